What follows belongs to an exercise in optimizing a design on an open flow for small area; a production flow would make more cautious choices. RTL that was checked went through simulation tests only; none was proved equivalent to the original. The runs stand in the order in which they began. Some may have run side by side, so a run need not build on the results above it, and the first need not be the original design. Not every run is shown, and edits may drop behaviour that the tests do not exercise. For runs 5, 11, 15, 16 and 20, only the layout was checked, not whether the RTL still works. No activity file was given, so power comes from the tool's default toggle rates.

## flow/config.mk

```make
export PLATFORM = sky130hd
export DESIGN_NAME = air_defense_top
export DESIGN_NICKNAME = air_defense_top
export VERILOG_FILES = /design/flow/design.v
export SDC_FILE = /design/flow/constraint.sdc
export NUM_CORES = 4
export LEC_CHECK = 0
export CAP_MARGIN = 20
export CORE_MARGIN = 2
export CORE_UTILIZATION = 40
export SLEW_MARGIN = 20
```

## flow/design.v

```verilog
`timescale 1ns / 1ps
module coord_parser (
    input  wire         clk,             
    input  wire         reset_n,         
    input  wire [47:0]  data_in,         
    input  wire         data_in_valid,   
    output wire [15:0]  x_coord,         
    output wire [15:0]  y_coord,         
    output wire [15:0]  z_coord,         
    output wire         data_valid,      
    input  wire         data_ready       
);
    reg [15:0] x_buffer_bin;
    reg [15:0] y_buffer_bin;
    reg [15:0] z_buffer_bin;
    reg        buffer_valid;
    wire [15:0] x_gray, y_gray, z_gray;
    assign x_gray = x_buffer_bin ^ (x_buffer_bin >> 1);
    assign y_gray = y_buffer_bin ^ (y_buffer_bin >> 1);
    assign z_gray = z_buffer_bin ^ (z_buffer_bin >> 1);
    always @(posedge clk or negedge reset_n) begin
        if (!reset_n) begin
            x_buffer_bin <= 16'd0;
            y_buffer_bin <= 16'd0;
            z_buffer_bin <= 16'd0;
            buffer_valid <= 1'b0;
        end else begin
            if (data_in_valid && !buffer_valid) begin
                x_buffer_bin <= data_in[47:32];
                y_buffer_bin <= data_in[31:16];
                z_buffer_bin <= data_in[15:0];
                buffer_valid <= 1'b1;
            end else if (buffer_valid && data_ready) begin
                buffer_valid <= 1'b0;
            end
        end
    end
    assign x_coord    = x_gray;
    assign y_coord    = y_gray;
    assign z_coord    = z_gray;
    assign data_valid = buffer_valid;
endmodule
`timescale 1ns / 1ps
module coord_cleaner (
    input  wire         clk,             
    input  wire         reset_n,         
    input  wire [15:0]  x_in,            
    input  wire [15:0]  y_in,            
    input  wire [15:0]  z_in,            
    input  wire         data_in_valid,   
    output wire         data_in_ready,   
    output wire [15:0]  x_out,           
    output wire [15:0]  y_out,           
    output wire [15:0]  z_out,           
    output wire         data_out_valid,  
    input  wire         data_out_ready   
);   
    parameter [15:0] THRESHOLD_X = 16'd4;
    parameter [15:0] THRESHOLD_Y = 16'd4;
    parameter [15:0] THRESHOLD_Z = 16'd4;
    reg [15:0] prev_x;
    reg [15:0] prev_y;
    reg [15:0] prev_z;
    reg [15:0] x_buffer;
    reg [15:0] y_buffer;
    reg [15:0] z_buffer;
    reg        buffer_valid;   
    wire [15:0] delta_x = (x_in > prev_x) ? (x_in - prev_x) : (prev_x - x_in);
    wire [15:0] delta_y = (y_in > prev_y) ? (y_in - prev_y) : (prev_y - y_in);
    wire [15:0] delta_z = (z_in > prev_z) ? (z_in - prev_z) : (prev_z - z_in);
    assign data_in_ready = ~buffer_valid;
    always @(posedge clk or negedge reset_n) begin
        if (!reset_n) begin
            prev_x       <= 16'd0;
            prev_y       <= 16'd0;
	    prev_z       <= 16'd0;
            x_buffer     <= 16'd0;
            y_buffer     <= 16'd0;
            z_buffer     <= 16'd0;
            buffer_valid <= 1'b0;
        end else begin
            if (data_in_valid && ~buffer_valid) begin
                if ((delta_x <= THRESHOLD_X) && (delta_y <= THRESHOLD_Y) && (delta_z <= THRESHOLD_Z)) begin
                    x_buffer     <= x_in;
                    y_buffer     <= y_in;
                    z_buffer     <= z_in;
                    buffer_valid <= 1'b1;
                    prev_x       <= x_in;
                    prev_y       <= y_in;
		            prev_z       <= z_in;
                end
            end
            else if (buffer_valid && data_out_ready) begin
                buffer_valid <= 1'b0;
            end
        end
    end
    assign x_out          = x_buffer;
    assign y_out          = y_buffer;
    assign z_out          = z_buffer;
    assign data_out_valid = buffer_valid;
endmodule
`timescale 1ns / 1ps
module target_acq (
    input  wire         clk,               
    input  wire         reset_n,           
    input  wire [15:0]  x_in,              
    input  wire [15:0]  y_in,              
    input  wire [15:0]  z_in,              
    input  wire         data_in_valid,     
    output wire         data_in_ready,     
    output wire [15:0]  x_out,             
    output wire [15:0]  y_out,             
    output wire [15:0]  z_out,             
    output wire         target_found,      
    output wire         data_out_valid,    
    input  wire         data_out_ready     
);
    parameter [15:0] TRACK_THRESHOLD = 16'd3;    
    parameter        LOCK_COUNT      = 4;        
    reg [15:0] prev_x;
    reg [15:0] prev_y;
    reg [15:0] prev_z;
    reg [15:0] x_buffer;
    reg [15:0] y_buffer;
    reg [15:0] z_buffer;
    reg [2:0]  lock_counter;          
    reg        buffer_valid;
    reg        target_acquired;
    wire [15:0] delta_x = (x_in > prev_x) ? (x_in - prev_x) : (prev_x - x_in);
    wire [15:0] delta_y = (y_in > prev_y) ? (y_in - prev_y) : (prev_y - y_in);
    wire [15:0] delta_z = (z_in > prev_z) ? (z_in - prev_z) : (prev_z - z_in);
    assign data_in_ready  = ~buffer_valid;       
    assign data_out_valid = buffer_valid;
    assign target_found   = target_acquired;
    assign x_out = x_buffer;
    assign y_out = y_buffer;
    assign z_out = z_buffer;
    always @(posedge clk or negedge reset_n) begin
        if (!reset_n) begin
            prev_x           <= 16'd0;
            prev_y           <= 16'd0;
            prev_z           <= 16'd0;
            x_buffer         <= 16'd0;
            y_buffer         <= 16'd0;
            z_buffer         <= 16'd0;
            lock_counter     <= 3'd0;
            buffer_valid     <= 1'b0;
            target_acquired  <= 1'b0;
        end else begin
            if (data_in_valid && ~buffer_valid) begin
                if ((delta_x <= TRACK_THRESHOLD) && (delta_y <= TRACK_THRESHOLD) && (delta_z <= TRACK_THRESHOLD))begin
                    if (lock_counter < LOCK_COUNT)
                        lock_counter <= lock_counter + 1'b1;
                    if (lock_counter + 1 >= LOCK_COUNT)
                        target_acquired <= 1'b1;
                end else begin
                    lock_counter    <= 3'd0;
                    target_acquired <= 1'b0;
                end
                prev_x <= x_in;
                prev_y <= y_in;
                prev_z <= z_in;
                x_buffer     <= x_in;
                y_buffer     <= y_in;
                z_buffer     <= z_in;
                buffer_valid <= 1'b1;
            end
            else if (buffer_valid && data_out_ready) begin
                buffer_valid <= 1'b0;
            end
        end
    end
endmodule
`timescale 1ns / 1ps
module lock_fsm (
    input  wire clk,                
    input  wire reset_n,            
    input  wire target_found,       
    input  wire data_valid,         
    output reg  lock_active         
);
    localparam [2:0] STATE_IDLE    = 3'd0,
                     STATE_ACQUIRE = 3'd1,
                     STATE_VERIFY  = 3'd2,
                     STATE_LOCKED  = 3'd3,
                     STATE_LOST    = 3'd4;
    reg [2:0] state, next_state;
    parameter TIMEOUT_MAX = 16'd50000;   
    reg [15:0] timeout_counter;
    always @(posedge clk or negedge reset_n) begin
        if (!reset_n)
            state <= STATE_IDLE;
        else
            state <= next_state;
    end
    always @(*) begin
        next_state = state;
        case (state)
            STATE_IDLE: begin
                if (target_found)
                    next_state = STATE_ACQUIRE;
            end
            STATE_ACQUIRE: begin
                if (target_found)
                    next_state = STATE_VERIFY;
                else
                    next_state = STATE_IDLE;
            end
            STATE_VERIFY: begin
                if (target_found)
                    next_state = STATE_LOCKED;
                else
                    next_state = STATE_IDLE;
            end
            STATE_LOCKED: begin
                if (timeout_counter >= TIMEOUT_MAX)
                    next_state = STATE_LOST;
            end
            STATE_LOST: begin
                next_state = STATE_IDLE;
            end
            default: next_state = STATE_IDLE;
        endcase
    end
    always @(posedge clk or negedge reset_n) begin
        if (!reset_n)
            timeout_counter <= 16'd0;
        else if (state == STATE_LOCKED) begin
            if (data_valid)
                timeout_counter <= 16'd0;  
            else
                timeout_counter <= timeout_counter + 1'b1;
        end else
            timeout_counter <= 16'd0;
    end
    always @(posedge clk or negedge reset_n) begin
        if (!reset_n)
            lock_active <= 1'b0;
        else begin
            if (state == STATE_LOCKED)
                lock_active <= 1'b1;
            else
                lock_active <= 1'b0;
        end
    end
endmodule
`timescale 1ns / 1ps
module tracker_core (
    input  wire         clk,
    input  wire         reset_n,
    input  wire         lock_active,       
    input  wire [15:0]  x_in,              
    input  wire [15:0]  y_in,              
    input  wire [15:0]  z_in,              
    input  wire         data_in_valid,     
    output wire         data_in_ready,     
    output wire [15:0]  x_curr,            
    output wire [15:0]  y_curr,            
    output wire [15:0]  z_curr,            
    output wire [15:0]  x_pred,            
    output wire [15:0]  y_pred,            
    output wire [15:0]  z_pred,            
    output wire         data_out_valid,    
    input  wire         data_out_ready,    
    output wire         target_moving      
);
    parameter [15:0] VELOCITY_THRESHOLD = 16'd2;
    reg [15:0] prev_x;
    reg [15:0] prev_y;
    reg [15:0] prev_z;
    reg [15:0] dx;
    reg [15:0] dy;
    reg [15:0] dz;
    reg [15:0] x_reg;
    reg [15:0] y_reg;
    reg [15:0] z_reg;
    reg [15:0] x_predict;
    reg [15:0] y_predict;
    reg [15:0] z_predict;
    reg        buffer_valid;
    wire [15:0] delta_x = (x_in > prev_x) ? (x_in - prev_x) : (prev_x - x_in);
    wire [15:0] delta_y = (y_in > prev_y) ? (y_in - prev_y) : (prev_y - y_in);
    wire [15:0] delta_z = (z_in > prev_z) ? (z_in - prev_z) : (prev_z - z_in);
    assign target_moving = (delta_x >= VELOCITY_THRESHOLD) || (delta_y >= VELOCITY_THRESHOLD) || (delta_z >= VELOCITY_THRESHOLD);
    assign data_in_ready  = ~buffer_valid && lock_active;
    assign data_out_valid = buffer_valid;
    assign x_curr = x_reg;
    assign y_curr = y_reg;
    assign z_curr = z_reg;
    assign x_pred = x_predict;
    assign y_pred = y_predict;
    assign z_pred = z_predict;
    always @(posedge clk or negedge reset_n) begin
        if (!reset_n) begin
            prev_x        <= 16'd0;
            prev_y        <= 16'd0;
            prev_z        <= 16'd0;
            dx            <= 16'd0;
            dy            <= 16'd0;
            dz            <= 16'd0;
            x_reg         <= 16'd0;
            y_reg         <= 16'd0;
            z_reg         <= 16'd0;
            x_predict     <= 16'd0;
            y_predict     <= 16'd0;
            z_predict     <= 16'd0;
            buffer_valid  <= 1'b0;
        end else begin
            if (data_in_valid && data_in_ready) begin
                dx <= x_in - prev_x;
                dy <= y_in - prev_y;
                dz <= z_in - prev_z;
                x_reg <= x_in;
                y_reg <= y_in;
                z_reg <= z_in;
                x_predict <= x_in + dx;
                y_predict <= y_in + dy;
                z_predict <= z_in + dz;
                prev_x <= x_in;
                prev_y <= y_in;
                prev_z <= z_in;
                buffer_valid <= 1'b1;
            end else if (buffer_valid && data_out_ready) begin
                buffer_valid <= 1'b0;  
            end
        end
    end
endmodule
`timescale 1ns / 1ps
module fire_ctrl (
    input  wire         clk,
    input  wire         reset_n,
    input  wire         lock_active,       
    input  wire         target_moving,     
    input  wire [15:0]  x_curr,            
    input  wire [15:0]  y_curr,            
    input  wire [15:0]  z_curr,            
    input  wire [15:0]  x_pred,            
    input  wire [15:0]  y_pred,            
    input  wire [15:0]  z_pred,            
    output reg          fire_pulse         
);
    parameter [15:0] STRIKE_TOLERANCE = 16'd3;
    wire [15:0] dx = (x_curr > x_pred) ? (x_curr - x_pred) : (x_pred - x_curr);
    wire [15:0] dy = (y_curr > y_pred) ? (y_curr - y_pred) : (y_pred - y_curr);
    wire [15:0] dz = (z_curr > z_pred) ? (z_curr - z_pred) : (z_pred - z_curr);
    wire within_strike_window = (dx <= STRIKE_TOLERANCE) && (dy <= STRIKE_TOLERANCE) && (dz <= STRIKE_TOLERANCE);
    reg fire_armed;
    always @(posedge clk or negedge reset_n) begin
        if (!reset_n) begin
            fire_pulse <= 1'b0;
            fire_armed <= 1'b0;
        end else begin
            if (lock_active && within_strike_window && target_moving && ~fire_armed) begin
                fire_pulse <= 1'b1;     
                fire_armed <= 1'b1;     
            end else begin
                fire_pulse <= 1'b0;     
                if (!within_strike_window)
                    fire_armed <= 1'b0;
            end
        end
    end
endmodule
`timescale 1ns / 1ps
module air_defense_top (
    input  wire         clk,
    input  wire         reset_n,         
    input  wire [47:0]  data_in,         
    input  wire         data_in_valid,
    output wire         in_ready,        
    output wire [15:0]  x_curr,
    output wire [15:0]  y_curr,
    output wire [15:0]  z_curr,
    output wire [15:0]  x_pred,
    output wire [15:0]  y_pred,
    output wire [15:0]  z_pred,
    output wire         track_valid,
    input  wire         track_ready,
    output wire         target_moving,
    output wire         lock_active,
    output wire         fire_pulse
);
    wire [15:0] p_x, p_y, p_z;
    wire        p_valid, p_ready;
    wire [15:0] c_x, c_y, c_z;
    wire        c_valid, c_ready;
    wire [15:0] a_x, a_y, a_z;
    wire        a_valid, a_ready;
    wire        target_found;
    wire        t_ready;
    coord_parser u_parser (
        .clk           (clk),
        .reset_n       (reset_n),
        .data_in       (data_in),
        .data_in_valid (data_in_valid),
        .x_coord       (p_x),
        .y_coord       (p_y),
        .z_coord       (p_z),
        .data_valid    (p_valid),
        .data_ready    (p_ready)
    );
    assign in_ready = ~p_valid;
    coord_cleaner u_cleaner (
        .clk            (clk),
        .reset_n        (reset_n),
        .x_in           (p_x),
        .y_in           (p_y),
        .z_in           (p_z),
        .data_in_valid  (p_valid),
        .data_in_ready  (p_ready),
        .x_out          (c_x),
        .y_out          (c_y),
        .z_out          (c_z),
        .data_out_valid (c_valid),
        .data_out_ready (c_ready)
    );
    target_acq u_acq (
        .clk            (clk),
        .reset_n        (reset_n),
        .x_in           (c_x),
        .y_in           (c_y),
        .z_in           (c_z),
        .data_in_valid  (c_valid),
        .data_in_ready  (c_ready),
        .x_out          (a_x),
        .y_out          (a_y),
        .z_out          (a_z),
        .target_found   (target_found),
        .data_out_valid (a_valid),
        .data_out_ready (a_ready)
    );
    lock_fsm u_lock (
        .clk          (clk),
        .reset_n      (reset_n),
        .target_found (target_found),
        .data_valid   (a_valid),
        .lock_active  (lock_active)
    );
    assign a_ready = t_ready | ~lock_active;
    tracker_core u_tracker (
        .clk            (clk),
        .reset_n        (reset_n),
        .lock_active    (lock_active),
        .x_in           (a_x),
        .y_in           (a_y),
        .z_in           (a_z),
        .data_in_valid  (a_valid),
        .data_in_ready  (t_ready),
        .x_curr         (x_curr),
        .y_curr         (y_curr),
        .z_curr         (z_curr),
        .x_pred         (x_pred),
        .y_pred         (y_pred),
        .z_pred         (z_pred),
        .data_out_valid (track_valid),
        .data_out_ready (track_ready),
        .target_moving  (target_moving)
    );
    fire_ctrl u_fire (
        .clk           (clk),
        .reset_n       (reset_n),
        .lock_active   (lock_active),
        .target_moving (target_moving),
        .x_curr        (x_curr),
        .y_curr        (y_curr),
        .z_curr        (z_curr),
        .x_pred        (x_pred),
        .y_pred        (y_pred),
        .z_pred        (z_pred),
        .fire_pulse    (fire_pulse)
    );
endmodule
```

## flow/constraint.sdc

```tcl
create_clock -name core_clock -period 6.5 [get_ports {clk}]
set_input_delay 1.3000 -clock core_clock [delete_from_list [all_inputs] [get_ports {clk}]]
set_output_delay 1.3000 -clock core_clock [all_outputs]
set_load 0.01 [all_outputs]
```

## flow/run.sh

```bash
#!/bin/bash
# synth_recipe.tcl (not shown) runs the flow's synth.tcl, then flattens the netlist and writes it again
# the make line also repeats each setting of config.mk as NAME=value (left out here)
make -C /OpenROAD-flow-scripts/flow DESIGN_CONFIG=/design/flow/config.mk WORK_HOME=/design/flow/orfs CLKGATE_MAP_FILE= SYNTH_SCRIPT=/design/flow/synth_recipe.tcl finish
```

==> impl_metrics.csv, run 1 <==
group,metric,value,unit
cts,clk_latency,580,ps
cts,tritoncts,"yes",
logic_synthesis,avgSynthCellArea,8.16,um2
cts,clock-sinks,318,
cells_and_area,fin_util,0.449,
global_routing,grt_overflow,0,
timing,clock_skew,24.0,ps
logic_synthesis,syn-num-nets,4452,
cts,post-cts-setup-buffer-count,0,
setup_path,cp_common_cell,"inv_1",
setup_path,cp-start-kind,"flip-flop",
die,core_area,0.0803,mm2
power_and_ir_drop,vdd_drop_max,0.148,mV
logic_synthesis,netlist.area_leader.share,0.246,
logic_synthesis,yosysSeqAreaShare,0.246,
logic_synthesis,yosys-top-cells-area,"dfrtp_1 25%, ha_1 16%, o21ai_0 5.1%",
cells_and_area,final_nets,4482,
logic_synthesis,synth_cell_types,92,
logic_synthesis,synthCells,3959,
place,dp_hpwl,77800,um
timing,slew_headroom,0.152,
timing,holdWs,459,ps
timing,setup-violations-final,0,
cts,cts_max_level,2,
cells_and_area,n_antenna_cell,0,
logic_synthesis,syn_area,0.0323,mm2
setup_path,slowest_stage,"clkdlybuf4s50_1",
cells_and_area,area_growth,11.5,%
status,status,"complete, no violations",
timing,fin_crit_sh,0.960,
routing,wl_per_cell,19.1,um
die,die-area,0.0831,mm2
routing,postRouteAntennaNets,0,
setup_path,path_class,"reg -> out",
setup_path,crit_fanout,6,
routing,route.detailed.drc,0,
cells_and_area,final_cells,5079,
logic_synthesis,synthFlopType,"dfrtp_1",
power_and_ir_drop,power_leakage,17.0,nW
global_routing,grtUsageTotal,0.228,
setup_path,end_kind,"primary output",
die,die_h,288,um
setup_path,cp_data_required_time,5200,ps
setup_path,cpLargestDelayFamily,"simple AND/OR/NAND/NOR gates",
power_and_ir_drop,power_density,160,mW/mm2
timing,finalMaxSlewViolations,0,
logic_synthesis,async_flop_share,1.00,
global_routing,grt_pass1_vias,26146,
setup_path,crit_arrival,4940,ps
power_and_ir_drop,total_power,5.77,mW
logic_synthesis,synth.most_common_cell,"ha_1",
place,dpl.cell_count,5006,
hold_path,hp-class,"reg -> reg",
routing,drtIter0Drc,1907,
routing,routed_wl,96900,um
timing,report.final.hold_viol_count,0,
logic_synthesis,synthTopCellsByCount,"420 x ha_1, 383 x inv_1, 374 x nand2_1",
place,place_ws,461,ps
setup_path,cp-startpoint,"u_tracker.prev_x[0]$_DFFE_PN0P_",
die,chipWidth,288,um
hold_path,hold_path_startpoint,"u_fire.fire_armed$_DFFE_PN0P_",
global_routing,grt_max_degree,151,
cells_and_area,drive_above_1_share,0.0523,
logic_synthesis,ys_ff_latch,318,
timing,tightest_slew,1240,ps
place,io_buffer_count,152,
timing,max_clock_freq,0.160,GHz
setup_path,r2r_start,"u_parser.y_buffer_bin[6]$_DFFE_PN0P_",
cts,cts.path.max_buffers,3,
place,gp_congestion,0.954,
routing,vias_per_cell,5.59,
cts,cts_inserted_buffers,41,
routing,dr.pass1.iters,5,
timing,setup_ws,263,ps
die,start_util,0.402,
routing,vias,28371,
logic_synthesis,synth-edff-count,0,
logic_synthesis,synth_warnings,6,
setup_path,crit_chain,"inv_1 > ha_1 > inv_1 > fa_1 > a21o_1 > a21oi_2 > o32ai_1 > nor3_1 > nand2_1 > a2111oi_0 > a21oi_1 > nor4_2 > buf_4 > o22ai_1 > or2_2 > clkdlybuf4s50_1",
cts,clkTransAtPathRegs,50,ps
die,num_rows,104,
cts,cts_root_buf,"clkbuf_16",
logic_synthesis,yosysTopAreaCell,"dfrtp_1",
setup_path,max_stage_delay,490,ps
place,placed_cell_area,0.0347,mm2
die,io_pins,153,
timing,finalSetupTns,0,ps
global_routing,antenna_found_initial,0,
job,maxCapViolCount,0,
timing,finalCriticalPeriod,6240,ps
global_routing,grt_first_pass_wirelength,150000,um
setup_path,crit_buf_inv,4,
cells_and_area,final_cell_area,0.0360,mm2
[flip-flops by register name (all words and copies together), names as in the netlist, 3 cells and up]
register                cells
u_tracker.z_predict        16
u_lock.state                3
u_parser.y_buffer_bin      16
u_lock.timeout_counter     16
u_cleaner.x_buffer         16
u_tracker.prev_z           16
u_tracker.prev_x           16
u_tracker.prev_y           16
u_tracker.dz               16
u_acq.z_buffer             16
u_cleaner.z_buffer         16
u_tracker.dy               16
u_acq.lock_counter          3
u_tracker.dx               16
u_tracker.x_predict        16
u_acq.prev_y               16
u_parser.x_buffer_bin      16
u_parser.z_buffer_bin      16
u_cleaner.prev_y           16
u_tracker.y_predict        16
u_acq.prev_x               16
[worst register-to-register path: stages, from the launching register on]
cell	delay, ps
dfrtp_1	410
xor2_1	310
ha_1	430
o211a_1	270
a211oi_1	350
or2_2	200
o21a_1	220
nor2_2	120
mux2_1	340
or3_1	340
a2111oi_0	960
and4b_1	340
nand4_1	100
nand4b_4	470
buf_4	430
mux2i_1	210
[layer usage]
layer | up-vias | global-route usage | share of wire
met2 | 767 | 0.332 | 0.41
li1 | 14146 | - | -
met1 | 13327 | 0.347 | 0.50
met3 | 131 | 0.0276 | 0.055
met4 | 0 | 0.0736 | 0.032
met5 | - | 0 | 0
[path summary, 6_finish.rpt]
path / end / slack (ps) / cells after the start
max: target_moving / 260 / 16
min: u_fire.fire_pulse$_DFF_PN0_ / 460 / 1
max reg2reg: u_cleaner.x_buffer[6]$_DFFE_PN0P_ / 880 / 15
min reg2reg: u_fire.fire_pulse$_DFF_PN0_ / 460 / 1
max in group asynchronous: u_acq.z_buffer[1]$_DFFE_PN0P_ / 4610 / 2
min in group asynchronous: u_parser.x_buffer_bin[0]$_DFFE_PN0P_ / 690 / 1
[cells by family after synthesis]
group / share of synthesized area
AOI/OAI and AO/OA: 0.231
adders and majority gates: 0.176
buffers and inverters: 0.0671
xor gates and xnor gates: 0.0670
muxes: 0.0597
DFF: 0.246
and+or+nand+nor: 0.153
[repair_timing]
action,4_1_cts,5_1_grt
endpoints found under the setup margin,1,1
pin swaps,0,0
hold buffers,0,0
gates resized for setup,1,6
[cell type report]
type / instances / area [um2]
clock inverter: 9 / 105
timing repair buffer: 168 / 1700
multi-input combinational: 3077 / 22300
inverter: 383 / 1440
tap: 1060 / 1330
fill: 8025 / 44300
clock buffer: 64 / 1230
sequential: 318 / 7960
[report_power, final]
| group | leakage (nW) | internal, mW | switching, mW |
|---|---|---|---|
| clock network | 0.655 | 1.38 | 0.899 |
| registers | 4.33 | 2.03 | 0.0496 |
| logic | 12.0 | 0.569 | 0.845 |
| total | 17.0 | 3.98 | 1.79 |
[cell usage in the layout (no fill, tap or decap), types with 45 or more instances in the layout]
cell type	n
ha_1	420
inv_1	383
nand2_1	374
o21ai_0	328
dfrtp_1	316
a21oi_1	286
nor2_1	204
clkdlybuf4s50_1	151
xor2_1	133
xnor2_1	114
a21o_1	112
mux2i_1	105
nor3_1	89
nand3_1	72
mux2_2	71
nand4_1	63
o21a_1	59
a31oi_1	46
a211oi_1	45
==> run 2: changes to the inputs <==
==> flow/design.v (replaced) <==
`timescale 1ns / 1ps
module air_defense_top (
    input  wire         clk,
    input  wire         reset_n,
    input  wire [47:0]  data_in,
    input  wire         data_in_valid,
    output wire         in_ready,
    output wire [15:0]  x_curr,
    output wire [15:0]  y_curr,
    output wire [15:0]  z_curr,
    output wire [15:0]  x_pred,
    output wire [15:0]  y_pred,
    output wire [15:0]  z_pred,
    output wire         track_valid,
    input  wire         track_ready,
    output wire         target_moving,
    output wire         lock_active,
    output wire         fire_pulse
);
    reg         p_valid, p_pass;
    reg  [3:0]  pd_x, pd_y, pd_z;       
    reg         c_valid;
    reg  [3:0]  cd_x, cd_y, cd_z;       
    reg         a_valid;
    reg  [15:0] a_x, a_y, a_z;          
    reg  [2:0]  lock_cnt;               
    reg  [2:0]  st;                     
    reg  [15:0] tmo;
    reg         t_valid;
    reg  [15:0] t_x, t_y, t_z;          
    reg  [15:0] v_x, v_y, v_z;          
    reg  [15:0] q_x, q_y, q_z;          
    reg         win;                    
    reg         armed, fire;
    wire la = st[2];
    wire [15:0] cm_x = c_valid ? {{12{cd_x[3]}}, cd_x} : 16'd0;
    wire [15:0] cm_y = c_valid ? {{12{cd_y[3]}}, cd_y} : 16'd0;
    wire [15:0] cm_z = c_valid ? {{12{cd_z[3]}}, cd_z} : 16'd0;
    wire [15:0] cr_x = a_x + cm_x;
    wire [15:0] cr_y = a_y + cm_y;
    wire [15:0] cr_z = a_z + cm_z;
    wire [15:0] b_x = data_in[47:32];
    wire [15:0] b_y = data_in[31:16];
    wire [15:0] b_z = data_in[15:0];
    wire [15:0] g_x = b_x ^ (b_x >> 1);
    wire [15:0] g_y = b_y ^ (b_y >> 1);
    wire [15:0] g_z = b_z ^ (b_z >> 1);
    wire [16:0] e_x = {1'b0, g_x} - {1'b0, cr_x};
    wire [16:0] e_y = {1'b0, g_y} - {1'b0, cr_y};
    wire [16:0] e_z = {1'b0, g_z} - {1'b0, cr_z};
    function in4(input [16:0] e);
        in4 = (e[16:3] == 14'd0 && e[2:0] <= 3'd4) ||
              (e[16:3] == 14'h3fff && e[2:0] >= 3'd4);
    endfunction
    wire pass_now = in4(e_x) & in4(e_y) & in4(e_z);
    wire p_take = data_in_valid & ~p_valid;
    wire c_take = p_valid & ~c_valid;
    wire a_take = c_valid & ~a_valid;
    wire t_take = a_valid & ~t_valid & la;
    wire a_drop = a_valid & (~t_valid | ~la);
    assign in_ready = ~p_valid;
    wire near3 = (cd_x[2:0] != 3'b100) & (cd_y[2:0] != 3'b100) & (cd_z[2:0] != 3'b100);
    wire [16:0] d_x = {1'b0, a_x} - {1'b0, t_x};
    wire [16:0] d_y = {1'b0, a_y} - {1'b0, t_y};
    wire [16:0] d_z = {1'b0, a_z} - {1'b0, t_z};
    function in1(input [16:0] d);
        in1 = (d[16:1] == 16'd0) || (d == 17'h1ffff);
    endfunction
    assign target_moving = ~(in1(d_x) & in1(d_y) & in1(d_z));
    wire [16:0] s_x = {1'b0, a_x} + {1'b0, v_x};
    wire [16:0] s_y = {1'b0, a_y} + {1'b0, v_y};
    wire [16:0] s_z = {1'b0, a_z} + {1'b0, v_z};
    function winf(input [15:0] v, input c);
        winf = (~c & (v[15:2] == 14'd0)) | (c & (v[15:2] == 14'h3fff) & (v[1:0] != 2'd0));
    endfunction
    wire win_next = winf(v_x, s_x[16]) & winf(v_y, s_y[16]) & winf(v_z, s_z[16]);
    wire found   = lock_cnt[2];
    wire locked  = (st == 3'b011) | (st == 3'b100);
    wire timeout = (tmo[15] & tmo[14] & tmo[9] & tmo[8] & tmo[6] & tmo[4]);  
    reg [2:0] st_n;
    always @(*) begin
        case (st)
            3'b000:  st_n = found ? 3'b001 : 3'b000;
            3'b001:  st_n = found ? 3'b010 : 3'b000;
            3'b010:  st_n = found ? 3'b011 : 3'b000;
            3'b011:  st_n = 3'b100;
            3'b100:  st_n = timeout ? 3'b101 : 3'b100;
            default: st_n = 3'b000;
        endcase
    end
    wire fire_now = la & win & target_moving & ~armed;
    always @(posedge clk or negedge reset_n) begin
        if (!reset_n) begin
            p_valid  <= 1'b0;
            p_pass   <= 1'b0;
            pd_x     <= 4'd0;
            pd_y     <= 4'd0;
            pd_z     <= 4'd0;
            c_valid  <= 1'b0;
            cd_x     <= 4'd0;
            cd_y     <= 4'd0;
            cd_z     <= 4'd0;
            a_valid  <= 1'b0;
            a_x      <= 16'd0;
            a_y      <= 16'd0;
            a_z      <= 16'd0;
            lock_cnt <= 3'd0;
            st       <= 3'd0;
            tmo      <= 16'd0;
            t_valid  <= 1'b0;
            t_x      <= 16'd0;
            t_y      <= 16'd0;
            t_z      <= 16'd0;
            v_x      <= 16'd0;
            v_y      <= 16'd0;
            v_z      <= 16'd0;
            q_x      <= 16'd0;
            q_y      <= 16'd0;
            q_z      <= 16'd0;
            win      <= 1'b1;
            armed    <= 1'b0;
            fire     <= 1'b0;
        end else begin
            if (p_take) begin
                p_valid <= 1'b1;
                p_pass  <= pass_now;
                pd_x    <= e_x[3:0];
                pd_y    <= e_y[3:0];
                pd_z    <= e_z[3:0];
            end else if (c_take) begin
                p_valid <= 1'b0;
            end
            if (c_take) begin
                if (p_pass) begin
                    c_valid <= 1'b1;
                    cd_x    <= pd_x;
                    cd_y    <= pd_y;
                    cd_z    <= pd_z;
                end
            end else if (a_take) begin
                c_valid <= 1'b0;
            end
            if (a_take) begin
                a_valid <= 1'b1;
                a_x     <= cr_x;
                a_y     <= cr_y;
                a_z     <= cr_z;
                if (near3) begin
                    if (!lock_cnt[2]) lock_cnt <= lock_cnt + 3'd1;
                end else begin
                    lock_cnt <= 3'd0;
                end
            end else if (a_drop) begin
                a_valid <= 1'b0;
            end
            st  <= st_n;
            tmo <= (locked & ~a_valid) ? tmo + 16'd1 : 16'd0;
            if (t_take) begin
                t_valid <= 1'b1;
                t_x     <= a_x;
                t_y     <= a_y;
                t_z     <= a_z;
                v_x     <= d_x[15:0];
                v_y     <= d_y[15:0];
                v_z     <= d_z[15:0];
                q_x     <= s_x[15:0];
                q_y     <= s_y[15:0];
                q_z     <= s_z[15:0];
                win     <= win_next;
            end else if (t_valid && track_ready) begin
                t_valid <= 1'b0;
            end
            fire  <= fire_now;
            armed <= fire_now | (armed & win);
        end
    end
    assign lock_active = la;
    assign track_valid = t_valid;
    assign fire_pulse  = fire;
    assign x_curr = t_x;
    assign y_curr = t_y;
    assign z_curr = t_z;
    assign x_pred = q_x;
    assign y_pred = q_y;
    assign z_pred = q_z;
endmodule
==> run 2 against run 1 <==
Effect of this change:
- non-clock buffer count is 2 higher
- critical path type unchanged
- clock power is 25% lower
- routed wire length is 48% lower
- combinational power is 71% lower
- largest power group unchanged
- sequential share of layout area is 6.0 points higher
==> impl_metrics.csv, run 2 <==
group,metric,value,unit
status,status,"complete, no violations",
logic_synthesis,synthCells,2127,
logic_synthesis,yosysSeqAreaShare,0.328,
die,chipWidth,221,um
cells_and_area,final_nets,2474,
routing,vias_per_cell,5.51,
die,core_area,0.0465,mm2
die,start_util,0.404,
global_routing,grtUsageTotal,0.205,
cts,clkTransAtPathRegs,60,ps
logic_synthesis,synth_cell_types,81,
setup_path,max_stage_delay,530,ps
logic_synthesis,avgSynthCellArea,8.82,um2
timing,finalMaxSlewViolations,0,
power_and_ir_drop,switchingPower,0.921,mW
cts,cts.path.max_buffers,3,
global_routing,grt_overflow,0,
global_routing,grt_max_degree,139,
routing,route.detailed.drc,0,
logic_synthesis,ys_ff_latch,246,
routing,dr.pass1.iters,5,
setup_path,end_kind,"primary output",
timing,tightest_slew,902,ps
timing,rsz0062_at_grt,"no",
cts,clock-sinks,246,
timing,fin_crit_sh,0.941,
timing,report.final.hold_viol_count,0,
cells_and_area,area_growth,16.9,%
setup_path,crit_fanout,3,
cts,tritoncts,"yes",
logic_synthesis,syn_area,0.0188,mm2
routing,vias,15875,
setup_path,crit_chain,"inv_1 > ha_1 > inv_1 > fa_1 > a21o_1 > a21oi_1 > xnor2_2 > nand4_1 > or4_1 > or4_1 > or4_1 > or4_1 > a22oi_2 > nand2_1 > dlymetal6s2s_1",
logic_synthesis,yosysTopAreaCell,"dfrtp_1",
setup_path,cp-start-kind,"flip-flop",
logic_synthesis,netlist.area_leader.share,0.327,
global_routing,grt_pass1_vias,14840,
die,num_rows,79,
cells_and_area,final_cell_mix,"245 x dfrtp_1, 230 x nand2_1, 192 x o21ai_0",
setup_path,path_class,"reg -> out",
cts,clk_latency,560,ps
timing,clock_skew,9.14,ps
power_and_ir_drop,power_leakage,9.63,nW
die,io_pins,153,
timing,setup-violations-final,0,
setup_path,cp_data_required_time,5200,ps
routing,routed_wl,50600,um
die,die-area,0.0487,mm2
job,maxCapViolCount,0,
hold_path,whs_path_depth,2,
logic_synthesis,synth_warnings,1,
cells_and_area,final_common_cell,"dfrtp_1",
setup_path,r2r_cells,25,
power_and_ir_drop,power_switching_share,0.251,
global_routing,antenna_found_initial,0,
setup_path,cp_common_cell,"or4_1",
timing,max_clock_freq,0.164,GHz
timing,slew_headroom,0.399,
die,die_h,221,um
cells_and_area,fin_util,0.472,
timing,finalCriticalPeriod,6110,ps
hold_path,hp-class,"reg -> reg",
cells_and_area,n_antenna_cell,0,
place,io_buffer_count,152,
routing,drtIter0Drc,944,
routing,wl_per_cell,17.6,um
logic_synthesis,yosys-top-cells-area,"dfrtp_1 33%, ha_1 11%, xor2_1 5.3%",
setup_path,crit_arrival,4810,ps
power_and_ir_drop,p_int,2.75,mW
place,gp_congestion,0.881,
logic_synthesis,synthTopCellsByCount,"245 x dfrtp_1, 230 x nand2_1, 192 x o21ai_0",
setup_path,slowest_stage,"or4_1",
global_routing,grt_first_pass_wirelength,79600,um
routing,postRouteAntennaNets,0,
cells_and_area,drive_above_1_share,0.0704,
place,dp_hpwl,39300,um
logic_synthesis,syn-num-nets,2349,
cts,cts_max_level,1,
cts,cts_inserted_buffers,29,
logic_synthesis,synth-edff-count,0,
power_and_ir_drop,vdd_drop_max,0.217,mV
power_and_ir_drop,power_density,168,mW/mm2
cts,hold_buffers,0,
logic_synthesis,async_flop_share,1.00,
logic_synthesis,synth.most_common_cell,"dfrtp_1",
logic_synthesis,synthFlopType,"dfrtp_1",
power_and_ir_drop,pwr-share-comb,0.112,
timing,finalSetupTns,0,ps
power_and_ir_drop,p_seq_frac,0.423,
power_and_ir_drop,clkPwrFrac,0.465,
cts,cts_root_buf,"clkbuf_16",
==> run 2: cell count changes after synthesis, moves of 32 or more <==
cell / delta
a21o_1: -71
a21oi_1: -187
clkbuf_1: -70
dfrtp_1: -73
ha_1: -262
inv_1: -287
mux2i_1: -96
nand2_1: -144
nand4_1: -32
nor2_1: -91
nor3_1: -41
o21a_1: -35
o21ai_0: -136
==> run 2: through the flow <==
stage          cell area [um2]  instances  worst slack [ps]  total power [mW]  hold WS [ps]
3_5_place_dp             20900       2828               639              1.99           471
3_3_place_gp             20900       2828               699              1.98           462
6_report                 21900       2881               386              3.67           475
5_1_grt                  21900       2881               174              3.84           494
2_1_floorplan            18800       2127              1400              1.85           446
4_1_cts                  21900       2881              29.5              3.72           485
==> run 2: cell families after synthesis <==
group | after synthesis | synth area share
buf+inv | 173 | 0.0347
compound gates | 541 | 0.182
mux | 74 | 0.0438
flops | 246 | 0.328
simple gates | 702 | 0.189
fa+ha+maj | 170 | 0.118
xor+xnor | 221 | 0.104
==> run 2: final timing paths <==
kind | from | end | slack (ps)
worst min-delay path | q_y[2]$_DFFE_PN0P_ | q_y[2]$_DFFE_PN0P_ | 470
worst max-delay path | a_y[0]$_DFFE_PN0P_ | target_moving | 390
worst max register to register | c_valid$_DFFE_PN0P_ | p_pass$_DFFE_PN0P_ | 790
worst min register to register | q_y[2]$_DFFE_PN0P_ | q_y[2]$_DFFE_PN0P_ | 470
max in group asynchronous | reset_n | q_z[9]$_DFFE_PN0P_ | 4430
min in group asynchronous | reset_n | a_y[8]$_DFFE_PN0P_ | 820
==> run 2: worst max-delay path, delay by kind of cell (launching register included) <==
kind            cells  cell delay, ps
buf+inv             3             390
flops               1             400
simple gates        6            2080
compound gates      3             630
xor+xnor            1             160
fa+ha+maj           2             590
==> run 2: area by class of cell <==
class,instances,area [um2]
clock inverters,18,241
inverters,97,364
multi-input cells,1708,12000
repair buffers,170,1680
fillers,4478,24500
well taps,607,759
clock buffers,35,758
flip-flops and latches,246,6160
==> run 2: routing by layer <==
| layer | global-route usage | part of all wire | vias to the layer above |
|---|---|---|---|
| li1 | - | - | 7999 |
| met1 | 0.307 | 0.50 | 7510 |
| met2 | 0.320 | 0.44 | 321 |
| met3 | 0.0208 | 0.044 | 45 |
| met4 | 0.0416 | 0.015 | 0 |
| met5 | 0 | 0 | - |
==> run 2: timing repair <==
| item | 4_1_cts | 5_1_grt |
|---|---|---|
| setup endpoints to repair | 0 | 1 |
| buffers inserted | 0 | 0 |
| gates resized for setup | 0 | 1 |
| hold endpoints to repair | 0 | 0 |
==> run 2: power groups by stage <==
stage                     registers (mW)  logic (mW)  clock network, mW
after floorplan                     1.58       0.272                  0
after global placement              1.58       0.402                  0
after detailed placement            1.58       0.411                  0
after CTS                           1.55       0.413               1.75
after global routing                1.56       0.462               1.82
final                               1.55       0.410               1.71
==> run 3: changes to the inputs <==
--- a/flow/config.mk
+++ b/flow/config.mk
@@ -5,6 +5,7 @@
 export SDC_FILE = /design/flow/constraint.sdc
 export NUM_CORES = 4
 export LEC_CHECK = 0
+export ABC_AREA = 1
 export CAP_MARGIN = 20
 export CORE_MARGIN = 2
 export CORE_UTILIZATION = 40
==> run 3 against run 2 <==
Effect of this change:
- synthesized area rose by 12%
- critical path type unchanged
- die area rose by 11%
- core utilization barely moved
- critical endpoint unchanged
- first-iteration DRC count rose by 36%
- final area rose by 11%
- routed wire length rose by 25%
- critical path depth rose by 2
- global-route usage rose by 2.9 points
- setup slack improved by 1000 ps
- sequential cell count did not move
- clock power rose by 12%
- clock skew rose by 8.1 ps
- largest cell class unchanged
==> impl_metrics.csv, run 3 <==
group,metric,value,unit
hold_path,hp-class,"reg -> reg",
die,start_util,0.407,
job,maxCapViolCount,0,
timing,finalCriticalPeriod,5110,ps
timing,finalSetupTns,0,ps
timing,slew_headroom,0.347,
setup_path,max_stage_delay,500,ps
die,chipWidth,233,um
logic_synthesis,synthCells,3160,
cells_and_area,final_nets,3520,
logic_synthesis,netlist.area_leader.share,0.293,
global_routing,grtUsageTotal,0.234,
routing,wl_per_cell,15.8,um
routing,vias,20627,
cts,clk_latency,600,ps
routing,dr.pass1.iters,5,
power_and_ir_drop,vdd_drop_max,0.204,mV
global_routing,antenna_found_initial,0,
logic_synthesis,syn-num-nets,3382,
timing,tightest_slew,979,ps
timing,finalMaxSlewViolations,0,
global_routing,grt_max_degree,174,
die,die_h,233,um
global_routing,grt_pass1_vias,20078,
logic_synthesis,yosysTopAreaCell,"dfrtp_1",
cts,cts_inserted_buffers,31,
setup_path,r2r_cells,24,
die,io_pins,153,
place,io_buffer_count,152,
routing,drtIter0Drc,1282,
routing,postRouteAntennaNets,0,
global_routing,grt_overflow,0,
timing,max_clock_freq,0.196,GHz
setup_path,cp-start-kind,"flip-flop",
cells_and_area,area_growth,16.0,%
cells_and_area,n_antenna_cell,0,
cells_and_area,final_cell_area,0.0243,mm2
logic_synthesis,synth_cell_types,50,
setup_path,crit_arrival,3810,ps
routing,routed_wl,63200,um
timing,setup-violations-final,0,
logic_synthesis,synth.most_common_cell,"nand2_1",
setup_path,slowest_stage,"clkdlybuf4s50_1",
logic_synthesis,yosysSeqAreaShare,0.294,
status,status,"complete, no violations",
place,place_ws,1440,ps
setup_path,crit_fanout,4,
setup_path,r2r_end,"p_pass$_DFFE_PN0P_",
setup_path,path_class,"reg -> out",
routing,route.detailed.drc,0,
logic_synthesis,yosys-top-cells-area,"dfrtp_1 29%, nand2_1 18%, ha_1 9.4%",
setup_path,r2r_start,"c_valid$_DFFE_PN0P_",
power_and_ir_drop,power_leakage,12.3,nW
setup_path,end_kind,"primary output",
cts,post-cts-setup-buffer-count,0,
cells_and_area,drive_above_1_share,0.0343,
place,gp_congestion,0.897,
logic_synthesis,async_flop_share,1.00,
die,core_area,0.0515,mm2
logic_synthesis,synth-edff-count,0,
logic_synthesis,synthFlopType,"dfrtp_1",
logic_synthesis,avgSynthCellArea,6.63,um2
routing,vias_per_cell,5.15,
hold_path,hold_path_startpoint,"tmo[15]$_DFF_PN0_",
cts,clock-sinks,246,
cts,hold_buffers,0,
timing,clock_skew,17.2,ps
die,die-area,0.0542,mm2
cts,cts_max_level,1,
timing,holdWs,465,ps
cts,cts.path.max_buffers,3,
global_routing,grt_first_pass_wirelength,102000,um
logic_synthesis,synthTopCellsByCount,"1032 x nand2_1, 414 x inv_1, 245 x dfrtp_1",
timing,report.final.hold_viol_count,0,
timing,setup_ws,1390,ps
setup_path,crit_chain,"inv_1 > ha_1 > inv_1 > fa_1 > nand3_1 > nand2_1 > nand2_1 > nand2_1 > nand2_1 > nand2_1 > nand2_1 > nand2_1 > nor3_1 > nand3b_1 > nand2_1 > nand3_1 > clkdlybuf4s50_1",
place,dp_hpwl,49900,um
power_and_ir_drop,power_density,162,mW/mm2
hold_path,whs_path_depth,1,
die,num_rows,83,
hold_path,min_to,"tmo[15]$_DFF_PN0_",
cts,cts-resized-gates,0,
setup_path,cp_common_cell,"nand2_1",
setup_path,cp_data_required_time,5200,ps
cts,clkTransAtPathRegs,60,ps
logic_synthesis,syn_area,0.0209,mm2
cells_and_area,fillers,5364,
cts,tritoncts,"yes",
timing,fin_crit_sh,0.786,
cells_and_area,final_common_cell,"nand2_1",
cells_and_area,fin_util,0.472,
cts,cts_root_buf,"clkbuf_16",
cells_and_area,final_cell_mix,"1032 x nand2_1, 414 x inv_1, 245 x dfrtp_1",
place,placed_cell_area,0.0232,mm2
timing,rsz0062_at_grt,"no",
logic_synthesis,ys_ff_latch,246,
setup_path,r2r_slack,1500,ps
logic_synthesis,synth_warnings,1,
## run 3: how the worst max path moves through the flow
stage | slack, ps | startpoint | depth (start not counted) | endpoint
6_report | 1390 | a_z[0]$_DFFE_PN0P_ | 17 | target_moving
5_1_grt | 950 | c_valid$_DFFE_PN0P_ | 24 | p_pass$_DFFE_PN0P_
4_1_cts | 1360 | a_z[0]$_DFFE_PN0P_ | 17 | target_moving
3_5_place_dp | 1440 | c_valid$_DFFE_PN0P_ | 24 | p_pass$_DFFE_PN0P_
3_3_place_gp | 1440 | c_valid$_DFFE_PN0P_ | 24 | p_pass$_DFFE_PN0P_
2_1_floorplan | 2800 | c_valid$_DFFE_PN0P_ | 27 | p_pass$_DFFE_PN0P_
## run 3: stage by stage
| step | cells | total power [mW] |
|---|---|---|
| floorplan | 3160 | 1.89 |
| CTS | 4002 | 3.99 |
| global route | 4002 | 4.13 |
| detailed placement | 3945 | 2.06 |
| global placement | 3945 | 2.06 |
| finish | 4002 | 3.94 |
## run 3: cell type report
cell class,count,area [um2],area share
clock buffers,41,873,0.0359
clock inverters,16,259,0.0107
inverters,423,1590,0.0655
multi-input cells,2438,13000,0.534
flip-flops and latches,246,6160,0.253
well taps,680,851,0.0350
repair buffers,158,1590,0.0654
## run 3: metal layers
metal / track usage / part of all wire / wire, um
met5: 0 / 0 / 0
met4: 0.0762 / 0.031 / 1970
met3: 0.0240 / 0.042 / 2640
met2: 0.408 / 0.48 / 30200
met1: 0.303 / 0.45 / 28400
## run 3: cell families (layout without fill, tap and decap cells)
| family | count (synthesis) | in the layout | share of synthesized area |
|---|---|---|---|
| AND/OR/NAND/NOR | 1657 | 1657 | 0.331 |
| XOR/XNOR | 138 | 138 | 0.0588 |
| flip-flops | 246 | 246 | 0.294 |
| adder cells (fa/ha/maj) | 170 | 170 | 0.106 |
| multiplexers | 6 | 6 | 0.00323 |
| buffers and inverters | 476 | 638 | 0.0871 |
| AO/OA/AOI/OAI | 467 | 467 | 0.121 |
## run 3: power breakdown
group | switching [mW] | internal, mW | leakage, nW
Combinational | 0.307 | 0.172 | 8.35
Sequential | 0.00612 | 1.55 | 3.41
Clock | 0.725 | 1.18 | 0.545
## run 3: critical path, delay by kind of cell, from the launching register on
kind / cells / cell delay, ps
adder cells (fa/ha/maj): 2 / 580
AND/OR/NAND/NOR: 12 / 1520
flip-flops: 1 / 420
buffers and inverters: 3 / 700
==> run 4: changes to the inputs <==
--- a/flow/config.mk
+++ b/flow/config.mk
@@ -8,5 +8,7 @@
 export ABC_AREA = 1
 export CAP_MARGIN = 20
 export CORE_MARGIN = 2
-export CORE_UTILIZATION = 40
+export CORE_UTILIZATION = 70
+export CTS_BUF_LIST = sky130_fd_sc_hd__clkbuf_4 sky130_fd_sc_hd__clkbuf_8
+export PLACE_DENSITY = 0.8
 export SLEW_MARGIN = 20
==> run 4 against run 3 <==
Effect of this change:
- final area fell by 2.2%
- critical path depth rose by 7
- die area down 42%
- via count is 8.1% higher
- first-iteration DRC count grew 88%
- largest cell class unchanged
- routed wire length about the same
- fmax is 2.0% lower
- sequential cell count unchanged
- sequential power barely moved
- register-to-register slack worse by 220 ps
- synthesized area unchanged
==> impl_metrics.csv, run 4 <==
group,metric,value,unit
power_and_ir_drop,p_int,2.59,mW
cts,cts_max_level,2,
power_and_ir_drop,power_density,152,mW/mm2
die,chipWidth,177,um
cts,cts-resized-gates,0,
cts,post-cts-setup-buffer-count,0,
timing,holdWs,478,ps
power_and_ir_drop,pwr-share-comb,0.134,
place,dpl.cell_count,3654,
global_routing,grtUsageTotal,0.405,
power_and_ir_drop,p_seq_frac,0.429,
die,die-area,0.0313,mm2
routing,vias_per_cell,5.97,
timing,slew_headroom,0.315,
setup_path,crit_arrival,5690,ps
timing,finalCriticalPeriod,5220,ps
global_routing,grt_first_pass_wirelength,102000,um
routing,route.detailed.drc,0,
timing,finalMaxSlewViolations,0,
global_routing,grt_overflow,0,
logic_synthesis,synthTopCellsByCount,"1032 x nand2_1, 414 x inv_1, 245 x dfrtp_1",
logic_synthesis,yosysTopAreaCell,"dfrtp_1",
logic_synthesis,syn-num-nets,3382,
logic_synthesis,yosys-top-cells-area,"dfrtp_1 29%, nand2_1 18%, ha_1 9.4%",
setup_path,crit_fanout,16,
logic_synthesis,synth.most_common_cell,"nand2_1",
routing,postRouteAntennaNets,0,
place,dp_hpwl,47200,um
routing,vias,22293,
global_routing,grt_pass1_vias,21234,
timing,finalSetupTns,0,ps
status,status,"complete, no violations",
global_routing,grt_max_degree,127,
routing,dr.pass1.iters,8,
cts,cts_root_buf,"clkbuf_8",
routing,wl_per_cell,16.9,um
routing,routed_wl,63300,um
die,core_area,0.0296,mm2
timing,report.final.hold_viol_count,0,
cells_and_area,final_nets,3533,
cts,tritoncts,"yes",
setup_path,cp_data_required_time,6980,ps
cells_and_area,final_cell_mix,"1032 x nand2_1, 414 x inv_1, 245 x dfrtp_1",
logic_synthesis,avgSynthCellArea,6.63,um2
logic_synthesis,synth_cell_types,50,
power_and_ir_drop,power_switching_share,0.283,
logic_synthesis,synth_warnings,1,
cells_and_area,final_common_cell,"nand2_1",
die,die_h,177,um
timing,max_clock_freq,0.192,GHz
logic_synthesis,syn_area,0.0209,mm2
logic_synthesis,yosysSeqAreaShare,0.294,
die,start_util,0.709,
job,maxCapViolCount,0,
logic_synthesis,netlist.area_leader.share,0.293,
routing,drtIter0Drc,2409,
timing,fin_crit_sh,0.802,
logic_synthesis,synthFlopType,"dfrtp_1",
die,io_pins,153,
cts,clkTransAtPathRegs,70,ps
logic_synthesis,synth-edff-count,0,
place,io_buffer_count,152,
cells_and_area,n_antenna_cell,0,
timing,rsz0062_at_grt,"no",
cts,hold_buffers,0,
place,gp_congestion,1.00,
cts,cts_inserted_buffers,44,
global_routing,antenna_found_initial,0,
logic_synthesis,synthCells,3160,
power_and_ir_drop,switchingPower,1.02,mW
power_and_ir_drop,vdd_drop_max,0.167,mV
setup_path,path_class,"reg -> reg",
cts,clk_latency,580,ps
power_and_ir_drop,power_leakage,12.3,nW
power_and_ir_drop,clkPwrFrac,0.437,
timing,setup-violations-final,0,
cells_and_area,area_growth,13.4,%
setup_path,end_kind,"flip-flop",
cts,clock-sinks,246,
cells_and_area,drive_above_1_share,0.0419,
logic_synthesis,async_flop_share,1.00,
cells_and_area,final_cells,3734,
cts,cts.path.max_buffers,3,
die,num_rows,63,
setup_path,cp-start-kind,"flip-flop",
timing,clock_skew,46.0,ps
timing,tightest_slew,1030,ps
hold_path,hp-class,"reg -> reg",
logic_synthesis,ys_ff_latch,246,
-- run 4: kinds of logic (layout without fill, tap and decap cells) --
family	after synthesis	in the layout	share of synthesized area
AO/OA/AOI/OAI	467	467	0.121
XOR/XNOR	138	138	0.0588
multiplexers	6	6	0.00323
adder cells (fa/ha/maj)	170	170	0.106
flip-flops	246	246	0.294
buffers and inverters	476	660	0.0871
AND/OR/NAND/NOR	1657	1657	0.331
-- run 4: area by class of cell --
type | instances | area (um2)
multi-input cells | 2438 | 13000
flip-flops and latches | 246 | 6160
fillers | 2157 | 5810
repair buffers | 158 | 1600
inverters | 423 | 1590
clock buffers | 57 | 741
well taps | 390 | 488
clock inverters | 22 | 196
-- run 4: power by group through the flow --
| stage | combinational [mW] | clock [mW] | sequential (mW) |
|---|---|---|---|
| after floorplan | 0.313 | 0 | 1.58 |
| after global placement | 0.460 | 0 | 1.58 |
| after detailed placement | 0.474 | 0 | 1.58 |
| after CTS | 0.477 | 1.57 | 1.55 |
| after global routing | 0.550 | 1.65 | 1.55 |
| final | 0.483 | 1.58 | 1.55 |
-- run 4: per-layer routing --
metal / share of wire / up-vias / GRT usage
met1: 0.40 / 10224 / 0.524
met4: 0.054 / 0 / 0.213
met5: 0 / - / 0
met2: 0.45 / 1205 / 0.648
li1: - / 10588 / -
met3: 0.097 / 276 / 0.0724
-- run 4: stage by stage --
stage	utilization	cell area, um2	setup WS [ps]	power (mW)
after floorplan	-	20900	2800	1.89
after global placement	0.771	22800	1760	2.04
after detailed placement	0.771	22800	1500	2.05
after CTS	0.803	23700	1440	3.60
after global routing	0.804	23800	953	3.76
final	0.804	23800	1280	3.62
-- run 4: worst paths after layout --
check                                    startpoint                   to  slack, ps  depth (start not counted)
worst max-delay path            c_valid$_DFFE_PN0P_   p_pass$_DFFE_PN0P_       1280                         24
worst min-delay path              tmo[15]$_DFF_PN0_    tmo[15]$_DFF_PN0_        480                          1
worst max register to register  c_valid$_DFFE_PN0P_   p_pass$_DFFE_PN0P_       1280                         24
worst min register to register    tmo[15]$_DFF_PN0_    tmo[15]$_DFF_PN0_        480                          1
max in group asynchronous                   reset_n  cd_y[0]$_DFFE_PN0P_       4490                          2
min in group asynchronous                   reset_n  t_x[11]$_DFFE_PN0P_        770                          1
-- run 4: critical path: stages, from the launching register on --
cell and delay [ps]:
dfrtp_1 800, nand2_2 450, inv_2 300, nand2_1 130
nand2_1 170, o21bai_1 140, a21boi_2 260, nor2_1 70
a21oi_1 180, xor2_1 200, inv_1 80, ha_1 390
nand2_1 150, inv_1 50, a21oi_1 290, nor2_1 90
nor2_1 170, nand3_1 100, nand2_1 70, nand2_1 50
nor2_1 80, nand2_1 70, a21oi_1 540, nand3_1 150
nand2_1 90
==> run 5: changes to the inputs <==
--- a/flow/design.v
+++ b/flow/design.v
@@ -33,21 +33,36 @@
     reg         win;                    
     reg         armed, fire;
     wire la = st[2];
+    function [16:0] radd(input [15:0] a, input [15:0] b, input ci);
+        integer i;
+        reg c;
+        begin
+            c = ci;
+            for (i = 0; i < 16; i = i + 1) begin
+                radd[i] = a[i] ^ b[i] ^ c;
+                c = (a[i] & b[i]) | (c & (a[i] ^ b[i]));
+            end
+            radd[16] = c;
+        end
+    endfunction
     wire [15:0] cm_x = c_valid ? {{12{cd_x[3]}}, cd_x} : 16'd0;
     wire [15:0] cm_y = c_valid ? {{12{cd_y[3]}}, cd_y} : 16'd0;
     wire [15:0] cm_z = c_valid ? {{12{cd_z[3]}}, cd_z} : 16'd0;
-    wire [15:0] cr_x = a_x + cm_x;
-    wire [15:0] cr_y = a_y + cm_y;
-    wire [15:0] cr_z = a_z + cm_z;
+    wire [15:0] cr_x = radd(a_x, cm_x, 1'b0);
+    wire [15:0] cr_y = radd(a_y, cm_y, 1'b0);
+    wire [15:0] cr_z = radd(a_z, cm_z, 1'b0);
     wire [15:0] b_x = data_in[47:32];
     wire [15:0] b_y = data_in[31:16];
     wire [15:0] b_z = data_in[15:0];
     wire [15:0] g_x = b_x ^ (b_x >> 1);
     wire [15:0] g_y = b_y ^ (b_y >> 1);
     wire [15:0] g_z = b_z ^ (b_z >> 1);
-    wire [16:0] e_x = {1'b0, g_x} - {1'b0, cr_x};
-    wire [16:0] e_y = {1'b0, g_y} - {1'b0, cr_y};
-    wire [16:0] e_z = {1'b0, g_z} - {1'b0, cr_z};
+    wire [16:0] e_x_c = radd(g_x, ~cr_x, 1'b1);
+    wire [16:0] e_x = {~e_x_c[16], e_x_c[15:0]};
+    wire [16:0] e_y_c = radd(g_y, ~cr_y, 1'b1);
+    wire [16:0] e_y = {~e_y_c[16], e_y_c[15:0]};
+    wire [16:0] e_z_c = radd(g_z, ~cr_z, 1'b1);
+    wire [16:0] e_z = {~e_z_c[16], e_z_c[15:0]};
     function in4(input [16:0] e);
         in4 = (e[16:3] == 14'd0 && e[2:0] <= 3'd4) ||
               (e[16:3] == 14'h3fff && e[2:0] >= 3'd4);
@@ -60,23 +75,27 @@
     wire a_drop = a_valid & (~t_valid | ~la);
     assign in_ready = ~p_valid;
     wire near3 = (cd_x[2:0] != 3'b100) & (cd_y[2:0] != 3'b100) & (cd_z[2:0] != 3'b100);
-    wire [16:0] d_x = {1'b0, a_x} - {1'b0, t_x};
-    wire [16:0] d_y = {1'b0, a_y} - {1'b0, t_y};
-    wire [16:0] d_z = {1'b0, a_z} - {1'b0, t_z};
+    wire [16:0] d_x_c = radd(a_x, ~t_x, 1'b1);
+    wire [16:0] d_x = {~d_x_c[16], d_x_c[15:0]};
+    wire [16:0] d_y_c = radd(a_y, ~t_y, 1'b1);
+    wire [16:0] d_y = {~d_y_c[16], d_y_c[15:0]};
+    wire [16:0] d_z_c = radd(a_z, ~t_z, 1'b1);
+    wire [16:0] d_z = {~d_z_c[16], d_z_c[15:0]};
     function in1(input [16:0] d);
         in1 = (d[16:1] == 16'd0) || (d == 17'h1ffff);
     endfunction
     assign target_moving = ~(in1(d_x) & in1(d_y) & in1(d_z));
-    wire [16:0] s_x = {1'b0, a_x} + {1'b0, v_x};
-    wire [16:0] s_y = {1'b0, a_y} + {1'b0, v_y};
-    wire [16:0] s_z = {1'b0, a_z} + {1'b0, v_z};
+    wire [16:0] s_x = radd(a_x, v_x, 1'b0);
+    wire [16:0] s_y = radd(a_y, v_y, 1'b0);
+    wire [16:0] s_z = radd(a_z, v_z, 1'b0);
     function winf(input [15:0] v, input c);
         winf = (~c & (v[15:2] == 14'd0)) | (c & (v[15:2] == 14'h3fff) & (v[1:0] != 2'd0));
     endfunction
     wire win_next = winf(v_x, s_x[16]) & winf(v_y, s_y[16]) & winf(v_z, s_z[16]);
     wire found   = lock_cnt[2];
     wire locked  = (st == 3'b011) | (st == 3'b100);
-    wire timeout = (tmo[15] & tmo[14] & tmo[9] & tmo[8] & tmo[6] & tmo[4]);  
+    wire timeout = (tmo == 16'h290f);
+    wire [15:0] tmo_step = {tmo[14:0], ~(tmo[15] ^ tmo[14] ^ tmo[12] ^ tmo[3])};
     reg [2:0] st_n;
     always @(*) begin
         case (st)
@@ -154,7 +173,7 @@
                 a_valid <= 1'b0;
             end
             st  <= st_n;
-            tmo <= (locked & ~a_valid) ? tmo + 16'd1 : 16'd0;
+            tmo <= (locked & ~a_valid) ? tmo_step : 16'd0;
             if (t_take) begin
                 t_valid <= 1'b1;
                 t_x     <= a_x;
==> flow/config.mk (replaced) <==
export PLATFORM = sky130hd
export DESIGN_NAME = air_defense_top
export DESIGN_NICKNAME = air_defense_top
export VERILOG_FILES = /design/flow/design.v
export SDC_FILE = /design/flow/constraint.sdc
export NUM_CORES = 4
export LEC_CHECK = 0
export CAP_MARGIN = 20
export CORE_MARGIN = 2
export CORE_UTILIZATION = 40
export SLEW_MARGIN = 20
==> run 5 against run 4 <==
Effect of this change:
- now fails the layout checks on setup timing
- register-to-register slack worse by 3100 ps
- core utilization is 27 points lower
- sequential cell count stayed put
- first-iteration DRC count is 82% lower
- critical endpoint is now target_moving
- fmax is 42% lower
- synthesized cell count is 62% lower
- largest cell class unchanged
- highest routed layer unchanged
==> impl_metrics.csv, run 5 <==
group,metric,value,unit
logic_synthesis,yosysSeqAreaShare,0.435,
cells_and_area,fillers,3025,
cts,clkTransAtPathRegs,60,ps
setup_path,cpLargestDelayFamily,"adder cells",
place,io_buffer_count,152,
cts,clock-sinks,246,
timing,report.final.hold_viol_count,0,
logic_synthesis,synth_simple_gate_area_share,0.109,
timing,rsz0062_at_grt,"yes",
logic_synthesis,synth-edff-count,0,
timing,setup_ws,-2460,ps
logic_synthesis,synthFlopType,"dfrtp_1",
setup_path,r2r_cells,27,
timing,finalCriticalPeriod,8960,ps
timing,fin_crit_sh,1.38,
logic_synthesis,synth_fa_ha_area_frac,0.263,
setup_path,crit_fanout,3,
hold_path,hp-class,"reg -> reg",
hold_path,min_to,"a_x[1]$_DFFE_PN0P_",
place,dp_hpwl,27400,um
logic_synthesis,yosys-top-cells-area,"dfrtp_1 43%, fa_1 25%, mux2_2 5.5%",
timing,finalMaxSlewViolations,0,
die,chipWidth,192,um
setup_path,r2r_start,"a_x[0]$_DFFE_PN0P_",
logic_synthesis,synth_warnings,1,
routing,vias,9588,
global_routing,grt_first_pass_wirelength,57600,um
setup_path,r2r_slack,-1780,ps
power_and_ir_drop,vdd_drop_max,0.201,mV
logic_synthesis,synthCells,1188,
cts,cts_max_level,1,
setup_path,end_kind,"primary output",
setup_path,r2r_end,"p_pass$_DFFE_PN0P_",
power_and_ir_drop,power_leakage,8.18,nW
die,core_area,0.0347,mm2
logic_synthesis,synth_top_family_by_area,"adder cells",
timing,holdWs,475,ps
setup_path,crit_buf_inv,4,
logic_synthesis,syn_area,0.0141,mm2
setup_path,path_class,"reg -> out",
routing,drtIter0Drc,441,
cells_and_area,final_common_cell,"dfrtp_1",
setup_path,crit_arrival,7660,ps
job,maxCapViolCount,0,
global_routing,antenna_found_initial,0,
routing,routed_wl,35400,um
routing,vias_per_cell,4.91,
hold_path,hold_path_startpoint,"a_x[1]$_DFFE_PN0P_",
status,status,"complete, but fails checks",
timing,tightest_slew,924,ps
die,start_util,0.407,
setup_path,crit_chain,"ha_4 > fa_2 > fa_2 > fa_2 > fa_2 > fa_2 > fa_2 > fa_2 > fa_2 > fa_2 > fa_2 > fa_2 > fa_2 > fa_2 > inv_2 > fa_1 > inv_1 > fa_1 > nor4_1 > nand4_1 > o41ai_4 > buf_4 > nand3_2 > buf_2",
timing,max_clock_freq,0.112,GHz
setup_path,cp-start-kind,"flip-flop",
setup_path,cp_common_cell,"fa_2",
logic_synthesis,synth_compound_area_frac,0.0615,
status,so.violations,"setup timing",
logic_synthesis,synthTopCellsByCount,"245 x dfrtp_1, 178 x nand2_1, 177 x fa_1",
cells_and_area,area_growth,32.0,%
die,die-area,0.0369,mm2
timing,slew_headroom,0.384,
die,io_pins,153,
power_and_ir_drop,power_density,175,mW/mm2
cts,cts_root_buf,"clkbuf_16",
cells_and_area,fin_util,0.538,
global_routing,grt_pass1_vias,10588,
routing,dr.pass1.iters,4,
cts,tritoncts,"yes",
logic_synthesis,avgSynthCellArea,11.9,um2
global_routing,grt_overflow,0,
cells_and_area,final_nets,1721,
routing,route.detailed.drc,0,
setup_path,slowest_stage,"fa_1",
hold_path,whs_path_depth,2,
cells_and_area,drive_above_1_share,0.309,
logic_synthesis,synth_cell_types,44,
logic_synthesis,synth_mux_area_frac,0.0557,
cells_and_area,n_antenna_cell,0,
timing,setup-violations-final,7,
cts,cts.path.max_buffers,3,
timing,finalSetupTns,-7670,ps
setup_path,max_stage_delay,470,ps
logic_synthesis,yosysTopAreaCell,"dfrtp_1",
timing,clock_skew,7.70,ps
global_routing,grtUsageTotal,0.203,
cts,clk_latency,540,ps
logic_synthesis,synthXorXnorAreaFrac,0.0334,
cells_and_area,final_cell_mix,"245 x dfrtp_1, 178 x nand2_1, 147 x clkdlybuf4s50_1, 147 x buf_4, 146 x fa_2",
logic_synthesis,syn-num-nets,1431,
routing,wl_per_cell,18.1,um
setup_path,cp_data_required_time,5200,ps
logic_synthesis,synth.most_common_cell,"dfrtp_1",
die,num_rows,68,
power_and_ir_drop,total_power,3.26,mW
place,gp_congestion,0.878,
global_routing,grt_max_degree,96,
routing,postRouteAntennaNets,0,
die,die_h,192,um
cts,cts_inserted_buffers,29,
logic_synthesis,netlist.area_leader.share,0.434,
logic_synthesis,async_flop_share,1.00,
logic_synthesis,ys_ff_latch,246,
-- run 5: cell types whose count changed after synthesis, sizes merged, moves of 26 or more --
cell	change
mux2	+64
xor2	-99
nand4	-27
fa	+165
nand3b	-26
nand3	-219
a21oi	-141
o21ai	-113
ha	-144
inv	-312
nand2	-859
nor2	-219
nor3	-35
-- run 5: worst max path at each step --
stage	from	end	slack (ps)	cells past startpoint
finish	t_x[0]$_DFFE_PN0P_	target_moving	-2460	24
detailed placement	data_in[33]	p_pass$_DFFE_PN0P_	-2640	26
CTS	t_x[0]$_DFFE_PN0P_	target_moving	-2560	24
global placement	data_in[33]	p_pass$_DFFE_PN0P_	-2460	26
global route	a_x[0]$_DFFE_PN0P_	target_moving	-2660	25
floorplan	data_in[32]	p_pass$_DFFE_PN0P_	-1680	25
-- run 5: logic make-up (layout without fill, tap and decap cells) --
group | count (synthesis) | count (layout)
AOI/OAI and AO/OA | 163 | 163
muxes | 70 | 70
buffers and inverters | 153 | 462
DFF | 246 | 246
and+or+nand+nor | 311 | 311
xor gates and xnor gates | 54 | 54
adders and majority gates | 191 | 191
-- run 5: layer usage --
layer  GRT usage  wire length [um]
met1       0.276             15900
met2       0.344             17400
met3      0.0301              1280
met4      0.0508               855
met5           0                 0
-- run 5: layout make-up --
cell class	instances	area [um2]	share of cell area
Clock inverter	5	27.5	0.00147
Multi-Input combinational cell	789	7990	0.428
Sequential cell	246	6160	0.330
Timing Repair Buffer	302	2660	0.142
Inverter	110	413	0.0221
Tap cell	455	569	0.0305
Clock buffer	45	856	0.0459
-- run 5: worst register-to-register path: stages (launching register included) --
cell      delay (ps)
dfrtp_1          360
buf_4            110
buf_6             90
ha_4             120
inv_2             30
fa_2             380
fa_2             360
fa_1             570
inv_2             50
fa_2             400
fa_2             380
fa_2             380
fa_2             370
fa_2             370
fa_2             370
fa_2             370
fa_2             380
fa_2             380
fa_2             400
fa_2             370
fa_2             360
inv_2             60
fa_1             410
nand4b_1         210
a211oi_2         180
nand4_1          180
a222oi_1         370
mux2_4           200
-- run 5: timing repair --
item | in CTS | in global routing
hold endpoints to repair | 0 | 0
gates resized for setup | 69 | 68
setup endpoints to repair | 12 | 12
pin swaps | 42 | 82
hold buffers | 0 | 0
buffers inserted | 8 | 4
-- run 5: metrics by stage --
stage               setup slack (ps)  area [um2]  std cells
finish                         -2460       18700       1952
detailed placement             -2640       17400       1892
CTS                            -2560       18500       1950
global route                   -2660       18700       1952
global placement               -2460       17400       1892
floorplan                      -1680       14400       1188
-- run 5: report_power, final --
group | internal, mW | leakage (nW) | switching [mW]
registers | 1.55 | 3.41 | 0.00636
logic | 0.0888 | 4.34 | 0.103
clock network | 0.893 | 0.434 | 0.623
total | 2.53 | 8.18 | 0.732
==> run 6: changes to the inputs <==
--- a/flow/design.v
+++ b/flow/design.v
@@ -31,43 +31,106 @@
     reg  [15:0] v_x, v_y, v_z;          
     reg  [15:0] q_x, q_y, q_z;          
     reg         win;                    
+    reg         mv;                     
     reg         armed, fire;
     wire la = st[2];
-    function [16:0] radd(input [15:0] a, input [15:0] b, input ci);
+    function [4:0] add4(input [3:0] a, input [3:0] b, input ci);
+        integer i;
+        reg c;
+        begin
+            c = ci;
+            for (i = 0; i < 4; i = i + 1) begin
+                add4[i] = a[i] ^ b[i] ^ c;
+                c = (a[i] & b[i]) | (c & (a[i] ^ b[i]));
+            end
+            add4[4] = c;
+        end
+    endfunction
+    function [5:0] add5(input [4:0] a, input [4:0] b, input ci);
+        integer i;
+        reg c;
+        begin
+            c = ci;
+            for (i = 0; i < 5; i = i + 1) begin
+                add5[i] = a[i] ^ b[i] ^ c;
+                c = (a[i] & b[i]) | (c & (a[i] ^ b[i]));
+            end
+            add5[5] = c;
+        end
+    endfunction
+    function [8:0] add8(input [7:0] a, input [7:0] b, input ci);
+        integer i;
+        reg c;
+        begin
+            c = ci;
+            for (i = 0; i < 8; i = i + 1) begin
+                add8[i] = a[i] ^ b[i] ^ c;
+                c = (a[i] & b[i]) | (c & (a[i] ^ b[i]));
+            end
+            add8[8] = c;
+        end
+    endfunction
+    function [12:0] add12(input [11:0] a, input [11:0] b, input ci);
+        integer i;
+        reg c;
+        begin
+            c = ci;
+            for (i = 0; i < 12; i = i + 1) begin
+                add12[i] = a[i] ^ b[i] ^ c;
+                c = (a[i] & b[i]) | (c & (a[i] ^ b[i]));
+            end
+            add12[12] = c;
+        end
+    endfunction
+    function [16:0] add16(input [15:0] a, input [15:0] b, input ci);
         integer i;
         reg c;
         begin
             c = ci;
             for (i = 0; i < 16; i = i + 1) begin
-                radd[i] = a[i] ^ b[i] ^ c;
-                c = (a[i] & b[i]) | (c & (a[i] ^ b[i]));
-            end
-            radd[16] = c;
-        end
-    endfunction
-    wire [15:0] cm_x = c_valid ? {{12{cd_x[3]}}, cd_x} : 16'd0;
-    wire [15:0] cm_y = c_valid ? {{12{cd_y[3]}}, cd_y} : 16'd0;
-    wire [15:0] cm_z = c_valid ? {{12{cd_z[3]}}, cd_z} : 16'd0;
-    wire [15:0] cr_x = radd(a_x, cm_x, 1'b0);
-    wire [15:0] cr_y = radd(a_y, cm_y, 1'b0);
-    wire [15:0] cr_z = radd(a_z, cm_z, 1'b0);
+                add16[i] = a[i] ^ b[i] ^ c;
+                c = (a[i] & b[i]) | (c & (a[i] ^ b[i]));
+            end
+            add16[16] = c;
+        end
+    endfunction
+    function [4:0] pcheck(input [15:0] g, input [15:0] a, input [4:0] cm);
+        reg [8:0] lo, hi;
+        reg       hz, ho, fz, fo;
+        reg [5:0] r;
+        begin
+            lo = add8(g[7:0],  ~a[7:0],  1'b1);    
+            hi = add8(g[15:8], ~a[15:8], 1'b1);    
+            hz = lo[8] ? (hi[8] & (hi[7:0] == 8'h00))
+                       : (hi[8] & (hi[7:0] == 8'h01));
+            ho = lo[8] ? (~hi[8] & (hi[7:0] == 8'hff))
+                       : (hi[8] & (hi[7:0] == 8'h00));
+            fz = hz & (lo[7:4] == 4'h0);
+            fo = ho & (lo[7:4] == 4'hf);
+            r  = add5(lo[4:0], ~cm, 1'b1);         
+            r[5] = lo[4] ^ ~cm[4] ^ r[5];
+            pcheck[4]   = (fz | fo) &
+                          (((r[5:3] == 3'b000) & (r[2:0] <= 3'd4)) |
+                           ((r[5:3] == 3'b111) & (r[2:0] >= 3'd4)));
+            pcheck[3:0] = r[3:0];
+        end
+    endfunction
     wire [15:0] b_x = data_in[47:32];
     wire [15:0] b_y = data_in[31:16];
     wire [15:0] b_z = data_in[15:0];
     wire [15:0] g_x = b_x ^ (b_x >> 1);
     wire [15:0] g_y = b_y ^ (b_y >> 1);
     wire [15:0] g_z = b_z ^ (b_z >> 1);
-    wire [16:0] e_x_c = radd(g_x, ~cr_x, 1'b1);
-    wire [16:0] e_x = {~e_x_c[16], e_x_c[15:0]};
-    wire [16:0] e_y_c = radd(g_y, ~cr_y, 1'b1);
-    wire [16:0] e_y = {~e_y_c[16], e_y_c[15:0]};
-    wire [16:0] e_z_c = radd(g_z, ~cr_z, 1'b1);
-    wire [16:0] e_z = {~e_z_c[16], e_z_c[15:0]};
-    function in4(input [16:0] e);
-        in4 = (e[16:3] == 14'd0 && e[2:0] <= 3'd4) ||
-              (e[16:3] == 14'h3fff && e[2:0] >= 3'd4);
-    endfunction
-    wire pass_now = in4(e_x) & in4(e_y) & in4(e_z);
+    wire [4:0] cm_x = c_valid ? {cd_x[3], cd_x} : 5'd0;
+    wire [4:0] cm_y = c_valid ? {cd_y[3], cd_y} : 5'd0;
+    wire [4:0] cm_z = c_valid ? {cd_z[3], cd_z} : 5'd0;
+    wire [4:0] pc_x = pcheck(g_x, a_x, cm_x);
+    wire [4:0] pc_y = pcheck(g_y, a_y, cm_y);
+    wire [4:0] pc_z = pcheck(g_z, a_z, cm_z);
+    wire pass_now = pc_x[4] & pc_y[4] & pc_z[4];
+    wire [15:0] cr_x = add16(a_x, {{11{cm_x[4]}}, cm_x}, 1'b0);
+    wire [15:0] cr_y = add16(a_y, {{11{cm_y[4]}}, cm_y}, 1'b0);
+    wire [15:0] cr_z = add16(a_z, {{11{cm_z[4]}}, cm_z}, 1'b0);
     wire p_take = data_in_valid & ~p_valid;
     wire c_take = p_valid & ~c_valid;
     wire a_take = c_valid & ~a_valid;
@@ -75,23 +138,41 @@
     wire a_drop = a_valid & (~t_valid | ~la);
     assign in_ready = ~p_valid;
     wire near3 = (cd_x[2:0] != 3'b100) & (cd_y[2:0] != 3'b100) & (cd_z[2:0] != 3'b100);
-    wire [16:0] d_x_c = radd(a_x, ~t_x, 1'b1);
-    wire [16:0] d_x = {~d_x_c[16], d_x_c[15:0]};
-    wire [16:0] d_y_c = radd(a_y, ~t_y, 1'b1);
-    wire [16:0] d_y = {~d_y_c[16], d_y_c[15:0]};
-    wire [16:0] d_z_c = radd(a_z, ~t_z, 1'b1);
-    wire [16:0] d_z = {~d_z_c[16], d_z_c[15:0]};
-    function in1(input [16:0] d);
-        in1 = (d[16:1] == 16'd0) || (d == 17'h1ffff);
-    endfunction
-    assign target_moving = ~(in1(d_x) & in1(d_y) & in1(d_z));
-    wire [16:0] s_x = radd(a_x, v_x, 1'b0);
-    wire [16:0] s_y = radd(a_y, v_y, 1'b0);
-    wire [16:0] s_z = radd(a_z, v_z, 1'b0);
-    function winf(input [15:0] v, input c);
-        winf = (~c & (v[15:2] == 14'd0)) | (c & (v[15:2] == 14'h3fff) & (v[1:0] != 2'd0));
-    endfunction
-    wire win_next = winf(v_x, s_x[16]) & winf(v_y, s_y[16]) & winf(v_z, s_z[16]);
+    function [16:0] dcalc(input [15:0] a, input [15:0] t, input [3:0] cd);
+        reg [12:0] lo;
+        reg [4:0]  hv, hi, r;
+        reg        hz, ho, sm;
+        begin
+            lo = add12(a[11:0],  ~t[11:0],  1'b1);
+            hv = add4(a[15:12], ~t[15:12], lo[12]);
+            hi = add4(a[15:12], ~t[15:12], 1'b1);      
+            hz = lo[12] ? (hi[4] & (hi[3:0] == 4'h0))
+                        : (hi[4] & (hi[3:0] == 4'h1));
+            ho = lo[12] ? (~hi[4] & (hi[3:0] == 4'hf))
+                        : (hi[4] & (hi[3:0] == 4'h0));
+            sm = (hz & (lo[11:3] == 9'h000)) | (ho & (lo[11:3] == 9'h1ff));
+            r  = add4(lo[3:0], cd, 1'b0);
+            r[4] = lo[3] ^ cd[3] ^ r[4];                
+            dcalc[16]   = ~(sm & ((r == 5'd0) | (r == 5'd1) | (r == 5'h1f)));
+            dcalc[15:0] = {hv[3:0], lo[11:0]};
+        end
+    endfunction
+    wire [16:0] dc_x = dcalc(a_x, t_x, cd_x);
+    wire [16:0] dc_y = dcalc(a_y, t_y, cd_y);
+    wire [16:0] dc_z = dcalc(a_z, t_z, cd_z);
+    wire mv_next = dc_x[16] | dc_y[16] | dc_z[16];
+    wire [15:0] s_x = add16(a_x, v_x, 1'b0);
+    wire [15:0] s_y = add16(a_y, v_y, 1'b0);
+    wire [15:0] s_z = add16(a_z, v_z, 1'b0);
+    function winf(input [15:0] a, input [15:0] v);
+        reg c2;
+        begin
+            c2 = (a[1] & v[1]) | ((a[1] | v[1]) & a[0] & v[0]);
+            winf = ((v[15:2] == 14'd0) & ~((a[15:2] == 14'h3fff) & c2)) |
+                   ((v[15:2] == 14'h3fff) & (v[1:0] != 2'd0) & ((a[15:2] != 14'd0) | c2));
+        end
+    endfunction
+    wire win_next = winf(a_x, v_x) & winf(a_y, v_y) & winf(a_z, v_z);
     wire found   = lock_cnt[2];
     wire locked  = (st == 3'b011) | (st == 3'b100);
     wire timeout = (tmo == 16'h290f);
@@ -107,7 +188,7 @@
             default: st_n = 3'b000;
         endcase
     end
-    wire fire_now = la & win & target_moving & ~armed;
+    wire fire_now = la & win & mv & ~armed;
     always @(posedge clk or negedge reset_n) begin
         if (!reset_n) begin
             p_valid  <= 1'b0;
@@ -137,15 +218,16 @@
             q_y      <= 16'd0;
             q_z      <= 16'd0;
             win      <= 1'b1;
+            mv       <= 1'b0;
             armed    <= 1'b0;
             fire     <= 1'b0;
         end else begin
             if (p_take) begin
                 p_valid <= 1'b1;
                 p_pass  <= pass_now;
-                pd_x    <= e_x[3:0];
-                pd_y    <= e_y[3:0];
-                pd_z    <= e_z[3:0];
+                pd_x    <= pc_x[3:0];
+                pd_y    <= pc_y[3:0];
+                pd_z    <= pc_z[3:0];
             end else if (c_take) begin
                 p_valid <= 1'b0;
             end
@@ -179,23 +261,28 @@
                 t_x     <= a_x;
                 t_y     <= a_y;
                 t_z     <= a_z;
-                v_x     <= d_x[15:0];
-                v_y     <= d_y[15:0];
-                v_z     <= d_z[15:0];
-                q_x     <= s_x[15:0];
-                q_y     <= s_y[15:0];
-                q_z     <= s_z[15:0];
+                v_x     <= dc_x[15:0];
+                v_y     <= dc_y[15:0];
+                v_z     <= dc_z[15:0];
+                q_x     <= s_x;
+                q_y     <= s_y;
+                q_z     <= s_z;
                 win     <= win_next;
             end else if (t_valid && track_ready) begin
                 t_valid <= 1'b0;
             end
+            if (a_take)
+                mv <= mv_next;
+            else if (t_take)
+                mv <= 1'b0;
             fire  <= fire_now;
             armed <= fire_now | (armed & win);
         end
     end
-    assign lock_active = la;
-    assign track_valid = t_valid;
-    assign fire_pulse  = fire;
+    assign target_moving = mv;
+    assign lock_active   = la;
+    assign track_valid   = t_valid;
+    assign fire_pulse    = fire;
     assign x_curr = t_x;
     assign y_curr = t_y;
     assign z_curr = t_z;
==> run 6 against run 5 <==
Effect of this change:
- now clean on timing, DRC and antenna
- via count is 8.5% higher
- combinational power is 4% lower
- register-to-register slack better by 1900 ps
- highest routed layer unchanged
- critical path depth is 4 lower
- critical endpoint is now a_y[15]$_DFFE_PN0P_
- clock power is 12% higher
- core utilization is 4.3 points lower
- die area is 9.9% higher
- hold slack better by 0.87 ps
- sequential share of layout area is 0.60 points lower
- final area is 2.3% higher
- sequential power hardly changed
==> impl_metrics.csv, run 6 <==
group,metric,value,unit
timing,max_clock_freq,0.157,GHz
logic_synthesis,synthCells,1353,
timing,fin_crit_sh,0.981,
cells_and_area,area_growth,22.6,%
die,die_h,201,um
cells_and_area,final_common_cell,"dfrtp_1",
cells_and_area,drive_above_1_share,0.154,
cells_and_area,final_nets,1821,
die,die-area,0.0405,mm2
global_routing,grt_pass1_vias,11232,
logic_synthesis,synth_cell_types,49,
logic_synthesis,synthTopCellsByCount,"246 x dfrtp_1, 198 x fa_1, 178 x nand2_1",
setup_path,crit_arrival,6800,ps
logic_synthesis,yosysSeqAreaShare,0.397,
cells_and_area,final_cell_mix,"245 x dfrtp_1, 177 x nand2_1, 156 x inv_1",
timing,finalSetupTns,0,ps
status,status,"complete, no violations",
place,dp_hpwl,29000,um
timing,slew_headroom,0.376,
routing,routed_wl,37800,um
setup_path,cp_data_required_time,6920,ps
routing,postRouteAntennaNets,0,
global_routing,antenna_found_initial,0,
die,core_area,0.0386,mm2
cts,clock-sinks,247,
cts,hold_buffers,0,
cells_and_area,n_antenna_cell,0,
logic_synthesis,synth-edff-count,0,
logic_synthesis,ys_ff_latch,247,
global_routing,grtUsageTotal,0.192,
power_and_ir_drop,power_leakage,8.58,nW
setup_path,cp-start-kind,"flip-flop",
place,placed_cell_area,0.0180,mm2
timing,report.final.hold_viol_count,0,
routing,wl_per_cell,18.3,um
cts,cts_max_level,1,
logic_synthesis,async_flop_share,1.00,
cts,clkTransAtPathRegs,60,ps
job,maxCapViolCount,0,
global_routing,grt_max_degree,134,
cells_and_area,final_cells,2071,
logic_synthesis,syn_area,0.0156,mm2
power_and_ir_drop,total_power,3.44,mW
hold_path,hp-class,"reg -> reg",
cts,cts_root_buf,"clkbuf_16",
routing,dr.pass1.iters,4,
routing,vias_per_cell,5.02,
setup_path,path_class,"reg -> reg",
logic_synthesis,netlist.area_leader.share,0.395,
routing,route.detailed.drc,0,
power_and_ir_drop,vdd_drop_max,0.178,mV
timing,finalCriticalPeriod,6380,ps
place,io_buffer_count,152,
timing,clock_skew,13.2,ps
place,gp_congestion,0.855,
timing,setup-violations-final,0,
die,start_util,0.404,
setup_path,end_kind,"flip-flop",
logic_synthesis,yosysTopAreaCell,"dfrtp_1",
timing,tightest_slew,936,ps
die,chipWidth,201,um
logic_synthesis,synth.most_common_cell,"dfrtp_1",
global_routing,grt_overflow,0,
setup_path,crit_fanout,4,
logic_synthesis,yosys-top-cells-area,"dfrtp_1 40%, fa_1 25%, mux2_2 5.2%",
logic_synthesis,avgSynthCellArea,11.5,um2
power_and_ir_drop,power_density,180,mW/mm2
global_routing,grt_first_pass_wirelength,61800,um
die,io_pins,153,
logic_synthesis,synthFlopType,"dfrtp_1",
routing,drtIter0Drc,472,
logic_synthesis,synth_warnings,1,
cts,cts_inserted_buffers,29,
timing,finalMaxSlewViolations,0,
cts,clk_latency,540,ps
logic_synthesis,syn-num-nets,1641,
routing,vias,10403,
die,num_rows,72,
cells_and_area,fin_util,0.495,
place,dpl.cell_count,2016,
cells_and_area,final_cell_area,0.0191,mm2
cts,cts.path.max_buffers,3,
cts,tritoncts,"yes",
-- run 6: cell types whose count changed after synthesis, moves of 9 or more --
cell    delta
xor2_1    +14
buf_2      -9
or4_1     +10
ha_1      +24
fa_1      +21
inv_1     +46
-- run 6: cells by family after synthesis --
group                      count (synthesis)  synth area share
AOI/OAI and AO/OA                        185            0.0661
xor gates and xnor gates                  67            0.0377
adders and majority gates                236             0.285
buffers and inverters                    198            0.0477
DFF                                      247             0.397
muxes                                     74            0.0534
and+or+nand+nor                          346             0.113
-- run 6: report_power, final --
part	leakage (nW)	internal (mW)	switching, mW
Sequential	3.42	1.55	0.00743
Clock	0.483	1.05	0.654
Combinational	4.67	0.0831	0.101
-- run 6: critical path: stages (launching register included) --
cell	delay [ps]
dfrtp_2	420
buf_4	150
and2_4	140
ha_2	180
fa_2	380
fa_2	350
fa_2	360
fa_2	380
fa_2	360
fa_2	380
fa_2	350
fa_2	340
fa_2	350
fa_2	360
fa_2	340
fa_2	340
fa_2	350
fa_2	350
xnor2_1	160
nor2_1	60
xnor2_1	150
-- run 6: layout make-up --
class | count | area, um2
fillers | 3531 | 19500
multi-input cells | 908 | 8850
flip-flops and latches | 247 | 6180
repair buffers | 191 | 1830
clock buffers | 37 | 786
well taps | 518 | 648
inverters | 156 | 586
clock inverters | 14 | 204
-- run 6: metrics by stage --
step           worst slack, ps  hold slack (ps)
6_report                   123              476
5_1_grt                  -14.8              488
4_1_cts                  -39.6              476
3_5_place_dp              -315              464
3_3_place_gp              -275              458
2_1_floorplan             14.9              443
-- run 6: final timing paths --
check,cells after the start,endpoint,from,slack (ps)
worst max-delay path,20,a_y[15]$_DFFE_PN0P_,c_valid$_DFFE_PN0P_,120
worst min-delay path,1,armed$_DFF_PN0_,armed$_DFF_PN0_,480
worst max register to register,20,a_y[15]$_DFFE_PN0P_,c_valid$_DFFE_PN0P_,120
worst min register to register,1,armed$_DFF_PN0_,armed$_DFF_PN0_,480
max in group asynchronous,2,c_valid$_DFFE_PN0P_,reset_n,4390
min in group asynchronous,1,q_y[4]$_DFFE_PN0P_,reset_n,800
-- run 6: routing by layer --
layer  vias up  share of wire  global-route usage
li1       4819              -                   -
met1      5347           0.46               0.272
met2       191           0.49               0.320
met3        46          0.038              0.0245
met4         0          0.018              0.0425
met5         -              0                   0
-- run 6: timing repair --
action,in CTS,in global routing
pin swaps,10,35
setup buffers,2,2
resized for setup,22,18
endpoints found under the setup margin,12,12
==> run 7: changes to the inputs <==
==> flow/flow/run.sh (new file) <==
#!/bin/bash
# Standard layout (standard.sh) with smaller port buffers, a clock
# tree without dummy loads, and power recovery (downsizing) after routing.
set -euo pipefail
export BUFFER_PORTS_ARGS="-buffer_cell sky130_fd_sc_hd__buf_1"
export CTS_ARGS="-sink_clustering_enable -repair_clock_nets -dont_use_dummy_load -sink_clustering_size 24 -sink_clustering_max_diameter 60 -buf_list {sky130_fd_sc_hd__clkbuf_4 sky130_fd_sc_hd__clkbuf_8}"
export RECOVER_POWER=0
bash standard.sh > standard.log 2>&1
==> flow/standard.sh (new file) <==
#!/bin/bash
# synth_recipe.tcl (not shown) runs the flow's synth.tcl, then flattens the netlist and writes it again
# the make line also repeats each setting of config.mk as NAME=value (left out here)
make -C /OpenROAD-flow-scripts/flow DESIGN_CONFIG=/design/flow/config.mk WORK_HOME=/design/flow/orfs CLKGATE_MAP_FILE= SYNTH_SCRIPT=/design/flow/synth_recipe.tcl "${@:-finish}"
--- a/flow/config.mk
+++ b/flow/config.mk
@@ -7,5 +7,5 @@
 export LEC_CHECK = 0
 export CAP_MARGIN = 20
 export CORE_MARGIN = 2
-export CORE_UTILIZATION = 40
+export CORE_UTILIZATION = 55
 export SLEW_MARGIN = 20
removed: flow/run.sh
==> run 7 against run 6 <==
Effect of this change:
- largest cell class unchanged
- die area decreased by 27%
- fmax increased by 0.31%
- total power decreased by 23%
- synthesized area unchanged
- routed wire length decreased by 4.6%
- final area decreased by 9.0%
==> impl_metrics.csv, run 7 <==
group,metric,value,unit
global_routing,grtUsageMet2,0.413,
setup_path,r2r_cells,16,
logic_synthesis,ys_ff_latch,247,
routing,routed_wl,36100,um
cts,hold_buffers,0,
global_routing,antenna_found_initial,0,
global_routing,grtUsageTotal,0.255,
cells_and_area,final_cell_mix,"245 x dfrtp_1, 177 x nand2_1, 156 x inv_1",
cts,cts_root_buf,"clkbuf_8",
cells_and_area,final_common_cell,"dfrtp_1",
cells_and_area,fillers,2366,
setup_path,crit_chain,"ha_1 > fa_1 > fa_1 > fa_1 > fa_2 > fa_1 > fa_1 > fa_1 > fa_1 > fa_1 > fa_1 > fa_2 > fa_1 > fa_1 > fa_1 > mux2_2",
job,maxCapViolCount,0,
die,die-area,0.0297,mm2
die,die_h,172,um
cells_and_area,seq_area,0.00618,mm2
logic_synthesis,netlist.area_leader.share,0.395,
timing,slew_headroom,0.297,
routing,route.detailed.drc,0,
setup_path,slowest_stage,"fa_1",
timing,tightest_slew,1050,ps
hold_path,hp-class,"reg -> reg",
global_routing,grt_use_met1,0.378,
global_routing,grt_max_degree,108,
setup_path,cp_common_cell,"fa_1",
routing,vias_per_cell,5.38,
die,num_rows,61,
setup_path,r2r_slack,140,ps
logic_synthesis,async_flop_share,1.00,
place,dpl.cell_count,1877,
routing,drtIter0Drc,555,
routing,dr.pass1.iters,4,
timing,fin_crit_sh,0.978,
global_routing,gr-usage-met3,0.0304,
setup_path,end_kind,"flip-flop",
cells_and_area,final_nets,1820,
routing,postRouteAntennaNets,0,
setup_path,path_class,"reg -> reg",
routing,wl_per_cell,18.9,um
cells_and_area,drive_above_1_share,0.142,
global_routing,grt_pass1_vias,10578,
routing,vias,10263,
logic_synthesis,synth-edff-count,0,
logic_synthesis,synth.most_common_cell,"dfrtp_1",
timing,report.final.hold_viol_count,0,
setup_path,crit_fanout,3,
cts,tritoncts,"yes",
timing,finalCriticalPeriod,6360,ps
setup_path,max_stage_delay,430,ps
setup_path,r2r_start,"a_z[0]$_DFFE_PN0P_",
setup_path,crit_end,"q_z[14]$_DFFE_PN0P_",
power_and_ir_drop,power_leakage,7.95,nW
setup_path,cp_data_required_time,6980,ps
cts,cts_max_level,1,
cts,cts_inserted_buffers,29,
cells_and_area,area_growth,11.5,%
place,dp_hpwl,27800,um
die,io_pins,153,
cts,clock-sinks,247,
die,chipWidth,172,um
logic_synthesis,yosysSeqAreaShare,0.397,
setup_path,crit_arrival,6840,ps
place,gp_congestion,0.836,
cts,clk_latency,600,ps
timing,setup_ws,143,ps
place,io_buffer_count,152,
logic_synthesis,synthCells,1353,
die,core_area,0.0279,mm2
global_routing,grt_first_pass_wirelength,57900,um
cells_and_area,final_cells,1908,
logic_synthesis,syn_area,0.0156,mm2
die,start_util,0.559,
logic_synthesis,synthFlopType,"dfrtp_1",
timing,max_clock_freq,0.157,GHz
power_and_ir_drop,vdd_drop_max,0.146,mV
setup_path,r2r_end,"q_z[14]$_DFFE_PN0P_",
place,place_ws,-299,ps
timing,finalMaxSlewViolations,0,
logic_synthesis,synthTopCellsByCount,"246 x dfrtp_1, 198 x fa_1, 178 x nand2_1",
timing,setup-violations-final,0,
logic_synthesis,syn-num-nets,1641,
power_and_ir_drop,power_density,153,mW/mm2
logic_synthesis,yosysTopAreaCell,"dfrtp_1",
logic_synthesis,synth_cell_types,49,
global_routing,top_usage_layer,"met2",
cts,clkTransAtPathRegs,90,ps
cells_and_area,multi_input_comb_area,0.00885,mm2
cells_and_area,n_antenna_cell,0,
status,status,"complete, no violations",
timing,clock_skew,59.7,ps
setup_path,cp-startpoint,"a_z[0]$_DFFE_PN0P_",
logic_synthesis,synth_warnings,1,
cts,cts.path.max_buffers,3,
global_routing,grt_overflow,0,
logic_synthesis,yosys-top-cells-area,"dfrtp_1 40%, fa_1 25%, mux2_2 5.2%",
setup_path,cp-start-kind,"flip-flop",
logic_synthesis,avgSynthCellArea,11.5,um2
run 7: cell counts after synthesis:
Identical to the previous run, type by type.
run 7: layer usage:
metal,routed length (um),part of all wire
met1,16800,0.46
met3,1420,0.039
met2,17300,0.48
met4,611,0.017
met5,0,0
run 7: through the flow:
step	power (mW)	TNS [ps]	area (um2)	utilization	hold slack (ps)
5_1_grt	2.77	-21.6	17400	0.623	496
2_1_floorplan	1.67	0	15700	-	443
6_report	2.65	0	17400	0.623	475
4_1_cts	2.69	0	17300	0.621	470
3_3_place_gp	1.75	-1180	16800	0.605	461
3_5_place_dp	1.75	-1820	16800	0.605	468
run 7: timing repair:
action,CTS,global route
endpoints found under the setup margin,10,11
pin swaps,13,50
gates resized for setup,21,17
buffers inserted,1,1
run 7: kinds of logic after synthesis:
group,after synthesis,share of synthesized area
AOI/OAI and AO/OA,185,0.0661
xor gates and xnor gates,67,0.0377
adders and majority gates,236,0.285
buffers and inverters,198,0.0477
DFF,247,0.397
muxes,74,0.0534
and+or+nand+nor,346,0.113
run 7: layout make-up:
cell class / count / share of cell area
multi-input combinational: 908 / 0.510
clock buffer: 29 / 0.0230
tap: 378 / 0.0272
sequential: 247 / 0.356
timing repair buffer: 190 / 0.0504
inverter: 156 / 0.0337
run 7: critical path: cells and delay by family (launching register included):
| family | cells | cell delay, ps |
|---|---|---|
| adders and majority gates | 15 | 5600 |
| DFF | 1 | 410 |
| muxes | 1 | 260 |
run 7: worst min path at each step:
| stage | cells past startpoint | startpoint | endpoint | slack [ps] |
|---|---|---|---|---|
| floorplan | 1 | tmo[10]$_DFF_PN0_ | tmo[11]$_DFF_PN0_ | 440 |
| global placement | 1 | armed$_DFF_PN0_ | armed$_DFF_PN0_ | 460 |
| detailed placement | 1 | armed$_DFF_PN0_ | armed$_DFF_PN0_ | 470 |
| CTS | 1 | pd_z[2]$_DFFE_PN0P_ | cd_z[2]$_DFFE_PN0P_ | 470 |
| global route | 1 | pd_y[2]$_DFFE_PN0P_ | cd_y[2]$_DFFE_PN0P_ | 500 |
| finish | 1 | pd_z[2]$_DFFE_PN0P_ | cd_z[2]$_DFFE_PN0P_ | 480 |
run 7: power breakdown:
group / internal (mW) / switching, mW / total [mW]
Clock: 0.393 / 0.542 / 0.936
Sequential: 1.55 / 0.00658 / 1.56
Combinational: 0.0630 / 0.0989 / 0.162
==> run 8: changes to the inputs <==
==> flow/flow/run.sh (replaced) <==
#!/bin/bash
# Standard layout (standard.sh) with smaller port buffers, a clock
# tree without dummy loads, and power recovery (downsizing) after routing.
set -euo pipefail
export BUFFER_PORTS_ARGS="-buffer_cell sky130_fd_sc_hd__buf_1"
export CTS_ARGS="-sink_clustering_enable -repair_clock_nets -dont_use_dummy_load -sink_clustering_size 16 -sink_clustering_max_diameter 50 -buf_list {sky130_fd_sc_hd__clkbuf_4 sky130_fd_sc_hd__clkbuf_8}"
export RECOVER_POWER=100
bash standard.sh > standard.log 2>&1
==> run 8 against run 7 <==
Effect of this change:
- now fails the layout checks on capacitance limit, slew limit
- combinational power is essentially flat
- sequential cell count did not move
- sequential share of layout area down 0.10 points
- hold slack worse by 1.3 ps
- cell count rose by 0.31%
- via count up 0.42%
- critical path type unchanged
- highest routed layer unchanged
==> impl_metrics.csv, run 8 <==
group,metric,value,unit
cts,cts_max_level,2,
job,maxCapViolCount,4,
global_routing,grt_pass1_vias,10655,
routing,routed_wl,36200,um
setup_path,r2r_cells,16,
cts,clock-sinks,247,
routing,dr.pass1.iters,4,
logic_synthesis,synthCells,1353,
logic_synthesis,syn-num-nets,1641,
routing,route.detailed.drc,0,
global_routing,grt_overflow,0,
power_and_ir_drop,power_leakage,7.95,nW
global_routing,grt_max_degree,108,
logic_synthesis,yosysSeqAreaShare,0.397,
setup_path,crit_arrival,6810,ps
place,place_ws,-299,ps
setup_path,end_kind,"flip-flop",
status,so.violations,"capacitance limit, slew limit",
die,die_h,172,um
routing,drtIter0Drc,550,
die,die-area,0.0297,mm2
die,chipWidth,172,um
cells_and_area,n_antenna_cell,0,
setup_path,path_class,"reg -> reg",
setup_path,cp-start-kind,"flip-flop",
routing,postRouteAntennaNets,0,
setup_path,r2r_end,"q_z[14]$_DFFE_PN0P_",
timing,holdWs,474,ps
cts,cts_inserted_buffers,35,
routing,vias_per_cell,5.38,
timing,tightest_slew,4170,ps
global_routing,grtUsageTotal,0.257,
setup_path,r2r_slack,120,ps
timing,setup_ws,123,ps
logic_synthesis,ys_ff_latch,247,
setup_path,r2r_start,"a_z[0]$_DFFE_PN0P_",
global_routing,antenna_found_initial,0,
hold_path,hold_path_startpoint,"armed$_DFF_PN0_",
timing,fin_crit_sh,0.981,
timing,finalCriticalPeriod,6380,ps
place,gp_congestion,0.836,
timing,report.final.hold_viol_count,0,
setup_path,cp_data_required_time,6930,ps
logic_synthesis,yosys-top-cells-area,"dfrtp_1 40%, fa_1 25%, mux2_2 5.2%",
timing,max_clock_freq,0.157,GHz
cts,tritoncts,"yes",
die,core_area,0.0279,mm2
setup_path,max_stage_delay,430,ps
power_and_ir_drop,power_density,158,mW/mm2
logic_synthesis,synth_cell_types,49,
setup_path,crit_fanout,3,
setup_path,crit_buf_inv,0,
cts,clk_latency,540,ps
logic_synthesis,synth-edff-count,0,
cells_and_area,final_cell_mix,"245 x dfrtp_1, 177 x nand2_1, 156 x inv_1",
hold_path,hp-class,"reg -> reg",
timing,slew_headroom,-1.78,
status,status,"complete, but fails checks",
cts,clkTransAtPathRegs,80,ps
logic_synthesis,synthTopCellsByCount,"246 x dfrtp_1, 198 x fa_1, 178 x nand2_1",
setup_path,cp_common_cell,"fa_1",
die,io_pins,153,
logic_synthesis,synth_warnings,1,
hold_path,min_to,"armed$_DFF_PN0_",
place,io_buffer_count,152,
global_routing,grt_first_pass_wirelength,58000,um
setup_path,crit_chain,"ha_1 > fa_1 > fa_1 > fa_1 > fa_2 > fa_1 > fa_1 > fa_1 > fa_1 > fa_1 > fa_1 > fa_1 > fa_1 > fa_1 > fa_1 > mux2_2",
logic_synthesis,avgSynthCellArea,11.5,um2
cts,cts.path.max_buffers,3,
cells_and_area,seq_area,0.00618,mm2
power_and_ir_drop,vdd_drop_max,0.162,mV
logic_synthesis,netlist.area_leader.share,0.395,
logic_synthesis,synth.most_common_cell,"dfrtp_1",
cells_and_area,area_growth,11.9,%
logic_synthesis,syn_area,0.0156,mm2
setup_path,slowest_stage,"fa_1",
cts,cts_root_buf,"clkbuf_8",
hold_path,whs_path_depth,1,
place,dp_hpwl,27800,um
cells_and_area,fillers,2350,
cells_and_area,final_common_cell,"dfrtp_1",
logic_synthesis,async_flop_share,1.00,
logic_synthesis,yosysTopAreaCell,"dfrtp_1",
timing,clock_skew,45.9,ps
cells_and_area,multi_input_comb_area,0.00885,mm2
die,start_util,0.559,
cts,hold_buffers,0,
die,num_rows,61,
routing,wl_per_cell,18.9,um
timing,setup-violations-final,0,
setup_path,cpLargestDelayFamily,"adder cells",
routing,vias,10306,
timing,finalMaxSlewViolations,303,
cells_and_area,drive_above_1_share,0.142,
logic_synthesis,synthFlopType,"dfrtp_1",
cells_and_area,final_nets,1826,
run 8: cell counts after synthesis:
Identical to the previous run, type by type.
run 8: cell type report:
type	count	area share
multi-input cells	908	0.508
flip-flops and latches	247	0.355
repair buffers	190	0.0484
inverters	156	0.0336
clock buffers	35	0.0277
well taps	378	0.0272
run 8: cells by family after synthesis:
group                      share of synthesized area
muxes                                         0.0534
adders and majority gates                      0.285
xor gates and xnor gates                      0.0377
and+or+nand+nor                                0.113
buffers and inverters                         0.0477
DFF                                            0.397
AOI/OAI and AO/OA                             0.0661
run 8: worst max-delay path by stage:
stage	depth (start not counted)	end	startpoint	slack [ps]
floorplan	19	a_x[15]$_DFFE_PN0P_	c_valid$_DFFE_PN0P_	10
global placement	19	a_y[15]$_DFFE_PN0P_	c_valid$_DFFE_PN0P_	-240
detailed placement	18	q_y[15]$_DFFE_PN0P_	a_y[0]$_DFFE_PN0P_	-300
CTS	19	a_y[15]$_DFFE_PN0P_	c_valid$_DFFE_PN0P_	3
global route	19	a_y[15]$_DFFE_PN0P_	c_valid$_DFFE_PN0P_	-5
finish	16	q_z[14]$_DFFE_PN0P_	a_z[0]$_DFFE_PN0P_	120
run 8: stage by stage:
step                      instance area [um2]  instances  power, mW  TNS, ps  utilization
after floorplan                         15700       1353       1.67        0            -
after global placement                  16800       1877       1.75    -1180        0.605
after detailed placement                16800       1877       1.75    -1820        0.605
after CTS                               17400       1913       2.79        0        0.624
after global routing                    17400       1914       2.87    -8.83        0.625
final                                   17400       1914       2.75        0        0.625
run 8: power by group:
part / internal [mW] / switching (mW)
clock network: 0.478 / 0.553
logic: 0.0612 / 0.0991
registers: 1.55 / 0.00659
total: 2.09 / 0.659
run 8: layer usage:
metal,track usage,part of all wire
met1,0.376,0.46
met2,0.411,0.48
met3,0.0373,0.038
met4,0.0617,0.021
met5,0,0
run 8: what timing repair did:
| action | in CTS | in global routing |
|---|---|---|
| pin swaps | 9 | 34 |
| buffers inserted | 1 | 1 |
| endpoints found under the setup margin | 10 | 12 |
| resized for setup | 21 | 17 |
==> run 9: changes to the inputs <==
==> flow/flow/run.sh (replaced) <==
#!/bin/bash
# Standard layout (standard.sh) with smaller port buffers and a clock
# tree of small buffers without dummy loads.
set -euo pipefail
export BUFFER_PORTS_ARGS="-buffer_cell sky130_fd_sc_hd__buf_1"
export CTS_ARGS="-sink_clustering_enable -repair_clock_nets -dont_use_dummy_load -sink_clustering_size 12 -sink_clustering_max_diameter 40 -buf_list {sky130_fd_sc_hd__clkbuf_4}"
bash standard.sh > standard.log 2>&1
--- a/flow/config.mk
+++ b/flow/config.mk
@@ -7,5 +7,5 @@
 export LEC_CHECK = 0
 export CAP_MARGIN = 20
 export CORE_MARGIN = 2
-export CORE_UTILIZATION = 55
+export CORE_UTILIZATION = 70
 export SLEW_MARGIN = 20
==> run 9 against run 8 <==
Effect of this change:
- now clean on timing, DRC and antenna
- sequential share of layout area grew 0.62 points
- sequential power is essentially flat
- synthesized area is the same
- critical path depth grew 3
- setup slack gained 23 ps
- via count grew 4.2%
- total power shrank 9.5%
- register-to-register slack gained 20 ps
- clock-buffer cell count grew 1
- critical path type unchanged
- largest power group unchanged
==> impl_metrics.csv, run 9 <==
group,metric,value,unit
logic_synthesis,ys_ff_latch,247,
place,gp_congestion,0.897,
logic_synthesis,synth-edff-count,0,
routing,dr.pass1.iters,5,
setup_path,r2r_cells,19,
cts,cts.path.max_buffers,3,
job,maxCapViolCount,0,
power_and_ir_drop,vdd_drop_max,0.127,mV
cts,cts_inserted_buffers,36,
cts,cts_root_buf,"clkbuf_4",
logic_synthesis,syn_area,0.0156,mm2
logic_synthesis,synth_cell_types,49,
cells_and_area,drive_above_1_share,0.149,
setup_path,cp_data_required_time,7030,ps
logic_synthesis,synthFlopType,"dfrtp_1",
logic_synthesis,yosys-top-cells-area,"dfrtp_1 40%, fa_1 25%, mux2_2 5.2%",
routing,routed_wl,35700,um
timing,setup-violations-final,0,
setup_path,crit_chain,"and2_4 > ha_2 > fa_2 > fa_2 > fa_2 > fa_2 > fa_2 > fa_2 > fa_2 > fa_2 > fa_2 > fa_2 > fa_2 > fa_2 > fa_2 > fa_2 > xnor2_1 > nor2_1 > xnor2_1",
power_and_ir_drop,power_density,145,mW/mm2
setup_path,r2r_end,"a_x[15]$_DFFE_PN0P_",
setup_path,slowest_stage,"dfrtp_2",
die,start_util,0.713,
setup_path,path_depth,19,
global_routing,grt_pass1_vias,11407,
timing,tightest_slew,996,ps
setup_path,end_kind,"flip-flop",
setup_path,r2r_slack,150,ps
place,dp_hpwl,27700,um
place,io_buffer_count,152,
timing,max_clock_freq,0.157,GHz
setup_path,cpLargestDelayFamily,"adder cells",
timing,slew_headroom,0.327,
global_routing,grt_overflow,0,
place,dpl.cell_count,1774,
cells_and_area,area_growth,9.93,%
cts,tritoncts,"yes",
hold_path,min_to,"tmo[2]$_DFF_PN0_",
cells_and_area,final_cells,1817,
logic_synthesis,yosysTopAreaCell,"dfrtp_1",
setup_path,max_stage_delay,490,ps
cells_and_area,multi_input_comb_area,0.00885,mm2
cells_and_area,final_common_cell,"dfrtp_1",
setup_path,crit_arrival,6880,ps
timing,fin_crit_sh,0.978,
timing,clock_skew,90.5,ps
setup_path,r2r_start,"c_valid$_DFFE_PN0P_",
die,chipWidth,153,um
timing,holdWs,468,ps
timing,finalMaxSlewViolations,0,
global_routing,grtUsageTotal,0.323,
die,num_rows,54,
timing,report.final.hold_viol_count,0,
logic_synthesis,avgSynthCellArea,11.5,um2
cts,clkTransAtPathRegs,110,ps
routing,vias_per_cell,5.91,
global_routing,antenna_found_initial,1,
logic_synthesis,netlist.area_leader.share,0.395,
cts,clk_latency,680,ps
cells_and_area,fillers,1472,
logic_synthesis,yosysSeqAreaShare,0.397,
cells_and_area,seq_area,0.00618,mm2
cells_and_area,final_nets,1826,
setup_path,path_class,"reg -> reg",
setup_path,crit_fanout,6,
hold_path,whs_path_depth,1,
cts,clock-sinks,247,
routing,wl_per_cell,19.6,um
setup_path,cp-start-kind,"flip-flop",
power_and_ir_drop,p_int,1.87,mW
die,die-area,0.0235,mm2
logic_synthesis,synth.most_common_cell,"dfrtp_1",
timing,finalCriticalPeriod,6350,ps
setup_path,cp_common_cell,"fa_2",
power_and_ir_drop,p_seq_frac,0.625,
cells_and_area,final_cell_area,0.0171,mm2
status,status,"complete, no violations",
die,core_area,0.0218,mm2
routing,route.detailed.drc,0,
hold_path,hold_path_startpoint,"tmo[1]$_DFF_PN0_",
logic_synthesis,synthTopCellsByCount,"246 x dfrtp_1, 198 x fa_1, 178 x nand2_1",
cts,hold_buffers,0,
routing,drtIter0Drc,614,
cts,cts_max_level,2,
logic_synthesis,syn-num-nets,1641,
routing,vias,10737,
logic_synthesis,async_flop_share,1.00,
power_and_ir_drop,switchingPower,0.622,mW
power_and_ir_drop,clkPwrFrac,0.310,
global_routing,grt_first_pass_wirelength,59000,um
timing,setup_ws,146,ps
setup_path,crit_buf_inv,0,
cells_and_area,final_cell_mix,"245 x dfrtp_1, 177 x nand2_1, 156 x inv_1",
routing,postRouteAntennaNets,0,
logic_synthesis,synthCells,1353,
cells_and_area,fin_util,0.784,
hold_path,hp-class,"reg -> reg",
die,io_pins,153,
logic_synthesis,synth_warnings,1,
power_and_ir_drop,power_switching_share,0.250,
die,die_h,153,um
place,place_ws,-381,ps
global_routing,grt_max_degree,126,
place,placed_cell_area,0.0167,mm2
power_and_ir_drop,power_leakage,7.88,nW
power_and_ir_drop,pwr-share-comb,0.065,
run 9: cell counts after synthesis:
Identical to the previous run, type by type.
run 9: worst max-delay path by stage:
stage,from,endpoint
floorplan,c_valid$_DFFE_PN0P_,a_x[15]$_DFFE_PN0P_
global placement,c_valid$_DFFE_PN0P_,a_y[15]$_DFFE_PN0P_
detailed placement,c_valid$_DFFE_PN0P_,a_x[15]$_DFFE_PN0P_
CTS,c_valid$_DFFE_PN0P_,a_y[15]$_DFFE_PN0P_
global route,c_valid$_DFFE_PN0P_,a_z[15]$_DFFE_PN0P_
finish,c_valid$_DFFE_PN0P_,a_x[15]$_DFFE_PN0P_
run 9: repair_timing:
item                                    in CTS  in global routing
setup buffers                                3                  3
resized for setup                           20                 23
gates cloned                                 0                  0
pin swaps                                   15                 42
endpoints found under the setup margin      11                 13
run 9: final cells by class:
cell class,count,area share
Antenna cell,1,0.000146
Clock buffer,36,0.0158
Inverter,156,0.0342
Multi-Input combinational cell,908,0.517
Sequential cell,247,0.361
Tap cell,280,0.0205
Timing Repair Buffer,189,0.0507
run 9: kinds of logic (layout without fill, tap and decap cells):
kind of cell    Yosys count  count (layout)  synth area share
simple gates            346             346             0.113
mux                      74              74            0.0534
other cells               0               1                 0
fa+ha+maj               236             236             0.285
xor+xnor                 67              67            0.0377
flops                   247             247             0.397
buf+inv                 198             381            0.0477
compound gates          185             185            0.0661
run 9: per-layer routing:
| layer | global-route usage | part of all wire | vias up |
|---|---|---|---|
| met5 | 0 | 0 | - |
| met4 | 0.109 | 0.034 | 0 |
| met3 | 0.0493 | 0.059 | 90 |
| met2 | 0.539 | 0.50 | 369 |
| met1 | 0.445 | 0.41 | 5449 |
| li1 | - | - | 4829 |
run 9: power by group through the flow:
stage	combinational, mW	sequential [mW]	clock, mW
final	0.161	1.56	0.772
after global routing	0.184	1.56	0.841
after CTS	0.163	1.56	0.784
after detailed placement	0.163	1.59	0
after global placement	0.158	1.59	0
after floorplan	0.0853	1.58	0
run 9: worst reg2reg max path: cells and delay by family (launching register included):
kind | cells | cell delay [ps]
XOR/XNOR | 2 | 320
adder cells (fa/ha/maj) | 15 | 5150
flip-flops | 1 | 490
AND/OR/NAND/NOR | 2 | 260
run 9: metrics by stage:
stage,setup TNS (ps),power (mW)
2_1_floorplan,0,1.67
3_3_place_gp,-1510,1.74
3_5_place_dp,-2370,1.75
4_1_cts,0,2.50
5_1_grt,-19.5,2.58
6_report,0,2.49
==> run 10: changes to the inputs <==
==> flow/flow/run.sh (replaced) <==
#!/bin/bash
# Standard layout (standard.sh) with smaller port buffers, a clock
# tree without dummy loads, and power recovery (downsizing) after routing.
set -euo pipefail
export BUFFER_PORTS_ARGS="-buffer_cell sky130_fd_sc_hd__buf_1"
export CTS_ARGS="-sink_clustering_enable -repair_clock_nets -dont_use_dummy_load -sink_clustering_size 24 -sink_clustering_max_diameter 60 -buf_list {sky130_fd_sc_hd__clkbuf_4 sky130_fd_sc_hd__clkbuf_8}"

bash standard.sh > standard.log 2>&1
==> run 10 against run 9 <==
Effect of this change:
- highest routed layer unchanged
- cell count shrank 0.94%
- non-clock buffer count down 1
- core utilization up 0.063 points
- global-route usage shrank 0.19 points
- critical path depth did not move
- still clean on timing, DRC and antenna
- sequential cell count did not move
- clock-buffer cell count down 15
==> impl_metrics.csv, run 10 <==
group,metric,value,unit
status,status,"complete, no violations",
logic_synthesis,syn_area,0.0156,mm2
timing,finalMaxSlewViolations,0,
timing,clock_skew,49.1,ps
timing,holdWs,465,ps
global_routing,grtUsageTotal,0.321,
routing,vias_per_cell,5.90,
logic_synthesis,synth_cell_types,49,
cts,cts_root_buf,"clkbuf_8",
power_and_ir_drop,clkPwrFrac,0.313,
global_routing,grt_use_met1,0.444,
die,num_rows,54,
place,place_ws,-381,ps
global_routing,grt_first_pass_wirelength,59000,um
global_routing,gr-usage-met3,0.0405,
global_routing,grtUsageMet2,0.544,
global_routing,grt_max_degree,126,
power_and_ir_drop,p_int,1.90,mW
cells_and_area,n_antenna_cell,0,
setup_path,cpLargestDelayFamily,"adder cells",
place,io_buffer_count,152,
logic_synthesis,netlist.area_leader.share,0.395,
logic_synthesis,ys_ff_latch,247,
setup_path,end_kind,"flip-flop",
cells_and_area,fillers,1446,
cts,cts_max_level,1,
timing,setup-violations-final,0,
timing,rsz0062_at_grt,"yes",
setup_path,cp_data_required_time,6940,ps
hold_path,hp-class,"reg -> reg",
setup_path,path_depth,19,
routing,dr.pass1.iters,5,
place,dp_hpwl,27700,um
setup_path,cp-start-kind,"flip-flop",
setup_path,slowest_stage,"dfrtp_2",
routing,wl_per_cell,19.8,um
logic_synthesis,synthTopCellsByCount,"246 x dfrtp_1, 198 x fa_1, 178 x nand2_1",
routing,postRouteAntennaNets,0,
global_routing,grt_overflow,0,
place,placed_cell_area,0.0167,mm2
cts,clk_latency,560,ps
timing,finalSetupTns,0,ps
logic_synthesis,avgSynthCellArea,11.5,um2
die,core_area,0.0218,mm2
power_and_ir_drop,total_power,2.50,mW
cts,cts_inserted_buffers,21,
logic_synthesis,yosysSeqAreaShare,0.397,
logic_synthesis,synthFlopType,"dfrtp_1",
setup_path,path_class,"reg -> reg",
logic_synthesis,synthCells,1353,
global_routing,top_usage_layer,"met2",
logic_synthesis,synth_warnings,1,
power_and_ir_drop,power_switching_share,0.239,
setup_path,r2r_slack,130,ps
setup_path,crit_arrival,6810,ps
setup_path,crit_fanout,6,
timing,finalCriticalPeriod,6370,ps
power_and_ir_drop,switchingPower,0.599,mW
power_and_ir_drop,pwr-share-comb,0.064,
routing,routed_wl,35700,um
cts,tritoncts,"yes",
routing,drtIter0Drc,710,
timing,fin_crit_sh,0.979,
die,io_pins,153,
cells_and_area,area_growth,10.0,%
setup_path,crit_chain,"and2_4 > ha_1 > fa_2 > fa_2 > fa_2 > fa_2 > fa_2 > fa_2 > fa_2 > fa_2 > fa_2 > fa_2 > fa_2 > fa_2 > fa_2 > fa_2 > xnor2_1 > nor2_1 > xnor2_1",
setup_path,r2r_cells,19,
die,chipWidth,153,um
routing,vias,10619,
timing,slew_headroom,0.355,
die,die-area,0.0235,mm2
power_and_ir_drop,power_density,146,mW/mm2
logic_synthesis,synth-edff-count,0,
setup_path,crit_buf_inv,0,
cells_and_area,final_nets,1810,
timing,tightest_slew,967,ps
timing,max_clock_freq,0.157,GHz
cts,cts.path.max_buffers,3,
routing,route.detailed.drc,0,
global_routing,grt_pass1_vias,11276,
place,gp_congestion,0.897,
global_routing,antenna_found_initial,0,
die,start_util,0.713,
cells_and_area,final_common_cell,"dfrtp_1",
timing,setup_ws,133,ps
die,die_h,153,um
power_and_ir_drop,vdd_drop_max,0.181,mV
cts,clkTransAtPathRegs,100,ps
logic_synthesis,yosysTopAreaCell,"dfrtp_1",
hold_path,whs_path_depth,1,
cells_and_area,final_cell_mix,"244 x dfrtp_1, 177 x nand2_1, 155 x inv_1",
cells_and_area,final_cell_area,0.0171,mm2
setup_path,cp_common_cell,"fa_2",
logic_synthesis,syn-num-nets,1641,
job,maxCapViolCount,0,
logic_synthesis,yosys-top-cells-area,"dfrtp_1 40%, fa_1 25%, mux2_2 5.2%",
power_and_ir_drop,power_leakage,7.87,nW
setup_path,max_stage_delay,500,ps
cts,clock-sinks,247,
logic_synthesis,synth.most_common_cell,"dfrtp_1",
timing,report.final.hold_viol_count,0,
cells_and_area,drive_above_1_share,0.141,
logic_synthesis,async_flop_share,1.00,
power_and_ir_drop,p_seq_frac,0.622,
==> run 10: power groups by stage <==
stage / Clock (mW) / Sequential, mW / Combinational, mW
2_1_floorplan: 0 / 1.58 / 0.0853
3_3_place_gp: 0 / 1.59 / 0.158
3_5_place_dp: 0 / 1.59 / 0.163
4_1_cts: 0.799 / 1.56 / 0.164
5_1_grt: 0.851 / 1.56 / 0.184
6_report: 0.783 / 1.56 / 0.161
==> run 10: cell type report <==
class | count | area, um2 | area share
Inverter | 156 | 586 | 0.0342
Clock buffer | 21 | 289 | 0.0169
Tap cell | 280 | 350 | 0.0205
Multi-Input combinational cell | 908 | 8850 | 0.517
Timing Repair Buffer | 188 | 865 | 0.0505
Sequential cell | 247 | 6180 | 0.361
==> run 10: what timing repair did <==
action,CTS,global route
endpoints found under the setup margin,12,13
resized for setup,25,22
pin swaps,12,45
buffers inserted,4,1
hold buffers,0,0
cloned,0,0
==> run 10: worst paths after layout <==
kind / start / to
max in group asynchronous: reset_n / q_z[5]$_DFFE_PN0P_
setup / recovery: c_valid$_DFFE_PN0P_ / a_x[15]$_DFFE_PN0P_
min in group asynchronous: reset_n / a_y[4]$_DFFE_PN0P_
hold reg to reg: tmo[2]$_DFF_PN0_ / tmo[3]$_DFF_PN0_
setup reg to reg: c_valid$_DFFE_PN0P_ / a_x[15]$_DFFE_PN0P_
hold / removal: tmo[2]$_DFF_PN0_ / tmo[3]$_DFF_PN0_
==> run 10: cells by family after synthesis <==
family          count (synthesis)  synth area share
simple gates                  346             0.113
flops                         247             0.397
fa+ha+maj                     236             0.285
buf+inv                       198            0.0477
compound gates                185            0.0661
mux                            74            0.0534
xor+xnor                       67            0.0377
==> run 10: metal layers <==
| metal | part of all wire | up-vias |
|---|---|---|
| li1 | - | 4780 |
| met1 | 0.41 | 5424 |
| met2 | 0.51 | 337 |
| met3 | 0.052 | 78 |
| met4 | 0.029 | 0 |
| met5 | 0 | - |
==> run 10: per-stage QoR <==
step,utilization,instances
6_report,0.785,1800
3_5_place_dp,0.764,1774
3_3_place_gp,0.764,1774
4_1_cts,0.782,1799
2_1_floorplan,-,1353
5_1_grt,0.785,1800
==> run 11: changes to the inputs <==
--- a/flow/design.v
+++ b/flow/design.v
@@ -34,6 +34,30 @@
     reg         mv;                     
     reg         armed, fire;
     wire la = st[2];
+    function [2:0] add2(input [1:0] a, input [1:0] b, input ci);
+        integer i;
+        reg c;
+        begin
+            c = ci;
+            for (i = 0; i < 2; i = i + 1) begin
+                add2[i] = a[i] ^ b[i] ^ c;
+                c = (a[i] & b[i]) | (c & (a[i] ^ b[i]));
+            end
+            add2[2] = c;
+        end
+    endfunction
+    function [14:0] add14(input [13:0] a, input [13:0] b, input ci);
+        integer i;
+        reg c;
+        begin
+            c = ci;
+            for (i = 0; i < 14; i = i + 1) begin
+                add14[i] = a[i] ^ b[i] ^ c;
+                c = (a[i] & b[i]) | (c & (a[i] ^ b[i]));
+            end
+            add14[14] = c;
+        end
+    endfunction
     function [4:0] add4(input [3:0] a, input [3:0] b, input ci);
         integer i;
         reg c;
@@ -68,18 +92,6 @@
                 c = (a[i] & b[i]) | (c & (a[i] ^ b[i]));
             end
             add8[8] = c;
-        end
-    endfunction
-    function [12:0] add12(input [11:0] a, input [11:0] b, input ci);
-        integer i;
-        reg c;
-        begin
-            c = ci;
-            for (i = 0; i < 12; i = i + 1) begin
-                add12[i] = a[i] ^ b[i] ^ c;
-                c = (a[i] & b[i]) | (c & (a[i] ^ b[i]));
-            end
-            add12[12] = c;
         end
     endfunction
     function [16:0] add16(input [15:0] a, input [15:0] b, input ci);
@@ -128,9 +140,6 @@
     wire [4:0] pc_y = pcheck(g_y, a_y, cm_y);
     wire [4:0] pc_z = pcheck(g_z, a_z, cm_z);
     wire pass_now = pc_x[4] & pc_y[4] & pc_z[4];
-    wire [15:0] cr_x = add16(a_x, {{11{cm_x[4]}}, cm_x}, 1'b0);
-    wire [15:0] cr_y = add16(a_y, {{11{cm_y[4]}}, cm_y}, 1'b0);
-    wire [15:0] cr_z = add16(a_z, {{11{cm_z[4]}}, cm_z}, 1'b0);
     wire p_take = data_in_valid & ~p_valid;
     wire c_take = p_valid & ~c_valid;
     wire a_take = c_valid & ~a_valid;
@@ -139,31 +148,35 @@
     assign in_ready = ~p_valid;
     wire near3 = (cd_x[2:0] != 3'b100) & (cd_y[2:0] != 3'b100) & (cd_z[2:0] != 3'b100);
     function [16:0] dcalc(input [15:0] a, input [15:0] t, input [3:0] cd);
-        reg [12:0] lo;
-        reg [4:0]  hv, hi, r;
+        reg [14:0] lo;
+        reg [2:0]  hv, hi;
+        reg [4:0]  r;
         reg        hz, ho, sm;
         begin
-            lo = add12(a[11:0],  ~t[11:0],  1'b1);
-            hv = add4(a[15:12], ~t[15:12], lo[12]);
-            hi = add4(a[15:12], ~t[15:12], 1'b1);      
-            hz = lo[12] ? (hi[4] & (hi[3:0] == 4'h0))
-                        : (hi[4] & (hi[3:0] == 4'h1));
-            ho = lo[12] ? (~hi[4] & (hi[3:0] == 4'hf))
-                        : (hi[4] & (hi[3:0] == 4'h0));
-            sm = (hz & (lo[11:3] == 9'h000)) | (ho & (lo[11:3] == 9'h1ff));
+            lo = add14(a[13:0],  ~t[13:0],  1'b1);
+            hv = add2(a[15:14], ~t[15:14], lo[14]);
+            hi = add2(a[15:14], ~t[15:14], 1'b1);      
+            hz = lo[14] ? (hi[2] & (hi[1:0] == 2'h0))
+                        : (hi[2] & (hi[1:0] == 2'h1));
+            ho = lo[14] ? (~hi[2] & (hi[1:0] == 2'h3))
+                        : (hi[2] & (hi[1:0] == 2'h0));
+            sm = (hz & (lo[13:3] == 11'h000)) | (ho & (lo[13:3] == 11'h7ff));
             r  = add4(lo[3:0], cd, 1'b0);
             r[4] = lo[3] ^ cd[3] ^ r[4];                
             dcalc[16]   = ~(sm & ((r == 5'd0) | (r == 5'd1) | (r == 5'h1f)));
-            dcalc[15:0] = {hv[3:0], lo[11:0]};
+            dcalc[15:0] = {hv[1:0], lo[13:0]};
         end
     endfunction
     wire [16:0] dc_x = dcalc(a_x, t_x, cd_x);
     wire [16:0] dc_y = dcalc(a_y, t_y, cd_y);
     wire [16:0] dc_z = dcalc(a_z, t_z, cd_z);
     wire mv_next = dc_x[16] | dc_y[16] | dc_z[16];
-    wire [15:0] s_x = add16(a_x, v_x, 1'b0);
-    wire [15:0] s_y = add16(a_y, v_y, 1'b0);
-    wire [15:0] s_z = add16(a_z, v_z, 1'b0);
+    wire [15:0] ad_x = a_valid ? v_x : {{12{cd_x[3]}}, cd_x};
+    wire [15:0] ad_y = a_valid ? v_y : {{12{cd_y[3]}}, cd_y};
+    wire [15:0] ad_z = a_valid ? v_z : {{12{cd_z[3]}}, cd_z};
+    wire [15:0] s_x = add16(a_x, ad_x, 1'b0);
+    wire [15:0] s_y = add16(a_y, ad_y, 1'b0);
+    wire [15:0] s_z = add16(a_z, ad_z, 1'b0);
     function winf(input [15:0] a, input [15:0] v);
         reg c2;
         begin
@@ -243,9 +256,9 @@
             end
             if (a_take) begin
                 a_valid <= 1'b1;
-                a_x     <= cr_x;
-                a_y     <= cr_y;
-                a_z     <= cr_z;
+                a_x     <= s_x;
+                a_y     <= s_y;
+                a_z     <= s_z;
                 if (near3) begin
                     if (!lock_cnt[2]) lock_cnt <= lock_cnt + 3'd1;
                 end else begin
==> run 11 against run 10 <==
Effect of this change:
- the layout now fails its checks (setup timing)
- clock-buffer cell count did not move
- die area down 4.3%
- final area shrank 4.7%
- synthesized area shrank 4.5%
- core utilization decreased by 0.58 points
- setup slack got worse by 140 ps
- sequential cell count unchanged
- clock skew is 28 ps higher
- sequential share of layout area increased by 1.8 points
- routed wire length decreased by 4.6%
- fmax shrank 2.2%
- register-to-register slack worse by 140 ps
- critical path type unchanged
==> impl_metrics.csv, run 11 <==
group,metric,value,unit
place,io_buffer_count,152,
timing,fin_crit_sh,1.00,
setup_path,crit_buf_inv,1,
setup_path,slowest_stage,"dfrtp_2",
cts,cts.path.max_buffers,3,
logic_synthesis,synth_cell_types,56,
cts,clkTransAtPathRegs,120,ps
setup_path,cp-startpoint,"a_valid$_DFFE_PN0P_",
global_routing,antenna_found_initial,0,
status,so.violations,"setup timing",
power_and_ir_drop,power_density,153,mW/mm2
logic_synthesis,yosys-top-cells-area,"dfrtp_1 41%, fa_1 20%, nand2_1 6.4%",
logic_synthesis,synth-edff-count,0,
logic_synthesis,syn_area,0.0149,mm2
power_and_ir_drop,pwr-share-comb,0.064,
cells_and_area,final_nets,1744,
routing,routed_wl,34100,um
hold_path,hold_path_startpoint,"pd_x[2]$_DFFE_PN0P_",
routing,vias,10533,
die,start_util,0.710,
logic_synthesis,async_flop_share,1.00,
timing,max_clock_freq,0.154,GHz
die,num_rows,53,
hold_path,hp-class,"reg -> reg",
die,io_pins,153,
die,die_h,150,um
logic_synthesis,synth.most_common_cell,"nand2_1",
setup_path,cp-start-kind,"flip-flop",
power_and_ir_drop,p_int,1.90,mW
routing,dr.pass1.iters,5,
power_and_ir_drop,switchingPower,0.598,mW
die,core_area,0.0210,mm2
status,status,"complete, but fails checks",
routing,route.detailed.drc,0,
timing,finalSetupTns,-17.1,ps
cts,tritoncts,"yes",
timing,finalMaxSlewViolations,0,
cells_and_area,drive_above_1_share,0.110,
place,gp_congestion,0.879,
power_and_ir_drop,total_power,2.50,mW
logic_synthesis,ys_ff_latch,247,
routing,postRouteAntennaNets,0,
power_and_ir_drop,clkPwrFrac,0.314,
global_routing,grt_pass1_vias,10624,
timing,setup_ws,-10.1,ps
power_and_ir_drop,power_switching_share,0.239,
place,dp_hpwl,25700,um
global_routing,grt_first_pass_wirelength,55600,um
global_routing,grtUsageTotal,0.319,
logic_synthesis,avgSynthCellArea,10.9,um2
global_routing,grt_use_met1,0.477,
global_routing,top_usage_layer,"met2",
power_and_ir_drop,vdd_drop_max,0.174,mV
routing,vias_per_cell,5.90,
timing,tightest_slew,1000,ps
setup_path,crit_fanout,7,
logic_synthesis,syn-num-nets,1599,
logic_synthesis,synthTopCellsByCount,"252 x nand2_1, 246 x dfrtp_1, 150 x fa_1",
cts,cts_inserted_buffers,21,
timing,clock_skew,76.8,ps
setup_path,end_kind,"flip-flop",
setup_path,cp_data_required_time,6900,ps
logic_synthesis,yosysSeqAreaShare,0.416,
cells_and_area,final_common_cell,"nand2_1",
cts,cts_max_level,1,
cells_and_area,final_cell_mix,"252 x nand2_1, 243 x dfrtp_1, 151 x buf_1",
die,die-area,0.0224,mm2
timing,setup-violations-final,2,
cts,post-cts-setup-buffer-count,0,
die,chipWidth,150,um
timing,finalCriticalPeriod,6510,ps
logic_synthesis,synthFlopType,"dfrtp_1",
setup_path,path_class,"reg -> reg",
logic_synthesis,netlist.area_leader.share,0.414,
routing,wl_per_cell,19.1,um
global_routing,grtUsageMet2,0.493,
global_routing,grt_overflow,0,
global_routing,grt_max_degree,146,
setup_path,cpLargestDelayFamily,"adder cells",
logic_synthesis,synth_warnings,1,
cts,hold_buffers,0,
job,maxCapViolCount,0,
setup_path,max_stage_delay,440,ps
timing,holdWs,452,ps
global_routing,gr-usage-met3,0.0503,
power_and_ir_drop,power_leakage,7.50,nW
setup_path,cp_common_cell,"fa_2",
setup_path,crit_arrival,6910,ps
cts,clock-sinks,247,
timing,rsz0062_at_grt,"yes",
timing,report.final.hold_viol_count,0,
setup_path,crit_chain,"buf_8 > mux2_4 > ha_4 > fa_2 > fa_2 > fa_2 > fa_2 > fa_2 > fa_2 > fa_2 > fa_2 > fa_2 > fa_2 > fa_2 > fa_2 > fa_2 > fa_2 > xnor2_2 > xnor2_1 > o21ai_1",
logic_synthesis,yosysTopAreaCell,"dfrtp_1",
cts,cts_root_buf,"clkbuf_8",
cells_and_area,n_antenna_cell,0,
timing,slew_headroom,0.333,
logic_synthesis,synthCells,1368,
setup_path,r2r_start,"a_valid$_DFFE_PN0P_",
routing,drtIter0Drc,912,
cts,clk_latency,570,ps
power_and_ir_drop,p_seq_frac,0.622,
cells_and_area,area_growth,9.74,%
[run 11: metal layers]
metal  wire length, um  vias up
met3              2080       75
met1             15000     5240
met4               892        0
met5                 0        -
met2             16100      395
li1                  -     4823
[run 11: cell families (layout without fill, tap and decap cells)]
logic type               Yosys count  count (layout)  synth area share
adder cells (fa/ha/maj)          179             179             0.226
flip-flops                       247             247             0.416
multiplexers                      86              86            0.0651
AO/OA/AOI/OAI                    181             181            0.0691
XOR/XNOR                          63              63            0.0371
buffers and inverters            180             323            0.0456
AND/OR/NAND/NOR                  432             432             0.141
[run 11: area by class of cell]
type | instances | area [um2]
Multi-Input combinational cell | 941 | 8250
Timing Repair Buffer | 172 | 772
Inverter | 130 | 488
Tap cell | 275 | 344
Sequential cell | 247 | 6190
Fill cell | 1431 | 4630
Clock buffer | 21 | 289
[run 11: stage by stage]
stage	area [um2]	utilization	instances	setup WS, ps
floorplan	15000	-	1368	1.94
global placement	15900	0.759	1764	31.5
finish	16300	0.779	1786	-10.1
global route	16300	0.779	1786	-147
detailed placement	15900	0.759	1764	-143
CTS	16200	0.775	1785	-31.3
[run 11: final timing paths]
check	slack [ps]	cells after the start	to
max in group asynchronous	4380	2	v_y[1]$_DFFE_PN0P_
setup reg to reg	-10	20	q_y[15]$_DFFE_PN0P_
setup / recovery	-10	20	q_y[15]$_DFFE_PN0P_
hold / removal	450	1	cd_x[2]$_DFFE_PN0P_
hold reg to reg	450	1	cd_x[2]$_DFFE_PN0P_
min in group asynchronous	840	1	q_x[4]$_DFFE_PN0P_
[run 11: power by group through the flow]
stage,sequential [mW],clock (mW),combinational (mW)
2_1_floorplan,1.58,0,0.0857
3_3_place_gp,1.59,0,0.156
3_5_place_dp,1.59,0,0.161
4_1_cts,1.56,0.800,0.163
5_1_grt,1.56,0.851,0.183
6_report,1.56,0.784,0.160
[run 11: timing repair]
action                                  CTS  global route
cloned                                    0             0
endpoints found under the setup margin    9            13
resized for setup                        13            17
pin swaps                                 4             8
==> run 12: changes to the inputs <==
--- a/flow/design.v
+++ b/flow/design.v
@@ -94,16 +94,16 @@
             add8[8] = c;
         end
     endfunction
-    function [16:0] add16(input [15:0] a, input [15:0] b, input ci);
+    function [12:0] add12(input [11:0] a, input [11:0] b, input ci);
         integer i;
         reg c;
         begin
             c = ci;
-            for (i = 0; i < 16; i = i + 1) begin
-                add16[i] = a[i] ^ b[i] ^ c;
+            for (i = 0; i < 12; i = i + 1) begin
+                add12[i] = a[i] ^ b[i] ^ c;
                 c = (a[i] & b[i]) | (c & (a[i] ^ b[i]));
             end
-            add16[16] = c;
+            add12[12] = c;
         end
     endfunction
     function [4:0] pcheck(input [15:0] g, input [15:0] a, input [4:0] cm);
@@ -148,23 +148,22 @@
     assign in_ready = ~p_valid;
     wire near3 = (cd_x[2:0] != 3'b100) & (cd_y[2:0] != 3'b100) & (cd_z[2:0] != 3'b100);
     function [16:0] dcalc(input [15:0] a, input [15:0] t, input [3:0] cd);
-        reg [14:0] lo;
-        reg [2:0]  hv, hi;
-        reg [4:0]  r;
+        reg [12:0] lo;
+        reg [4:0]  hv, hi, r;
         reg        hz, ho, sm;
         begin
-            lo = add14(a[13:0],  ~t[13:0],  1'b1);
-            hv = add2(a[15:14], ~t[15:14], lo[14]);
-            hi = add2(a[15:14], ~t[15:14], 1'b1);      
-            hz = lo[14] ? (hi[2] & (hi[1:0] == 2'h0))
-                        : (hi[2] & (hi[1:0] == 2'h1));
-            ho = lo[14] ? (~hi[2] & (hi[1:0] == 2'h3))
-                        : (hi[2] & (hi[1:0] == 2'h0));
-            sm = (hz & (lo[13:3] == 11'h000)) | (ho & (lo[13:3] == 11'h7ff));
+            lo = add12(a[11:0],  ~t[11:0],  1'b1);
+            hv = add4(a[15:12], ~t[15:12], lo[12]);
+            hi = add4(a[15:12], ~t[15:12], 1'b1);      
+            hz = lo[12] ? (hi[4] & (hi[3:0] == 4'h0))
+                        : (hi[4] & (hi[3:0] == 4'h1));
+            ho = lo[12] ? (~hi[4] & (hi[3:0] == 4'hf))
+                        : (hi[4] & (hi[3:0] == 4'h0));
+            sm = (hz & (lo[11:3] == 9'h000)) | (ho & (lo[11:3] == 9'h1ff));
             r  = add4(lo[3:0], cd, 1'b0);
             r[4] = lo[3] ^ cd[3] ^ r[4];                
             dcalc[16]   = ~(sm & ((r == 5'd0) | (r == 5'd1) | (r == 5'h1f)));
-            dcalc[15:0] = {hv[1:0], lo[13:0]};
+            dcalc[15:0] = {hv[3:0], lo[11:0]};
         end
     endfunction
     wire [16:0] dc_x = dcalc(a_x, t_x, cd_x);
@@ -174,9 +173,19 @@
     wire [15:0] ad_x = a_valid ? v_x : {{12{cd_x[3]}}, cd_x};
     wire [15:0] ad_y = a_valid ? v_y : {{12{cd_y[3]}}, cd_y};
     wire [15:0] ad_z = a_valid ? v_z : {{12{cd_z[3]}}, cd_z};
-    wire [15:0] s_x = add16(a_x, ad_x, 1'b0);
-    wire [15:0] s_y = add16(a_y, ad_y, 1'b0);
-    wire [15:0] s_z = add16(a_z, ad_z, 1'b0);
+    function [15:0] sadd(input [15:0] a, input [15:0] b);
+        reg [14:0] lo;
+        reg [2:0]  h0, h1;
+        begin
+            lo = add14(a[13:0], b[13:0], 1'b0);
+            h0 = add2(a[15:14], b[15:14], 1'b0);
+            h1 = add2(a[15:14], b[15:14], 1'b1);
+            sadd = {lo[14] ? h1[1:0] : h0[1:0], lo[13:0]};
+        end
+    endfunction
+    wire [15:0] s_x = sadd(a_x, ad_x);
+    wire [15:0] s_y = sadd(a_y, ad_y);
+    wire [15:0] s_z = sadd(a_z, ad_z);
     function winf(input [15:0] a, input [15:0] v);
         reg c2;
         begin
==> flow/flow/run.sh (replaced) <==
#!/bin/bash
# Standard layout (standard.sh) with smaller port buffers, a clock
# tree without dummy loads.
set -euo pipefail
export BUFFER_PORTS_ARGS="-buffer_cell sky130_fd_sc_hd__buf_1"
export CTS_ARGS="-sink_clustering_enable -repair_clock_nets -dont_use_dummy_load -sink_clustering_size 12 -sink_clustering_max_diameter 40 -buf_list {sky130_fd_sc_hd__clkbuf_4 sky130_fd_sc_hd__clkbuf_8}"

bash standard.sh > standard.log 2>&1
==> run 12 against run 11 <==
Effect of this change:
- the run now finishes clean
- die area up 1.6%
- clock power grew 33%
- fmax is 4.0% higher
- combinational power about the same
- critical endpoint unchanged
- largest power group unchanged
- core utilization grew 0.99 points
- highest routed layer unchanged
==> impl_metrics.csv, run 12 <==
group,metric,value,unit
cts,clkTransAtPathRegs,70,ps
logic_synthesis,avgSynthCellArea,10.7,um2
cells_and_area,final_cell_mix,"251 x nand2_1, 245 x dfrtp_1, 152 x inv_1",
setup_path,crit_chain,"mux2_2 > ha_1 > fa_2 > fa_2 > fa_1 > fa_1 > fa_1 > fa_2 > fa_2 > fa_1 > fa_2 > fa_2 > fa_1 > inv_1 > fa_1 > inv_1 > fa_2 > o21ai_2 > xnor2_2 > o21ai_1",
place,dp_hpwl,25200,um
die,die-area,0.0228,mm2
timing,clock_skew,41.2,ps
routing,wl_per_cell,18.2,um
timing,holdWs,475,ps
cts,cts.path.max_buffers,3,
die,num_rows,53,
timing,finalSetupTns,0,ps
place,gp_congestion,0.881,
logic_synthesis,synth_compound_area_frac,0.0743,
power_and_ir_drop,power_leakage,7.67,nW
cells_and_area,fillers,1458,
timing,fin_crit_sh,0.963,
logic_synthesis,syn_area,0.0151,mm2
cts,cts_root_buf,"clkbuf_8",
logic_synthesis,syn-num-nets,1658,
cells_and_area,drive_above_1_share,0.109,
logic_synthesis,synthCells,1418,
die,start_util,0.717,
global_routing,grt_pass1_vias,11027,
cts,cts_max_level,2,
global_routing,grtUsageTotal,0.315,
global_routing,grt_first_pass_wirelength,55600,um
routing,route.detailed.drc,0,
place,placed_cell_area,0.0160,mm2
timing,setup-violations-final,0,
cells_and_area,final_cell_area,0.0166,mm2
routing,routed_wl,33800,um
place,place_ws,-163,ps
timing,tightest_slew,1060,ps
cells_and_area,area_growth,10.1,%
timing,max_clock_freq,0.160,GHz
setup_path,crit_fanout,6,
routing,vias,10738,
global_routing,grt_max_degree,165,
routing,vias_per_cell,5.79,
logic_synthesis,synth_warnings,1,
global_routing,grt_overflow,0,
cells_and_area,fin_util,0.789,
logic_synthesis,synth_simple_gate_area_share,0.140,
logic_synthesis,synth_fa_ha_area_frac,0.232,
cells_and_area,final_common_cell,"nand2_1",
timing,slew_headroom,0.292,
job,maxCapViolCount,0,
logic_synthesis,yosysTopAreaCell,"dfrtp_1",
logic_synthesis,yosysSeqAreaShare,0.409,
logic_synthesis,synthFlopType,"dfrtp_1",
logic_synthesis,async_flop_share,1.00,
place,io_buffer_count,152,
logic_synthesis,netlist.area_leader.share,0.407,
cells_and_area,multi_input_comb_area,0.00825,mm2
timing,rsz0062_at_grt,"no",
timing,report.final.hold_viol_count,0,
logic_synthesis,synthXorXnorAreaFrac,0.0365,
logic_synthesis,synthTopCellsByCount,"251 x nand2_1, 246 x dfrtp_1, 155 x o21ai_0",
cells_and_area,final_cells,1853,
cells_and_area,final_nets,1820,
die,die_h,151,um
power_and_ir_drop,power_density,166,mW/mm2
logic_synthesis,synth-edff-count,0,
setup_path,path_class,"reg -> reg",
setup_path,cp-start-kind,"flip-flop",
die,io_pins,153,
logic_synthesis,synth_cell_types,54,
global_routing,antenna_found_initial,0,
setup_path,cp_common_cell,"fa_2",
setup_path,max_stage_delay,450,ps
setup_path,end_kind,"flip-flop",
hold_path,hp-class,"reg -> reg",
timing,finalMaxSlewViolations,0,
logic_synthesis,yosys-top-cells-area,"dfrtp_1 41%, fa_1 20%, nand2_1 6.2%",
status,status,"complete, no violations",
timing,setup_ws,241,ps
place,dpl.cell_count,1814,
logic_synthesis,ys_ff_latch,247,
routing,postRouteAntennaNets,0,
cts,cts_inserted_buffers,37,
logic_synthesis,synth_mux_area_frac,0.0565,
cells_and_area,seq_area,0.00618,mm2
logic_synthesis,synth.most_common_cell,"nand2_1",
power_and_ir_drop,vdd_drop_max,0.128,mV
setup_path,crit_buf_inv,2,
routing,drtIter0Drc,709,
timing,finalCriticalPeriod,6260,ps
cts,clock-sinks,247,
logic_synthesis,synth_top_family_by_area,"adder cells",
setup_path,crit_arrival,6610,ps
cts,tritoncts,"yes",
die,chipWidth,151,um
power_and_ir_drop,total_power,2.76,mW
setup_path,cpLargestDelayFamily,"adder cells",
routing,dr.pass1.iters,5,
setup_path,slowest_stage,"dfrtp_2",
die,core_area,0.0211,mm2
cells_and_area,n_antenna_cell,0,
cts,clk_latency,530,ps
setup_path,cp_data_required_time,6850,ps
==> run 12: cell types whose count changed after synthesis, moves of 6 or more <==
cell	before	now
mux2_2	53	75
ha_1	29	35
inv_1	128	152
buf_2	2	15
clkbuf_1	40	31
nor4b_1	12	5
o21ai_1	61	2
a21oi_1	6	17
mux2_1	33	0
o21ai_0	76	155
==> run 12: cell type report <==
type                            count  area share
Clock buffer                       37      0.0306
Inverter                          152      0.0343
Multi-Input combinational cell    967       0.496
Sequential cell                   247       0.372
Tap cell                          275      0.0207
Timing Repair Buffer              175      0.0466
==> run 12: cells by family after synthesis <==
kind of cell,Yosys count
buffers and inverters,204
AOI/OAI and AO/OA,205
and+or+nand+nor,435
xor gates and xnor gates,63
muxes,76
adders and majority gates,188
DFF,247
==> run 12: worst paths after layout <==
path / startpoint / end / slack, ps / depth (start not counted)
hold reg to reg: tmo[14]$_DFF_PN0_ / tmo[15]$_DFF_PN0_ / 480 / 1
max in group asynchronous: reset_n / a_valid$_DFFE_PN0P_ / 4850 / 2
min in group asynchronous: reset_n / t_z[0]$_DFFE_PN0P_ / 970 / 2
setup / recovery: a_valid$_DFFE_PN0P_ / q_y[15]$_DFFE_PN0P_ / 240 / 20
setup reg to reg: a_valid$_DFFE_PN0P_ / q_y[15]$_DFFE_PN0P_ / 240 / 20
hold / removal: tmo[14]$_DFF_PN0_ / tmo[15]$_DFF_PN0_ / 480 / 1
==> run 12: where the power goes <==
part / total, mW / leakage [nW] / switching [mW] / internal (mW)
clock network: 1.04 / 0.266 / 0.540 / 0.504
logic: 0.161 / 3.98 / 0.0984 / 0.0628
registers: 1.56 / 3.42 / 0.00697 / 1.55
==> run 12: worst reg2reg max path, stage by stage, from the launching register on <==
cell	delay, ps
dfrtp_2	450
mux2_2	360
ha_1	210
fa_2	360
fa_2	350
fa_1	380
fa_1	380
fa_1	390
fa_2	350
fa_2	340
fa_1	390
fa_2	350
fa_2	350
fa_1	360
inv_1	70
fa_1	160
inv_1	60
fa_2	380
o21ai_2	180
xnor2_2	130
o21ai_1	80
==> run 12: timing repair <==
item	4_1_cts	5_1_grt
setup endpoints to repair	10	16
hold endpoints to repair	0	0
pin swaps	2	6
setup buffers	2	0
gates resized for setup	12	22
hold buffers	0	0
==> run 12: layer usage <==
metal  vias to the layer above  wire (um)  GRT usage  part of all wire
met2                       324      16700      0.521              0.49
met1                      5372      14200      0.442              0.42
li1                       4980          -          -                 -
met5                         -          0          0                 0
met3                        62       2050     0.0557             0.061
met4                         0        786     0.0818             0.023
==> run 13: changes to the inputs <==
==> flow/flow/run.sh (replaced) <==
#!/bin/bash
# Standard layout (standard.sh) with smaller port buffers, a clock
# tree without dummy loads.
set -euo pipefail
export BUFFER_PORTS_ARGS="-buffer_cell sky130_fd_sc_hd__buf_1"
export CTS_ARGS="-sink_clustering_enable -repair_clock_nets -dont_use_dummy_load -sink_clustering_size 16 -sink_clustering_max_diameter 45 -buf_list {sky130_fd_sc_hd__clkbuf_8}"

bash standard.sh > standard.log 2>&1
==> run 13 against run 12 <==
Effect of this change:
- cell count is 0.22% lower
- synthesized area stayed put
- non-clock buffer count is 1 lower
- via count stayed put
- sequential share of layout area is 0.081 points higher
- clock power is 4% lower
- core utilization is 0.17 points lower
- setup slack worse by 26 ps
- total power is 1.6% lower
- largest power group unchanged
- still clean
- sequential power hardly changed
- sequential cell count stayed put
==> impl_metrics.csv, run 13 <==
group,metric,value,unit
cts,clk_latency,530,ps
logic_synthesis,synth_simple_gate_area_share,0.140,
logic_synthesis,synth_mux_area_frac,0.0565,
cts,post-cts-setup-buffer-count,0,
die,die-area,0.0228,mm2
logic_synthesis,synth.most_common_cell,"nand2_1",
logic_synthesis,avgSynthCellArea,10.7,um2
die,die_h,151,um
place,dp_hpwl,25200,um
die,num_rows,53,
routing,vias,10738,
timing,finalCriticalPeriod,6280,ps
logic_synthesis,synth_warnings,1,
cts,cts_inserted_buffers,34,
setup_path,crit_arrival,6660,ps
setup_path,r2r_end,"q_y[14]$_DFFE_PN0P_",
cells_and_area,final_common_cell,"nand2_1",
logic_synthesis,async_flop_share,1.00,
global_routing,grt_pass1_vias,11055,
timing,tightest_slew,992,ps
cells_and_area,final_cell_mix,"251 x nand2_1, 245 x dfrtp_1, 152 x inv_1",
timing,report.final.hold_viol_count,0,
timing,rsz0062_at_grt,"no",
logic_synthesis,synthCells,1418,
cells_and_area,n_antenna_cell,0,
cells_and_area,area_growth,9.82,%
global_routing,grt_overflow,0,
die,core_area,0.0211,mm2
setup_path,r2r_start,"a_valid$_DFFE_PN0P_",
logic_synthesis,yosysTopAreaCell,"dfrtp_1",
logic_synthesis,synth_fa_ha_area_frac,0.232,
routing,routed_wl,33800,um
die,io_pins,153,
global_routing,antenna_found_initial,0,
global_routing,grt_max_degree,165,
power_and_ir_drop,vdd_drop_max,0.151,mV
hold_path,whs_path_depth,1,
cts,cts.path.max_buffers,3,
logic_synthesis,netlist.area_leader.share,0.407,
cts,hold_buffers,0,
hold_path,min_to,"tmo[8]$_DFF_PN0_",
logic_synthesis,syn_area,0.0151,mm2
setup_path,cp_data_required_time,6880,ps
timing,slew_headroom,0.338,
timing,finalMaxSlewViolations,0,
logic_synthesis,synthTopCellsByCount,"251 x nand2_1, 246 x dfrtp_1, 155 x o21ai_0",
routing,route.detailed.drc,0,
timing,max_clock_freq,0.159,GHz
logic_synthesis,yosys-top-cells-area,"dfrtp_1 41%, fa_1 20%, nand2_1 6.2%",
logic_synthesis,synth_compound_area_frac,0.0743,
power_and_ir_drop,power_density,164,mW/mm2
setup_path,end_kind,"flip-flop",
setup_path,r2r_slack,220,ps
logic_synthesis,ys_ff_latch,247,
die,start_util,0.717,
cts,clock-sinks,247,
power_and_ir_drop,total_power,2.72,mW
job,maxCapViolCount,0,
logic_synthesis,synth_cell_types,54,
setup_path,cp-start-kind,"flip-flop",
cells_and_area,drive_above_1_share,0.105,
setup_path,crit_fanout,6,
status,status,"complete, no violations",
setup_path,r2r_cells,20,
power_and_ir_drop,power_leakage,7.66,nW
cts,cts_root_buf,"clkbuf_8",
timing,finalSetupTns,0,ps
routing,dr.pass1.iters,6,
cells_and_area,final_nets,1816,
setup_path,path_class,"reg -> reg",
cts,cts_max_level,2,
place,io_buffer_count,152,
global_routing,grt_first_pass_wirelength,55600,um
cts,tritoncts,"yes",
global_routing,grtUsageTotal,0.315,
timing,clock_skew,41.8,ps
logic_synthesis,synth-edff-count,0,
hold_path,hp-class,"reg -> reg",
routing,vias_per_cell,5.81,
hold_path,hold_path_startpoint,"tmo[7]$_DFF_PN0_",
die,chipWidth,151,um
place,gp_congestion,0.881,
timing,fin_crit_sh,0.967,
logic_synthesis,synthXorXnorAreaFrac,0.0365,
logic_synthesis,synth_top_family_by_area,"adder cells",
logic_synthesis,syn-num-nets,1658,
logic_synthesis,synthFlopType,"dfrtp_1",
cts,clkTransAtPathRegs,70,ps
logic_synthesis,yosysSeqAreaShare,0.409,
routing,drtIter0Drc,702,
routing,wl_per_cell,18.3,um
routing,postRouteAntennaNets,0,
timing,setup-violations-final,0,
## run 13: cell counts after synthesis
No cell type changed its count.
## run 13: layout make-up
| type | instances | area (um2) |
|---|---|---|
| well taps | 275 | 344 |
| repair buffers | 174 | 779 |
| inverters | 152 | 571 |
| multi-input cells | 967 | 8260 |
| fillers | 1486 | 4490 |
| flip-flops and latches | 247 | 6180 |
| clock buffers | 34 | 468 |
## run 13: stage by stage
| stage | hold slack, ps | utilization | instances | instance area (um2) | setup slack [ps] |
|---|---|---|---|---|---|
| floorplan | 443 | - | 1418 | 15100 | 8.06 |
| global placement | 454 | 0.759 | 1814 | 16000 | -2.47 |
| detailed placement | 468 | 0.759 | 1814 | 16000 | -163 |
| CTS | 483 | 0.783 | 1848 | 16500 | 18.2 |
| global route | 500 | 0.787 | 1849 | 16600 | 12.7 |
| finish | 479 | 0.787 | 1849 | 16600 | 215 |
## run 13: logic make-up (layout without fill, tap and decap cells)
| group | count (synthesis) | after routing |
|---|---|---|
| AOI/OAI and AO/OA | 205 | 205 |
| xor gates and xnor gates | 63 | 63 |
| adders and majority gates | 188 | 188 |
| buffers and inverters | 204 | 360 |
| DFF | 247 | 247 |
| muxes | 76 | 76 |
| and+or+nand+nor | 435 | 435 |
## run 13: routing by layer
| metal | track usage | vias up | share of wire |
|---|---|---|---|
| li1 | - | 4983 | - |
| met1 | 0.443 | 5410 | 0.43 |
| met2 | 0.528 | 303 | 0.50 |
| met3 | 0.0506 | 42 | 0.055 |
| met4 | 0.0701 | 0 | 0.016 |
| met5 | 0 | - | 0 |
## run 13: critical path: stages (launching register included)
cell	delay [ps]
dfrtp_2	460
mux2_2	360
ha_1	200
fa_2	340
fa_2	350
fa_1	380
fa_1	380
fa_1	390
fa_1	390
fa_2	350
fa_1	380
fa_1	390
fa_2	350
fa_1	360
inv_1	70
fa_1	160
inv_1	60
fa_2	360
buf_4	160
xnor2_2	150
o21ai_0	90
## run 13: repair_timing
action / 4_1_cts / 5_1_grt
pin swaps: 2 / 3
endpoints found under the hold margin: 0 / 0
resized for setup: 14 / 16
setup endpoints to repair: 10 / 12
## run 13: power by group
part	switching (mW)	leakage, nW	internal (mW)	total [mW]
combinational	0.0980	4.00	0.0628	0.161
sequential	0.00696	3.42	1.55	1.56
clock	0.535	0.244	0.465	1.00
total	0.640	7.66	2.08	2.72
## run 13: how the worst max path moves through the flow
stage	startpoint	endpoint	slack [ps]
after floorplan	a_valid$_DFFE_PN0P_	q_x[15]$_DFFE_PN0P_	8
after global placement	a_valid$_DFFE_PN0P_	q_y[15]$_DFFE_PN0P_	-2
after detailed placement	a_valid$_DFFE_PN0P_	q_y[15]$_DFFE_PN0P_	-160
after CTS	a_valid$_DFFE_PN0P_	q_x[15]$_DFFE_PN0P_	20
after global routing	a_valid$_DFFE_PN0P_	q_y[15]$_DFFE_PN0P_	10
final	a_valid$_DFFE_PN0P_	q_y[14]$_DFFE_PN0P_	220
==> run 14: changes to the inputs <==
--- a/flow/config.mk
+++ b/flow/config.mk
@@ -7,5 +7,6 @@
 export LEC_CHECK = 0
 export CAP_MARGIN = 20
 export CORE_MARGIN = 2
-export CORE_UTILIZATION = 70
+export CORE_UTILIZATION = 88
+export PLACE_DENSITY = 0.92
 export SLEW_MARGIN = 20
==> run 14 against run 13 <==
Effect of this change:
- the run now fails in global routing (5_1_grt)
- synthesized area did not move
- synthesized cell count did not move
==> impl_metrics.csv, run 14 <==
group,metric,value,unit
die,die_h,135,um
logic_synthesis,synth.most_common_cell,"nand2_1",
global_routing,grt_max_degree,178,
place,io_buffer_count,152,
place,gp_congestion,0.903,
logic_synthesis,synth-edff-count,0,
logic_synthesis,ys_ff_latch,247,
logic_synthesis,synth_simple_gate_area_share,0.140,
logic_synthesis,syn-num-nets,1658,
global_routing,grt_first_pass_wirelength,112000,um
place,dp_hpwl,33700,um
logic_synthesis,synth_compound_area_frac,0.0743,
logic_synthesis,async_flop_share,1.00,
logic_synthesis,synth_warnings,1,
logic_synthesis,synthFlopType,"dfrtp_1",
logic_synthesis,synthCells,1418,
cts,clock-sinks,247,
status,tool.error,"[ERROR GRT-0116] Global routing finished with congestion. Check the congestion regions in the DRC Viewer.",
logic_synthesis,yosysTopAreaCell,"dfrtp_1",
logic_synthesis,yosysSeqAreaShare,0.409,
logic_synthesis,syn_area,0.0151,mm2
logic_synthesis,synth_mux_area_frac,0.0565,
logic_synthesis,synth_cell_types,54,
global_routing,grtUsageTotal,0.843,
place,place_ws,-311,ps
die,chipWidth,135,um
logic_synthesis,netlist.area_leader.share,0.407,
logic_synthesis,yosys-top-cells-area,"dfrtp_1 41%, fa_1 20%, nand2_1 6.2%",
logic_synthesis,synth_top_family_by_area,"adder cells",
cts,cts_inserted_buffers,28,
global_routing,grt_pass1_vias,17746,
global_routing,grt_overflow,190,
cts,cts_max_level,1,
cts,post-cts-setup-buffer-count,0,
die,start_util,0.905,
cts,cts.path.max_buffers,3,
logic_synthesis,synthTopCellsByCount,"251 x nand2_1, 246 x dfrtp_1, 155 x o21ai_0",
status,status,"did not finish",
logic_synthesis,synth_fa_ha_area_frac,0.232,
die,io_pins,153,
place,placed_cell_area,0.0159,mm2
logic_synthesis,synthXorXnorAreaFrac,0.0365,
cts,hold_buffers,0,
status,failing_step,"global routing (5_1_grt)",
die,num_rows,47,
logic_synthesis,avgSynthCellArea,10.7,um2
cts,cts_root_buf,"clkbuf_8",
## run 14: cell counts after synthesis
No cell type changed its count.
## run 14: power by group through the flow
| stage | Clock [mW] | Sequential (mW) | Combinational (mW) |
|---|---|---|---|
| after CTS | 0.908 | 1.56 | 0.185 |
| after global placement | 0 | 1.59 | 0.155 |
| after detailed placement | 0 | 1.59 | 0.174 |
| after floorplan | 0 | 1.58 | 0.0871 |
## run 14: layer usage
layer	track usage	GRT overflow
met1	0.829	1
met3	0.688	4
met2	0.990	91
met4	0.946	94
met5	0.164	0
## run 14: timing repair
action                     CTS
hold endpoints to repair     0
pin swaps                    4
setup endpoints to repair   18
resized for setup           30
## run 14: worst max path at each step
stage | slack, ps | to | depth (start not counted) | from
after floorplan | 8 | q_x[15]$_DFFE_PN0P_ | 23 | a_valid$_DFFE_PN0P_
after global placement | 30 | q_y[15]$_DFFE_PN0P_ | 20 | a_valid$_DFFE_PN0P_
after detailed placement | -310 | q_y[15]$_DFFE_PN0P_ | 20 | a_valid$_DFFE_PN0P_
after CTS | 20 | a_z[15]$_DFFE_PN0P_ | 20 | a_valid$_DFFE_PN0P_
## run 14: logic make-up after synthesis
logic type,after synthesis
simple gates,435
compound gates,205
mux,76
fa+ha+maj,188
xor+xnor,63
flops,247
buf+inv,204
## run 14: through the flow
stage	cells	setup TNS [ps]	util
after floorplan	1418	0	-
after CTS	1783	0	0.982
after global placement	1755	0	0.954
after detailed placement	1755	-1950	0.954
==> run 15: changes to the inputs <==
--- a/flow/design.v
+++ b/flow/design.v
@@ -173,28 +173,24 @@
     wire [15:0] ad_x = a_valid ? v_x : {{12{cd_x[3]}}, cd_x};
     wire [15:0] ad_y = a_valid ? v_y : {{12{cd_y[3]}}, cd_y};
     wire [15:0] ad_z = a_valid ? v_z : {{12{cd_z[3]}}, cd_z};
-    function [15:0] sadd(input [15:0] a, input [15:0] b);
+    function [16:0] sadd(input [15:0] a, input [15:0] b);
         reg [14:0] lo;
         reg [2:0]  h0, h1;
         begin
             lo = add14(a[13:0], b[13:0], 1'b0);
             h0 = add2(a[15:14], b[15:14], 1'b0);
             h1 = add2(a[15:14], b[15:14], 1'b1);
-            sadd = {lo[14] ? h1[1:0] : h0[1:0], lo[13:0]};
+            sadd = {lo[14] ? h1 : h0, lo[13:0]};
         end
     endfunction
-    wire [15:0] s_x = sadd(a_x, ad_x);
-    wire [15:0] s_y = sadd(a_y, ad_y);
-    wire [15:0] s_z = sadd(a_z, ad_z);
-    function winf(input [15:0] a, input [15:0] v);
-        reg c2;
-        begin
-            c2 = (a[1] & v[1]) | ((a[1] | v[1]) & a[0] & v[0]);
-            winf = ((v[15:2] == 14'd0) & ~((a[15:2] == 14'h3fff) & c2)) |
-                   ((v[15:2] == 14'h3fff) & (v[1:0] != 2'd0) & ((a[15:2] != 14'd0) | c2));
-        end
+    wire [16:0] s_x = sadd(a_x, ad_x);
+    wire [16:0] s_y = sadd(a_y, ad_y);
+    wire [16:0] s_z = sadd(a_z, ad_z);
+    function winf(input [15:0] v, input c);
+        winf = ((v[15:2] == 14'd0) & ~c) |
+               ((v[15:2] == 14'h3fff) & (v[1:0] != 2'd0) & c);
     endfunction
-    wire win_next = winf(a_x, v_x) & winf(a_y, v_y) & winf(a_z, v_z);
+    wire win_next = winf(v_x, s_x[16]) & winf(v_y, s_y[16]) & winf(v_z, s_z[16]);
     wire found   = lock_cnt[2];
     wire locked  = (st == 3'b011) | (st == 3'b100);
     wire timeout = (tmo == 16'h290f);
@@ -265,9 +261,9 @@
             end
             if (a_take) begin
                 a_valid <= 1'b1;
-                a_x     <= s_x;
-                a_y     <= s_y;
-                a_z     <= s_z;
+                a_x     <= s_x[15:0];
+                a_y     <= s_y[15:0];
+                a_z     <= s_z[15:0];
                 if (near3) begin
                     if (!lock_cnt[2]) lock_cnt <= lock_cnt + 3'd1;
                 end else begin
@@ -286,9 +282,9 @@
                 v_x     <= dc_x[15:0];
                 v_y     <= dc_y[15:0];
                 v_z     <= dc_z[15:0];
-                q_x     <= s_x;
-                q_y     <= s_y;
-                q_z     <= s_z;
+                q_x     <= s_x[15:0];
+                q_y     <= s_y[15:0];
+                q_z     <= s_z[15:0];
                 win     <= win_next;
             end else if (t_valid && track_ready) begin
                 t_valid <= 1'b0;
--- a/flow/config.mk
+++ b/flow/config.mk
@@ -7,6 +7,6 @@
 export LEC_CHECK = 0
 export CAP_MARGIN = 20
 export CORE_MARGIN = 2
-export CORE_UTILIZATION = 88
-export PLACE_DENSITY = 0.92
+export CORE_UTILIZATION = 80
+export PLACE_DENSITY = 0.85
 export SLEW_MARGIN = 20
==> run 15 against run 14 <==
Effect of this change:
- synthesized cell count shrank 3.5%
- synthesized area is 1.7% lower
- now fails the layout checks on setup timing
==> impl_metrics.csv, run 15 <==
group,metric,value,unit
status,status,"complete, but fails checks",
status,so.violations,"setup timing",
timing,rsz0062_at_grt,"yes",
logic_synthesis,synth-edff-count,0,
global_routing,grt_pass1_vias,11752,
logic_synthesis,synth_top_family_by_area,"adder cells",
place,io_buffer_count,152,
setup_path,crit_buf_inv,2,
routing,wl_per_cell,20.6,um
hold_path,hold_path_startpoint,"tmo[4]$_DFF_PN0_",
timing,setup_ws,-237,ps
timing,holdWs,484,ps
global_routing,grtUsageMet2,0.657,
timing,setup-violations-final,6,
routing,routed_wl,36200,um
logic_synthesis,synth.most_common_cell,"nand2_1",
routing,drtIter0Drc,974,
cells_and_area,area_growth,10.6,%
setup_path,cp_data_required_time,7020,ps
cells_and_area,final_cell_area,0.0164,mm2
logic_synthesis,synth_cell_types,53,
cells_and_area,drive_above_1_share,0.125,
setup_path,crit_fanout,4,
logic_synthesis,synthCells,1369,
logic_synthesis,synth_simple_gate_area_share,0.127,
logic_synthesis,syn-num-nets,1612,
global_routing,gr-usage-met3,0.0677,
logic_synthesis,synthXorXnorAreaFrac,0.0348,
setup_path,r2r_start,"a_valid$_DFFE_PN0P_",
logic_synthesis,avgSynthCellArea,10.9,um2
power_and_ir_drop,total_power,2.68,mW
die,io_pins,153,
global_routing,grt_max_degree,181,
place,placed_cell_area,0.0159,mm2
logic_synthesis,synth_compound_area_frac,0.0693,
setup_path,crit_chain,"buf_12 > mux2_4 > ha_4 > fa_2 > fa_2 > fa_2 > fa_2 > fa_2 > fa_2 > fa_2 > fa_2 > fa_2 > fa_2 > fa_2 > fa_2 > inv_2 > fa_2 > mux2i_2 > fa_2 > nor4_2 > nand4_1 > a21oi_2 > a22o_1",
logic_synthesis,syn_area,0.0149,mm2
logic_synthesis,yosys-top-cells-area,"dfrtp_1 41%, fa_1 21%, nand2_1 6.4%",
routing,postRouteAntennaNets,0,
cts,cts_max_level,1,
logic_synthesis,async_flop_share,1.00,
logic_synthesis,synth_mux_area_frac,0.0611,
global_routing,top_usage_layer,"met2",
logic_synthesis,netlist.area_leader.share,0.414,
die,chipWidth,140,um
place,gp_congestion,0.894,
power_and_ir_drop,power_leakage,7.62,nW
setup_path,slowest_stage,"dfrtp_2",
die,num_rows,49,
logic_synthesis,ys_ff_latch,247,
cts,clock-sinks,247,
cells_and_area,fin_util,0.909,
routing,route.detailed.drc,0,
logic_synthesis,yosysTopAreaCell,"dfrtp_1",
setup_path,max_stage_delay,450,ps
cts,cts_inserted_buffers,31,
cells_and_area,final_nets,1777,
setup_path,crit_arrival,7260,ps
setup_path,end_kind,"flip-flop",
timing,slew_headroom,0.343,
cells_and_area,seq_area,0.00618,mm2
cells_and_area,fillers,753,
timing,max_clock_freq,0.148,GHz
timing,finalCriticalPeriod,6740,ps
power_and_ir_drop,power_density,163,mW/mm2
global_routing,grt_overflow,0,
setup_path,cp-start-kind,"flip-flop",
die,die_h,140,um
global_routing,antenna_found_initial,0,
global_routing,grt_first_pass_wirelength,58700,um
cts,cts.path.max_buffers,3,
routing,dr.pass1.iters,6,
timing,tightest_slew,985,ps
setup_path,cp_common_cell,"fa_2",
setup_path,cp-startpoint,"a_valid$_DFFE_PN0P_",
routing,vias_per_cell,6.23,
cells_and_area,multi_input_comb_area,0.00813,mm2
cells_and_area,n_antenna_cell,0,
setup_path,cpLargestDelayFamily,"adder cells",
cells_and_area,final_common_cell,"nand2_1",
cells_and_area,final_cell_mix,"253 x nand2_1, 245 x dfrtp_1, 151 x buf_1",
timing,finalMaxSlewViolations,0,
logic_synthesis,synthTopCellsByCount,"254 x nand2_1, 246 x dfrtp_1, 156 x fa_1",
power_and_ir_drop,vdd_drop_max,0.190,mV
logic_synthesis,synth_fa_ha_area_frac,0.240,
routing,vias,10970,
timing,fin_crit_sh,1.04,
logic_synthesis,yosysSeqAreaShare,0.416,
timing,clock_skew,47.0,ps
die,core_area,0.0181,mm2
cts,clk_latency,590,ps
logic_synthesis,synth_warnings,1,
timing,report.final.hold_viol_count,0,
hold_path,hp-class,"reg -> reg",
job,maxCapViolCount,0,
die,start_util,0.822,
cts,tritoncts,"yes",
global_routing,grt_use_met1,0.481,
place,dp_hpwl,25900,um
setup_path,path_class,"reg -> reg",
place,place_ws,-372,ps
cts,clkTransAtPathRegs,80,ps
logic_synthesis,synthFlopType,"dfrtp_1",
die,die-area,0.0197,mm2
global_routing,grtUsageTotal,0.381,
cts,cts_root_buf,"clkbuf_8",
==> run 15: cell types whose count changed after synthesis, moves of 5 or more <==
cell and change:
o21ai_0 -43, buf_2 -5, mux2_2 -13, a21oi_1 -6
mux2_1 +16, xnor2_1 -8, nor2_1 -15, nor4_1 -10
nor3_1 +7, o21ai_1 +36, nand4_1 -12
==> run 15: final timing paths <==
| kind | endpoint | slack, ps | cells after the start |
|---|---|---|---|
| worst max-delay path | win$_DFFE_PN1P_ | -240 | 23 |
| worst min-delay path | tmo[5]$_DFF_PN0_ | 480 | 1 |
| worst max register to register | win$_DFFE_PN1P_ | -240 | 23 |
| worst min register to register | tmo[5]$_DFF_PN0_ | 480 | 1 |
| max in group asynchronous | a_y[8]$_DFFE_PN0P_ | 4820 | 2 |
| min in group asynchronous | t_z[7]$_DFFE_PN0P_ | 930 | 2 |
==> run 15: metrics by stage <==
stage,std cells,setup TNS [ps]
after floorplan,1369,-172
after global placement,1725,-411
after detailed placement,1725,-1300
after CTS,1760,-880
after global routing,1761,-1510
final,1761,-930
==> run 15: power breakdown <==
group | total (mW) | switching, mW | internal, mW
sequential | 1.56 | 0.00761 | 1.55
combinational | 0.169 | 0.105 | 0.0639
clock | 0.951 | 0.532 | 0.419
total | 2.68 | 0.645 | 2.03
==> run 15: kinds of logic (layout without fill, tap and decap cells) <==
logic type                 count (synthesis)  after routing
adders and majority gates                191            191
DFF                                      247            247
muxes                                     81             81
xor gates and xnor gates                  59             59
and+or+nand+nor                          399            399
AOI/OAI and AO/OA                        188            188
buffers and inverters                    204            367
==> run 15: area by class of cell <==
class                           instances  area share
Multi-Input combinational cell        918       0.495
Clock buffer                           31      0.0259
Inverter                              152      0.0347
Sequential cell                       247       0.376
Timing Repair Buffer                  184      0.0513
Tap cell                              229      0.0174
==> run 15: repair_timing <==
action	in CTS	in global routing
cloned	0	0
setup buffers	4	2
endpoints found under the hold margin	0	0
endpoints found under the setup margin	7	7
resized for setup	21	8
pin swaps	9	2
hold buffers	0	0
==> run 15: routing by layer <==
layer | up-vias | share of wire
li1 | 4772 | -
met1 | 5477 | 0.36
met2 | 570 | 0.52
met3 | 151 | 0.072
met4 | 0 | 0.049
met5 | - | 0
==> run 16: changes to the inputs <==
==> flow/flow/run.sh (replaced) <==
#!/bin/bash
# Standard layout (standard.sh) with:
#  - an area-recovering ABC script for the synthesis's logic mapping (the
#    flow's scripts are copied and only abc_speed.script is replaced; the
#    flip-flops, mapped before ABC, are untouched),
#  - one-site port buffers (buf_1),
#  - a clock tree of clkbuf_8 without dummy loads.
set -euo pipefail
cp -r "$FLOW_HOME/scripts" ./scripts
cp flow/abc_area_recover.script ./scripts/abc_speed.script
export SCRIPTS_DIR="$PWD/scripts"
export BUFFER_PORTS_ARGS="-buffer_cell sky130_fd_sc_hd__buf_1"
export CTS_ARGS="-sink_clustering_enable -repair_clock_nets -dont_use_dummy_load -sink_clustering_size 16 -sink_clustering_max_diameter 45 -buf_list {sky130_fd_sc_hd__clkbuf_8}"
bash standard.sh > standard.log 2>&1
==> flow/flow/abc_area_recover.script (new file) <==
&get -n
&st
&syn2
&dch
&nf -R 20
&put
==> run 16 against run 15 <==
Effect of this change:
- the layout still fails its checks (setup timing)
- register-to-register slack lost 180 ps
- synthesized cell count is 2.6% lower
- synthesized area is 2.0% lower
- largest cell class unchanged
- clock-buffer cell count is the same
- setup slack lost 180 ps
- final area fell by 0.56%
- critical endpoint unchanged
- sequential power barely moved
- largest power group unchanged
- critical path depth rose by 1
- cell count increased by 0.74%
- die area shrank 1.9%
- hold slack worse by 14 ps
==> impl_metrics.csv, run 16 <==
group,metric,value,unit
status,status,"complete, but fails checks",
status,so.violations,"setup timing",
routing,routed_wl,35600,um
cts,cts_max_level,1,
global_routing,grtUsageTotal,0.384,
cells_and_area,drive_above_1_share,0.0829,
logic_synthesis,avgSynthCellArea,10.9,um2
timing,setup_ws,-416,ps
logic_synthesis,syn-num-nets,1576,
power_and_ir_drop,vdd_drop_max,0.175,mV
routing,drtIter0Drc,1073,
setup_path,path_class,"reg -> reg",
timing,rsz0062_at_grt,"yes",
power_and_ir_drop,power_density,164,mW/mm2
logic_synthesis,yosys-top-cells-area,"dfrtp_1 42%, fa_1 21%, nand2_1 6.7%",
logic_synthesis,yosysSeqAreaShare,0.424,
logic_synthesis,synthTopCellsByCount,"261 x nand2_1, 246 x dfrtp_1, 156 x fa_1",
logic_synthesis,synth_compound_area_frac,0.0730,
logic_synthesis,synth.most_common_cell,"nand2_1",
cts,hold_buffers,0,
setup_path,cp_data_required_time,6970,ps
place,gp_congestion,0.889,
routing,route.detailed.drc,0,
place,dpl.cell_count,1741,
hold_path,min_to,"tmo[7]$_DFF_PN0_",
logic_synthesis,synth_top_family_by_area,"adder cells",
die,die-area,0.0193,mm2
hold_path,hold_path_startpoint,"tmo[6]$_DFF_PN0_",
cts,tritoncts,"yes",
die,num_rows,49,
setup_path,r2r_start,"a_valid$_DFFE_PN0P_",
routing,postRouteAntennaNets,0,
global_routing,antenna_found_initial,1,
routing,vias_per_cell,6.25,
timing,max_clock_freq,0.145,GHz
global_routing,gr-usage-met3,0.0749,
setup_path,cp-start-kind,"flip-flop",
job,maxCapViolCount,0,
cts,cts_root_buf,"clkbuf_8",
routing,vias,11085,
setup_path,r2r_end,"win$_DFFE_PN1P_",
power_and_ir_drop,power_leakage,7.36,nW
timing,report.final.hold_viol_count,0,
die,core_area,0.0179,mm2
setup_path,crit_arrival,7390,ps
hold_path,whs_path_depth,1,
timing,finalMaxSlewViolations,0,
timing,setup-violations-final,6,
cts,clkTransAtPathRegs,80,ps
die,chipWidth,139,um
hold_path,hp-class,"reg -> reg",
cts,clk_latency,610,ps
timing,clock_skew,36.0,ps
routing,wl_per_cell,20.1,um
timing,tightest_slew,1030,ps
timing,fin_crit_sh,1.06,
cells_and_area,area_growth,12.2,%
logic_synthesis,synthCells,1333,
logic_synthesis,synth_cell_types,42,
setup_path,r2r_cells,24,
logic_synthesis,synth_fa_ha_area_frac,0.244,
cells_and_area,final_cells,1774,
logic_synthesis,ys_ff_latch,247,
setup_path,end_kind,"flip-flop",
die,die_h,139,um
global_routing,grt_pass1_vias,11902,
cells_and_area,final_nets,1789,
cts,cts_inserted_buffers,31,
logic_synthesis,synth_mux_area_frac,0.0564,
global_routing,grt_first_pass_wirelength,59000,um
logic_synthesis,yosysTopAreaCell,"dfrtp_1",
logic_synthesis,synth_simple_gate_area_share,0.131,
timing,slew_headroom,0.315,
logic_synthesis,syn_area,0.0146,mm2
place,place_ws,-472,ps
logic_synthesis,synth_warnings,1,
global_routing,grtUsageMet2,0.637,
global_routing,grt_use_met1,0.514,
cts,clock-sinks,247,
die,io_pins,153,
logic_synthesis,synthFlopType,"dfrtp_1",
place,io_buffer_count,152,
die,start_util,0.814,
cells_and_area,final_cell_mix,"260 x nand2_1, 245 x dfrtp_1, 151 x buf_1",
logic_synthesis,async_flop_share,1.00,
cells_and_area,fin_util,0.913,
global_routing,grt_overflow,0,
logic_synthesis,synth-edff-count,0,
logic_synthesis,synthXorXnorAreaFrac,0.0324,
global_routing,top_usage_layer,"met2",
timing,finalCriticalPeriod,6920,ps
place,dp_hpwl,25100,um
global_routing,grt_max_degree,242,
routing,dr.pass1.iters,5,
cells_and_area,final_common_cell,"nand2_1",
setup_path,r2r_slack,-420,ps
logic_synthesis,netlist.area_leader.share,0.422,
cts,cts.path.max_buffers,3,
setup_path,crit_fanout,7,
==> run 16: routing by layer <==
metal  share of wire  wire [um]
met5               0          0
met4           0.038       1340
met3           0.078       2770
met2            0.51      18100
met1            0.38      13400
==> run 16: final cells by class <==
cell class / instances / area [um2]
Clock buffer: 31 / 427
Timing Repair Buffer: 180 / 821
Inverter: 149 / 563
Multi-Input combinational cell: 937 / 8060
Antenna cell: 1 / 2.50
Fill cell: 730 / 1550
Tap cell: 229 / 287
Sequential cell: 247 / 6190
==> run 16: kinds of logic after synthesis <==
family	after synthesis
DFF	247
buffers and inverters	149
AOI/OAI and AO/OA	199
muxes	73
xor gates and xnor gates	54
adders and majority gates	191
and+or+nand+nor	420
==> run 16: timing repair <==
action                                  CTS  global route
gates resized for setup                   4            12
setup buffers                             0             1
endpoints found under the setup margin    6             7
hold endpoints to repair                  0             0
pin swaps                                 6             2
==> run 16: through the flow <==
| stage | cell area [um2] | TNS, ps | hold slack [ps] | power, mW |
|---|---|---|---|---|
| floorplan | 14700 | -663 | 443 | 1.67 |
| CTS | 16300 | -1110 | 478 | 2.68 |
| detailed placement | 15900 | -1250 | 468 | 1.75 |
| global placement | 15900 | -490 | 455 | 1.74 |
| global route | 16300 | -1850 | 501 | 2.76 |
| finish | 16300 | -1060 | 470 | 2.68 |
==> run 16: how the worst max path moves through the flow <==
stage                                   start               to  slack [ps]  cells after the start
after global routing      a_valid$_DFFE_PN0P_  win$_DFFE_PN1P_        -560                     23
final                     a_valid$_DFFE_PN0P_  win$_DFFE_PN1P_        -420                     24
after floorplan           a_valid$_DFFE_PN0P_  win$_DFFE_PN1P_        -400                     23
after detailed placement  a_valid$_DFFE_PN0P_  win$_DFFE_PN1P_        -470                     24
after CTS                 a_valid$_DFFE_PN0P_  win$_DFFE_PN1P_        -420                     24
after global placement    a_valid$_DFFE_PN0P_  win$_DFFE_PN1P_        -270                     24
==> run 16: power by group <==
group,leakage (nW),switching (mW),internal (mW)
clock,0.223,0.532,0.419
combinational,3.71,0.109,0.0618
sequential,3.42,0.00793,1.55
==> run 16: critical path, stage by stage (launching register included) <==
cell and delay, ps:
dfrtp_4 510, buf_6 150, mux2_4 310, ha_4 160
fa_2 340, fa_2 360, fa_2 360, fa_2 350
fa_2 350, fa_2 360, fa_2 350, fa_2 350
fa_2 340, fa_2 350, fa_2 360, fa_2 340
clkinv_2 60, fa_2 210, o21ai_2 60, fa_2 360
nor3_2 130, nand4_1 150, nor2_2 170, a21oi_1 80
o41ai_2 240
==> run 17: changes to the inputs <==
==> flow/design.v: back to that of run 12 <==
==> run 17 against run 16 <==
Effect of this change:
- now clean on timing, DRC and antenna
- sequential share of layout area up 0.078 points
- register-to-register slack improved by 570 ps
- die area grew 1.7%
- cell count increased by 1.6%
- fmax up 9.0%
- largest power group unchanged
- highest routed layer unchanged
==> impl_metrics.csv, run 17 <==
group,metric,value,unit
place,gp_congestion,0.912,
cts,cts_root_buf,"clkbuf_8",
cells_and_area,final_cell_mix,"257 x nand2_1, 245 x dfrtp_1, 154 x clkinv_1",
cts,clock-sinks,247,
global_routing,grtUsageTotal,0.386,
logic_synthesis,avgSynthCellArea,10.7,um2
global_routing,grt_overflow,0,
logic_synthesis,synth_mux_area_frac,0.0524,
logic_synthesis,synth-edff-count,0,
cells_and_area,fillers,793,
power_and_ir_drop,vdd_drop_max,0.177,mV
logic_synthesis,synthXorXnorAreaFrac,0.0372,
power_and_ir_drop,power_density,160,mW/mm2
setup_path,cp_data_required_time,6950,ps
logic_synthesis,ys_ff_latch,247,
timing,holdWs,477,ps
power_and_ir_drop,power_leakage,7.27,nW
routing,top_layer_used,"met4",
cts,hold_buffers,0,
logic_synthesis,synth_fa_ha_area_frac,0.236,
status,status,"complete, no violations",
logic_synthesis,yosysSeqAreaShare,0.417,
power_and_ir_drop,pwr-share-comb,0.065,
cts,tritoncts,"yes",
setup_path,path_class,"reg -> reg",
timing,report.final.hold_viol_count,0,
power_and_ir_drop,clkPwrFrac,0.339,
cts,cts.path.max_buffers,3,
logic_synthesis,yosysTopAreaCell,"dfrtp_1",
die,chipWidth,140,um
cells_and_area,fin_util,0.902,
cells_and_area,area_growth,10.0,%
logic_synthesis,synthFlopType,"dfrtp_1",
power_and_ir_drop,p_int,1.98,mW
cts,cts_inserted_buffers,27,
logic_synthesis,synth_top_family_by_area,"adder cells",
cells_and_area,final_common_cell,"nand2_1",
timing,max_clock_freq,0.158,GHz
cells_and_area,multi_input_comb_area,0.00819,mm2
cts,clkTransAtPathRegs,90,ps
die,core_area,0.0181,mm2
die,num_rows,49,
timing,finalSetupTns,0,ps
routing,wl_met1,13300,um
routing,wl_met3,2880,um
logic_synthesis,synthTopCellsByCount,"257 x nand2_1, 246 x dfrtp_1, 156 x clkinv_1",
logic_synthesis,synth_compound_area_frac,0.0784,
cts,post-cts-setup-buffer-count,0,
global_routing,grt_max_degree,125,
power_and_ir_drop,power_switching_share,0.242,
routing,dr.pass1.iters,22,
global_routing,grt_pass1_vias,12060,
timing,finalCriticalPeriod,6340,ps
logic_synthesis,netlist.area_leader.share,0.415,
timing,finalMaxSlewViolations,0,
timing,fin_crit_sh,0.976,
place,io_buffer_count,152,
power_and_ir_drop,switchingPower,0.633,mW
logic_synthesis,syn_area,0.0148,mm2
cts,clk_latency,610,ps
logic_synthesis,synth_cell_types,42,
job,maxCapViolCount,0,
die,die_h,140,um
logic_synthesis,synthCells,1383,
cts,cts-resized-gates,0,
cells_and_area,seq_area,0.00619,mm2
routing,postRouteAntennaNets,0,
setup_path,end_kind,"flip-flop",
setup_path,cp-start-kind,"flip-flop",
routing,vias_per_cell,6.34,
cells_and_area,final_nets,1815,
cells_and_area,drive_above_1_share,0.0559,
timing,tightest_slew,1070,ps
power_and_ir_drop,p_seq_frac,0.595,
timing,clock_skew,62.5,ps
routing,routed_wl,36000,um
logic_synthesis,async_flop_share,1.00,
routing,met2_length,18100,um
cts,cts_max_level,1,
logic_synthesis,yosys-top-cells-area,"dfrtp_1 42%, fa_1 21%, nand2_1 6.5%",
routing,vias,11424,
timing,rsz0062_at_grt,"no",
power_and_ir_drop,total_power,2.62,mW
logic_synthesis,syn-num-nets,1623,
die,io_pins,153,
logic_synthesis,synth_simple_gate_area_share,0.140,
die,die-area,0.0196,mm2
hold_path,hp-class,"reg -> reg",
cells_and_area,final_cells,1802,
global_routing,grt_first_pass_wirelength,59900,um
setup_path,crit_fanout,6,
logic_synthesis,synth_warnings,1,
place,dp_hpwl,26200,um
global_routing,antenna_found_initial,0,
die,start_util,0.820,
routing,wl_per_cell,20.0,um
setup_path,crit_arrival,6790,ps
cells_and_area,n_antenna_cell,0,
routing,drtIter0Drc,952,
logic_synthesis,synth.most_common_cell,"nand2_1",
routing,route.detailed.drc,0,
timing,slew_headroom,0.286,
timing,setup-violations-final,0,
place,dpl.cell_count,1774,
-- run 17: changes by cell type after synthesis, moves of 5 or more --
cell	previous run	this run
a21oi_1	25	33
clkinv_1	149	156
nand4_1	20	35
nor2_1	32	42
nor3_1	16	9
nor4_1	24	31
or4_1	1	6
xnor2_1	35	45
-- run 17: worst max-delay path, stage by stage (launching register included) --
cell and delay [ps]:
dfrtp_4 540, mux2_4 320, ha_1 210, fa_2 350, fa_2 350, fa_2 350
fa_2 350, fa_2 360, fa_2 350, fa_2 350, fa_2 350, fa_2 350
fa_2 340, fa_1 380, clkinv_1 70, fa_1 180, clkinv_2 60, fa_2 370
a21oi_1 170, xnor2_1 160, xnor2_1 170, o21ai_0 110
-- run 17: per-stage QoR --
stage	area (um2)	setup WS [ps]
after floorplan	14900	62.1
after detailed placement	15900	37.0
final	16300	157
after global placement	15900	195
after CTS	16300	69.0
after global routing	16300	1.23
-- run 17: final timing paths --
| check | from | end | slack, ps | cells past startpoint |
|---|---|---|---|---|
| setup / recovery | a_valid$_DFFE_PN0P_ | q_x[15]$_DFFE_PN0P_ | 160 | 21 |
| hold / removal | pd_x[3]$_DFFE_PN0P_ | pd_x[3]$_DFFE_PN0P_ | 480 | 1 |
| setup reg to reg | a_valid$_DFFE_PN0P_ | q_x[15]$_DFFE_PN0P_ | 160 | 21 |
| hold reg to reg | pd_x[3]$_DFFE_PN0P_ | pd_x[3]$_DFFE_PN0P_ | 480 | 1 |
| max in group asynchronous | reset_n | win$_DFFE_PN1P_ | 4590 | 3 |
| min in group asynchronous | reset_n | t_x[15]$_DFFE_PN0P_ | 740 | 1 |
-- run 17: cells by family (layout without fill, tap and decap cells) --
family                     after synthesis  count (layout)
and+or+nand+nor                        445             445
muxes                                   69              69
buffers and inverters                  156             346
DFF                                    247             247
AOI/OAI and AO/OA                      215             215
adders and majority gates              188             188
xor gates and xnor gates                63              63
-- run 17: cell type report --
cell class | instances | area share
inverters | 156 | 0.0360
flip-flops and latches | 247 | 0.379
repair buffers | 163 | 0.0423
clock buffers | 27 | 0.0228
multi-input cells | 980 | 0.502
well taps | 229 | 0.0176
-- run 17: power by group through the flow --
stage	Combinational (mW)	Sequential (mW)	Clock (mW)
6_report	0.171	1.56	0.887
3_3_place_gp	0.157	1.59	0
3_5_place_dp	0.166	1.59	0
2_1_floorplan	0.0863	1.58	0
4_1_cts	0.168	1.56	0.883
5_1_grt	0.190	1.56	0.941
-- run 17: metal layers --
layer	GRT usage	up-vias
li1	-	4979
met1	0.520	5650
met2	0.646	634
met3	0.0571	161
met4	0.159	0
met5	0	-
==> run 18: changes to the inputs <==
==> flow/flow/run.sh (replaced) <==
#!/bin/bash
# Standard layout (standard.sh) with smaller port buffers, a clock
# tree without dummy loads.
set -euo pipefail
export BUFFER_PORTS_ARGS="-buffer_cell sky130_fd_sc_hd__buf_1"
export CTS_ARGS="-sink_clustering_enable -repair_clock_nets -dont_use_dummy_load -sink_clustering_size 32 -sink_clustering_max_diameter 60 -buf_list {sky130_fd_sc_hd__clkbuf_16}"

bash standard.sh > standard.log 2>&1
removed: flow/flow/abc_area_recover.script
==> run 18 against run 17 <==
Effect of this change:
- routed wire length increased by 0.53%
- hold slack improved by 1.0 ps
- global-route usage decreased by 0.73 points
- non-clock buffer count increased by 3
- die area increased by 1.9%
- combinational power decreased by 2%
- critical path depth decreased by 1
- largest power group unchanged
==> impl_metrics.csv, run 18 <==
group,metric,value,unit
timing,tightest_slew,901,ps
hold_path,hp-class,"reg -> reg",
logic_synthesis,yosysSeqAreaShare,0.409,
logic_synthesis,async_flop_share,1.00,
routing,vias,11218,
logic_synthesis,yosys-top-cells-area,"dfrtp_1 41%, fa_1 20%, nand2_1 6.2%",
cells_and_area,seq_area,0.00618,mm2
die,chipWidth,141,um
die,num_rows,50,
cts,clk_latency,510,ps
cts,cts_max_level,1,
cts,hold_buffers,0,
cts,clock-sinks,247,
logic_synthesis,synthCells,1418,
place,io_buffer_count,152,
logic_synthesis,ys_ff_latch,247,
routing,routed_wl,36200,um
place,dpl.cell_count,1766,
place,dp_hpwl,26300,um
routing,vias_per_cell,6.29,
cells_and_area,drive_above_1_share,0.0936,
routing,route.detailed.drc,0,
power_and_ir_drop,pwr-share-comb,0.062,
logic_synthesis,synth_top_family_by_area,"adder cells",
cells_and_area,area_growth,8.72,%
logic_synthesis,syn_area,0.0151,mm2
logic_synthesis,yosysTopAreaCell,"dfrtp_1",
setup_path,cp-start-kind,"flip-flop",
timing,setup-violations-final,0,
logic_synthesis,synth-edff-count,0,
timing,clock_skew,31.9,ps
timing,report.final.hold_viol_count,0,
cts,cts_root_buf,"clkbuf_16",
setup_path,crit_fanout,6,
job,maxCapViolCount,0,
routing,drtIter0Drc,960,
timing,finalMaxSlewViolations,0,
cells_and_area,final_nets,1791,
logic_synthesis,synthXorXnorAreaFrac,0.0365,
cells_and_area,final_cell_mix,"250 x nand2_1, 245 x dfrtp_1, 152 x inv_1",
power_and_ir_drop,vdd_drop_max,0.189,mV
timing,max_clock_freq,0.158,GHz
power_and_ir_drop,p_seq_frac,0.575,
logic_synthesis,synth_warnings,1,
logic_synthesis,avgSynthCellArea,10.7,um2
die,start_util,0.811,
cells_and_area,multi_input_comb_area,0.00826,mm2
cells_and_area,final_cells,1783,
place,place_ws,-141,ps
global_routing,antenna_found_initial,0,
cts,cts_inserted_buffers,17,
cells_and_area,n_antenna_cell,0,
timing,finalSetupTns,0,ps
cts,cts.path.max_buffers,3,
routing,wl_per_cell,20.3,um
die,die-area,0.0200,mm2
power_and_ir_drop,p_int,2.08,mW
status,status,"complete, no violations",
power_and_ir_drop,power_density,165,mW/mm2
setup_path,end_kind,"flip-flop",
cells_and_area,final_common_cell,"nand2_1",
timing,fin_crit_sh,0.971,
routing,postRouteAntennaNets,0,
power_and_ir_drop,clkPwrFrac,0.364,
place,gp_congestion,0.867,
setup_path,crit_arrival,6690,ps
timing,slew_headroom,0.399,
setup_path,cp_data_required_time,6880,ps
logic_synthesis,synth_mux_area_frac,0.0565,
power_and_ir_drop,switchingPower,0.630,mW
die,io_pins,153,
power_and_ir_drop,power_switching_share,0.232,
timing,setup_ws,189,ps
logic_synthesis,synth_compound_area_frac,0.0743,
logic_synthesis,syn-num-nets,1658,
logic_synthesis,synth_cell_types,54,
logic_synthesis,synth_fa_ha_area_frac,0.232,
global_routing,grt_pass1_vias,11775,
logic_synthesis,synth_simple_gate_area_share,0.140,
timing,finalCriticalPeriod,6310,ps
die,core_area,0.0186,mm2
cts,clkTransAtPathRegs,100,ps
power_and_ir_drop,power_leakage,7.57,nW
logic_synthesis,synthFlopType,"dfrtp_1",
die,die_h,141,um
cells_and_area,fillers,938,
routing,dr.pass1.iters,9,
global_routing,grt_max_degree,213,
logic_synthesis,synth.most_common_cell,"nand2_1",
global_routing,grt_first_pass_wirelength,59100,um
cts,tritoncts,"yes",
global_routing,grtUsageTotal,0.379,
logic_synthesis,synthTopCellsByCount,"251 x nand2_1, 246 x dfrtp_1, 155 x o21ai_0",
logic_synthesis,netlist.area_leader.share,0.407,
setup_path,path_class,"reg -> reg",
global_routing,grt_overflow,0,
run 18: cell types whose count changed in the layout (fill, tap and decap cells not counted), sizes merged, moves of 4 or more:
cell	before	now
clkinv	156	0
inv	0	152
a21oi	33	17
nor2	42	28
clkbuf	28	18
mux2	69	75
nand2	257	251
o21ai	152	157
nand3	12	8
o211ai	7	3
or4	6	2
run 18: cell families (layout without fill, tap and decap cells):
| group | Yosys count | after routing |
|---|---|---|
| xor gates and xnor gates | 63 | 63 |
| and+or+nand+nor | 435 | 435 |
| buffers and inverters | 204 | 335 |
| adders and majority gates | 188 | 188 |
| muxes | 76 | 76 |
| AOI/OAI and AO/OA | 205 | 205 |
| DFF | 247 | 247 |
run 18: what timing repair did:
item	CTS	global route
resized for setup	13	18
setup endpoints to repair	12	15
buffers inserted	1	0
pin swaps	3	6
run 18: layout make-up:
type / count / share of cell area
timing repair buffer: 166 / 0.0429
multi-input combinational: 967 / 0.503
tap: 234 / 0.0178
sequential: 247 / 0.376
inverter: 152 / 0.0347
clock buffer: 17 / 0.0259
run 18: worst paths after layout:
| kind | start | endpoint | slack [ps] | cells after the start |
|---|---|---|---|---|
| max | a_valid$_DFFE_PN0P_ | a_z[15]$_DFFE_PN0P_ | 190 | 20 |
| min | armed$_DFF_PN0_ | armed$_DFF_PN0_ | 480 | 1 |
| max reg2reg | a_valid$_DFFE_PN0P_ | a_z[15]$_DFFE_PN0P_ | 190 | 20 |
| min reg2reg | armed$_DFF_PN0_ | armed$_DFF_PN0_ | 480 | 1 |
| max in group asynchronous | reset_n | a_y[8]$_DFFE_PN0P_ | 4440 | 2 |
| min in group asynchronous | reset_n | st[2]$_DFF_PN0_ | 910 | 1 |
run 18: metal layers:
layer  wire length (um)  track usage  vias to the layer above
met5                  0            0                        -
met4               1360        0.145                        0
met3               2410       0.0547                      119
met2              18500        0.641                      540
met1              13900        0.509                     5630
li1                   -            -                     4929
run 18: power by group through the flow:
stage	clock [mW]	combinational [mW]	sequential, mW
6_report	0.985	0.167	1.56
5_1_grt	1.04	0.189	1.56
4_1_cts	0.987	0.168	1.56
3_5_place_dp	0	0.166	1.59
3_3_place_gp	0	0.157	1.59
2_1_floorplan	0	0.0871	1.58
run 18: stage by stage:
step | hold WS (ps) | total power [mW] | instance area, um2 | util
finish | 478 | 2.71 | 16400 | 0.882
detailed placement | 462 | 1.75 | 15900 | 0.854
CTS | 481 | 2.71 | 16400 | 0.879
global route | 501 | 2.78 | 16400 | 0.882
floorplan | 443 | 1.67 | 15100 | -
global placement | 455 | 1.74 | 15900 | 0.854
run 18: critical path: stages (launching register included):
cell     delay (ps)
dfrtp_2         470
mux2_2          360
ha_1            210
fa_2            350
fa_2            350
fa_2            350
fa_2            350
fa_2            350
fa_2            350
fa_2            340
fa_2            340
fa_1            380
fa_1            390
fa_1            380
inv_1            80
fa_1            170
inv_1            50
fa_1            390
mux2i_1         210
xnor2_1         170
o21ai_0         120
==> run 19: changes to the inputs <==
==> flow/flow/run.sh (replaced) <==
#!/bin/bash
# Standard layout (standard.sh) with smaller port buffers, a clock
# tree without dummy loads.
set -euo pipefail
export BUFFER_PORTS_ARGS="-buffer_cell sky130_fd_sc_hd__buf_1"
export CTS_ARGS="-sink_clustering_enable -repair_clock_nets -dont_use_dummy_load -sink_clustering_size 16 -sink_clustering_max_diameter 45 -buf_list {sky130_fd_sc_hd__clkbuf_8}"

bash standard.sh > standard.log 2>&1
==> run 19 against run 18 <==
Effect of this change:
- hold slack improved by 2.4 ps
- largest power group unchanged
- setup slack is essentially flat
- die area unchanged
- first-iteration DRC count rose by 4.1%
- critical path type unchanged
- non-clock buffer count stayed put
- still clean on timing, DRC and antenna
- fmax about the same
==> impl_metrics.csv, run 19 <==
group,metric,value,unit
place,dp_hpwl,26300,um
power_and_ir_drop,power_leakage,7.57,nW
global_routing,grtUsageTotal,0.369,
routing,drtIter0Drc,999,
routing,postRouteAntennaNets,0,
logic_synthesis,yosysSeqAreaShare,0.409,
die,num_rows,50,
routing,vias_per_cell,6.28,
power_and_ir_drop,power_density,160,mW/mm2
cells_and_area,final_cell_area,0.0164,mm2
cells_and_area,n_antenna_cell,0,
logic_synthesis,synth_cell_types,54,
routing,dr.pass1.iters,5,
setup_path,crit_arrival,6730,ps
setup_path,r2r_cells,20,
logic_synthesis,synthFlopType,"dfrtp_1",
hold_path,hp-class,"reg -> reg",
timing,finalSetupTns,0,ps
timing,finalMaxSlewViolations,0,
setup_path,cp-start-kind,"flip-flop",
timing,holdWs,481,ps
global_routing,grt_pass1_vias,11612,
setup_path,path_class,"reg -> reg",
place,io_buffer_count,152,
logic_synthesis,avgSynthCellArea,10.7,um2
global_routing,grt_first_pass_wirelength,57700,um
setup_path,r2r_slack,190,ps
die,start_util,0.811,
cts,cts_root_buf,"clkbuf_8",
job,maxCapViolCount,0,
setup_path,cp-startpoint,"a_valid$_DFFE_PN0P_",
logic_synthesis,yosys-top-cells-area,"dfrtp_1 41%, fa_1 20%, nand2_1 6.2%",
cells_and_area,area_growth,8.48,%
logic_synthesis,ys_ff_latch,247,
routing,wl_per_cell,19.9,um
die,die-area,0.0200,mm2
routing,route.detailed.drc,0,
cts,clk_latency,590,ps
timing,report.final.hold_viol_count,0,
hold_path,hold_path_startpoint,"armed$_DFF_PN0_",
die,die_h,141,um
logic_synthesis,yosysTopAreaCell,"dfrtp_1",
cts,hold_buffers,0,
cells_and_area,final_cell_mix,"251 x nand2_1, 245 x dfrtp_1, 152 x inv_1",
logic_synthesis,synthCells,1418,
setup_path,cp_data_required_time,6920,ps
cells_and_area,fillers,965,
logic_synthesis,syn-num-nets,1658,
cells_and_area,final_nets,1802,
global_routing,antenna_found_initial,0,
timing,finalCriticalPeriod,6310,ps
cells_and_area,drive_above_1_share,0.0994,
logic_synthesis,syn_area,0.0151,mm2
logic_synthesis,synthTopCellsByCount,"251 x nand2_1, 246 x dfrtp_1, 155 x o21ai_0",
timing,tightest_slew,866,ps
place,placed_cell_area,0.0159,mm2
cts,cts_inserted_buffers,28,
logic_synthesis,synth-edff-count,0,
logic_synthesis,synth.most_common_cell,"nand2_1",
setup_path,crit_fanout,6,
timing,max_clock_freq,0.158,GHz
setup_path,crit_end,"a_y[14]$_DFFE_PN0P_",
power_and_ir_drop,vdd_drop_max,0.152,mV
setup_path,r2r_end,"a_y[14]$_DFFE_PN0P_",
timing,clock_skew,49.6,ps
global_routing,grt_overflow,0,
setup_path,r2r_start,"a_valid$_DFFE_PN0P_",
timing,slew_headroom,0.423,
die,chipWidth,141,um
logic_synthesis,async_flop_share,1.00,
timing,fin_crit_sh,0.971,
timing,setup-violations-final,0,
routing,vias,11271,
die,io_pins,153,
die,core_area,0.0186,mm2
global_routing,grt_max_degree,213,
cts,clock-sinks,247,
cts,cts_max_level,1,
status,status,"complete, no violations",
cts,clkTransAtPathRegs,100,ps
power_and_ir_drop,total_power,2.63,mW
logic_synthesis,netlist.area_leader.share,0.407,
cells_and_area,final_common_cell,"nand2_1",
cts,tritoncts,"yes",
cts,cts.path.max_buffers,3,
place,gp_congestion,0.867,
routing,routed_wl,35700,um
cells_and_area,fin_util,0.880,
logic_synthesis,synth_warnings,1,
setup_path,end_kind,"flip-flop",
[run 19: worst min-delay path by stage]
stage	endpoint	slack, ps	depth (start not counted)
finish	armed$_DFF_PN0_	480	1
global route	tmo[6]$_DFF_PN0_	500	1
CTS	armed$_DFF_PN0_	480	1
detailed placement	armed$_DFF_PN0_	460	1
global placement	tmo[6]$_DFF_PN0_	450	1
floorplan	tmo[5]$_DFF_PN0_	440	1
[run 19: cell families after synthesis]
group / after synthesis / share of synthesized area
simple gates: 435 / 0.140
compound gates: 205 / 0.0743
flops: 247 / 0.409
xor+xnor: 63 / 0.0365
fa+ha+maj: 188 / 0.232
mux: 76 / 0.0565
buf+inv: 204 / 0.0519
[run 19: critical path, stage by stage, from the launching register on]
cell and delay, ps:
dfrtp_2 450, mux2_2 360, ha_1 190, fa_1 380, fa_1 390, fa_2 360
fa_2 360, fa_1 380, fa_1 390, fa_2 360, fa_2 360, fa_2 350
fa_2 350, fa_1 360, inv_1 70, fa_1 170, inv_1 70, fa_2 390
buf_4 150, xnor2_2 160, o21ai_0 110
[run 19: what timing repair did]
item                                    in CTS  in global routing
pin swaps                                    2                  6
endpoints found under the setup margin      10                 13
hold endpoints to repair                     0                  0
resized for setup                           12                 20
buffers inserted                             0                  0
[run 19: cell type report]
cell class	count	area [um2]	area share
well taps	234	293	0.0179
inverters	152	571	0.0348
multi-input cells	967	8260	0.504
repair buffers	166	704	0.0430
clock buffers	28	385	0.0235
flip-flops and latches	247	6180	0.377
[run 19: metrics by stage]
stage               instances  setup slack, ps
floorplan                1418             8.06
global placement         1766             6.63
detailed placement       1766             -141
CTS                      1794             17.2
global route             1794            -8.09
finish                   1794              190
[run 19: where the power goes]
| group | switching (mW) | internal, mW | total [mW] | leakage [nW] |
|---|---|---|---|---|
| clock | 0.522 | 0.381 | 0.902 | 0.201 |
| sequential | 0.00812 | 1.55 | 1.56 | 3.42 |
| combinational | 0.103 | 0.0643 | 0.167 | 3.95 |
[run 19: routing by layer]
metal / wire length, um / vias up / part of all wire / track usage
met3: 2200 / 117 / 0.062 / 0.0483
met1: 13900 / 5706 / 0.39 / 0.492
met2: 18400 / 506 / 0.52 / 0.641
met5: 0 / - / 0 / 0
li1: - / 4942 / - / -
met4: 1190 / 0 / 0.033 / 0.122
==> run 20: changes to the inputs <==
--- a/flow/design.v
+++ b/flow/design.v
@@ -58,6 +58,30 @@
             add14[14] = c;
         end
     endfunction
+    function [3:0] add3(input [2:0] a, input [2:0] b, input ci);
+        integer i;
+        reg c;
+        begin
+            c = ci;
+            for (i = 0; i < 3; i = i + 1) begin
+                add3[i] = a[i] ^ b[i] ^ c;
+                c = (a[i] & b[i]) | (c & (a[i] ^ b[i]));
+            end
+            add3[3] = c;
+        end
+    endfunction
+    function [13:0] add13(input [12:0] a, input [12:0] b, input ci);
+        integer i;
+        reg c;
+        begin
+            c = ci;
+            for (i = 0; i < 13; i = i + 1) begin
+                add13[i] = a[i] ^ b[i] ^ c;
+                c = (a[i] & b[i]) | (c & (a[i] ^ b[i]));
+            end
+            add13[13] = c;
+        end
+    endfunction
     function [4:0] add4(input [3:0] a, input [3:0] b, input ci);
         integer i;
         reg c;
@@ -94,18 +118,6 @@
             add8[8] = c;
         end
     endfunction
-    function [12:0] add12(input [11:0] a, input [11:0] b, input ci);
-        integer i;
-        reg c;
-        begin
-            c = ci;
-            for (i = 0; i < 12; i = i + 1) begin
-                add12[i] = a[i] ^ b[i] ^ c;
-                c = (a[i] & b[i]) | (c & (a[i] ^ b[i]));
-            end
-            add12[12] = c;
-        end
-    endfunction
     function [4:0] pcheck(input [15:0] g, input [15:0] a, input [4:0] cm);
         reg [8:0] lo, hi;
         reg       hz, ho, fz, fo;
@@ -148,22 +160,23 @@
     assign in_ready = ~p_valid;
     wire near3 = (cd_x[2:0] != 3'b100) & (cd_y[2:0] != 3'b100) & (cd_z[2:0] != 3'b100);
     function [16:0] dcalc(input [15:0] a, input [15:0] t, input [3:0] cd);
-        reg [12:0] lo;
-        reg [4:0]  hv, hi, r;
+        reg [13:0] lo;
+        reg [3:0]  hv, hi;
+        reg [4:0]  r;
         reg        hz, ho, sm;
         begin
-            lo = add12(a[11:0],  ~t[11:0],  1'b1);
-            hv = add4(a[15:12], ~t[15:12], lo[12]);
-            hi = add4(a[15:12], ~t[15:12], 1'b1);      
-            hz = lo[12] ? (hi[4] & (hi[3:0] == 4'h0))
-                        : (hi[4] & (hi[3:0] == 4'h1));
-            ho = lo[12] ? (~hi[4] & (hi[3:0] == 4'hf))
-                        : (hi[4] & (hi[3:0] == 4'h0));
-            sm = (hz & (lo[11:3] == 9'h000)) | (ho & (lo[11:3] == 9'h1ff));
+            lo = add13(a[12:0],  ~t[12:0],  1'b1);
+            hv = add3(a[15:13], ~t[15:13], lo[13]);
+            hi = add3(a[15:13], ~t[15:13], 1'b1);      
+            hz = lo[13] ? (hi[3] & (hi[2:0] == 3'h0))
+                        : (hi[3] & (hi[2:0] == 3'h1));
+            ho = lo[13] ? (~hi[3] & (hi[2:0] == 3'h7))
+                        : (hi[3] & (hi[2:0] == 3'h0));
+            sm = (hz & (lo[12:3] == 10'h000)) | (ho & (lo[12:3] == 10'h3ff));
             r  = add4(lo[3:0], cd, 1'b0);
             r[4] = lo[3] ^ cd[3] ^ r[4];                
             dcalc[16]   = ~(sm & ((r == 5'd0) | (r == 5'd1) | (r == 5'h1f)));
-            dcalc[15:0] = {hv[3:0], lo[11:0]};
+            dcalc[15:0] = {hv[2:0], lo[12:0]};
         end
     endfunction
     wire [16:0] dc_x = dcalc(a_x, t_x, cd_x);
==> run 20 against run 19 <==
Effect of this change:
- synthesized area shrank 0.69%
- still clean on timing, DRC and antenna
- hold slack lost 17 ps
- fmax shrank 2.1%
- register-to-register slack lost 130 ps
- setup slack lost 130 ps
- critical path type unchanged
- via count grew 0.58%
- combinational power is essentially flat
==> impl_metrics.csv, run 20 <==
group,metric,value,unit
power_and_ir_drop,power_leakage,7.60,nW
setup_path,slowest_stage,"dfrtp_2",
cells_and_area,area_growth,9.14,%
cells_and_area,final_common_cell,"nand2_1",
die,die-area,0.0199,mm2
global_routing,grt_overflow,0,
logic_synthesis,synth.most_common_cell,"nand2_1",
setup_path,path_depth,19,
cells_and_area,n_antenna_cell,0,
logic_synthesis,netlist.area_leader.share,0.410,
die,die_h,141,um
place,placed_cell_area,0.0159,mm2
setup_path,cp_data_required_time,6850,ps
routing,vias,11336,
logic_synthesis,synth_warnings,1,
cts,cts_inserted_buffers,34,
cells_and_area,final_nets,1795,
status,status,"complete, no violations",
cells_and_area,final_cell_area,0.0164,mm2
timing,max_clock_freq,0.155,GHz
routing,routed_wl,37200,um
setup_path,max_stage_delay,430,ps
logic_synthesis,yosysSeqAreaShare,0.412,
global_routing,grt_first_pass_wirelength,60100,um
logic_synthesis,synth-edff-count,0,
timing,finalCriticalPeriod,6440,ps
setup_path,crit_fanout,6,
cts,cts_max_level,2,
cts,tritoncts,"yes",
logic_synthesis,synthFlopType,"dfrtp_1",
global_routing,grtUsageTotal,0.390,
setup_path,crit_chain,"mux2_2 > ha_1 > fa_2 > fa_2 > fa_2 > fa_1 > fa_1 > fa_1 > fa_1 > fa_2 > fa_1 > fa_2 > fa_2 > fa_1 > inv_1 > fa_2 > mux2i_2 > xnor2_1 > o21ai_0",
timing,holdWs,463,ps
global_routing,grt_pass1_vias,11774,
logic_synthesis,synth_cell_types,52,
timing,slew_headroom,0.368,
cts,clock-sinks,247,
setup_path,r2r_cells,19,
die,io_pins,153,
setup_path,cp_common_cell,"fa_2",
timing,report.final.hold_viol_count,0,
logic_synthesis,synthCells,1404,
logic_synthesis,syn-num-nets,1641,
cts,cts.path.max_buffers,3,
logic_synthesis,yosys-top-cells-area,"dfrtp_1 41%, fa_1 20%, nand2_1 6.5%",
setup_path,end_kind,"flip-flop",
place,dp_hpwl,26900,um
logic_synthesis,async_flop_share,1.00,
die,num_rows,50,
die,chipWidth,141,um
routing,postRouteAntennaNets,0,
hold_path,hp-class,"reg -> reg",
setup_path,crit_arrival,6800,ps
routing,wl_per_cell,20.8,um
logic_synthesis,yosysTopAreaCell,"dfrtp_1",
routing,dr.pass1.iters,5,
timing,fin_crit_sh,0.991,
global_routing,grt_max_degree,198,
cts,clkTransAtPathRegs,100,ps
cts,clk_latency,560,ps
routing,vias_per_cell,6.33,
cells_and_area,final_cell_mix,"258 x nand2_1, 245 x dfrtp_1, 151 x buf_1",
place,gp_congestion,0.903,
timing,tightest_slew,946,ps
logic_synthesis,syn_area,0.0150,mm2
cells_and_area,drive_above_1_share,0.105,
job,maxCapViolCount,0,
routing,drtIter0Drc,1089,
power_and_ir_drop,vdd_drop_max,0.179,mV
setup_path,crit_buf_inv,1,
timing,clock_skew,71.6,ps
setup_path,cpLargestDelayFamily,"adder cells",
hold_path,whs_path_depth,1,
timing,finalMaxSlewViolations,0,
global_routing,antenna_found_initial,0,
logic_synthesis,avgSynthCellArea,10.7,um2
cts,cts_root_buf,"clkbuf_8",
timing,setup-violations-final,0,
cts,hold_buffers,0,
die,start_util,0.808,
place,io_buffer_count,152,
setup_path,path_class,"reg -> reg",
die,core_area,0.0186,mm2
setup_path,cp-start-kind,"flip-flop",
logic_synthesis,synthTopCellsByCount,"258 x nand2_1, 246 x dfrtp_1, 150 x fa_1, 150 x o21ai_0, 142 x inv_1",
power_and_ir_drop,power_density,167,mW/mm2
logic_synthesis,ys_ff_latch,247,
routing,route.detailed.drc,0,
-- run 20: repair_timing --
item	in CTS	in global routing
setup buffers	0	1
setup endpoints to repair	7	11
resized for setup	9	15
pin swaps	0	3
-- run 20: metrics by stage --
stage	instances	setup WS (ps)	utilization	total power, mW	TNS (ps)
after floorplan	1404	30.1	-	1.67	0
after global placement	1755	19.7	0.853	1.74	0
after detailed placement	1755	-117	0.853	1.75	-449
after CTS	1789	3.32	0.880	2.73	0
after global routing	1790	-75.8	0.882	2.81	-138
final	1790	56.5	0.882	2.74	0
-- run 20: power breakdown --
part           switching [mW]  internal [mW]  leakage (nW)  total, mW
clock                   0.542          0.465         0.244       1.01
sequential            0.00776           1.55          3.42       1.56
combinational           0.105         0.0644          3.93      0.169
total                   0.655           2.08          7.60       2.74
-- run 20: kinds of logic after synthesis --
family          after synthesis  synth area share
xor+xnor                     65            0.0379
simple gates                436             0.140
compound gates              196            0.0710
fa+ha+maj                   185             0.229
flops                       247             0.412
mux                          81            0.0605
buf+inv                     194            0.0497
-- run 20: layout make-up --
class / instances / area, um2
well taps: 234 / 293
repair buffers: 170 / 738
fillers: 944 / 2190
inverters: 142 / 533
multi-input cells: 963 / 8170
clock buffers: 34 / 468
flip-flops and latches: 247 / 6180
-- run 20: layer usage --
metal / global-route usage / part of all wire / vias to the layer above
met5: 0 / 0 / -
li1: - / - / 4933
met2: 0.627 / 0.49 / 641
met4: 0.173 / 0.046 / 0
met1: 0.539 / 0.38 / 5619
met3: 0.0635 / 0.082 / 143
-- run 20: worst paths after layout --
check,from,end,slack [ps]
worst max-delay path,a_valid$_DFFE_PN0P_,q_z[15]$_DFFE_PN0P_,60
worst min-delay path,tmo[6]$_DFF_PN0_,tmo[7]$_DFF_PN0_,460
worst max register to register,a_valid$_DFFE_PN0P_,q_z[15]$_DFFE_PN0P_,60
worst min register to register,tmo[6]$_DFF_PN0_,tmo[7]$_DFF_PN0_,460
max in group asynchronous,reset_n,v_z[11]$_DFFE_PN0P_,4360
min in group asynchronous,reset_n,pd_y[3]$_DFFE_PN0P_,810
==> run 21: changes to the inputs <==
==> flow/design.v: back to that of run 12 <==
==> flow/flow/run.sh (replaced) <==
#!/bin/bash
# Standard layout (standard.sh) with smaller port buffers, a clock
# tree without dummy loads.
set -euo pipefail
export BUFFER_PORTS_ARGS="-buffer_cell sky130_fd_sc_hd__buf_1"
export CTS_ARGS="-sink_clustering_enable -repair_clock_nets -dont_use_dummy_load -sink_clustering_size 20 -sink_clustering_max_diameter 55 -buf_list {sky130_fd_sc_hd__clkbuf_8}"

bash standard.sh > standard.log 2>&1
==> run 21 against run 20 <==
Effect of this change:
- clock skew is 26 ps lower
- final area is 0.68% lower
- still clean
- core utilization is 0.89 points lower
- critical path type unchanged
- global-route usage is 2.4 points lower
- die area is 0.67% higher
- critical endpoint is now q_y[15]$_DFFE_PN0P_
==> impl_metrics.csv, run 21 <==
group,metric,value,unit
global_routing,grt_pass1_vias,11622,
setup_path,crit_fanout,6,
logic_synthesis,synth_cell_types,54,
cts,cts_root_buf,"clkbuf_8",
timing,tightest_slew,899,ps
setup_path,r2r_start,"a_valid$_DFFE_PN0P_",
timing,setup_ws,188,ps
logic_synthesis,synthFlopType,"dfrtp_1",
die,core_area,0.0186,mm2
logic_synthesis,synth_compound_area_frac,0.0743,
die,io_pins,153,
power_and_ir_drop,power_density,153,mW/mm2
setup_path,crit_chain,"mux2_2 > ha_1 > fa_1 > fa_1 > fa_2 > fa_2 > fa_1 > fa_1 > fa_1 > fa_1 > fa_2 > fa_2 > fa_1 > inv_1 > fa_1 > inv_1 > fa_2 > nand2_1 > o21ai_1 > xnor2_1 > o21ai_1",
setup_path,slowest_stage,"dfrtp_2",
hold_path,hp-class,"reg -> reg",
timing,holdWs,484,ps
logic_synthesis,synth_mux_area_frac,0.0565,
cts,cts_inserted_buffers,20,
logic_synthesis,synth_top_family_by_area,"adder cells",
logic_synthesis,synthCells,1418,
timing,clock_skew,45.8,ps
die,chipWidth,141,um
power_and_ir_drop,vdd_drop_max,0.189,mV
routing,drtIter0Drc,906,
setup_path,max_stage_delay,450,ps
power_and_ir_drop,power_leakage,7.51,nW
place,dp_hpwl,26300,um
setup_path,cp_data_required_time,6920,ps
die,die-area,0.0200,mm2
logic_synthesis,yosysSeqAreaShare,0.409,
cts,cts.path.max_buffers,3,
job,maxCapViolCount,0,
place,gp_congestion,0.867,
cells_and_area,area_growth,7.66,%
global_routing,grtUsageTotal,0.366,
die,num_rows,50,
place,io_buffer_count,152,
setup_path,cpLargestDelayFamily,"adder cells",
cells_and_area,n_antenna_cell,0,
logic_synthesis,syn_area,0.0151,mm2
logic_synthesis,avgSynthCellArea,10.7,um2
die,start_util,0.811,
global_routing,grt_max_degree,213,
cells_and_area,final_cell_area,0.0163,mm2
timing,setup-violations-final,0,
cts,clk_latency,550,ps
setup_path,cp_common_cell,"fa_1",
cells_and_area,drive_above_1_share,0.0927,
setup_path,crit_buf_inv,2,
logic_synthesis,synth_simple_gate_area_share,0.140,
routing,postRouteAntennaNets,0,
setup_path,r2r_slack,190,ps
global_routing,antenna_found_initial,0,
routing,wl_per_cell,19.7,um
logic_synthesis,yosysTopAreaCell,"dfrtp_1",
cts,tritoncts,"yes",
cells_and_area,final_common_cell,"nand2_1",
global_routing,grt_overflow,0,
hold_path,min_to,"armed$_DFF_PN0_",
place,placed_cell_area,0.0159,mm2
cts,clock-sinks,247,
cts,clkTransAtPathRegs,110,ps
logic_synthesis,synth-edff-count,0,
timing,fin_crit_sh,0.971,
cells_and_area,final_cell_mix,"251 x nand2_1, 245 x dfrtp_1, 152 x inv_1",
cts,cts_max_level,1,
setup_path,crit_arrival,6730,ps
hold_path,hold_path_startpoint,"armed$_DFF_PN0_",
cells_and_area,fin_util,0.873,
logic_synthesis,yosys-top-cells-area,"dfrtp_1 41%, fa_1 20%, nand2_1 6.2%",
setup_path,end_kind,"flip-flop",
routing,dr.pass1.iters,7,
logic_synthesis,synth_warnings,1,
logic_synthesis,async_flop_share,1.00,
logic_synthesis,synthXorXnorAreaFrac,0.0365,
setup_path,cp-start-kind,"flip-flop",
timing,max_clock_freq,0.158,GHz
logic_synthesis,synthTopCellsByCount,"251 x nand2_1, 246 x dfrtp_1, 155 x o21ai_0",
logic_synthesis,netlist.area_leader.share,0.407,
timing,finalCriticalPeriod,6310,ps
routing,routed_wl,35200,um
logic_synthesis,synth_fa_ha_area_frac,0.232,
routing,vias,11064,
logic_synthesis,ys_ff_latch,247,
hold_path,whs_path_depth,1,
setup_path,r2r_cells,21,
timing,finalMaxSlewViolations,0,
logic_synthesis,syn-num-nets,1658,
cells_and_area,final_nets,1795,
die,die_h,141,um
setup_path,r2r_end,"q_y[15]$_DFFE_PN0P_",
global_routing,grt_first_pass_wirelength,57500,um
timing,report.final.hold_viol_count,0,
routing,vias_per_cell,6.19,
setup_path,path_class,"reg -> reg",
routing,route.detailed.drc,0,
timing,slew_headroom,0.401,
place,place_ws,-141,ps
cells_and_area,fillers,1004,
logic_synthesis,synth.most_common_cell,"nand2_1",
status,status,"complete, no violations",
[run 21: how the worst max path moves through the flow]
stage	from	end	slack, ps	cells past startpoint
finish	a_valid$_DFFE_PN0P_	q_y[15]$_DFFE_PN0P_	190	21
CTS	a_valid$_DFFE_PN0P_	q_x[15]$_DFFE_PN0P_	2	22
global route	a_valid$_DFFE_PN0P_	q_y[15]$_DFFE_PN0P_	-10	21
floorplan	a_valid$_DFFE_PN0P_	q_x[15]$_DFFE_PN0P_	8	23
detailed placement	a_valid$_DFFE_PN0P_	q_y[15]$_DFFE_PN0P_	-140	20
global placement	a_valid$_DFFE_PN0P_	q_z[15]$_DFFE_PN0P_	7	20
[run 21: per-layer routing]
metal  wire length (um)  share of wire  vias to the layer above  GRT usage
met2              18000           0.51                      427      0.625
met3               2000          0.057                       91     0.0516
met4               1210          0.034                        0      0.123
met1              14000           0.40                     5620      0.495
met5                  0              0                        -          0
li1                   -              -                     4926          -
[run 21: layout make-up]
| class | count | area [um2] | share of cell area |
|---|---|---|---|
| clock buffer | 20 | 275 | 0.0169 |
| sequential | 247 | 6180 | 0.380 |
| tap | 234 | 293 | 0.0180 |
| inverter | 152 | 571 | 0.0351 |
| timing repair buffer | 167 | 712 | 0.0437 |
| multi-input combinational | 967 | 8240 | 0.506 |
[run 21: kinds of logic after synthesis]
group,after synthesis
AOI/OAI and AO/OA,205
xor gates and xnor gates,63
adders and majority gates,188
buffers and inverters,204
DFF,247
muxes,76
and+or+nand+nor,435
[run 21: timing repair]
action / in CTS / in global routing
gates resized for setup: 8 / 22
endpoints found under the setup margin: 8 / 14
hold buffers: 0 / 0
buffers inserted: 1 / 0
pin swaps: 2 / 5
[run 21: per-stage QoR]
stage	TNS, ps	instances	power, mW
after floorplan	0	1418	1.67
after global placement	0	1766	1.74
after detailed placement	-1000	1766	1.75
after CTS	0	1787	2.50
after global routing	-11.8	1787	2.57
final	0	1787	2.49
[run 21: report_power, final]
part,total (mW),switching [mW],internal (mW)
registers,1.56,0.00806,1.55
clock network,0.764,0.487,0.277
logic,0.168,0.103,0.0646
total,2.49,0.598,1.89

## port drivers added, routing unchanged
No port has a modelled driver above. Below, the same layouts with a new extraction and two added sets of constraints.
Step 1 sets driving cells, clkbuf_16 on the clock port and buf_2 on the other inputs (assumed; they add their load-dependent delay and slew).
Step 2 adds t to the input delays and takes it off the output delays; t is the mean of the earliest and latest rising clock arrival at the registers after step 1. Input paths then give back, and output paths get back, about the clock's delay inside the block.
a / b / c = ideal ports / drivers / drivers and shift; a / b = the first two.
run | t, ns | setup WS [ns] | slew at the worst register clock pin (ns)
run 1 | 0.625 | 0.263 / 0.201 / 0.826 | 0.06 / 0.06
run 2 | 0.611 | 0.386 / 0.332 / 0.794 | 0.06 / 0.06
run 3 | 0.649 | 1.389 / 1.333 / 1.502 | 0.07 / 0.07
run 4 | 0.607 | 1.284 / 1.284 / 1.284 | 0.07 / 0.07
run 5 | 0.583 | -2.456 / -2.505 / -2.223 | 0.06 / 0.06
run 6 | 0.588 | 0.123 / 0.123 / 0.025 | 0.06 / 0.06
run 7 | 0.619 | 0.143 / 0.143 / 0.143 | 0.11 / 0.11
run 8 | 0.567 | 0.123 / 0.123 / 0.123 | 0.09 / 0.09
run 9 | 0.684 | 0.146 / 0.146 / 0.146 | 0.12 / 0.12
run 10 | 0.579 | 0.133 / 0.133 / 0.133 | 0.12 / 0.12
run 11 | 0.575 | -0.010 / -0.010 / -0.010 | 0.12 / 0.12
run 12 | 0.552 | 0.241 / 0.241 / 0.241 | 0.07 / 0.07
run 13 | 0.548 | 0.215 / 0.215 / 0.215 | 0.10 / 0.10
run 15 | 0.611 | -0.237 / -0.237 / -0.237 | 0.09 / 0.09
run 16 | 0.629 | -0.416 / -0.416 / -0.416 | 0.09 / 0.09
run 17 | 0.617 | 0.157 / 0.157 / 0.070 | 0.10 / 0.10
run 18 | 0.543 | 0.189 / 0.189 / 0.189 | 0.10 / 0.10
run 19 | 0.610 | 0.190 / 0.190 / 0.190 | 0.10 / 0.10
run 20 | 0.561 | 0.056 / 0.056 / 0.056 | 0.10 / 0.10
run 21 | 0.571 | 0.188 / 0.188 / 0.188 | 0.11 / 0.11
The setup slack of run 6, which loses most, moves by 0.000 ns with the drivers and by -0.098 ns with both steps.
